From an optimization exercise on the open Yosys and OpenROAD flow, aimed at small area; shortcuts taken in it are not production practice. Where RTL was checked, it was by simulation tests only, not by an equivalence proof against the original. The runs stand in the order in which they began. Some may have run side by side, so a run need not build on the results above it, and the first need not be the original design. Not every run is shown, and edits may drop behaviour that the tests do not exercise. For runs 1 and 10, only the layout was checked, not whether the RTL still works. The clock port is modelled as an ideal driver; clocking choices that lean on that would not hold on a real chip. No activity file was given, so power comes from the tool's default toggle rates.

==> flow/design.v <==
package general_defines;
    parameter INT_DATA_W = 32;
    parameter POSIT_DATA_W = 8;
    parameter ROB_LENGTH = 16;
    parameter IQ_LENGTH = 8;
    parameter BYPASS_LENGTH = 3;
    parameter PHYS_REG_LENGTH = 64;
    parameter ARCH_REG_LENGTH = 32;
    parameter INSTR_MEM_LENGTH = 256;
    parameter DATA_MEM_LENGTH = 256;
    parameter FETCH_BUFFER_LENGTH = 8;
    parameter PHT_LENGTH = 256; 
    parameter BTB_LENGTH = 64;
    localparam ROB_IDX_W = (ROB_LENGTH > 1) ? $clog2(ROB_LENGTH) : 1;
    localparam IQ_IDX_W = (IQ_LENGTH > 1) ? $clog2(IQ_LENGTH) : 1;
    localparam BYPASS_IDX_W = (BYPASS_LENGTH > 1) ? $clog2(BYPASS_LENGTH) : 1;
    localparam PHYS_REG_IDX_W = (PHYS_REG_LENGTH > 1) ? $clog2(PHYS_REG_LENGTH) : 1;
    localparam ARCH_REG_IDX_W = (ARCH_REG_LENGTH > 1) ? $clog2(ARCH_REG_LENGTH) : 1;
    localparam INSTR_MEM_IDX_W = (INSTR_MEM_LENGTH > 1) ? $clog2(INSTR_MEM_LENGTH) : 1;
    localparam DATA_MEM_IDX_W = (DATA_MEM_LENGTH > 1) ? $clog2(DATA_MEM_LENGTH) : 1;
    localparam FETCH_BUFFER_IDX_W = (FETCH_BUFFER_LENGTH > 1) ? $clog2(FETCH_BUFFER_LENGTH) : 1;
    localparam PHT_IDX_W = (PHT_LENGTH> 1) ? $clog2(PHT_LENGTH) : 1;
    localparam BTB_IDX_W = (BTB_LENGTH > 1) ? $clog2(BTB_LENGTH) : 1;
    typedef struct packed{
        logic valid;
        logic [INSTR_MEM_IDX_W-1:0] pc;
        logic [ARCH_REG_IDX_W-1:0] logical_rd;
        logic [PHYS_REG_IDX_W-1:0] phys_rd;
        logic [PHYS_REG_IDX_W-1:0] old_phys_rd;   
        logic [INT_DATA_W-1:0] result;
        logic done;
        logic is_store;
        logic is_load;
        logic [6:0] opcode;
        logic [2:0] funct3;
        logic [6:0] funct7;
        logic is_branch;
        logic pred_taken;
        logic [INSTR_MEM_IDX_W-1:0] pred_target;
        logic branch_taken;                      
        logic [INSTR_MEM_IDX_W-1:0] branch_target;   
    } rob_entry_t;
    typedef struct packed {
        logic [6:0] opcode;
        logic [INSTR_MEM_IDX_W-1:0] pc;
        logic [PHYS_REG_IDX_W-1:0] phys_rd;
        logic [PHYS_REG_IDX_W-1:0] phys_rs1;
        logic [PHYS_REG_IDX_W-1:0] phys_rs2;
        logic [INT_DATA_W-1:0] imm;
        logic [2:0] fu_type;  
        logic rs1_ready;
        logic rs2_ready;
        logic [INT_DATA_W-1:0] rs1_value;  
        logic [INT_DATA_W-1:0] rs2_value;
        logic valid;
        logic [2:0] funct3;
        logic [6:0] funct7;
        logic [ROB_IDX_W-1:0] rob_idx;
    } iq_entry_t;
    typedef struct packed {
        logic valid;
        logic [PHYS_REG_IDX_W-1:0] phys_rd;
        logic [INT_DATA_W-1:0] result;
    } bypass_entry_t;
endpackage
import general_defines::*;
module bp(
    input  logic rst, 
    input  logic clk,
    input  logic [INSTR_MEM_IDX_W-1:0] fetch_pc,    
    input  logic actual_taken,                      
    input  logic update_valid,                      
    input  logic [INSTR_MEM_IDX_W-1:0] update_pc,   
    output logic pred_taken                          
);
    logic [1:0] state [0:PHT_LENGTH-1];    
    logic [PHT_IDX_W-1:0] pht_idx;
    assign pht_idx = fetch_pc[PHT_IDX_W-1:0];
    logic [PHT_IDX_W-1:0] upd_idx;
    assign upd_idx = update_pc[PHT_IDX_W-1:0];
    always_comb begin
        if(state[pht_idx][1] == 1'b0)    
            pred_taken = 1'b1;
        else                             
            pred_taken = 1'b0;
    end
    always_ff @(posedge clk) begin
        if(rst) begin
            for(int i = 0; i < PHT_LENGTH; i++) begin
                state[i] <= 2'b10;
            end
        end
        else if(update_valid) begin
            case(state[upd_idx])
                2'b00: begin   
                    if(actual_taken == 1'b1)
                        state[upd_idx] <= 2'b00;  
                    else
                        state[upd_idx] <= 2'b01;  
                end
                2'b01: begin   
                    if(actual_taken == 1'b1)
                        state[upd_idx] <= 2'b00;  
                    else
                        state[upd_idx] <= 2'b10;  
                end
                2'b10: begin   
                    if(actual_taken == 1'b1)
                        state[upd_idx] <= 2'b01;  
                    else
                        state[upd_idx] <= 2'b11;  
                end
                2'b11: begin   
                    if(actual_taken == 1'b1)
                        state[upd_idx] <= 2'b10;  
                    else
                        state[upd_idx] <= 2'b11;  
                end
            endcase
        end
    end
endmodule
import general_defines::*;
module btb(
    input  logic clk,
    input  logic rst,
    input  logic [INSTR_MEM_IDX_W-1:0] fetch_pc,  
    output logic btb_hit,
    output logic [INSTR_MEM_IDX_W-1:0] btb_target,
    input  logic update_valid,
    input  logic [INSTR_MEM_IDX_W-1:0] update_pc,
    input  logic [INSTR_MEM_IDX_W-1:0] update_target
);
    logic [BTB_LENGTH-1:0] valid;  
    logic [INSTR_MEM_IDX_W-1:0] tag    [0:BTB_LENGTH-1];
    logic [INSTR_MEM_IDX_W-1:0] target [0:BTB_LENGTH-1];
    logic [BTB_IDX_W-1:0] fetch_idx;
    logic [BTB_IDX_W-1:0] update_idx;
    assign fetch_idx  = fetch_pc[BTB_IDX_W-1:0];
    assign update_idx = update_pc[BTB_IDX_W-1:0];
    always_comb begin
        if(valid[fetch_idx] && tag[fetch_idx] == fetch_pc) begin
            btb_hit    = 1'b1;
            btb_target = target[fetch_idx];
        end
        else begin
            btb_hit    = 1'b0;
            btb_target = '0;
        end
    end
    always_ff @(posedge clk) begin
        if(rst) begin
            for(int i = 0; i < BTB_LENGTH; i++) begin
                valid[i]  <= 1'b0;
                tag[i]    <= '0;
                target[i] <= '0;
            end
        end
        else if(update_valid) begin
            valid[update_idx]  <= 1'b1;
            tag[update_idx]    <= update_pc;
            target[update_idx] <= update_target;
        end
    end
endmodule
import general_defines::*;
module bpu (
    input  logic                        clk,
    input  logic                        rst,
    input  logic [INSTR_MEM_IDX_W-1:0]  fetch_pc,
    output logic                        pred_taken,
    output logic                        btb_hit,
    output logic [INSTR_MEM_IDX_W-1:0]  btb_target,
    input  logic                        update_valid,
    input  logic [INSTR_MEM_IDX_W-1:0]  update_pc,
    input  logic                        update_taken,
    input  logic [INSTR_MEM_IDX_W-1:0]  update_target
);
    bp bp_u (
        .clk          (clk),
        .rst          (rst),
        .fetch_pc     (fetch_pc),
        .actual_taken (update_taken),
        .update_valid (update_valid),
        .update_pc    (update_pc),
        .pred_taken   (pred_taken)
    );
    btb btb_u (
        .clk          (clk),
        .rst          (rst),
        .fetch_pc     (fetch_pc),
        .btb_hit      (btb_hit),
        .btb_target   (btb_target),
        .update_valid (update_valid),
        .update_pc    (update_pc),
        .update_target(update_target)
    );
endmodule
==> flow/run.sh <==
#!/bin/bash
# synth_recipe.tcl (not shown) runs the flow's synth.tcl, then flattens the netlist and writes it again
# the make line also repeats each setting of config.mk as NAME=value (left out here)
make -C /OpenROAD-flow-scripts/flow DESIGN_CONFIG=/design/flow/config.mk WORK_HOME=/design/flow/orfs CLKGATE_MAP_FILE= SYNTH_SCRIPT=/design/flow/synth_recipe.tcl finish
==> flow/config.mk <==
export PLATFORM = sky130hd
export DESIGN_NAME = bpu
export DESIGN_NICKNAME = bpu
export VERILOG_FILES = /design/flow/design.v
export SDC_FILE = /design/flow/constraint.sdc
export NUM_CORES = 4
export LEC_CHECK = 0
export CAP_MARGIN = 20
export CORE_MARGIN = 2
export CORE_UTILIZATION = 40
export SLEW_MARGIN = 20
==> flow/constraint.sdc <==
create_clock -name core_clock -period 8.0 [get_ports {clk}]
set_input_delay 1.6000 -clock core_clock [delete_from_list [all_inputs] [get_ports {clk}]]
set_output_delay 1.6000 -clock core_clock [all_outputs]
set_load 0.01 [all_outputs]
==> reports/metrics.cfg, run 1 <==
[logic_synthesis]
yosys_warnings=2
async_flop_share_pct=0
synth_area_leader_cell=edfxtp_1
synthCells=4998
synth.avg_cell_area_um2=14.9
synth-edff-count=1536
yosysTopAreaCellShare_pct=61.9
ys_top_cells_by_area=edfxtp_1 62%, mux4_2 15%, and2_1 5.4%
yosys.cell_types.count=47
synth-seq-cells=1600
synth_area_mm2=0.0745
ys_seq_area_share_pct=63.7
ys.flop_type=edfxtp_1

[clocking]
path_clk_slew_ns=0.06
post_cts_buffers=0
cts_buffers=169
clkLatencyLatePin_ns=0.84
clock-sinks=1600
cts_tree=built
postCtsHoldBufs=0
clk_path_buf_depth=3
cts_htree_levels=4
cts_resized=0
cts_root_buffer=clkbuf_16

[hold_path]
holdCritPathClass=reg2reg

[route]
highest_layer=met5
wl_per_cell_um=29.0
drtIter0Drc=5163
vias=44300
wl_met2_um=107000
wl_met3_um=18800
firstDrtPassIters=6
ant_nets=0
wl_met1_um=87500
drc_errors=0
vias_per_cell=5.82
drt-total-wl_um=221000

[die]
die_area_mm2=0.190
core_mm2=0.185
pin_count=38
die_x_um=435
die_h_um=435
start_util_pct=40.2
fp-row-count=158

[sta]
tns_ns=0
fmax_mhz=138
hold-worst-slack_ns=0.467
setup_viol=0
finalHoldViolCount=0
period_needed_ns=7.27
finalMaxSlewViolations=0
period_share_pct=90.8
worst_pin_slew_ns=1.17
fin_skew_ns=0.0571
slew_headroom_pct=22.1
rsz0062_at_grt=no

[grt]
grt_overflow_total=0
grt_max_degree=177
grt_pass1_wl_um=320000
antenna_found_initial=16
grt_pass1_vias=44600
grtUsageTotal_pct=23.2

[power_and_ir_drop]
powerDensity_mw_per_mm2=229
p_leak_nw=27.6
p_switching_mw=4.64
clkPwrFrac_pct=40.7
irDropWorstVdd_uv=201
p_sw_share_pct=24.4
power_frac_comb_pct=8.6
pwr-share-seq_pct=50.7
power.internal_mw=14.4

[cells_and_area]
layout_commonest_cell=edfxtp_1
finalInstanceArea_mm2=0.0832
fillCellCount=16300
drive_gt1_share_pct=21.4
area_growth_pct=11.7
final_nets=5016
fin_util_pct=44.9
layout_common_cells=1536 x edfxtp_1, 636 x and2_1, 492 x mux4_2

[outcome]
status=complete, no violations

[critical_path]
worstSetupStartpointType=primary input
crit_type=in2out
critPathMaxFanout=45
crit_required_ns=6.40
end_kind=primary output
cp_data_arrival_time_ns=5.67

[run]
maxCapViolations=0

[place]
io_buffer_count=37
hpwl_um=133000
globalplace.congestion=0.826
dpl_cell_area_mm2=0.0778

[registers in the layout, summed over array words and instances, names as in the netlist]
signal,count
btb_u.tag,512
btb_u.target,512
bp_u.state,512
btb_u.valid,64
[worst paths after layout]
check	startpoint	endpoint	slack, ns	depth (start not counted)
worst min register to register	btb_u.valid[31]	btb_u.valid[31]	0.47	2
worst max-delay path	fetch_pc[0]	pred_taken	0.73	9
worst max register to register	bp_u.state[175][1]	bp_u.state[83][1]	3.87	9
worst min-delay path	btb_u.valid[31]	btb_u.valid[31]	0.47	2
[metal layers]
| layer | global-route usage (%) | vias to the layer above |
|---|---|---|
| li1 | - | 18800 |
| met1 | 31.1 | 23000 |
| met2 | 37.5 | 2049 |
| met3 | 4.63 | 420 |
| met4 | 8.19 | 12 |
| met5 | 0 | - |
[power groups by stage]
stage                     Clock (mW)  Sequential [mW]  Combinational (mW)
after detailed placement           0             9.83                1.63
after global routing            8.15             9.68                1.71
after global placement             0             9.82                1.62
final                           7.74             9.65                1.63
after floorplan                    0             9.77                1.09
after CTS                       7.82             9.65                1.63
[cells in the mapped netlist, drive strengths merged (9+ instances only)]
library cell / number
or2: 65
o32ai: 20
a22oi: 72
xnor2: 10
inv: 33
edfxtp: 1536
mux2i: 11
nand2: 114
and3: 19
nor3: 284
o21ai: 30
a21o: 256
a21oi: 93
mux4: 492
buf: 152
nor2b: 17
nor2: 295
nand3: 291
dfxtp: 64
and2: 648
o211ai: 9
clkbuf: 430
[worst max-delay path, cell delays in order]
cell	delay, ns
buf_8	0.37
buf_12	0.31
buf_12	0.30
mux4_2	0.57
mux4_2	0.51
mux4_2	0.52
mux4_2	0.54
inv_1	0.11
clkdlybuf4s50_1	0.55
[through the flow]
step	setup WS (ns)	std cells	total power, mW
floorplan	1.81	5189	10.9
global placement	0.651	7292	11.4
detailed placement	0.676	7292	11.5
CTS	0.669	7603	19.1
global route	0.528	7607	19.5
finish	0.733	7608	19.0
[cells by family after synthesis]
logic type | count (synthesis) | synth area share, %
fa+ha+maj | 7 | 0.113
mux | 503 | 15.0
flops | 1600 | 63.7
xor+xnor | 12 | 0.141
compound gates | 500 | 4.70
simple gates | 1759 | 12.9
buf+inv | 616 | 3.48
other cells | 1 | 0.00504
[final cells by class]
cell class,instances,area (um2),share of cell area [%]
Clock inverter,82,753,0.905
Antenna cell,5,12.5,0.0150
Sequential cell,1600,47400,57.0
Timing Repair Buffer,205,1800,2.17
Clock buffer,229,4650,5.59
Multi-Input combinational cell,2973,25300,30.5
Inverter,34,128,0.153
Tap cell,2480,3100,3.73
==> inputs of run 2 (changes only) <==
--- a/flow/design.v
+++ b/flow/design.v
@@ -65,7 +65,7 @@
 endpackage
 import general_defines::*;
 module bp(
-    input  logic rst, 
+    input  logic rst,
     input  logic clk,
     input  logic [INSTR_MEM_IDX_W-1:0] fetch_pc,    
     input  logic actual_taken,                      
@@ -73,50 +73,34 @@
     input  logic [INSTR_MEM_IDX_W-1:0] update_pc,   
     output logic pred_taken                          
 );
-    logic [1:0] state [0:PHT_LENGTH-1];    
-    logic [PHT_IDX_W-1:0] pht_idx;
-    assign pht_idx = fetch_pc[PHT_IDX_W-1:0];
-    logic [PHT_IDX_W-1:0] upd_idx;
-    assign upd_idx = update_pc[PHT_IDX_W-1:0];
+    logic [PHT_LENGTH-1:0] c1, c0;
+    assign pred_taken = ~c1[fetch_pc];
+    logic u1, u0, n1, n0;
+    assign u1 = c1[update_pc];
+    assign u0 = c0[update_pc];
     always_comb begin
-        if(state[pht_idx][1] == 1'b0)    
-            pred_taken = 1'b1;
-        else                             
-            pred_taken = 1'b0;
+        if (rst) begin
+            n1 = 1'b1;
+            n0 = 1'b0;
+        end else if (actual_taken) begin    
+            n1 = u1 & u0;
+            n0 = u1 & ~u0;
+        end else begin                      
+            n1 = u1 | u0;
+            n0 = u1 | ~u0;
+        end
+    end
+    logic [PHT_LENGTH-1:0] we;
+    always_comb begin
+        for (int i = 0; i < PHT_LENGTH; i++)
+            we[i] = rst | (update_valid & (update_pc == i[INSTR_MEM_IDX_W-1:0]));
     end
     always_ff @(posedge clk) begin
-        if(rst) begin
-            for(int i = 0; i < PHT_LENGTH; i++) begin
-                state[i] <= 2'b10;
+        for (int i = 0; i < PHT_LENGTH; i++) begin
+            if (we[i]) begin
+                c1[i] <= n1;
+                c0[i] <= n0;
             end
-        end
-        else if(update_valid) begin
-            case(state[upd_idx])
-                2'b00: begin   
-                    if(actual_taken == 1'b1)
-                        state[upd_idx] <= 2'b00;  
-                    else
-                        state[upd_idx] <= 2'b01;  
-                end
-                2'b01: begin   
-                    if(actual_taken == 1'b1)
-                        state[upd_idx] <= 2'b00;  
-                    else
-                        state[upd_idx] <= 2'b10;  
-                end
-                2'b10: begin   
-                    if(actual_taken == 1'b1)
-                        state[upd_idx] <= 2'b01;  
-                    else
-                        state[upd_idx] <= 2'b11;  
-                end
-                2'b11: begin   
-                    if(actual_taken == 1'b1)
-                        state[upd_idx] <= 2'b10;  
-                    else
-                        state[upd_idx] <= 2'b11;  
-                end
-            endcase
         end
     end
 endmodule
@@ -131,35 +115,28 @@
     input  logic [INSTR_MEM_IDX_W-1:0] update_pc,
     input  logic [INSTR_MEM_IDX_W-1:0] update_target
 );
-    logic [BTB_LENGTH-1:0] valid;  
-    logic [INSTR_MEM_IDX_W-1:0] tag    [0:BTB_LENGTH-1];
+    localparam TAG_W = INSTR_MEM_IDX_W - BTB_IDX_W;
+    logic [BTB_LENGTH-1:0] valid;
+    logic [TAG_W-1:0]           tag    [0:BTB_LENGTH-1];
     logic [INSTR_MEM_IDX_W-1:0] target [0:BTB_LENGTH-1];
-    logic [BTB_IDX_W-1:0] fetch_idx;
-    logic [BTB_IDX_W-1:0] update_idx;
+    logic [BTB_IDX_W-1:0] fetch_idx, update_idx;
     assign fetch_idx  = fetch_pc[BTB_IDX_W-1:0];
     assign update_idx = update_pc[BTB_IDX_W-1:0];
+    assign btb_hit    = valid[fetch_idx] &&
+                        (tag[fetch_idx] == fetch_pc[INSTR_MEM_IDX_W-1:BTB_IDX_W]);
+    assign btb_target = btb_hit ? target[fetch_idx] : '0;
+    logic [BTB_LENGTH-1:0] we;
     always_comb begin
-        if(valid[fetch_idx] && tag[fetch_idx] == fetch_pc) begin
-            btb_hit    = 1'b1;
-            btb_target = target[fetch_idx];
-        end
-        else begin
-            btb_hit    = 1'b0;
-            btb_target = '0;
-        end
+        for (int i = 0; i < BTB_LENGTH; i++)
+            we[i] = update_valid & (update_idx == i[BTB_IDX_W-1:0]);
     end
     always_ff @(posedge clk) begin
-        if(rst) begin
-            for(int i = 0; i < BTB_LENGTH; i++) begin
-                valid[i]  <= 1'b0;
-                tag[i]    <= '0;
-                target[i] <= '0;
+        for (int i = 0; i < BTB_LENGTH; i++) begin
+            valid[i] <= ~rst & (valid[i] | we[i]);
+            if (we[i]) begin
+                tag[i]    <= update_pc[INSTR_MEM_IDX_W-1:BTB_IDX_W];
+                target[i] <= update_target;
             end
-        end
-        else if(update_valid) begin
-            valid[update_idx]  <= 1'b1;
-            tag[update_idx]    <= update_pc;
-            target[update_idx] <= update_target;
         end
     end
 endmodule
==> run 2 against run 1 <==
Net effect: sequential power fell by 21%; critical path depth is 2 higher; non-clock buffer count down 22; via count decreased by 29%; setup slack worse by 0.17 ns; fmax is 2.3% lower; global-route usage increased by 3.8 points; core utilization grew 0.94 points; critical endpoint is now btb_target[3].
==> reports/metrics.cfg, run 2 <==
[cells_and_area]
largest_register_ffs=512
final_nets=3180  ; was 5016
layout_commonest_cell=edfxtp_1  ; unchanged
reg.largest.list=btb_u.target: 512 flops, bp_u.c0: 256 flops, bp_u.c1: 256 flops  ; was bp_u.state: 512 flops, btb_u.tag: 512 flops, btb_u.target: 512 flops
top_register=btb_u.target
finalInstanceArea_mm2=0.0567  ; was 0.0832 mm2
drive_gt1_share_pct=19.2  ; was 21.4%
final_cell_count_no_fill=4897  ; was 7608
fillCellCount=10700  ; was 16300
layout_common_cells=1152 x edfxtp_1, 302 x a22oi_1, 233 x mux4_2  ; was 1536 x edfxtp_1, 636 x and2_1, 492 x mux4_2
area_growth_pct=13.8  ; was 11.7%

[critical_path]
crit_required_ns=6.40  ; about the same
rr_worst_depth=9  ; unchanged
path_cells=clkdlybuf4s50_1, buf_12, nor4bb_1, nand3_1, nand4_1, nor4_1, and4_1, o21ai_0, nand3b_1, nor4_1, clkdlybuf4s50_1  ; was buf_8, buf_12, buf_12, mux4_2, mux4_2, mux4_2, mux4_2, inv_1, clkdlybuf4s50_1
cp_data_arrival_time_ns=5.84  ; was 5.67 ns
cp.depth=11  ; was 9
slowest_stage=clkdlybuf4s50_1  ; was mux4_2
crit_family=simple AND/OR/NAND/NOR gates  ; was multiplexers
worst-path-buf-inv=3  ; was 5
critPathMaxFanout=21  ; was 45
cpPeakStageDelay_ns=0.96  ; was 0.57 ns
worstSetupStartpointType=primary input  ; unchanged
crit_type=in2out  ; unchanged
end_kind=primary output  ; unchanged
reg2reg_slack_ns=4.01  ; was 3.87 ns

[power_and_ir_drop]
p_leak_nw=18.4  ; was 27.6 nW
irDropWorstVdd_uv=186  ; was 201 uV
powerDensity_mw_per_mm2=255  ; was 229 mW/mm2

[clocking]
cts_resized=0  ; unchanged
cts_htree_levels=3  ; was 4
clkLatencyLatePin_ns=0.74  ; was 0.84 ns
postCtsHoldBufs=0  ; unchanged
clock-sinks=1216  ; was 1600
cts_buffers=121  ; was 169
clk_path_buf_depth=3  ; unchanged
cts_root_buffer=clkbuf_16  ; unchanged
post_cts_buffers=0  ; unchanged
path_clk_slew_ns=0.06  ; about the same
cts_tree=built  ; unchanged

[logic_synthesis]
netlist_top_cells_count=1152 x edfxtp_1, 302 x a22oi_1, 233 x mux4_2  ; was 1536 x edfxtp_1, 648 x and2_1, 492 x mux4_2
ys_top_cells_by_area=edfxtp_1 69%, mux4_2 11%, a22oi_1 4.6%  ; was edfxtp_1 62%, mux4_2 15%, and2_1 5.4%
synth-simple-area-share_pct=6.84  ; was 12.9%
synth_top_family_by_area=multiplexers  ; unchanged
synth.most_common_cell=edfxtp_1  ; unchanged
yosys_warnings=4  ; was 2
synth.avg_cell_area_um2=16.4  ; was 14.9 um2
ys_seq_area_share_pct=72.0  ; was 63.7%
ys.flop_type=edfxtp_1  ; unchanged
yosys.cell_types.count=63  ; was 47
synth_xor_area_share_pct=0.0176  ; was 0.141%
yosysTopAreaCellShare_pct=69.4  ; was 61.9%
synth-edff-count=1152  ; was 1536
synth_area_mm2=0.0498  ; was 0.0745 mm2
synth-seq-cells=1216  ; was 1600
yosys.area_share.adder_pct=0  ; was 0.113%
synthCells=3036  ; was 4998
muxShareOfSynthArea_pct=11.2  ; was 15.0%
synth_area_leader_cell=edfxtp_1  ; unchanged
synth_compound_area_share_pct=7.98  ; was 4.70%
async_flop_share_pct=0  ; unchanged

[grt]
grt_max_degree=129  ; was 177
antenna_found_initial=9  ; was 16
grt_pass1_vias=29900  ; was 44600
grtUsageTotal_pct=27.0  ; was 23.2%
grt_overflow_total=0  ; unchanged
grt_pass1_wl_um=239000  ; was 320000 um

[die]
core_mm2=0.124  ; was 0.185 mm2
die_area_mm2=0.127  ; was 0.190 mm2
pin_count=38  ; unchanged
die_h_um=357  ; was 435 um
die_x_um=357  ; was 435 um
start_util_pct=40.3  ; was 40.2%
fp-row-count=129  ; was 158

[place]
io_buffer_count=37  ; unchanged
dpl_cell_area_mm2=0.0527  ; was 0.0778 mm2
globalplace.congestion=0.963  ; was 0.826
place_ws_ns=0.690  ; was 0.676 ns
numPlacedInstances=4666  ; was 7292
hpwl_um=107000  ; was 133000 um

[sta]
finalMaxSlewViolations=0  ; unchanged
period_needed_ns=7.44  ; was 7.27 ns
fmax_mhz=134  ; was 138 MHz
rsz0062_at_grt=no  ; unchanged
tns_ns=0  ; unchanged
finalHoldViolCount=0  ; unchanged
fin_skew_ns=0.0307  ; was 0.0571 ns
setup_slack_ns=0.560  ; was 0.733 ns
setup_viol=0  ; unchanged
worst_pin_slew_ns=1.20  ; was 1.17 ns
period_share_pct=93.0  ; was 90.8%
slew_headroom_pct=19.6  ; was 22.1%

[outcome]
status=complete, no violations  ; unchanged

[route]
drtIter0Drc=5262  ; was 5163
vias_per_cell=6.44  ; was 5.82
wl_per_cell_um=35.4  ; was 29.0 um
ant_nets=0  ; unchanged
drt-total-wl_um=173000  ; was 221000 um
drc_errors=0  ; unchanged
firstDrtPassIters=5  ; was 6
vias=31500  ; was 44300

[hold_path]
holdPathStages=1  ; was 2
holdCritPathClass=reg2reg  ; unchanged

[run]
maxCapViolations=0  ; unchanged

[run 2: metal layers]
layer	global-route usage (%)	wire [um]	vias up
met5	0	10	-
met4	10.6	7400	2
met3	6.28	21500	350
met2	40.6	77400	2205
met1	38.2	67000	16400
li1	-	-	12500
[run 2: cell families after synthesis]
group | count (synthesis)
mux | 265
xor+xnor | 1
simple gates | 731
compound gates | 587
flops | 1216
buf+inv | 236
[run 2: final cells by class]
| cell class | count | area, um2 | area share [%] |
|---|---|---|---|
| tap | 1637 | 2050 | 3.61 |
| inverter | 46 | 178 | 0.313 |
| antenna | 3 | 7.51 | 0.0132 |
| clock buffer | 165 | 3310 | 5.84 |
| multi-input combinational | 1584 | 13100 | 23.1 |
| timing repair buffer | 183 | 1490 | 2.63 |
| clock inverter | 63 | 677 | 1.19 |
| sequential | 1216 | 35900 | 63.3 |
[run 2: worst paths after layout]
kind	start	endpoint
setup / recovery	fetch_pc[5]	btb_target[3]
hold / removal	btb_u.valid[2]	btb_u.valid[2]
setup reg to reg	bp_u.c1[205]	bp_u.c1[253]
hold reg to reg	btb_u.valid[2]	btb_u.valid[2]
[run 2: stage by stage]
stage / total power [mW] / hold WS, ns / utilization [%]
finish: 14.5 / 0.467 / 45.8
global route: 14.8 / 0.482 / 45.8
CTS: 14.5 / 0.469 / 45.8
detailed placement: 8.86 / 0.454 / 42.6
global placement: 8.84 / 0.443 / 42.6
floorplan: 8.37 / 0.435 / -
[run 2: where the power goes]
group,switching (mW),internal [mW]
combinational,0.738,0.421
clock,2.51,3.20
sequential,0.121,7.47
==> inputs of run 3 (changes only) <==
==> flow/config.mk (replaced) <==
export PLATFORM = sky130hd
export DESIGN_NAME = bpu
export DESIGN_NICKNAME = bpu
export VERILOG_FILES = /design/flow/design.v
export SDC_FILE = /design/flow/constraint.sdc
export NUM_CORES = 4
export LEC_CHECK = 0
export CAP_MARGIN = 0
export CORE_MARGIN = 2
export CORE_UTILIZATION = 60
export CTS_BUF_LIST = sky130_fd_sc_hd__clkbuf_4 sky130_fd_sc_hd__clkbuf_8
export CTS_CLUSTER_DIAMETER = 50
export CTS_CLUSTER_SIZE = 20
export SLEW_MARGIN = 0
==> run 3 against run 2 <==
Net effect: core utilization increased by 21 points; non-clock buffer count rose by 5; final cell count decreased by 12%; synthesized area unchanged.
==> reports/metrics.cfg, run 3 <==
[outcome]
status=complete, no violations  ; unchanged

[critical_path]
r2r_start=bp_u.c0[79]  ; was bp_u.c1[205]
critPathLaunch=fetch_pc[5]  ; unchanged
worstSetupStartpointType=primary input  ; unchanged
critPathMaxFanout=18  ; was 21
cp_data_arrival_time_ns=5.89  ; was 5.84 ns
end_kind=primary output  ; unchanged
crit_type=in2out  ; unchanged
crit_required_ns=6.40  ; about the same

[sta]
fmax_mhz=134  ; about the same
slew_headroom_pct=13.4  ; was 19.6%
worst_pin_slew_ns=1.30  ; was 1.20 ns
rsz0062_at_grt=no  ; unchanged
period_needed_ns=7.49  ; was 7.44 ns
setup_viol=0  ; unchanged
tns_ns=0  ; unchanged
fin_skew_ns=0.0540  ; was 0.0307 ns
period_share_pct=93.6  ; was 93.0%
finalHoldViolCount=0  ; unchanged
setup_slack_ns=0.512  ; was 0.560 ns
finalMaxSlewViolations=0  ; unchanged

[clocking]
clock-sinks=1216  ; unchanged
cts_buffers=118  ; was 121
cts_htree_levels=3  ; unchanged
clk_path_buf_depth=3  ; unchanged
cts_resized=0  ; unchanged
postCtsHoldBufs=0  ; unchanged
cts_tree=built  ; unchanged
path_clk_slew_ns=0.10  ; was 0.06 ns
post_cts_buffers=0  ; unchanged
clkLatencyLatePin_ns=0.82  ; was 0.74 ns
cts_root_buffer=clkbuf_8  ; was clkbuf_16

[cells_and_area]
reg.largest.list=btb_u.target: 512 flops, bp_u.c0: 256 flops, bp_u.c1: 256 flops  ; unchanged
top_register=btb_u.target  ; unchanged
area_growth_pct=9.90  ; was 13.8%
finalInstanceArea_mm2=0.0548  ; was 0.0567 mm2
drive_gt1_share_pct=20.0  ; was 19.2%
largest_register_ffs=512  ; unchanged
final_nets=3182  ; was 3180
layout_commonest_cell=edfxtp_1  ; unchanged
fin_util_pct=66.7  ; was 45.8%
layout_common_cells=1152 x edfxtp_1, 302 x a22oi_1, 233 x mux4_2  ; unchanged
fillCellCount=5629  ; was 10700

[place]
hpwl_um=110000  ; was 107000 um
globalplace.congestion=1.02  ; was 0.963
io_buffer_count=37  ; unchanged
dpl_cell_area_mm2=0.0519  ; was 0.0527 mm2
place_ws_ns=0.758  ; was 0.690 ns

[grt]
grtUsageTotal_pct=40.9  ; was 27.0%
antenna_found_initial=5  ; was 9
grt_overflow_total=0  ; unchanged
grt_pass1_vias=31100  ; was 29900
grt_max_degree=155  ; was 129
grt_pass1_wl_um=240000  ; was 239000 um

[power_and_ir_drop]
p_leak_nw=17.8  ; was 18.4 nW
powerDensity_mw_per_mm2=241  ; was 255 mW/mm2
irDropWorstVdd_uv=166  ; was 186 uV

[hold_path]
min_from=btb_u.valid[30]  ; was btb_u.valid[2]
holdCritPathClass=reg2reg  ; unchanged

[logic_synthesis]
synth-seq-cells=1216  ; unchanged
ys.flop_type=edfxtp_1  ; unchanged
synthCells=3036  ; unchanged
ys_seq_area_share_pct=72.0  ; unchanged
synth-edff-count=1152  ; unchanged
yosysTopAreaCellShare_pct=69.4  ; unchanged
yosys.cell_types.count=63  ; unchanged
yosys_warnings=4  ; unchanged
synth.most_common_cell=edfxtp_1  ; unchanged
netlist_top_cells_count=1152 x edfxtp_1, 302 x a22oi_1, 233 x mux4_2  ; unchanged
ys_top_cells_by_area=edfxtp_1 69%, mux4_2 11%, a22oi_1 4.6%  ; unchanged
synth_area_mm2=0.0498  ; unchanged
synth_area_leader_cell=edfxtp_1  ; unchanged
synth.avg_cell_area_um2=16.4  ; unchanged
async_flop_share_pct=0  ; unchanged

[die]
die_area_mm2=0.0854  ; was 0.127 mm2
start_util_pct=60.7  ; was 40.3%
core_mm2=0.0821  ; was 0.124 mm2
die_x_um=292  ; was 357 um
die_h_um=292  ; was 357 um
fp-row-count=105  ; was 129
pin_count=38  ; unchanged

[route]
vias=31700  ; was 31500
drtIter0Drc=5185  ; was 5262
firstDrtPassIters=8  ; was 5
drt-total-wl_um=172000  ; was 173000 um
vias_per_cell=7.31  ; was 6.44
drc_errors=0  ; unchanged
ant_nets=0  ; unchanged
wl_per_cell_um=39.8  ; was 35.4 um

[run]
maxCapViolations=0  ; unchanged

-- run 3: cell counts after synthesis --
Identical to the previous run, type by type.
-- run 3: kinds of logic after synthesis --
family / after synthesis / share of synthesized area, %
compound gates: 587 / 7.98
xor+xnor: 1 / 0.0176
mux: 265 / 11.2
simple gates: 731 / 6.84
flops: 1216 / 72.0
buf+inv: 236 / 1.96
-- run 3: final timing paths --
kind,cells past startpoint,slack (ns),to
worst max-delay path,11,0.51,btb_target[3]
worst min-delay path,2,0.48,btb_u.valid[30]
worst max register to register,9,3.50,bp_u.c0[160]
worst min register to register,2,0.48,btb_u.valid[30]
-- run 3: critical path, stage by stage --
cell	delay [ns]
clkdlybuf4s50_1	0.74
buf_4	0.38
nor4b_1	0.90
nand3_1	0.19
nand4_1	0.16
nor4_1	0.07
and4_1	0.24
o21ai_0	0.16
nand3b_1	0.41
nor4_1	0.44
clkdlybuf4s50_1	0.60
-- run 3: stage by stage --
step | power, mW | hold WS (ns) | cells
5_1_grt | 13.5 | 0.491 | 4330
3_3_place_gp | 8.81 | 0.441 | 4104
4_1_cts | 13.2 | 0.478 | 4329
2_1_floorplan | 8.37 | 0.435 | 3036
3_5_place_dp | 8.86 | 0.453 | 4104
6_report | 13.2 | 0.477 | 4331
-- run 3: final cells by class --
type                    count  area, um2  area share [%]
diodes                      2       5.00         0.00914
clock buffers             123       1660            3.03
clock inverters           102       1140            2.09
inverters                  46        178           0.325
multi-input cells        1584      13000            23.8
flip-flops and latches   1216      35900            65.5
well taps                1070       1340            2.45
repair buffers            188       1510            2.76
-- run 3: per-layer routing --
layer	track usage [%]	vias up	routed length (um)
met4	26.9	2	14200
met1	53.6	16100	58900
li1	-	12500	-
met5	0	-	8
met3	8.67	614	19800
met2	63.0	2409	79300
-- run 3: where the power goes --
| part | total (mW) | switching (mW) | internal (mW) |
|---|---|---|---|
| registers | 7.59 | 0.131 | 7.46 |
| clock network | 4.46 | 2.58 | 1.87 |
| logic | 1.15 | 0.738 | 0.414 |
| total | 13.2 | 3.45 | 9.75 |
==> inputs of run 4 (changes only) <==
==> flow/design.v (replaced) <==
package general_defines;
    parameter INT_DATA_W = 32;
    parameter POSIT_DATA_W = 8;
    parameter ROB_LENGTH = 16;
    parameter IQ_LENGTH = 8;
    parameter BYPASS_LENGTH = 3;
    parameter PHYS_REG_LENGTH = 64;
    parameter ARCH_REG_LENGTH = 32;
    parameter INSTR_MEM_LENGTH = 256;
    parameter DATA_MEM_LENGTH = 256;
    parameter FETCH_BUFFER_LENGTH = 8;
    parameter PHT_LENGTH = 256; 
    parameter BTB_LENGTH = 64;
    localparam ROB_IDX_W = (ROB_LENGTH > 1) ? $clog2(ROB_LENGTH) : 1;
    localparam IQ_IDX_W = (IQ_LENGTH > 1) ? $clog2(IQ_LENGTH) : 1;
    localparam BYPASS_IDX_W = (BYPASS_LENGTH > 1) ? $clog2(BYPASS_LENGTH) : 1;
    localparam PHYS_REG_IDX_W = (PHYS_REG_LENGTH > 1) ? $clog2(PHYS_REG_LENGTH) : 1;
    localparam ARCH_REG_IDX_W = (ARCH_REG_LENGTH > 1) ? $clog2(ARCH_REG_LENGTH) : 1;
    localparam INSTR_MEM_IDX_W = (INSTR_MEM_LENGTH > 1) ? $clog2(INSTR_MEM_LENGTH) : 1;
    localparam DATA_MEM_IDX_W = (DATA_MEM_LENGTH > 1) ? $clog2(DATA_MEM_LENGTH) : 1;
    localparam FETCH_BUFFER_IDX_W = (FETCH_BUFFER_LENGTH > 1) ? $clog2(FETCH_BUFFER_LENGTH) : 1;
    localparam PHT_IDX_W = (PHT_LENGTH> 1) ? $clog2(PHT_LENGTH) : 1;
    localparam BTB_IDX_W = (BTB_LENGTH > 1) ? $clog2(BTB_LENGTH) : 1;
    typedef struct packed{
        logic valid;
        logic [INSTR_MEM_IDX_W-1:0] pc;
        logic [ARCH_REG_IDX_W-1:0] logical_rd;
        logic [PHYS_REG_IDX_W-1:0] phys_rd;
        logic [PHYS_REG_IDX_W-1:0] old_phys_rd;   
        logic [INT_DATA_W-1:0] result;
        logic done;
        logic is_store;
        logic is_load;
        logic [6:0] opcode;
        logic [2:0] funct3;
        logic [6:0] funct7;
        logic is_branch;
        logic pred_taken;
        logic [INSTR_MEM_IDX_W-1:0] pred_target;
        logic branch_taken;                      
        logic [INSTR_MEM_IDX_W-1:0] branch_target;   
    } rob_entry_t;
    typedef struct packed {
        logic [6:0] opcode;
        logic [INSTR_MEM_IDX_W-1:0] pc;
        logic [PHYS_REG_IDX_W-1:0] phys_rd;
        logic [PHYS_REG_IDX_W-1:0] phys_rs1;
        logic [PHYS_REG_IDX_W-1:0] phys_rs2;
        logic [INT_DATA_W-1:0] imm;
        logic [2:0] fu_type;  
        logic rs1_ready;
        logic rs2_ready;
        logic [INT_DATA_W-1:0] rs1_value;  
        logic [INT_DATA_W-1:0] rs2_value;
        logic valid;
        logic [2:0] funct3;
        logic [6:0] funct7;
        logic [ROB_IDX_W-1:0] rob_idx;
    } iq_entry_t;
    typedef struct packed {
        logic valid;
        logic [PHYS_REG_IDX_W-1:0] phys_rd;
        logic [INT_DATA_W-1:0] result;
    } bypass_entry_t;
endpackage
module bpu_aoi222 (
    input  logic s0, d0,
    input  logic s1, d1,
    input  logic s2, d2,
    output logic y
);
    assign y = ~((s0 & d0) | (s1 & d1) | (s2 & d2));
endmodule
module bpu_sel64 (
    input  logic [63:0] sel,
    input  logic [63:0] d,
    output logic        y
);
    logic [20:0] t;      
    for (genvar g = 0; g < 21; g++) begin : g_aoi
        bpu_aoi222 u (
            .s0(sel[3*g]),   .d0(d[3*g]),
            .s1(sel[3*g+1]), .d1(d[3*g+1]),
            .s2(sel[3*g+2]), .d2(d[3*g+2]),
            .y (t[g])
        );
    end
    assign y = ~(&t) | (sel[63] & d[63]);
endmodule
import general_defines::*;
module bpu (
    input  logic                        clk,
    input  logic                        rst,
    input  logic [INSTR_MEM_IDX_W-1:0]  fetch_pc,
    output logic                        pred_taken,
    output logic                        btb_hit,
    output logic [INSTR_MEM_IDX_W-1:0]  btb_target,
    input  logic                        update_valid,
    input  logic [INSTR_MEM_IDX_W-1:0]  update_pc,
    input  logic                        update_taken,
    input  logic [INSTR_MEM_IDX_W-1:0]  update_target
);
    localparam NS    = BTB_LENGTH;                   
    localparam NB    = PHT_LENGTH / BTB_LENGTH;      
    localparam TAG_W = INSTR_MEM_IDX_W - BTB_IDX_W;  
    logic [PHT_LENGTH-1:0] c1, c0;
    logic [NS-1:0]         valid;
    logic [NS-1:0]         tag    [0:TAG_W-1];
    logic [NS-1:0]         target [0:INSTR_MEM_IDX_W-1];
    logic [NS-1:0] fsel;                             
    always_comb begin
        for (int i = 0; i < NS; i++)
            fsel[i] = (fetch_pc[BTB_IDX_W-1:0] == i[BTB_IDX_W-1:0]);
    end
    logic [NB-1:0] bank1;                            
    for (genvar h = 0; h < NB; h++) begin : g_fbank
        bpu_sel64 u (.sel(fsel), .d(c1[h*NS +: NS]), .y(bank1[h]));
    end
    assign pred_taken = ~bank1[fetch_pc[INSTR_MEM_IDX_W-1:BTB_IDX_W]];
    logic                       r_valid;
    logic [TAG_W-1:0]           r_tag;
    logic [INSTR_MEM_IDX_W-1:0] r_target;
    bpu_sel64 u_rvalid (.sel(fsel), .d(valid), .y(r_valid));
    for (genvar b = 0; b < TAG_W; b++) begin : g_rtag
        bpu_sel64 u (.sel(fsel), .d(tag[b]), .y(r_tag[b]));
    end
    for (genvar b = 0; b < INSTR_MEM_IDX_W; b++) begin : g_rtgt
        bpu_sel64 u (.sel(fsel), .d(target[b]), .y(r_target[b]));
    end
    assign btb_hit    = r_valid && (r_tag == fetch_pc[INSTR_MEM_IDX_W-1:BTB_IDX_W]);
    assign btb_target = btb_hit ? r_target : '0;
    logic [NS-1:0] swe;
    always_comb begin
        for (int i = 0; i < NS; i++)
            swe[i] = rst | (update_valid & (update_pc[BTB_IDX_W-1:0] == i[BTB_IDX_W-1:0]));
    end
    logic [NB-1:0] ub1, ub0;
    for (genvar h = 0; h < NB; h++) begin : g_ubank
        bpu_sel64 u1 (.sel(swe), .d(c1[h*NS +: NS]), .y(ub1[h]));
        bpu_sel64 u0 (.sel(swe), .d(c0[h*NS +: NS]), .y(ub0[h]));
    end
    logic u1, u0, n1, n0;
    assign u1 = ub1[update_pc[INSTR_MEM_IDX_W-1:BTB_IDX_W]];
    assign u0 = ub0[update_pc[INSTR_MEM_IDX_W-1:BTB_IDX_W]];
    always_comb begin
        if (update_taken) begin             
            n1 = u1 & u0;
            n0 = u1 & ~u0;
        end else begin                      
            n1 = u1 | u0;
            n0 = u1 | ~u0;
        end
    end
    logic [NB-1:0] d1, d0;
    always_comb begin
        for (int h = 0; h < NB; h++) begin
            if (rst) begin
                d1[h] = 1'b1;
                d0[h] = 1'b0;
            end else if (update_pc[INSTR_MEM_IDX_W-1:BTB_IDX_W] == h[TAG_W-1:0]) begin
                d1[h] = n1;
                d0[h] = n0;
            end else begin
                d1[h] = ub1[h];
                d0[h] = ub0[h];
            end
        end
    end
    always_ff @(posedge clk) begin
        for (int i = 0; i < NS; i++) begin
            if (swe[i]) begin
                for (int h = 0; h < NB; h++) begin
                    c1[h*NS + i] <= d1[h];
                    c0[h*NS + i] <= d0[h];
                end
            end
            valid[i] <= ~rst & (valid[i] | swe[i]);
            if (swe[i]) begin
                for (int b = 0; b < TAG_W; b++)
                    tag[b][i] <= update_pc[BTB_IDX_W + b];
                for (int b = 0; b < INSTR_MEM_IDX_W; b++)
                    target[b][i] <= update_target[b];
            end
        end
    end
endmodule
--- a/flow/config.mk
+++ b/flow/config.mk
@@ -5,10 +5,13 @@
 export SDC_FILE = /design/flow/constraint.sdc
 export NUM_CORES = 4
 export LEC_CHECK = 0
-export CAP_MARGIN = 0
+export CAP_MARGIN = 20
 export CORE_MARGIN = 2
 export CORE_UTILIZATION = 60
 export CTS_BUF_LIST = sky130_fd_sc_hd__clkbuf_4 sky130_fd_sc_hd__clkbuf_8
 export CTS_CLUSTER_DIAMETER = 50
 export CTS_CLUSTER_SIZE = 20
-export SLEW_MARGIN = 0
+export SETUP_SLACK_MARGIN = 0.2
+export SLEW_MARGIN = 20
+export SYNTH_HIERARCHICAL = 1
+export SYNTH_MINIMUM_KEEP_SIZE = 0
==> run 4 against run 3 <==
Net effect: still clean on timing, DRC and antenna; global-route usage down 7.1 points; synthesized cell count down 22%; clock skew down 0.018 ns; register-to-register slack better by 0.94 ns; via count down 13%; final cell count down 14%; total power down 7.3%; final area down 9.4%; critical path depth unchanged; largest power group unchanged; highest routed layer unchanged.
==> reports/metrics.cfg, run 4 <==
[logic_synthesis]
yosys.cell_types.count=38  ; was 63
ys_top_cells_by_area=edfxtp_1 78%, a222oi_1 11%, dfxtp_1 2.9%  ; was edfxtp_1 69%, mux4_2 11%, a22oi_1 4.6%
synth-edff-count=1152  ; unchanged
netlist_top_cells_count=1152 x edfxtp_1, 483 x a222oi_1, 186 x nand2_1  ; was 1152 x edfxtp_1, 302 x a22oi_1, 233 x mux4_2
synth_area_leader_cell=edfxtp_1  ; unchanged
yosys_warnings=11  ; was 4
ys.flop_type=edfxtp_1  ; unchanged
synth.most_common_cell=edfxtp_1  ; unchanged
ys_seq_area_share_pct=81.3  ; was 72.0%
async_flop_share_pct=0  ; unchanged
yosysTopAreaCellShare_pct=78.4  ; was 69.4%
synth_area_mm2=0.0441  ; was 0.0498 mm2
synth.avg_cell_area_um2=18.6  ; was 16.4 um2
synth-seq-cells=1216  ; unchanged
synthCells=2372  ; was 3036

[clocking]
path_clk_slew_ns=0.10  ; about the same
clk_path_buf_depth=3  ; unchanged
clock-sinks=1216  ; unchanged
clkLatencyLatePin_ns=0.78  ; was 0.82 ns
post_cts_buffers=0  ; unchanged
cts_htree_levels=3  ; unchanged
cts_root_buffer=clkbuf_8  ; unchanged
cts_buffers=106  ; was 118
cts_tree=built  ; unchanged

[critical_path]
worst-path-buf-inv=4  ; was 3
cpPeakStageDelay_ns=0.81  ; was 0.90 ns
r2r_start=c0[131]  ; was bp_u.c0[79]
slowest_stage=nor4_1  ; was nor4b_1
worstSetupStartpointType=primary input  ; unchanged
crit_family=simple AND/OR/NAND/NOR gates  ; unchanged
crit_type=in2out  ; unchanged
critPathMaxFanout=16  ; was 18
path_cells=clkdlybuf4s50_1, nand2b_2, nor2_1, buf_4, a222oi_1, nand4_1, nor4_1, nand2_1, mux4_2, inv_1, clkdlybuf4s50_1  ; was clkdlybuf4s50_1, buf_4, nor4b_1, nand3_1, nand4_1, nor4_1, and4_1, o21ai_0, nand3b_1, nor4_1, clkdlybuf4s50_1
critPathLaunch=fetch_pc[4]  ; was fetch_pc[5]
crit_required_ns=6.40  ; about the same
cp_data_arrival_time_ns=6.06  ; was 5.89 ns
worst_path_most_repeated_cell=clkdlybuf4s50_1
end_kind=primary output  ; unchanged

[grt]
antenna_found_initial=2  ; was 5
grt_pass1_vias=25700  ; was 31100
grt_overflow_total=0  ; unchanged
use_met2_pct=51.1  ; was 63.0%
use_met3_pct=7.53  ; was 8.67%
grtUsageTotal_pct=33.9  ; was 40.9%
grt_use_met1_pct=48.4  ; was 53.6%
grt_pass1_wl_um=182000  ; was 240000 um
grt_max_degree=67  ; was 155
busiest_layer=met2  ; unchanged

[route]
wl_per_cell_um=34.6  ; was 39.8 um
drtIter0Drc=6056  ; was 5185
drt-total-wl_um=128000  ; was 172000 um
firstDrtPassIters=13  ; was 8
drc_errors=0  ; unchanged
vias=27500  ; was 31700
vias_per_cell=7.41  ; was 7.31
ant_nets=0  ; unchanged

[sta]
setup_viol=0  ; unchanged
tns_ns=0  ; unchanged
worst_pin_slew_ns=1.06  ; was 1.30 ns
period_share_pct=95.7  ; was 93.6%
fin_skew_ns=0.0361  ; was 0.0540 ns
fmax_mhz=131  ; was 134 MHz
rsz0062_at_grt=no  ; unchanged
finalHoldViolCount=0  ; unchanged
period_needed_ns=7.66  ; was 7.49 ns
slew_headroom_pct=28.8  ; was 13.4%
finalMaxSlewViolations=0  ; unchanged

[die]
start_util_pct=60.6  ; was 60.7%
die_x_um=275  ; was 292 um
pin_count=38  ; unchanged
fp-row-count=99  ; was 105
core_mm2=0.0728  ; was 0.0821 mm2
die_h_um=275  ; was 292 um
die_area_mm2=0.0757  ; was 0.0854 mm2

[run]
maxCapViolations=0  ; unchanged

[place]
globalplace.congestion=1.02  ; about the same
io_buffer_count=37  ; unchanged
numPlacedInstances=3506  ; was 4104
hpwl_um=84300  ; was 110000 um

[power_and_ir_drop]
powerDensity_mw_per_mm2=247  ; was 241 mW/mm2
p_total_mw=12.2  ; was 13.2 mW
irDropWorstVdd_uv=282  ; was 166 uV
p_leak_nw=16.0  ; was 17.8 nW

[cells_and_area]
final_nets=2684  ; was 3182
area_growth_pct=12.5  ; was 9.90%
top_register=target  ; was btb_u.target
fin_util_pct=68.1  ; was 66.7%
final_cell_count_no_fill=3707  ; was 4331
reg.largest.list=target: 512 flops, c0: 256 flops, c1: 256 flops  ; was btb_u.target: 512 flops, bp_u.c0: 256 flops, bp_u.c1: 256 flops
fillCellCount=4856  ; was 5629
drive_gt1_share_pct=15.6  ; was 20.0%
largest_register_ffs=512  ; unchanged
layout_commonest_cell=edfxtp_1  ; unchanged
layout_common_cells=1152 x edfxtp_1, 483 x a222oi_1, 186 x nand2_1  ; was 1152 x edfxtp_1, 302 x a22oi_1, 233 x mux4_2

[hold_path]
holdCritPathClass=reg2reg  ; unchanged
min_from=valid[43]  ; was btb_u.valid[30]

[outcome]
status=complete, no violations  ; unchanged

## run 4: report_power, final
group / total [mW] / leakage (nW) / switching, mW / internal, mW
Clock: 4.05 / 1.28 / 2.43 / 1.62
Sequential: 7.48 / 11.3 / 0.106 / 7.37
Combinational: 0.706 / 3.43 / 0.532 / 0.174
## run 4: per-stage QoR
step	hold WS [ns]	setup slack, ns	cell area [um2]
6_report	0.482	0.344	49600
5_1_grt	0.503	0.294	49600
4_1_cts	0.480	0.222	49600
3_5_place_dp	0.454	0.237	47000
3_3_place_gp	0.446	0.274	47000
2_1_floorplan	0.436	1.38	44100
## run 4: logic make-up (layout without fill, tap and decap cells)
logic type               after synthesis  after routing  synth area share (%)
buffers and inverters                 59            431                 0.624
other                                  0              4                     0
AO/OA/AOI/OAI                        587            587                  12.3
AND/OR/NAND/NOR                      504            504                  5.61
multiplexers                           1              1                0.0510
adder cells (fa/ha/maj)                3              3                0.0681
flip-flops                          1216           1216                  81.3
XOR/XNOR                               2              2                0.0397
## run 4: cell type report
cell class / count / area (um2) / share of cell area, %
Sequential cell: 1216 / 35900 / 72.3
Inverter: 7 / 26.3 / 0.0529
Timing Repair Buffer: 228 / 1850 / 3.74
Clock inverter: 84 / 1030 / 2.07
Tap cell: 959 / 1200 / 2.42
Antenna cell: 4 / 10.0 / 0.0202
Multi-Input combinational cell: 1097 / 8120 / 16.4
Clock buffer: 112 / 1520 / 3.06
## run 4: timing repair
item,4_1_cts,5_1_grt
endpoints found under the setup margin,0,9
hold buffers,0,0
resized for setup,0,2
## run 4: modules after synthesis, one instance, submodules excluded
module	area, um2	times used	cells
bpu_sel64	51.3	23	9
bpu	38100	1	1682
bpu_aoi222	10.0	483	1
## run 4: tightest hold or removal path, stage by stage, from the launching register on
cell and delay (ns):
dfxtp_1 0.34, a21oi_1 0.04, nor2_1 0.07
## run 4: worst paths after layout
| path | end | slack [ns] | depth (start not counted) |
|---|---|---|---|
| setup / recovery | pred_taken | 0.34 | 11 |
| hold / removal | valid[43] | 0.48 | 2 |
| setup reg to reg | c0[170] | 4.44 | 7 |
| hold reg to reg | valid[43] | 0.48 | 2 |
## run 4: routing by layer
layer	vias up	wire length, um
li1	11300	-
met3	306	16200
met5	-	13
met2	1999	58000
met4	2	5930
met1	13800	47900
==> inputs of run 5 (changes only) <==
--- a/flow/config.mk
+++ b/flow/config.mk
@@ -8,9 +8,9 @@
 export CAP_MARGIN = 20
 export CORE_MARGIN = 2
 export CORE_UTILIZATION = 60
-export CTS_BUF_LIST = sky130_fd_sc_hd__clkbuf_4 sky130_fd_sc_hd__clkbuf_8
-export CTS_CLUSTER_DIAMETER = 50
-export CTS_CLUSTER_SIZE = 20
+export CTS_BUF_LIST = sky130_fd_sc_hd__clkbuf_8
+export CTS_CLUSTER_DIAMETER = 80
+export CTS_CLUSTER_SIZE = 16
 export SETUP_SLACK_MARGIN = 0.2
 export SLEW_MARGIN = 20
 export SYNTH_HIERARCHICAL = 1
==> run 5 against run 4 <==
Net effect: hold slack better by 0.00062 ns; register-to-register slack about the same; synthesized cell count unchanged; total power down 9.6%; sequential cell count unchanged; global-route usage down 0.23 points; core utilization down 1.6 points; non-clock buffer count unchanged.
==> reports/metrics.cfg, run 5 <==
[critical_path]
crit_required_ns=6.40  ; about the same
worst-path-buf-inv=4  ; unchanged
r2r_start=c1[54]  ; was c0[131]
end_kind=primary output  ; unchanged
critPathMaxFanout=16  ; unchanged
crit_family=simple AND/OR/NAND/NOR gates  ; unchanged
cp_data_arrival_time_ns=6.05  ; was 6.06 ns
reg2reg_slack_ns=4.44  ; about the same
worst_path_most_repeated_cell=clkdlybuf4s50_1  ; unchanged
cpPeakStageDelay_ns=0.74  ; was 0.81 ns
worstSetupStartpointType=primary input  ; unchanged
crit_type=in2out  ; unchanged
rr_worst_depth=7  ; unchanged
path_cells=clkdlybuf4s50_1, nand2b_2, nor2_1, buf_4, a222oi_1, nand4_1, nor4_1, nand2_1, mux4_2, inv_1, clkdlybuf4s50_1  ; unchanged
r2r_end=c1[51]  ; was c0[170]
slowest_stage=nor4_1  ; unchanged

[sta]
tns_ns=0  ; unchanged
finalMaxSlewViolations=0  ; unchanged
fin_skew_ns=0.0346  ; was 0.0361 ns
setup_viol=0  ; unchanged
finalHoldViolCount=0  ; unchanged
slew_headroom_pct=27.0  ; was 28.8%
hold-worst-slack_ns=0.482  ; about the same
period_needed_ns=7.65  ; was 7.66 ns
worst_pin_slew_ns=1.09  ; was 1.06 ns
period_share_pct=95.7  ; about the same
setup_slack_ns=0.346  ; was 0.344 ns
fmax_mhz=131  ; about the same
rsz0062_at_grt=no  ; unchanged

[route]
vias_per_cell=7.48  ; was 7.41
wl_per_cell_um=35.0  ; was 34.6 um
drt-total-wl_um=127000  ; was 128000 um
drc_errors=0  ; unchanged
firstDrtPassIters=14  ; was 13
ant_nets=0  ; unchanged
drtIter0Drc=6115  ; was 6056
vias=27200  ; was 27500

[die]
die_h_um=275  ; unchanged
die_x_um=275  ; unchanged
fp-row-count=99  ; unchanged
die_area_mm2=0.0757  ; unchanged
start_util_pct=60.6  ; unchanged
pin_count=38  ; unchanged
core_mm2=0.0728  ; unchanged

[power_and_ir_drop]
power_frac_comb_pct=6.4  ; was 5.8%
powerDensity_mw_per_mm2=228  ; was 247 mW/mm2
pwr-share-seq_pct=67.7  ; was 61.1%
p_leak_nw=15.5  ; was 16.0 nW
clkPwrFrac_pct=25.9  ; was 33.1%
power.internal_mw=8.54  ; was 9.17 mW
p_switching_mw=2.51  ; was 3.07 mW
p_sw_share_pct=22.7  ; was 25.1%
irDropWorstVdd_uv=172  ; was 282 uV

[cells_and_area]
largest_register_ffs=512  ; unchanged
drive_gt1_share_pct=12.1  ; was 15.6%
final_nets=2663  ; was 2684
layout_commonest_cell=edfxtp_1  ; unchanged
seq_area_mm2=0.0359  ; unchanged
fillCellCount=4969  ; was 4856
top_register=target  ; unchanged
layout_common_cells=1152 x edfxtp_1, 483 x a222oi_1, 186 x nand2_1  ; unchanged
reg.largest.list=target: 512 flops, c0: 256 flops, c1: 256 flops  ; unchanged
fin_util_pct=66.5  ; was 68.1%
multi_input_area_mm2=0.00812  ; unchanged
area_growth_pct=9.82  ; was 12.5%

[clocking]
cts_tree=built  ; unchanged
clk_path_buf_depth=3  ; unchanged
clkLatencyLatePin_ns=0.74  ; was 0.78 ns
cts_htree_levels=3  ; unchanged
cts_buffers=85  ; was 106
postCtsHoldBufs=0  ; unchanged
clock-sinks=1216  ; unchanged
cts_root_buffer=clkbuf_8  ; unchanged
path_clk_slew_ns=0.09  ; was 0.10 ns

[logic_synthesis]
synth.most_common_cell=edfxtp_1  ; unchanged
ys.flop_type=edfxtp_1  ; unchanged
yosys.cell_types.count=38  ; unchanged
synth_area_leader_cell=edfxtp_1  ; unchanged
synth-seq-cells=1216  ; unchanged
synthCells=2372  ; unchanged
async_flop_share_pct=0  ; unchanged
synth_area_mm2=0.0441  ; unchanged
netlist_top_cells_count=1152 x edfxtp_1, 483 x a222oi_1, 186 x nand2_1  ; unchanged
yosys_warnings=11  ; unchanged
synth-edff-count=1152  ; unchanged
yosysTopAreaCellShare_pct=78.4  ; unchanged
synth.avg_cell_area_um2=18.6  ; unchanged
ys_top_cells_by_area=edfxtp_1 78%, a222oi_1 11%, dfxtp_1 2.9%  ; unchanged
ys_seq_area_share_pct=81.3  ; unchanged

[grt]
grt_pass1_wl_um=180000  ; was 182000 um
use_met3_pct=7.26  ; was 7.53%
busiest_layer=met2  ; unchanged
grtUsageTotal_pct=33.6  ; was 33.9%
grt_overflow_total=0  ; unchanged
grt_max_degree=67  ; unchanged
grt_pass1_vias=25400  ; was 25700
antenna_found_initial=6  ; was 2
use_met2_pct=50.4  ; was 51.1%
grt_use_met1_pct=48.4  ; about the same

[hold_path]
holdPathStages=2  ; unchanged
min_from=valid[5]  ; was valid[43]
holdCritPathClass=reg2reg  ; unchanged
whs_endpoint=valid[5]  ; was valid[43]

[place]
io_buffer_count=37  ; unchanged
place_ws_ns=0.237  ; unchanged
hpwl_um=84300  ; unchanged
globalplace.congestion=1.02  ; unchanged

[run]
maxCapViolations=0  ; unchanged

[outcome]
status=complete, no violations  ; unchanged

## run 5: cell counts after synthesis
Identical to the previous run, type by type.
## run 5: area by class of cell
type                       instances  share of cell area (%)
antenna                            2                  0.0103
clock buffer                      85                    2.41
clock inverter                    46                   0.434
inverter                           7                  0.0542
multi-input combinational       1097                    16.8
sequential                      1216                    74.0
tap                              959                    2.48
timing repair buffer             228                    3.83
## run 5: logic make-up (layout without fill, tap and decap cells)
kind of cell             count (synthesis)  count (layout)  share of synthesized area [%]
adder cells (fa/ha/maj)                  3               3                         0.0681
buffers and inverters                   59             366                          0.624
AO/OA/AOI/OAI                          587             587                           12.3
other                                    0               2                              0
AND/OR/NAND/NOR                        504             504                           5.61
XOR/XNOR                                 2               2                         0.0397
multiplexers                             1               1                         0.0510
flip-flops                            1216            1216                           81.3
## run 5: power groups by stage
stage	Sequential, mW	Combinational, mW	Clock (mW)
after floorplan	7.59	0.301	0
after global placement	7.61	0.677	0
after detailed placement	7.63	0.690	0
after CTS	7.48	0.691	2.91
after global routing	7.51	0.733	3.13
final	7.48	0.707	2.87
## run 5: Yosys stat by module (local to each module, per instance)
module	cell area [um2]	cells inside
bpu	38100	1682
bpu_aoi222	10.0	1
bpu_sel64	51.3	9
## run 5: per-layer routing
layer  vias to the layer above  share of wire, %
li1                      11200                 -
met4                         8               4.7
met5                         -             0.035
met1                     13700                37
met2                      2004                45
met3                       299                13
## run 5: worst max path at each step
stage / start / endpoint / slack, ns / depth (start not counted)
after global routing: fetch_pc[4] / pred_taken / 0.34 / 11
after CTS: fetch_pc[4] / btb_target[4] / 0.22 / 11
after floorplan: update_pc[0] / c1[0] / 1.38 / 10
after detailed placement: fetch_pc[4] / btb_target[4] / 0.24 / 11
after global placement: fetch_pc[5] / btb_target[4] / 0.27 / 12
final: fetch_pc[4] / pred_taken / 0.35 / 11
## run 5: worst reg2reg max path, cell delays in order (launching register included)
cell and delay (ns):
edfxtp_1 0.40, a222oi_1 0.48, nand4_1 0.43, nor4_1 0.80, nand2_1 0.17, a31oi_1 0.29
o21ai_4 0.27, buf_4 0.38
## run 5: through the flow
step | area [um2] | std cells | power [mW]
after floorplan | 44100 | 2372 | 7.89
after global placement | 47000 | 3503 | 8.29
after detailed placement | 47000 | 3506 | 8.32
after CTS | 48400 | 3637 | 11.1
after global routing | 48500 | 3640 | 11.4
final | 48500 | 3640 | 11.1
## run 5: timing repair
action                     in CTS  in global routing
buffers inserted                0                  0
setup endpoints to repair       0                  4
gates resized for setup         0                  2
==> inputs of run 6 (changes only) <==
--- a/flow/config.mk
+++ b/flow/config.mk
@@ -7,7 +7,7 @@
 export LEC_CHECK = 0
 export CAP_MARGIN = 20
 export CORE_MARGIN = 2
-export CORE_UTILIZATION = 60
+export CORE_UTILIZATION = 75
 export CTS_BUF_LIST = sky130_fd_sc_hd__clkbuf_8
 export CTS_CLUSTER_DIAMETER = 80
 export CTS_CLUSTER_SIZE = 16
==> run 6 against run 5 <==
Net effect: via count rose by 2.5%; final area shrank 0.92%; wire length fell by 3.8%; critical path type unchanged; clock skew rose by 0.0076 ns; sequential share of layout area is 0.69 points higher; setup slack worse by 0.22 ns.
==> reports/metrics.cfg, run 6 <==
[route]
vias=27900  ; was 27200
vias_per_cell=8.13  ; was 7.48
ant_nets=0  ; unchanged
firstDrtPassIters=14  ; unchanged
drc_errors=0  ; unchanged
drt-total-wl_um=122000  ; was 127000 um
drtIter0Drc=7421  ; was 6115
wl_per_cell_um=35.7  ; was 35.0 um

[clocking]
cts_root_buffer=clkbuf_8  ; unchanged
clk_path_buf_depth=3  ; unchanged
post_cts_buffers=0  ; unchanged
cts_tree=built  ; unchanged
clkLatencyLatePin_ns=0.74  ; about the same
cts_buffers=85  ; unchanged
cts_htree_levels=3  ; unchanged
path_clk_slew_ns=0.10  ; was 0.09 ns
clock-sinks=1216  ; unchanged

[power_and_ir_drop]
power_frac_comb_pct=6.3  ; was 6.4%
powerDensity_mw_per_mm2=230  ; was 228 mW/mm2
pwr-share-seq_pct=67.8  ; was 67.7%
p_sw_share_pct=22.6  ; was 22.7%
p_leak_nw=15.5  ; about the same
p_switching_mw=2.50  ; was 2.51 mW
clkPwrFrac_pct=25.9  ; about the same
power.internal_mw=8.56  ; was 8.54 mW
irDropWorstVdd_uv=239  ; was 172 uV

[place]
hpwl_um=79900  ; was 84300 um
globalplace.congestion=0.989  ; was 1.02
place_ws_ns=0.147  ; was 0.237 ns
numPlacedInstances=3289  ; was 3506
io_buffer_count=37  ; unchanged

[sta]
period_share_pct=98.4  ; was 95.7%
rsz0062_at_grt=yes  ; was no
period_needed_ns=7.87  ; was 7.65 ns
slew_headroom_pct=23.4  ; was 27.0%
worst_pin_slew_ns=1.14  ; was 1.09 ns
fin_skew_ns=0.0422  ; was 0.0346 ns
tns_ns=0  ; unchanged
setup_viol=0  ; unchanged
setup_slack_ns=0.125  ; was 0.346 ns
finalHoldViolCount=0  ; unchanged
hold-worst-slack_ns=0.482  ; about the same
fmax_mhz=127  ; was 131 MHz
finalMaxSlewViolations=0  ; unchanged

[grt]
grtUsageTotal_pct=40.9  ; was 33.6%
grt_max_degree=71  ; was 67
grt_pass1_vias=26300  ; was 25400
grt_overflow_total=0  ; unchanged
grt_pass1_wl_um=176000  ; was 180000 um
antenna_found_initial=2  ; was 6

[cells_and_area]
reg.largest.list=target: 512 flops, c0: 256 flops, c1: 256 flops  ; unchanged
drive_gt1_share_pct=11.7  ; was 12.1%
multi_input_area_mm2=0.00815  ; was 0.00812 mm2
seq_area_mm2=0.0359  ; unchanged
area_growth_pct=8.81  ; was 9.82%
fillCellCount=2753  ; was 4969
final_cell_count_no_fill=3433  ; was 3640
largest_register_ffs=512  ; unchanged
layout_common_cells=1152 x edfxtp_1, 483 x a222oi_1, 185 x nand2_1  ; was 1152 x edfxtp_1, 483 x a222oi_1, 186 x nand2_1
layout_commonest_cell=edfxtp_1  ; unchanged
top_register=target  ; unchanged
final_nets=2641  ; was 2663

[logic_synthesis]
async_flop_share_pct=0  ; unchanged
synth-seq-cells=1216  ; unchanged
synth_area_mm2=0.0441  ; unchanged
ys.flop_type=edfxtp_1  ; unchanged
synthCells=2372  ; unchanged
synth_area_leader_cell=edfxtp_1  ; unchanged
yosysTopAreaCellShare_pct=78.4  ; unchanged
yosys_warnings=11  ; unchanged
yosys.cell_types.count=38  ; unchanged
synth.most_common_cell=edfxtp_1  ; unchanged
netlist_top_cells_count=1152 x edfxtp_1, 483 x a222oi_1, 186 x nand2_1  ; unchanged
ys_top_cells_by_area=edfxtp_1 78%, a222oi_1 11%, dfxtp_1 2.9%  ; unchanged
synth-edff-count=1152  ; unchanged
synth.avg_cell_area_um2=18.6  ; unchanged
ys_seq_area_share_pct=81.3  ; unchanged

[die]
start_util_pct=76.2  ; was 60.6%
fp-row-count=88  ; was 99
die_x_um=247  ; was 275 um
die_area_mm2=0.0608  ; was 0.0757 mm2
die_h_um=247  ; was 275 um
pin_count=38  ; unchanged
core_mm2=0.0579  ; was 0.0728 mm2

[critical_path]
crit_type=in2out  ; unchanged
r2r_start=c1[118]  ; was c1[54]
r2r_end=c1[69]  ; was c1[51]
worstSetupStartpointType=primary input  ; unchanged
rr_worst_depth=7  ; unchanged
end_kind=primary output  ; unchanged
crit_end=pred_taken  ; unchanged
cp_data_arrival_time_ns=6.27  ; was 6.05 ns
critPathLaunch=fetch_pc[5]  ; was fetch_pc[4]
reg2reg_slack_ns=4.09  ; was 4.44 ns
critPathMaxFanout=15  ; was 16
crit_required_ns=6.40  ; about the same

[outcome]
status=complete, no violations  ; unchanged

[hold_path]
min_from=valid[5]  ; unchanged
holdCritPathClass=reg2reg  ; unchanged
holdPathStages=2  ; unchanged

[run]
maxCapViolations=0  ; unchanged

[run 6: cell counts after synthesis]
Identical to the previous run, type by type.
[run 6: per-module statistics from Yosys, one instance, submodules excluded]
module      times used  flops+latches
bpu_sel64           23              0
bpu_aoi222         483              0
bpu                  1           1216
[run 6: logic make-up after synthesis]
logic type	share of synthesized area, %
DFF	81.3
AOI/OAI and AO/OA	12.3
and+or+nand+nor	5.61
buffers and inverters	0.624
adders and majority gates	0.0681
xor gates and xnor gates	0.0397
muxes	0.0510
[run 6: worst min path at each step]
stage	end	slack, ns
2_1_floorplan	valid[0]	0.44
3_3_place_gp	valid[60]	0.45
3_5_place_dp	valid[19]	0.46
4_1_cts	valid[19]	0.48
5_1_grt	valid[48]	0.50
6_report	valid[5]	0.48
[run 6: power by group through the flow]
stage               Combinational (mW)  Clock [mW]  Sequential [mW]
finish                           0.693        2.87             7.50
global route                     0.710        3.07             7.52
CTS                              0.659        2.85             7.49
detailed placement               0.658           0             7.64
global placement                 0.637           0             7.61
floorplan                        0.301           0             7.59
[run 6: metrics by stage]
| step | cell area (um2) | utilization [%] | total power [mW] |
|---|---|---|---|
| 2_1_floorplan | 44100 | - | 7.89 |
| 3_3_place_gp | 46500 | 80.3 | 8.24 |
| 3_5_place_dp | 46500 | 80.3 | 8.30 |
| 4_1_cts | 47900 | 82.8 | 11.0 |
| 5_1_grt | 48000 | 82.9 | 11.3 |
| 6_report | 48000 | 82.9 | 11.1 |
[run 6: area by class of cell]
class	count	area share [%]
Inverter	7	0.0547
Tap cell	765	1.99
Antenna cell	3	0.0156
Clock buffer	87	2.49
Multi-Input combinational cell	1097	17.0
Clock inverter	52	0.443
Sequential cell	1216	74.7
Timing Repair Buffer	206	3.30
[run 6: timing repair]
| action | CTS | global route |
|---|---|---|
| resized for setup | 2 | 4 |
| hold buffers | 0 | 0 |
| endpoints found under the setup margin | 9 | 2 |
[run 6: metal layers]
layer,global-route usage (%),up-vias,wire length (um)
met5,0.572,-,41
met4,22.4,2,8280
met3,11.6,431,20600
met2,59.6,2861,53900
met1,57.0,13400,39700
li1,-,11200,-
[run 6: critical path, cell delays in order]
cell,delay [ns]
clkdlybuf4s50_1,0.64
or2_1,0.55
nor2_1,0.13
buf_4,0.23
a222oi_1,0.48
nand4_1,0.41
nor4_1,0.93
nand2_1,0.11
mux4_2,0.52
inv_1,0.09
clkdlybuf4s50_1,0.57
==> inputs of run 7 (changes only) <==
==> flow/flow/run.sh (new file) <==
#!/bin/bash
set -uo pipefail
export BUFFER_PORTS_ARGS="-buffer_cell sky130_fd_sc_hd__buf_2"
export RECOVER_POWER=100
bash standard.sh > standard.log 2>&1
==> flow/standard.sh (new file) <==
#!/bin/bash
# synth_recipe.tcl (not shown) runs the flow's synth.tcl, then flattens the netlist and writes it again
# the make line also repeats each setting of config.mk as NAME=value (left out here)
make -C /OpenROAD-flow-scripts/flow DESIGN_CONFIG=/design/flow/config.mk WORK_HOME=/design/flow/orfs CLKGATE_MAP_FILE= SYNTH_SCRIPT=/design/flow/synth_recipe.tcl "${@:-finish}"
--- a/flow/config.mk
+++ b/flow/config.mk
@@ -7,7 +7,7 @@
 export LEC_CHECK = 0
 export CAP_MARGIN = 20
 export CORE_MARGIN = 2
-export CORE_UTILIZATION = 75
+export CORE_UTILIZATION = 60
 export CTS_BUF_LIST = sky130_fd_sc_hd__clkbuf_8
 export CTS_CLUSTER_DIAMETER = 80
 export CTS_CLUSTER_SIZE = 16
removed: flow/run.sh
==> run 7 against run 6 <==
Net effect: now fails the layout checks on capacitance limit, slew limit; sequential power hardly changed; first-iteration DRC count is 21% lower; final cell count is 5.2% higher; wire length grew 5.2%; fmax is 6.7% higher; non-clock buffer count is 1 lower; clock power barely moved; die area rose by 25%; clock skew about the same; clock-buffer cell count shrank 1; critical path type is now in2reg; largest power group unchanged; highest routed layer unchanged.
==> reports/metrics.cfg, run 7 <==
[logic_synthesis]
ys_seq_area_share_pct=81.3  ; unchanged
synth_area_leader_cell=edfxtp_1  ; unchanged
yosys_warnings=11  ; unchanged
synth_area_mm2=0.0441  ; unchanged
synth.avg_cell_area_um2=18.6  ; unchanged
synth-edff-count=1152  ; unchanged
async_flop_share_pct=0  ; unchanged
synth-seq-cells=1216  ; unchanged
netlist_top_cells_count=1152 x edfxtp_1, 483 x a222oi_1, 186 x nand2_1  ; unchanged
synth.most_common_cell=edfxtp_1  ; unchanged
synthCells=2372  ; unchanged
ys_top_cells_by_area=edfxtp_1 78%, a222oi_1 11%, dfxtp_1 2.9%  ; unchanged
ys.flop_type=edfxtp_1  ; unchanged
yosysTopAreaCellShare_pct=78.4  ; unchanged
yosys.cell_types.count=38  ; unchanged

[route]
drt-total-wl_um=129000  ; was 122000 um
wl_per_cell_um=35.7  ; about the same
firstDrtPassIters=10  ; was 14
drc_errors=0  ; unchanged
vias_per_cell=7.52  ; was 8.13
ant_nets=0  ; unchanged
drtIter0Drc=5885  ; was 7421
vias=27100  ; was 27900

[cells_and_area]
drive_gt1_share_pct=8.02  ; was 11.7%
area_growth_pct=7.85  ; was 8.81%
largest_register_ffs=512  ; unchanged
finalInstanceArea_mm2=0.0476  ; was 0.0480 mm2
final_nets=2640  ; was 2641
fin_util_pct=65.3  ; was 82.9%
final_cell_count_no_fill=3610  ; was 3433
reg.largest.list=target: 512 flops, c0: 256 flops, c1: 256 flops  ; unchanged
top_register=target  ; unchanged
layout_commonest_cell=edfxtp_1  ; unchanged
layout_common_cells=1152 x edfxtp_1, 483 x a222oi_1, 186 x nand2_1  ; was 1152 x edfxtp_1, 483 x a222oi_1, 185 x nand2_1

[critical_path]
worst_path_most_repeated_cell=nand2_1  ; was clkdlybuf4s50_1
slowest_stage=nor4b_1  ; was nor4_1
cpPeakStageDelay_ns=2.50  ; was 0.93 ns
critPathLaunch=update_pc[3]  ; was fetch_pc[5]
path_cells=clkbuf_1, nor4b_1, nand2_1, nand2_1, buf_4, a222oi_1, nand4_1, nor4_1, nand2_1, inv_1, maj3_1, a21oi_1, clkbuf_2  ; was clkdlybuf4s50_1, or2_1, nor2_1, buf_4, a222oi_1, nand4_1, nor4_1, nand2_1, mux4_2, inv_1, clkdlybuf4s50_1
rr_worst_depth=7  ; unchanged
r2r_end=c0[95]  ; was c1[69]
critPathMaxFanout=33  ; was 15
cp_data_arrival_time_ns=7.78  ; was 6.27 ns
crit_required_ns=8.40  ; was 6.40 ns
r2r_start=c0[100]  ; was c1[118]
crit_family=simple AND/OR/NAND/NOR gates  ; unchanged
crit_type=in2reg  ; was in2out
cp.depth=13  ; was 11
worstSetupStartpointType=primary input  ; unchanged
reg2reg_slack_ns=3.94  ; was 4.09 ns
crit_end=c0[95]  ; was pred_taken
worst-path-buf-inv=4  ; unchanged
end_kind=flip-flop  ; was primary output

[clocking]
clkLatencyLatePin_ns=0.75  ; was 0.74 ns
cts_resized=0  ; was 2
cts_htree_levels=3  ; unchanged
post_cts_buffers=0  ; unchanged
clk_path_buf_depth=3  ; unchanged
path_clk_slew_ns=0.10  ; about the same
cts_buffers=85  ; unchanged
cts_root_buffer=clkbuf_8  ; unchanged
clock-sinks=1216  ; unchanged
cts_tree=built  ; unchanged
postCtsHoldBufs=0  ; unchanged

[place]
hpwl_um=83400  ; was 79900 um
globalplace.congestion=1.02  ; was 0.989
dpl_cell_area_mm2=0.0467  ; was 0.0465 mm2
io_buffer_count=37  ; unchanged
place_ws_ns=1.04  ; was 0.147 ns
numPlacedInstances=3483  ; was 3289

[die]
pin_count=38  ; unchanged
die_x_um=275  ; was 247 um
die_area_mm2=0.0757  ; was 0.0608 mm2
die_h_um=275  ; was 247 um
fp-row-count=99  ; was 88
start_util_pct=60.6  ; was 76.2%
core_mm2=0.0728  ; was 0.0579 mm2

[sta]
tns_ns=0  ; unchanged
slew_headroom_pct=-151  ; was 23.4%
rsz0062_at_grt=no  ; was yes
period_needed_ns=7.38  ; was 7.87 ns
finalHoldViolCount=0  ; unchanged
finalMaxSlewViolations=837  ; was 0
hold-worst-slack_ns=0.478  ; was 0.482 ns
setup_viol=0  ; unchanged
setup_slack_ns=0.622  ; was 0.125 ns
worst_pin_slew_ns=3.77  ; was 1.14 ns
fmax_mhz=136  ; was 127 MHz
period_share_pct=92.2  ; was 98.4%
fin_skew_ns=0.0419  ; was 0.0422 ns

[grt]
grt_overflow_total=0  ; unchanged
grt_pass1_wl_um=182000  ; was 176000 um
grt_pass1_vias=25300  ; was 26300
grtUsageTotal_pct=34.1  ; was 40.9%
grt_max_degree=71  ; unchanged
antenna_found_initial=5  ; was 2

[power_and_ir_drop]
powerDensity_mw_per_mm2=231  ; was 230 mW/mm2
irDropWorstVdd_uv=219  ; was 239 uV
p_leak_nw=15.0  ; was 15.5 nW
p_total_mw=11.0  ; was 11.1 mW

[outcome]
failed_checks=capacitance limit, slew limit
status=failed layout checks  ; was complete, no violations

[hold_path]
holdCritPathClass=reg2reg  ; unchanged

[run]
maxCapViolations=18  ; was 0

-- run 7: cell counts after synthesis --
No cell type changed its count.
-- run 7: area by class of cell --
type	instances	area, um2
Antenna cell	7	17.5
Clock buffer	86	1180
Clock inverter	33	143
Fill cell	5061	25200
Inverter	7	26.3
Multi-Input combinational cell	1097	8020
Sequential cell	1216	35900
Tap cell	959	1200
Timing Repair Buffer	205	1120
-- run 7: how the worst min path moves through the flow --
stage / start / endpoint / slack, ns / cells after the start
2_1_floorplan: valid[0] / valid[0] / 0.44 / 2
3_3_place_gp: valid[53] / valid[53] / 0.45 / 2
3_5_place_dp: valid[4] / valid[4] / 0.45 / 2
4_1_cts: valid[10] / valid[10] / 0.48 / 2
5_1_grt: valid[7] / valid[7] / 0.50 / 2
6_report: valid[10] / valid[10] / 0.48 / 2
-- run 7: per-module statistics from Yosys, one instance, submodules excluded --
module	cells	times used	cell area, um2	flops+latches
bpu	1682	1	38100	1216
bpu_aoi222	1	483	10.0	0
bpu_sel64	9	23	51.3	0
-- run 7: layer usage --
layer / up-vias / routed length [um] / global-route usage (%)
met5: - / 12 / 0
met4: 2 / 6620 / 15.4
met3: 303 / 14900 / 6.59
met2: 1928 / 60300 / 53.1
met1: 13800 / 47100 / 47.5
li1: 11200 / - / -
-- run 7: kinds of logic after synthesis --
family | Yosys count | synth area share [%]
fa+ha+maj | 3 | 0.0681
buf+inv | 59 | 0.624
xor+xnor | 2 | 0.0397
flops | 1216 | 81.3
mux | 1 | 0.0510
compound gates | 587 | 12.3
simple gates | 504 | 5.61
-- run 7: where the power goes --
group	total (mW)	switching [mW]	internal, mW
Clock	2.84	1.85	0.992
Combinational	0.645	0.517	0.128
Sequential	7.50	0.108	7.39
-- run 7: worst register-to-register path, stage by stage, from the launching register on --
cell,delay [ns]
edfxtp_1,0.39
a222oi_1,0.43
nand4_1,0.50
nor4_1,0.74
nand2_1,0.21
maj3_1,0.38
a21oi_1,0.28
clkbuf_2,0.80
==> inputs of run 8 (changes only) <==
==> flow/flow/run.sh (replaced) <==
#!/bin/bash
# The standard layout (standard.sh, standard synthesis unchanged),
# with port buffers of a plain buffer cell instead of the default delay
# buffer. The whole make output goes to standard.log in this folder.
set -uo pipefail
export BUFFER_PORTS_ARGS="-buffer_cell sky130_fd_sc_hd__buf_2"
bash standard.sh > standard.log 2>&1
--- a/flow/config.mk
+++ b/flow/config.mk
@@ -7,7 +7,7 @@
 export LEC_CHECK = 0
 export CAP_MARGIN = 20
 export CORE_MARGIN = 2
-export CORE_UTILIZATION = 60
+export CORE_UTILIZATION = 75
 export CTS_BUF_LIST = sky130_fd_sc_hd__clkbuf_8
 export CTS_CLUSTER_DIAMETER = 80
 export CTS_CLUSTER_SIZE = 16
==> run 8 against run 7 <==
Net effect: now clean on timing, DRC and antenna; sequential share of layout area decreased by 0.32 points; non-clock buffer count decreased by 9; wire length shrank 2.7%; largest power group unchanged; sequential cell count unchanged; synthesized cell count unchanged; final area is 0.43% higher.
==> reports/metrics.cfg, run 8 <==
[route]
drc_errors=0  ; unchanged
wl_per_cell_um=36.6  ; was 35.7 um
ant_nets=0  ; unchanged
drt-total-wl_um=125000  ; was 129000 um
firstDrtPassIters=13  ; was 10
drtIter0Drc=7730  ; was 5885
vias_per_cell=8.14  ; was 7.52
vias=27900  ; was 27100

[cells_and_area]
drive_gt1_share_pct=11.8  ; was 8.02%
top_register=target  ; unchanged
fin_util_pct=82.5  ; was 65.3%
layout_common_cells=1152 x edfxtp_1, 483 x a222oi_1, 185 x nand2_1  ; was 1152 x edfxtp_1, 483 x a222oi_1, 186 x nand2_1
area_growth_pct=8.32  ; was 7.85%
final_cell_count_no_fill=3425  ; was 3610
finalInstanceArea_mm2=0.0478  ; was 0.0476 mm2
reg.largest.list=target: 512 flops, c0: 256 flops, c1: 256 flops  ; unchanged
layout_commonest_cell=edfxtp_1  ; unchanged
final_nets=2631  ; was 2640
largest_register_ffs=512  ; unchanged

[grt]
grtUsageTotal_pct=42.1  ; was 34.1%
grt_overflow_total=0  ; unchanged
grt_pass1_wl_um=179000  ; was 182000 um
grt_max_degree=71  ; unchanged
antenna_found_initial=6  ; was 5
grt_pass1_vias=26000  ; was 25300

[logic_synthesis]
synth-edff-count=1152  ; unchanged
synth-simple-area-share_pct=5.61  ; unchanged
synth.most_common_cell=edfxtp_1  ; unchanged
synth-seq-cells=1216  ; unchanged
synth_area_leader_cell=edfxtp_1  ; unchanged
yosysTopAreaCellShare_pct=78.4  ; unchanged
async_flop_share_pct=0  ; unchanged
muxShareOfSynthArea_pct=0.0510  ; unchanged
synth_top_family_by_area=compound AO/OA/AOI/OAI gates  ; unchanged
synthCells=2372  ; unchanged
yosys_warnings=11  ; unchanged
ys_top_cells_by_area=edfxtp_1 78%, a222oi_1 11%, dfxtp_1 2.9%  ; unchanged
synth_area_mm2=0.0441  ; unchanged
yosys.area_share.adder_pct=0.0681  ; unchanged
netlist_top_cells_count=1152 x edfxtp_1, 483 x a222oi_1, 186 x nand2_1  ; unchanged
synth_compound_area_share_pct=12.3  ; unchanged
synth.avg_cell_area_um2=18.6  ; unchanged
ys.flop_type=edfxtp_1  ; unchanged
synth_xor_area_share_pct=0.0397  ; unchanged
ys_seq_area_share_pct=81.3  ; unchanged
yosys.cell_types.count=38  ; unchanged

[die]
pin_count=38  ; unchanged
die_h_um=247  ; was 275 um
die_area_mm2=0.0608  ; was 0.0757 mm2
die_x_um=247  ; was 275 um
fp-row-count=88  ; was 99
start_util_pct=76.2  ; was 60.6%
core_mm2=0.0579  ; was 0.0728 mm2

[sta]
fin_skew_ns=0.0472  ; was 0.0419 ns
period_share_pct=90.3  ; was 92.2%
tns_ns=0  ; unchanged
period_needed_ns=7.22  ; was 7.38 ns
setup_viol=0  ; unchanged
worst_pin_slew_ns=1.19  ; was 3.77 ns
rsz0062_at_grt=no  ; unchanged
finalMaxSlewViolations=0  ; was 837
finalHoldViolCount=0  ; unchanged
slew_headroom_pct=20.4  ; was -151%
fmax_mhz=138  ; was 136 MHz

[place]
io_buffer_count=37  ; unchanged
hpwl_um=79700  ; was 83400 um
globalplace.congestion=0.980  ; was 1.02
dpl_cell_area_mm2=0.0463  ; was 0.0467 mm2
numPlacedInstances=3280  ; was 3483

[clocking]
cts_buffers=85  ; unchanged
post_cts_buffers=0  ; unchanged
cts_tree=built  ; unchanged
clkLatencyLatePin_ns=0.76  ; was 0.75 ns
cts_htree_levels=3  ; unchanged
postCtsHoldBufs=0  ; unchanged
path_clk_slew_ns=0.11  ; was 0.10 ns
clock-sinks=1216  ; unchanged
cts_root_buffer=clkbuf_8  ; unchanged
cts_resized=0  ; unchanged
clk_path_buf_depth=3  ; unchanged

[critical_path]
r2r_end=c1[36]  ; was c0[95]
crit_type=in2out  ; was in2reg
crit_required_ns=6.40  ; was 8.40 ns
cp_data_arrival_time_ns=5.62  ; was 7.78 ns
critPathMaxFanout=16  ; was 33
r2r_start=c0[3]  ; was c0[100]
end_kind=primary output  ; was flip-flop
rr_worst_depth=7  ; unchanged
reg2reg_slack_ns=3.87  ; was 3.94 ns
worstSetupStartpointType=primary input  ; unchanged

[power_and_ir_drop]
p_leak_nw=15.5  ; was 15.0 nW
p_total_mw=11.0  ; about the same
irDropWorstVdd_uv=226  ; was 219 uV
powerDensity_mw_per_mm2=231  ; about the same

[hold_path]
min_from=valid[16]  ; was valid[10]
whs_endpoint=valid[16]  ; was valid[10]
holdPathStages=2  ; unchanged
holdCritPathClass=reg2reg  ; unchanged

[outcome]
status=complete, no violations  ; was failed layout checks

[run]
maxCapViolations=0  ; was 18

==> run 8: worst max-delay path by stage <==
stage | cells past startpoint | end | slack (ns) | start
after floorplan | 10 | c1[0] | 1.38 | update_pc[0]
after global placement | 10 | pred_taken | 1.02 | fetch_pc[5]
after detailed placement | 10 | pred_taken | 0.96 | fetch_pc[5]
after CTS | 10 | pred_taken | 0.96 | fetch_pc[5]
after global routing | 10 | pred_taken | 0.78 | fetch_pc[5]
final | 11 | pred_taken | 0.78 | fetch_pc[4]
==> run 8: through the flow <==
stage	setup WS [ns]	hold WS, ns
floorplan	1.38	0.436
global placement	1.02	0.446
detailed placement	0.962	0.457
CTS	0.960	0.482
global route	0.782	0.505
finish	0.779	0.486
==> run 8: Yosys stat by module, one instance, submodules excluded <==
module      times used  cell area (um2)
bpu                  1            38100
bpu_sel64           23             51.3
bpu_aoi222         483             10.0
==> run 8: cell type report <==
class                   instances  area [um2]
flip-flops and latches       1216       35900
fillers                      2775       10100
multi-input cells            1097        8100
repair buffers                196        1400
clock buffers                  88        1210
well taps                     765         957
clock inverters                52         210
inverters                       7        26.3
diodes                          4        10.0
==> run 8: cell families after synthesis <==
| family | after synthesis |
|---|---|
| buffers and inverters | 59 |
| and+or+nand+nor | 504 |
| muxes | 1 |
| AOI/OAI and AO/OA | 587 |
| xor gates and xnor gates | 2 |
| DFF | 1216 |
| adders and majority gates | 3 |
==> run 8: report_power, final <==
group          total (mW)  internal [mW]  switching, mW
sequential           7.50           7.38          0.118
clock                2.88           1.02           1.86
combinational       0.667          0.146          0.521
==> run 8: worst max-delay path, cell delays in order <==
cell and delay, ns:
buf_2 0.15, or2_1 0.65, nor2_1 0.14, buf_4 0.25, a222oi_1 0.63, nand4_1 0.37
nor4_1 0.93, nand2_1 0.13, mux4_2 0.54, inv_1 0.09, buf_2 0.13
==> run 8: per-layer routing <==
| metal | up-vias | global-route usage, % | wire (um) |
|---|---|---|---|
| li1 | 11100 | - | - |
| met1 | 13500 | 59.6 | 40500 |
| met2 | 2856 | 61.6 | 56000 |
| met3 | 400 | 13.0 | 21900 |
| met4 | 8 | 19.0 | 6920 |
| met5 | - | 0 | 63 |
==> inputs of run 9 (changes only) <==
==> flow/flow/run.sh (replaced) <==
#!/bin/bash
set -uo pipefail
here=$(pwd)
export BUFFER_PORTS_ARGS="-buffer_cell sky130_fd_sc_hd__buf_2"
export POST_CTS_TCL="$here/flow/post_cts.tcl"
bash standard.sh > standard.log 2>&1
==> flow/flow/post_cts.tcl (new file) <==
# After clock tree synthesis and its timing repair: downsize gates that have
# slack to spare, then repair any slew or capacitance limit that this breaks,
# and legalise the placement again.
estimate_parasitics -placement
repair_timing -recover_power 100 -verbose
repair_design -slew_margin 20 -cap_margin 20 -verbose
detailed_placement
check_placement -verbose
==> run 9 against run 8 <==
Net effect: still clean; clock-buffer cell count unchanged; sequential power about the same; first-iteration DRC count grew 4.8%; clock skew rose by 0.0075 ns; global-route usage rose by 0.23 points; critical path type unchanged.
==> reports/metrics.cfg, run 9 <==
[outcome]
status=complete, no violations  ; unchanged

[critical_path]
worstSetupStartpointType=primary input  ; unchanged
crit_required_ns=6.40  ; about the same
slowest_stage=a222oi_1  ; was nor4_1
cpPeakStageDelay_ns=0.92  ; was 0.93 ns
worst-path-buf-inv=3  ; was 4
worst_path_most_repeated_cell=buf_2  ; unchanged
end_kind=primary output  ; unchanged
reg2reg_slack_ns=3.47  ; was 3.87 ns
critPathMaxFanout=16  ; unchanged
crit_family=simple AND/OR/NAND/NOR gates  ; unchanged
cp_data_arrival_time_ns=5.93  ; was 5.62 ns
crit_type=in2out  ; unchanged
path_cells=buf_2, nand2b_1, nor2_1, clkbuf_1, a222oi_1, nand4_1, nor4_1, nand2_1, xnor2_1, and3_1, and2_0, buf_2  ; was buf_2, or2_1, nor2_1, buf_4, a222oi_1, nand4_1, nor4_1, nand2_1, mux4_2, inv_1, buf_2

[route]
firstDrtPassIters=17  ; was 13
drtIter0Drc=8104  ; was 7730
ant_nets=0  ; unchanged
wl_per_cell_um=36.6  ; about the same
vias=28100  ; was 27900
vias_per_cell=8.17  ; was 8.14
drt-total-wl_um=126000  ; was 125000 um
drc_errors=0  ; unchanged

[logic_synthesis]
synth-simple-area-share_pct=5.61  ; unchanged
synth.avg_cell_area_um2=18.6  ; unchanged
ys_seq_area_share_pct=81.3  ; unchanged
ys_top_cells_by_area=edfxtp_1 78%, a222oi_1 11%, dfxtp_1 2.9%  ; unchanged
synth_top_family_by_area=compound AO/OA/AOI/OAI gates  ; unchanged
synth_compound_area_share_pct=12.3  ; unchanged
synth_xor_area_share_pct=0.0397  ; unchanged
yosys.area_share.adder_pct=0.0681  ; unchanged
ys.flop_type=edfxtp_1  ; unchanged
yosys_warnings=11  ; unchanged
netlist_top_cells_count=1152 x edfxtp_1, 483 x a222oi_1, 186 x nand2_1  ; unchanged
yosys.cell_types.count=38  ; unchanged
synth.most_common_cell=edfxtp_1  ; unchanged
muxShareOfSynthArea_pct=0.0510  ; unchanged
synth-seq-cells=1216  ; unchanged
synth_area_mm2=0.0441  ; unchanged
yosysTopAreaCellShare_pct=78.4  ; unchanged
synth_area_leader_cell=edfxtp_1  ; unchanged
synth-edff-count=1152  ; unchanged
async_flop_share_pct=0  ; unchanged
synthCells=2372  ; unchanged

[die]
start_util_pct=76.2  ; unchanged
pin_count=38  ; unchanged
fp-row-count=88  ; unchanged
die_x_um=247  ; unchanged
core_mm2=0.0579  ; unchanged
die_h_um=247  ; unchanged
die_area_mm2=0.0608  ; unchanged

[sta]
worst_pin_slew_ns=1.22  ; was 1.19 ns
period_needed_ns=7.53  ; was 7.22 ns
slew_headroom_pct=18.8  ; was 20.4%
period_share_pct=94.1  ; was 90.3%
setup_viol=0  ; unchanged
finalHoldViolCount=0  ; unchanged
fin_skew_ns=0.0547  ; was 0.0472 ns
fmax_mhz=133  ; was 138 MHz
hold-worst-slack_ns=0.486  ; about the same
finalMaxSlewViolations=0  ; unchanged
tns_ns=0  ; unchanged
rsz0062_at_grt=no  ; unchanged

[power_and_ir_drop]
power_frac_comb_pct=6.0  ; about the same
p_sw_share_pct=22.6  ; about the same
pwr-share-seq_pct=67.9  ; was 67.8%
powerDensity_mw_per_mm2=231  ; about the same
power.internal_mw=8.55  ; about the same
irDropWorstVdd_uv=233  ; was 226 uV
p_switching_mw=2.50  ; about the same
clkPwrFrac_pct=26.1  ; about the same
p_leak_nw=15.3  ; was 15.5 nW

[grt]
grt_max_degree=67  ; was 71
grt_pass1_wl_um=180000  ; was 179000 um
grt_pass1_vias=26100  ; was 26000
antenna_found_initial=7  ; was 6
grt_overflow_total=0  ; unchanged
grtUsageTotal_pct=42.3  ; was 42.1%

[cells_and_area]
reg.largest.list=target: 512 flops, c0: 256 flops, c1: 256 flops  ; unchanged
area_growth_pct=8.22  ; was 8.32%
top_register=target  ; unchanged
final_nets=2647  ; was 2631
finalInstanceArea_mm2=0.0478  ; about the same
layout_commonest_cell=edfxtp_1  ; unchanged
largest_register_ffs=512  ; unchanged
layout_common_cells=1152 x edfxtp_1, 483 x a222oi_1, 185 x nand2_1  ; unchanged
multi_input_area_mm2=0.00804  ; was 0.00810 mm2
drive_gt1_share_pct=10.1  ; was 11.8%
seq_area_mm2=0.0359  ; unchanged
fillCellCount=2829  ; was 2775

[place]
globalplace.congestion=0.980  ; unchanged
io_buffer_count=37  ; unchanged
dpl_cell_area_mm2=0.0463  ; unchanged
hpwl_um=79700  ; unchanged

[clocking]
clkLatencyLatePin_ns=0.76  ; about the same
cts_tree=built  ; unchanged
clock-sinks=1216  ; unchanged
path_clk_slew_ns=0.10  ; was 0.11 ns

[hold_path]
holdCritPathClass=reg2reg  ; unchanged

[run]
maxCapViolations=0  ; unchanged

[run 9: cell count changes in the layout (fill, tap and decap cells not counted), sizes merged]
cell | before | now
buf | 196 | 103
clkbuf | 88 | 197
clkinv | 0 | 1
inv | 59 | 58
[run 9: final timing paths]
path	start	endpoint	cells after the start
hold reg to reg	valid[44]	valid[44]	2
setup reg to reg	c0[3]	c0[42]	7
hold / removal	valid[44]	valid[44]	2
setup / recovery	fetch_pc[5]	btb_target[1]	12
[run 9: per-layer routing]
layer | vias up | routed length, um | GRT usage (%)
li1 | 11200 | - | -
met1 | 13600 | 40700 | 60.6
met2 | 2931 | 55500 | 61.7
met3 | 408 | 22400 | 12.6
met4 | 10 | 7300 | 18.9
met5 | - | 80 | 0
[run 9: metrics by stage]
stage          setup WS, ns  util (%)  instances  power [mW]
6_report              0.471      82.4       3441        11.0
5_1_grt               0.598      82.4       3439        11.3
3_3_place_gp           1.02      79.9       3279        8.22
2_1_floorplan          1.38         -       2372        7.89
3_5_place_dp          0.962      80.0       3280        8.28
[run 9: layout make-up]
class                           instances  area share [%]
Clock inverter                         52           0.440
Tap cell                              765            2.00
Antenna cell                            4          0.0210
Timing Repair Buffer                  212            2.97
Sequential cell                      1216            75.1
Multi-Input combinational cell       1097            16.8
Inverter                                7          0.0550
Clock buffer                           88            2.54
[run 9: power groups by stage]
stage / Sequential, mW / Clock, mW / Combinational [mW]
finish: 7.50 / 2.88 / 0.667
floorplan: 7.59 / 0 / 0.301
global placement: 7.61 / 0 / 0.618
global route: 7.53 / 3.08 / 0.682
detailed placement: 7.64 / 0 / 0.640
[run 9: Yosys stat by module (local to each module, per instance)]
module	cell area [um2]	flops+latches
bpu_sel64	51.3	0
bpu	38100	1216
bpu_aoi222	10.0	0
[run 9: cell families (layout without fill, tap and decap cells)]
kind of cell / after synthesis / in the layout
AO/OA/AOI/OAI: 587 / 587
multiplexers: 1 / 1
flip-flops: 1216 / 1216
other: 0 / 4
XOR/XNOR: 2 / 2
AND/OR/NAND/NOR: 504 / 504
buffers and inverters: 59 / 359
adder cells (fa/ha/maj): 3 / 3
[run 9: worst min-delay path: stages (launching register included)]
cell and delay, ns:
dfxtp_1 0.34, a21oi_1 0.04, nor2_1 0.07
==> inputs of run 10 (changes only) <==
--- a/flow/design.v
+++ b/flow/design.v
@@ -71,6 +71,38 @@
 );
     assign y = ~((s0 & d0) | (s1 & d1) | (s2 & d2));
 endmodule
+module bpu_dec64 (
+    input  logic [5:0]  a,
+    input  logic        en,
+    input  logic        all,
+    output logic [63:0] y
+);
+    logic [7:0] lo, hi;
+    always_comb begin
+        for (int i = 0; i < 8; i++) begin
+            lo[i] = all | (en & (a[2:0] == i[2:0]));
+            hi[i] = all | (a[5:3] == i[2:0]);
+        end
+        for (int j = 0; j < 8; j++)
+            for (int i = 0; i < 8; i++)
+                y[8*j + i] = hi[j] & lo[i];
+    end
+endmodule
+module bpu_fdec64 (
+    input  logic [5:0]  a,
+    output logic [63:0] y
+);
+    logic [7:0] lo, hi;
+    always_comb begin
+        for (int i = 0; i < 8; i++) begin
+            lo[i] = (a[2:0] == i[2:0]);
+            hi[i] = (a[5:3] == i[2:0]);
+        end
+        for (int j = 0; j < 8; j++)
+            for (int i = 0; i < 8; i++)
+                y[8*j + i] = hi[j] & lo[i];
+    end
+endmodule
 module bpu_sel64 (
     input  logic [63:0] sel,
     input  logic [63:0] d,
@@ -107,11 +139,9 @@
     logic [NS-1:0]         valid;
     logic [NS-1:0]         tag    [0:TAG_W-1];
     logic [NS-1:0]         target [0:INSTR_MEM_IDX_W-1];
-    logic [NS-1:0] fsel;                             
-    always_comb begin
-        for (int i = 0; i < NS; i++)
-            fsel[i] = (fetch_pc[BTB_IDX_W-1:0] == i[BTB_IDX_W-1:0]);
-    end
+    logic [NS-1:0] fsel, fsel_b;
+    bpu_fdec64 u_fdec   (.a(fetch_pc[BTB_IDX_W-1:0]), .y(fsel));
+    bpu_fdec64 u_fdec_b (.a(fetch_pc[BTB_IDX_W-1:0]), .y(fsel_b));
     logic [NB-1:0] bank1;                            
     for (genvar h = 0; h < NB; h++) begin : g_fbank
         bpu_sel64 u (.sel(fsel), .d(c1[h*NS +: NS]), .y(bank1[h]));
@@ -120,24 +150,22 @@
     logic                       r_valid;
     logic [TAG_W-1:0]           r_tag;
     logic [INSTR_MEM_IDX_W-1:0] r_target;
-    bpu_sel64 u_rvalid (.sel(fsel), .d(valid), .y(r_valid));
+    bpu_sel64 u_rvalid (.sel(fsel_b), .d(valid), .y(r_valid));
     for (genvar b = 0; b < TAG_W; b++) begin : g_rtag
-        bpu_sel64 u (.sel(fsel), .d(tag[b]), .y(r_tag[b]));
+        bpu_sel64 u (.sel(fsel_b), .d(tag[b]), .y(r_tag[b]));
     end
     for (genvar b = 0; b < INSTR_MEM_IDX_W; b++) begin : g_rtgt
-        bpu_sel64 u (.sel(fsel), .d(target[b]), .y(r_target[b]));
+        bpu_sel64 u (.sel(fsel_b), .d(target[b]), .y(r_target[b]));
     end
     assign btb_hit    = r_valid && (r_tag == fetch_pc[INSTR_MEM_IDX_W-1:BTB_IDX_W]);
     assign btb_target = btb_hit ? r_target : '0;
-    logic [NS-1:0] swe;
-    always_comb begin
-        for (int i = 0; i < NS; i++)
-            swe[i] = rst | (update_valid & (update_pc[BTB_IDX_W-1:0] == i[BTB_IDX_W-1:0]));
-    end
+    logic [NS-1:0] swe, cwe;
+    bpu_dec64 u_sdec (.a(update_pc[BTB_IDX_W-1:0]), .en(update_valid), .all(rst), .y(swe));
+    bpu_dec64 u_cdec (.a(update_pc[BTB_IDX_W-1:0]), .en(update_valid), .all(rst), .y(cwe));
     logic [NB-1:0] ub1, ub0;
     for (genvar h = 0; h < NB; h++) begin : g_ubank
-        bpu_sel64 u1 (.sel(swe), .d(c1[h*NS +: NS]), .y(ub1[h]));
-        bpu_sel64 u0 (.sel(swe), .d(c0[h*NS +: NS]), .y(ub0[h]));
+        bpu_sel64 u1 (.sel(cwe), .d(c1[h*NS +: NS]), .y(ub1[h]));
+        bpu_sel64 u0 (.sel(cwe), .d(c0[h*NS +: NS]), .y(ub0[h]));
     end
     logic u1, u0, n1, n0;
     assign u1 = ub1[update_pc[INSTR_MEM_IDX_W-1:BTB_IDX_W]];
@@ -168,7 +196,7 @@
     end
     always_ff @(posedge clk) begin
         for (int i = 0; i < NS; i++) begin
-            if (swe[i]) begin
+            if (cwe[i]) begin
                 for (int h = 0; h < NB; h++) begin
                     c1[h*NS + i] <= d1[h];
                     c0[h*NS + i] <= d0[h];
==> flow/run.sh (new file) <==
#!/bin/bash
# synth_recipe.tcl (not shown) runs the flow's synth.tcl, then flattens the netlist and writes it again
# the make line also repeats each setting of config.mk as NAME=value (left out here)
make -C /OpenROAD-flow-scripts/flow DESIGN_CONFIG=/design/flow/config.mk WORK_HOME=/design/flow/orfs CLKGATE_MAP_FILE= SYNTH_SCRIPT=/design/flow/synth_recipe.tcl finish
removed: flow/flow/run.sh
removed: flow/flow/post_cts.tcl
removed: flow/standard.sh
==> run 10 against run 9 <==
Net effect: still clean on timing, DRC and antenna; clock-buffer cell count shrank 3; clock power is essentially flat; setup slack lost 0.29 ns; clock skew shrank 0.023 ns; first-iteration DRC count shrank 12%; sequential cell count is the same; sequential power grew 0.7%; final area grew 1.8%; core utilization shrank 0.12 points; largest cell class unchanged.
==> reports/metrics.cfg, run 10 <==
[outcome]
status=complete, no violations  ; unchanged

[power_and_ir_drop]
p_leak_nw=15.4  ; was 15.3 nW
powerDensity_mw_per_mm2=230  ; was 231 mW/mm2
irDropWorstVdd_uv=251  ; was 233 uV

[clocking]
clock-sinks=1216  ; unchanged
post_cts_buffers=0
cts_root_buffer=clkbuf_8
cts_tree=built  ; unchanged
path_clk_slew_ns=0.09  ; was 0.10 ns
clkLatencyLatePin_ns=0.75  ; was 0.76 ns
cts_buffers=85
clk_path_buf_depth=3
cts_htree_levels=3
postCtsHoldBufs=0
cts_resized=0

[logic_synthesis]
synth_area_leader_cell=edfxtp_1  ; unchanged
ys_seq_area_share_pct=80.2  ; was 81.3%
muxShareOfSynthArea_pct=0.0504  ; was 0.0510%
yosysTopAreaCellShare_pct=77.4  ; was 78.4%
synth_compound_area_share_pct=12.9  ; was 12.3%
synth_top_family_by_area=compound AO/OA/AOI/OAI gates  ; unchanged
synth-seq-cells=1216  ; unchanged
yosys.area_share.adder_pct=0.0672  ; was 0.0681%
ys.flop_type=edfxtp_1  ; unchanged
synth.avg_cell_area_um2=18.1  ; was 18.6 um2
synthCells=2466  ; was 2372
synth.most_common_cell=edfxtp_1  ; unchanged
synth-edff-count=1152  ; unchanged
synth-simple-area-share_pct=6.07  ; was 5.61%
synth_area_mm2=0.0447  ; was 0.0441 mm2
async_flop_share_pct=0  ; unchanged
yosys.cell_types.count=42  ; was 38
synth_xor_area_share_pct=0.0392  ; was 0.0397%
yosys_warnings=13  ; was 11
netlist_top_cells_count=1152 x edfxtp_1, 483 x a222oi_1, 259 x nor2_1  ; was 1152 x edfxtp_1, 483 x a222oi_1, 186 x nand2_1
ys_top_cells_by_area=edfxtp_1 77%, a222oi_1 11%, dfxtp_1 2.9%  ; was edfxtp_1 78%, a222oi_1 11%, dfxtp_1 2.9%

[critical_path]
worstSetupStartpointType=primary input  ; unchanged
path_cells=clkdlybuf4s50_1, nand2b_1, nor2_1, a222oi_1, nand4_1, nor4_2, nand2_1, xnor2_1, and3_1, and2_1, clkdlybuf4s50_1  ; was buf_2, nand2b_1, nor2_1, clkbuf_1, a222oi_1, nand4_1, nor4_1, nand2_1, xnor2_1, and3_1, and2_0, buf_2
crit_required_ns=6.40  ; about the same
worst_path_most_repeated_cell=clkdlybuf4s50_1  ; was buf_2
worst-path-buf-inv=2  ; was 3
critPathMaxFanout=12  ; was 16
slowest_stage=clkdlybuf4s50_1  ; was a222oi_1
crit_type=in2out  ; unchanged
end_kind=primary output  ; unchanged
crit_family=simple AND/OR/NAND/NOR gates  ; unchanged
cp_data_arrival_time_ns=6.22  ; was 5.93 ns
cpPeakStageDelay_ns=0.63  ; was 0.92 ns

[cells_and_area]
layout_commonest_cell=edfxtp_1  ; unchanged
reg.largest.list=target: 512 flops, c0: 256 flops, c1: 256 flops  ; unchanged
drive_gt1_share_pct=11.2  ; was 10.1%
seq_area_mm2=0.0359  ; unchanged
multi_input_area_mm2=0.00873  ; was 0.00804 mm2
fillCellCount=2774  ; was 2829
largest_register_ffs=512  ; unchanged
layout_common_cells=1152 x edfxtp_1, 483 x a222oi_1, 259 x nor2_1  ; was 1152 x edfxtp_1, 483 x a222oi_1, 185 x nand2_1
area_growth_pct=8.67  ; was 8.22%
final_nets=2731  ; was 2647
top_register=target  ; unchanged

[sta]
slew_headroom_pct=21.6  ; was 18.8%
setup_slack_ns=0.180  ; was 0.471 ns
setup_viol=0  ; unchanged
fin_skew_ns=0.0315  ; was 0.0547 ns
tns_ns=0  ; unchanged
rsz0062_at_grt=no  ; unchanged
period_needed_ns=7.82  ; was 7.53 ns
finalHoldViolCount=0  ; unchanged
finalMaxSlewViolations=0  ; unchanged
worst_pin_slew_ns=1.18  ; was 1.22 ns
fmax_mhz=128  ; was 133 MHz
period_share_pct=97.8  ; was 94.1%

[route]
vias=28600  ; was 28100
ant_nets=0  ; unchanged
drc_errors=0  ; unchanged
drtIter0Drc=7102  ; was 8104
drt-total-wl_um=122000  ; was 126000 um
vias_per_cell=8.13  ; was 8.17
firstDrtPassIters=16  ; was 17
wl_per_cell_um=34.5  ; was 36.6 um

[grt]
use_met2_pct=61.9  ; was 61.7%
grt_pass1_vias=27000  ; was 26100
busiest_layer=met2  ; unchanged
grt_pass1_wl_um=175000  ; was 180000 um
grt_overflow_total=0  ; unchanged
antenna_found_initial=3  ; was 7
grtUsageTotal_pct=39.7  ; was 42.3%
grt_max_degree=71  ; was 67
use_met3_pct=8.65  ; was 12.6%
grt_use_met1_pct=53.8  ; was 60.6%

[die]
die_x_um=248  ; was 247 um
die_area_mm2=0.0616  ; was 0.0608 mm2
start_util_pct=75.8  ; was 76.2%
die_h_um=248  ; was 247 um
core_mm2=0.0590  ; was 0.0579 mm2
pin_count=38  ; unchanged
fp-row-count=89  ; was 88

[place]
io_buffer_count=37  ; unchanged
place_ws_ns=0.301  ; was 0.962 ns
globalplace.congestion=0.970  ; was 0.980
hpwl_um=79100  ; was 79700 um

[hold_path]
holdCritPathClass=reg2reg  ; unchanged

[run]
maxCapViolations=0  ; unchanged

-- run 10: cell count changes after synthesis, sizes merged, moves of 6 or more --
cell,change
buf,-12
nand2,-136
o21ai,+98
and4bb,-6
or4b,+10
nand3,-6
nand3b,+6
a21oi,-36
clkbuf,+14
or3b,+6
nor2,+128
nor2b,-6
nand4b,+14
nand4bb,+18
-- run 10: worst reg2reg max path, stage by stage (launching register included) --
cell and delay (ns):
edfxtp_1 0.37, a222oi_1 0.35, nand3_1 0.39, nor4_1 0.79
nand2_1 0.27, or3_1 0.47, a31oi_4 0.16, buf_4 0.57
-- run 10: stage by stage --
stage	hold WS [ns]	utilization (%)	cells	power, mW	area, um2
finish	0.478	82.3	3524	11.2	48600
global route	0.492	82.3	3522	11.4	48600
CTS	0.477	82.2	3518	11.1	48500
detailed placement	0.455	79.8	3386	8.41	47100
global placement	0.443	79.8	3386	8.34	47100
floorplan	0.433	-	2466	7.99	44700
-- run 10: logic make-up after synthesis --
logic type,after synthesis
xor+xnor,2
compound gates,653
buf+inv,63
mux,1
flops,1216
fa+ha+maj,3
simple gates,528
-- run 10: worst paths after layout --
path	startpoint	cells after the start	end	slack, ns
max	fetch_pc[2]	11	btb_target[1]	0.18
min	valid[38]	2	valid[38]	0.48
max reg2reg	c0[201]	7	c0[223]	4.24
min reg2reg	valid[38]	2	valid[38]	0.48
-- run 10: modules after synthesis, one instance, submodules excluded --
module	times used	flops+latches	area, um2	cells inside
bpu	1	1216	36700	1400
bpu_dec64	2	0	527	93
bpu_fdec64	2	0	469	95
bpu_aoi222	483	0	10.0	1
bpu_sel64	23	0	51.3	9
-- run 10: cell type report --
class | count | share of cell area (%)
flip-flops and latches | 1216 | 73.8
multi-input cells | 1187 | 18.0
repair buffers | 204 | 3.28
clock buffers | 85 | 2.41
well taps | 773 | 1.99
clock inverters | 47 | 0.445
inverters | 9 | 0.0695
diodes | 3 | 0.0155
-- run 10: routing by layer --
metal  vias to the layer above  part of all wire (%)
li1                      11600                     -
met1                     13800                    33
met2                      2862                    47
met3                       440                    14
met4                         0                   6.3
met5                         -                     0
-- run 10: power by group --
part | total (mW) | switching, mW | leakage [nW] | internal, mW
registers | 7.55 | 0.142 | 11.2 | 7.41
logic | 0.758 | 0.558 | 3.29 | 0.200
clock network | 2.85 | 1.86 | 0.842 | 0.995
total | 11.2 | 2.56 | 15.4 | 8.60
==> inputs of run 11 (changes only) <==
==> flow/design.v: back to that of run 4 <==
==> flow/flow/run.sh (new file) <==
#!/bin/bash
set -uo pipefail
export BUFFER_PORTS_ARGS="-buffer_cell sky130_fd_sc_hd__buf_2"
export CTS_ARGS="-sink_clustering_enable -repair_clock_nets -sink_clustering_size 30 -sink_clustering_max_diameter 80 -buf_list sky130_fd_sc_hd__clkbuf_16 -dont_use_dummy_load"
bash standard.sh > standard.log 2>&1
==> flow/standard.sh (new file) <==
#!/bin/bash
# synth_recipe.tcl (not shown) runs the flow's synth.tcl, then flattens the netlist and writes it again
# the make line also repeats each setting of config.mk as NAME=value (left out here)
make -C /OpenROAD-flow-scripts/flow DESIGN_CONFIG=/design/flow/config.mk WORK_HOME=/design/flow/orfs CLKGATE_MAP_FILE= SYNTH_SCRIPT=/design/flow/synth_recipe.tcl "${@:-finish}"
removed: flow/run.sh
==> run 11 against run 10 <==
Net effect: still clean on timing, DRC and antenna; clock skew rose by 0.045 ns; register-to-register slack got worse by 0.42 ns; core utilization fell by 0.24 points; total power fell by 1.7%; first-iteration DRC count rose by 15%; via count fell by 2.5%; fmax rose by 6.7%; combinational power fell by 11%; clock power fell by 2%; critical path type unchanged; highest routed layer is now met5.
==> reports/metrics.cfg, run 11 <==
[outcome]
status=complete, no violations  ; unchanged

[clocking]
cts_htree_levels=2  ; was 3
clock-sinks=1216  ; unchanged
clkLatencyLatePin_ns=0.66  ; was 0.75 ns
postCtsHoldBufs=0  ; unchanged
post_cts_buffers=0  ; unchanged
clk_path_buf_depth=3  ; unchanged
cts_root_buffer=clkbuf_16  ; was clkbuf_8
cts_tree=built  ; unchanged
cts_resized=0  ; unchanged
cts_buffers=47  ; was 85
path_clk_slew_ns=0.11  ; was 0.09 ns

[critical_path]
crit_end=pred_taken  ; was btb_target[1]
end_kind=primary output  ; unchanged
r2r_start=c0[234]  ; was c0[201]
slowest_stage=nor4_1  ; was clkdlybuf4s50_1
reg2reg_slack_ns=3.82  ; was 4.24 ns
worstSetupStartpointType=primary input  ; unchanged
worst_path_most_repeated_cell=buf_2  ; was clkdlybuf4s50_1
cpPeakStageDelay_ns=0.96  ; was 0.63 ns
rr_worst_depth=7  ; unchanged
critPathLaunch=fetch_pc[5]  ; was fetch_pc[2]
path_cells=buf_2, nand2b_1, nor2_1, a222oi_1, nand4_1, nor4_1, nand2_1, mux4_2, inv_1, buf_2  ; was clkdlybuf4s50_1, nand2b_1, nor2_1, a222oi_1, nand4_1, nor4_2, nand2_1, xnor2_1, and3_1, and2_1, clkdlybuf4s50_1
critPathMaxFanout=16  ; was 12
cp_data_arrival_time_ns=5.73  ; was 6.22 ns
r2r_end=c1[216]  ; was c0[223]
crit_type=in2out  ; unchanged
crit_required_ns=6.40  ; about the same

[sta]
fmax_mhz=136  ; was 128 MHz
finalHoldViolCount=0  ; unchanged
rsz0062_at_grt=no  ; unchanged
tns_ns=0  ; unchanged
worst_pin_slew_ns=1.22  ; was 1.18 ns
slew_headroom_pct=18.4  ; was 21.6%
fin_skew_ns=0.0765  ; was 0.0315 ns
hold-worst-slack_ns=0.482  ; was 0.478 ns
setup_viol=0  ; unchanged
finalMaxSlewViolations=0  ; unchanged
period_share_pct=91.6  ; was 97.8%
period_needed_ns=7.33  ; was 7.82 ns

[logic_synthesis]
yosys.cell_types.count=38  ; was 42
synth-seq-cells=1216  ; unchanged
ys.flop_type=edfxtp_1  ; unchanged
ys_seq_area_share_pct=81.3  ; was 80.2%
synth.most_common_cell=edfxtp_1  ; unchanged
netlist_top_cells_count=1152 x edfxtp_1, 483 x a222oi_1, 186 x nand2_1  ; was 1152 x edfxtp_1, 483 x a222oi_1, 259 x nor2_1
synth.avg_cell_area_um2=18.6  ; was 18.1 um2
ys_top_cells_by_area=edfxtp_1 78%, a222oi_1 11%, dfxtp_1 2.9%  ; was edfxtp_1 77%, a222oi_1 11%, dfxtp_1 2.9%
synthCells=2372  ; was 2466
synth-edff-count=1152  ; unchanged
yosys_warnings=11  ; was 13
yosysTopAreaCellShare_pct=78.4  ; was 77.4%
synth_area_leader_cell=edfxtp_1  ; unchanged
synth_area_mm2=0.0441  ; was 0.0447 mm2
async_flop_share_pct=0  ; unchanged

[place]
numPlacedInstances=3280  ; was 3386
io_buffer_count=37  ; unchanged
hpwl_um=79700  ; was 79100 um
globalplace.congestion=0.980  ; was 0.970

[route]
drc_errors=0  ; unchanged
vias_per_cell=8.39  ; was 8.13
drt-total-wl_um=127000  ; was 122000 um
drtIter0Drc=8183  ; was 7102
firstDrtPassIters=12  ; was 16
vias=27900  ; was 28600
ant_nets=0  ; unchanged
wl_per_cell_um=38.0  ; was 34.5 um

[run]
maxCapViolations=0  ; unchanged

[die]
core_mm2=0.0579  ; was 0.0590 mm2
fp-row-count=88  ; was 89
die_x_um=247  ; was 248 um
die_h_um=247  ; was 248 um
start_util_pct=76.2  ; was 75.8%
pin_count=38  ; unchanged
die_area_mm2=0.0608  ; was 0.0616 mm2

[power_and_ir_drop]
irDropWorstVdd_uv=222  ; was 251 uV
p_leak_nw=15.1  ; was 15.4 nW
powerDensity_mw_per_mm2=231  ; was 230 mW/mm2

[grt]
grt_pass1_vias=26000  ; was 27000
grt_pass1_wl_um=181000  ; was 175000 um
grtUsageTotal_pct=42.5  ; was 39.7%
grt_overflow_total=0  ; unchanged
grt_max_degree=71  ; unchanged
antenna_found_initial=4  ; was 3

[cells_and_area]
drive_gt1_share_pct=10.5  ; was 11.2%
reg.largest.list=target: 512 flops, c0: 256 flops, c1: 256 flops  ; unchanged
area_growth_pct=7.74  ; was 8.67%
top_register=target  ; unchanged
layout_commonest_cell=edfxtp_1  ; unchanged
layout_common_cells=1152 x edfxtp_1, 483 x a222oi_1, 185 x nand2_1  ; was 1152 x edfxtp_1, 483 x a222oi_1, 259 x nor2_1
final_cell_count_no_fill=3329  ; was 3524
largest_register_ffs=512  ; unchanged
final_nets=2593  ; was 2731

[hold_path]
holdCritPathClass=reg2reg  ; unchanged

run 11: cell count changes after synthesis, sizes merged, moves of 10 or more:
cell / before / now
a21oi: 31 / 67
o21ai: 105 / 7
nand4b: 14 / 0
buf: 12 / 24
nand2: 50 / 186
clkbuf: 42 / 28
nor2: 259 / 131
or4b: 10 / 0
nand4bb: 18 / 0
run 11: worst max-delay path: cells and delay by family:
kind	cells	cell delay (ns)
buf+inv	3	0.35
simple gates	5	2.53
compound gates	1	0.67
mux	1	0.55
run 11: worst min path at each step:
stage | start | endpoint | cells past startpoint
5_1_grt | valid[16] | valid[16] | 2
2_1_floorplan | valid[0] | valid[0] | 2
4_1_cts | valid[16] | valid[16] | 2
3_5_place_dp | valid[49] | valid[49] | 2
6_report | valid[16] | valid[16] | 2
3_3_place_gp | valid[48] | valid[48] | 2
run 11: metrics by stage:
step | utilization, % | power (mW) | instance area [um2] | setup WS (ns)
after CTS | 82.0 | 10.9 | 47500 | 0.928
final | 82.1 | 11.0 | 47500 | 0.673
after global routing | 82.1 | 11.2 | 47500 | 0.743
after floorplan | - | 7.89 | 44100 | 1.38
after global placement | 79.9 | 8.22 | 46300 | 1.02
after detailed placement | 80.0 | 8.28 | 46300 | 0.962
run 11: layout make-up:
| type | count | area, um2 |
|---|---|---|
| multi-input cells | 1097 | 8100 |
| flip-flops and latches | 1216 | 35900 |
| inverters | 7 | 26.3 |
| well taps | 765 | 957 |
| diodes | 1 | 2.50 |
| repair buffers | 196 | 1400 |
| clock buffers | 47 | 1180 |
| fillers | 2804 | 10400 |
run 11: report_power, final:
group          switching (mW)  internal [mW]
Clock                    1.73           1.06
Combinational           0.525          0.146
Sequential              0.121           7.38
run 11: Yosys stat by module (local to each module, per instance):
module / copies in the design / flip-flops and latches
bpu: 1 / 1216
bpu_aoi222: 483 / 0
bpu_sel64: 23 / 0
run 11: cells by family after synthesis:
family          count (synthesis)  share of synthesized area, %
flops                        1216                          81.3
compound gates                587                          12.3
simple gates                  504                          5.61
buf+inv                        59                         0.624
fa+ha+maj                       3                        0.0681
xor+xnor                        2                        0.0397
mux                             1                        0.0510
run 11: layer usage:
layer	track usage, %	part of all wire [%]	vias to the layer above
met5	0	0.036	-
met4	19.0	5.9	6
met3	12.6	18	392
met2	62.7	45	2954
met1	60.1	31	13600
li1	-	-	11000
==> inputs of run 12 (changes only) <==
==> flow/flow/run.sh (replaced) <==
#!/bin/bash
set -uo pipefail
export BUFFER_PORTS_ARGS="-buffer_cell sky130_fd_sc_hd__buf_2"
export CTS_ARGS="-sink_clustering_enable -repair_clock_nets -sink_clustering_size 16 -sink_clustering_max_diameter 80 -buf_list sky130_fd_sc_hd__clkbuf_8 -dont_use_dummy_load"
bash standard.sh > standard.log 2>&1
==> run 12 against run 11 <==
Net effect: largest cell class unchanged; highest routed layer unchanged; critical endpoint unchanged; synthesized cell count unchanged; sequential share of layout area hardly changed; clock skew increased by 0.0026 ns; clock-buffer cell count up 38; still clean on timing, DRC and antenna.
==> reports/metrics.cfg, run 12 <==
[place]
place_ws_ns=0.962  ; unchanged
globalplace.congestion=0.980  ; unchanged
io_buffer_count=37  ; unchanged
numPlacedInstances=3280  ; unchanged
hpwl_um=79700  ; unchanged

[grt]
grtUsageTotal_pct=41.9  ; was 42.5%
antenna_found_initial=10  ; was 4
grt_max_degree=71  ; unchanged
grt_pass1_vias=26000  ; about the same
grt_overflow_total=0  ; unchanged
grt_pass1_wl_um=179000  ; was 181000 um

[logic_synthesis]
ys_seq_area_share_pct=81.3  ; unchanged
synth_area_leader_cell=edfxtp_1  ; unchanged
netlist_top_cells_count=1152 x edfxtp_1, 483 x a222oi_1, 186 x nand2_1  ; unchanged
yosys_warnings=11  ; unchanged
synthCells=2372  ; unchanged
yosys.cell_types.count=38  ; unchanged
yosysTopAreaCellShare_pct=78.4  ; unchanged
synth.avg_cell_area_um2=18.6  ; unchanged
ys_top_cells_by_area=edfxtp_1 78%, a222oi_1 11%, dfxtp_1 2.9%  ; unchanged
async_flop_share_pct=0  ; unchanged
synth-edff-count=1152  ; unchanged
synth.most_common_cell=edfxtp_1  ; unchanged
ys.flop_type=edfxtp_1  ; unchanged
synth-seq-cells=1216  ; unchanged
synth_area_mm2=0.0441  ; unchanged

[cells_and_area]
top_register=target  ; unchanged
final_nets=2631  ; was 2593
layout_common_cells=1152 x edfxtp_1, 483 x a222oi_1, 185 x nand2_1  ; unchanged
area_growth_pct=7.76  ; was 7.74%
layout_commonest_cell=edfxtp_1  ; unchanged
drive_gt1_share_pct=11.8  ; was 10.5%
largest_register_ffs=512  ; unchanged
reg.largest.list=target: 512 flops, c0: 256 flops, c1: 256 flops  ; unchanged
final_cell_count_no_fill=3372  ; was 3329

[critical_path]
slowest_stage=nor4_1  ; unchanged
path_cells=buf_2, nand2b_1, nor2_1, a222oi_1, nand4_1, nor4_1, nand2_1, mux4_2, inv_1, buf_2  ; unchanged
worst_path_most_repeated_cell=buf_2  ; unchanged
crit_required_ns=6.40  ; about the same
end_kind=primary output  ; unchanged
worstSetupStartpointType=primary input  ; unchanged
crit_type=in2out  ; unchanged
critPathMaxFanout=16  ; unchanged
cp_data_arrival_time_ns=5.75  ; was 5.73 ns
cpPeakStageDelay_ns=0.97  ; was 0.96 ns

[sta]
finalHoldViolCount=0  ; unchanged
rsz0062_at_grt=no  ; unchanged
slew_headroom_pct=21.6  ; was 18.4%
worst_pin_slew_ns=1.17  ; was 1.22 ns
fin_skew_ns=0.0792  ; was 0.0765 ns
finalMaxSlewViolations=0  ; unchanged
period_needed_ns=7.35  ; was 7.33 ns
fmax_mhz=136  ; about the same
setup_viol=0  ; unchanged
period_share_pct=91.9  ; was 91.6%
setup_slack_ns=0.647  ; was 0.673 ns
tns_ns=0  ; unchanged
hold-worst-slack_ns=0.486  ; was 0.482 ns

[power_and_ir_drop]
p_total_mw=10.9  ; was 11.0 mW
irDropWorstVdd_uv=227  ; was 222 uV
powerDensity_mw_per_mm2=229  ; was 231 mW/mm2
p_leak_nw=15.2  ; was 15.1 nW

[clocking]
cts_tree=built  ; unchanged
cts_htree_levels=3  ; was 2
post_cts_buffers=0  ; unchanged
cts_resized=0  ; unchanged
cts_buffers=85  ; was 47
clk_path_buf_depth=3  ; unchanged
postCtsHoldBufs=0  ; unchanged
cts_root_buffer=clkbuf_8  ; was clkbuf_16
path_clk_slew_ns=0.10  ; was 0.11 ns
clock-sinks=1216  ; unchanged
clkLatencyLatePin_ns=0.75  ; was 0.66 ns

[die]
core_mm2=0.0579  ; unchanged
start_util_pct=76.2  ; unchanged
die_area_mm2=0.0608  ; unchanged
die_x_um=247  ; unchanged
die_h_um=247  ; unchanged
fp-row-count=88  ; unchanged
pin_count=38  ; unchanged

[route]
vias_per_cell=8.27  ; was 8.39
drc_errors=0  ; unchanged
drtIter0Drc=7615  ; was 8183
firstDrtPassIters=11  ; was 12
drt-total-wl_um=125000  ; was 127000 um
vias=27900  ; about the same
ant_nets=0  ; unchanged
wl_per_cell_um=37.0  ; was 38.0 um

[outcome]
status=complete, no violations  ; unchanged

[run]
maxCapViolations=0  ; unchanged

[hold_path]
holdCritPathClass=reg2reg  ; unchanged

==> run 12: metal layers <==
layer  routed length [um]  track usage [%]  share of wire, %
met1                39900             59.3                32
met2                55300             61.1                44
met3                22200             13.2                18
met4                 7080             19.0               5.7
met5                   75                0             0.060
==> run 12: logic make-up after synthesis <==
family	share of synthesized area [%]
flip-flops	81.3
multiplexers	0.0510
AND/OR/NAND/NOR	5.61
XOR/XNOR	0.0397
buffers and inverters	0.624
AO/OA/AOI/OAI	12.3
adder cells (fa/ha/maj)	0.0681
==> run 12: power breakdown <==
| group | switching, mW | internal, mW |
|---|---|---|
| logic | 0.521 | 0.146 |
| registers | 0.117 | 7.38 |
| clock network | 1.78 | 0.955 |
| total | 2.41 | 8.48 |
==> run 12: critical path: cells and delay by family <==
kind	cells	cell delay (ns)
simple gates	5	2.55
compound gates	1	0.72
mux	1	0.55
buf+inv	3	0.32
==> run 12: path summary, 6_finish.rpt <==
kind               start          to  slack, ns  cells past startpoint
max          fetch_pc[5]  pred_taken       0.65                     10
min            valid[44]   valid[44]       0.49                      2
max reg2reg        c0[3]      c1[36]       3.84                      7
min reg2reg    valid[44]   valid[44]       0.49                      2
==> run 12: cell type report <==
class                      count  area, um2
fill                        2815      10400
sequential                  1216      35900
multi-input combinational   1097       8100
timing repair buffer         196       1400
inverter                       7       26.3
tap                          765        957
clock buffer                  85       1170
antenna                        6       15.0
==> run 12: per-module statistics from Yosys, one instance, submodules excluded <==
module	cell area, um2	times used
bpu	38100	1
bpu_sel64	51.3	23
bpu_aoi222	10.0	483
==> run 12: metrics by stage <==
stage | area [um2] | utilization [%]
floorplan | 44100 | -
global placement | 46300 | 79.9
detailed placement | 46300 | 80.0
CTS | 47500 | 82.0
global route | 47500 | 82.1
finish | 47500 | 82.1
==> inputs of run 13 (changes only) <==
==> flow/flow/run.sh (replaced) <==
#!/bin/bash
set -uo pipefail
here=$(pwd)
export BUFFER_PORTS_ARGS="-buffer_cell sky130_fd_sc_hd__buf_2"
export CTS_ARGS="-sink_clustering_enable -repair_clock_nets -sink_clustering_size 16 -sink_clustering_max_diameter 80 -buf_list sky130_fd_sc_hd__clkbuf_8 -dont_use_dummy_load"
export PRE_GLOBAL_PLACE_TCL="$here/flow/pre_gpl.tcl"
bash standard.sh > standard.log 2>&1
==> flow/flow/pre_gpl.tcl (new file) <==
# Remove the buffers synthesis inserted, as ORFS does before timing-driven
# global placement; repair_design after placement buffers what needs it.
remove_buffers
--- a/flow/config.mk
+++ b/flow/config.mk
@@ -11,6 +11,7 @@
 export CTS_BUF_LIST = sky130_fd_sc_hd__clkbuf_8
 export CTS_CLUSTER_DIAMETER = 80
 export CTS_CLUSTER_SIZE = 16
+export GPL_TIMING_DRIVEN = 0
 export SETUP_SLACK_MARGIN = 0.2
 export SLEW_MARGIN = 20
 export SYNTH_HIERARCHICAL = 1
==> run 13 against run 12 <==
Net effect: clock power hardly changed; clock-buffer cell count stayed put; register-to-register slack lost 0.19 ns; combinational power fell by 5.7%; largest cell class unchanged; critical path depth up 1; wire length decreased by 8.5%; sequential share of layout area up 0.78 points; critical endpoint is now btb_target[2].
==> reports/metrics.cfg, run 13 <==
[sta]
fin_skew_ns=0.0400  ; was 0.0792 ns
setup_viol=0  ; unchanged
fmax_mhz=131  ; was 136 MHz
finalHoldViolCount=0  ; unchanged
period_share_pct=95.5  ; was 91.9%
finalMaxSlewViolations=0  ; unchanged
rsz0062_at_grt=no  ; unchanged
period_needed_ns=7.64  ; was 7.35 ns
worst_pin_slew_ns=1.25  ; was 1.17 ns
tns_ns=0  ; unchanged
slew_headroom_pct=16.0  ; was 21.6%
setup_slack_ns=0.363  ; was 0.647 ns

[clocking]
cts_buffers=85  ; unchanged
path_clk_slew_ns=0.12  ; was 0.10 ns
clkLatencyLatePin_ns=0.73  ; was 0.75 ns
cts_htree_levels=3  ; unchanged
cts_tree=built  ; unchanged
postCtsHoldBufs=0  ; unchanged
clk_path_buf_depth=3  ; unchanged
clock-sinks=1216  ; unchanged
post_cts_buffers=0  ; unchanged
cts_root_buffer=clkbuf_8  ; unchanged

[hold_path]
holdCritPathClass=reg2reg  ; unchanged

[logic_synthesis]
synth-edff-count=1152  ; unchanged
yosys.area_share.adder_pct=0.0681  ; unchanged
async_flop_share_pct=0  ; unchanged
synth-seq-cells=1216  ; unchanged
yosys_warnings=11  ; unchanged
muxShareOfSynthArea_pct=0.0510  ; unchanged
synth_compound_area_share_pct=12.3  ; unchanged
ys.flop_type=edfxtp_1  ; unchanged
yosys.cell_types.count=38  ; unchanged
synth-simple-area-share_pct=5.61  ; unchanged
yosysTopAreaCellShare_pct=78.4  ; unchanged
synth_area_leader_cell=edfxtp_1  ; unchanged
synthCells=2372  ; unchanged
synth_area_mm2=0.0441  ; unchanged
synth_xor_area_share_pct=0.0397  ; unchanged
ys_seq_area_share_pct=81.3  ; unchanged
synth_top_family_by_area=compound AO/OA/AOI/OAI gates  ; unchanged
synth.most_common_cell=edfxtp_1  ; unchanged
netlist_top_cells_count=1152 x edfxtp_1, 483 x a222oi_1, 186 x nand2_1  ; unchanged
ys_top_cells_by_area=edfxtp_1 78%, a222oi_1 11%, dfxtp_1 2.9%  ; unchanged
synth.avg_cell_area_um2=18.6  ; unchanged

[power_and_ir_drop]
irDropWorstVdd_uv=197  ; was 227 uV
p_leak_nw=14.5  ; was 15.2 nW
powerDensity_mw_per_mm2=230  ; was 229 mW/mm2
p_total_mw=10.8  ; was 10.9 mW

[route]
vias_per_cell=8.21  ; was 8.27
firstDrtPassIters=10  ; was 11
drtIter0Drc=6485  ; was 7615
wl_per_cell_um=35.3  ; was 37.0 um
drc_errors=0  ; unchanged
ant_nets=0  ; unchanged
vias=26500  ; was 27900
drt-total-wl_um=114000  ; was 125000 um

[critical_path]
cpPeakStageDelay_ns=0.80  ; was 0.97 ns
reg2reg_slack_ns=3.65  ; was 3.84 ns
r2r_end=c0[243]  ; was c1[36]
crit_required_ns=6.40  ; about the same
rr_worst_depth=7  ; unchanged
end_kind=primary output  ; unchanged
critPathLaunch=fetch_pc[5]  ; unchanged
slowest_stage=nor4_4  ; was nor4_1
critPathMaxFanout=16  ; unchanged
r2r_start=c0[249]  ; was c0[3]
cp_data_arrival_time_ns=6.04  ; was 5.75 ns
crit_type=in2out  ; unchanged
worstSetupStartpointType=primary input  ; unchanged
crit_end=btb_target[2]  ; was pred_taken
path_cells=buf_2, nand2_1, nor2_2, a222oi_1, nand4_1, nor4_4, nand2_1, xnor2_1, and3_1, and2_1, buf_2  ; was buf_2, nand2b_1, nor2_1, a222oi_1, nand4_1, nor4_1, nand2_1, mux4_2, inv_1, buf_2

[grt]
grt_max_degree=72  ; was 71
busiest_layer=met2  ; unchanged
use_met3_pct=9.95  ; was 13.2%
grt_pass1_vias=25000  ; was 26000
grtUsageTotal_pct=37.9  ; was 41.9%
use_met2_pct=57.6  ; was 61.1%
grt_use_met1_pct=52.1  ; was 59.3%
grt_pass1_wl_um=164000  ; was 179000 um
antenna_found_initial=14  ; was 10
grt_overflow_total=0  ; unchanged

[place]
io_buffer_count=37  ; unchanged
dpl_cell_area_mm2=0.0458  ; was 0.0463 mm2
hpwl_um=67200  ; was 79700 um
place_ws_ns=0.486  ; was 0.962 ns
globalplace.congestion=0.968  ; was 0.980

[die]
start_util_pct=76.2  ; unchanged
fp-row-count=88  ; unchanged
pin_count=38  ; unchanged
die_h_um=247  ; unchanged
die_area_mm2=0.0608  ; unchanged
die_x_um=247  ; unchanged
core_mm2=0.0579  ; unchanged

[cells_and_area]
layout_commonest_cell=edfxtp_1  ; unchanged
drive_gt1_share_pct=11.6  ; was 11.8%
final_nets=2490  ; was 2631
area_growth_pct=6.65  ; was 7.76%
largest_register_ffs=512  ; unchanged
reg.largest.list=target: 512 flops, c0: 256 flops, c1: 256 flops  ; unchanged
layout_common_cells=1152 x edfxtp_1, 483 x a222oi_1, 128 x nand2_1  ; was 1152 x edfxtp_1, 483 x a222oi_1, 185 x nand2_1
top_register=target  ; unchanged
finalInstanceArea_mm2=0.0471  ; was 0.0475 mm2

[run]
maxCapViolations=0  ; unchanged

[outcome]
status=complete, no violations  ; unchanged

run 13: cell counts after synthesis:
No cell type changed its count.
run 13: worst max-delay path: cells and delay by family:
kind / cells / cell delay (ns)
xor gates and xnor gates: 1 / 0.15
and+or+nand+nor: 7 / 3.46
buffers and inverters: 2 / 0.31
AOI/OAI and AO/OA: 1 / 0.49
run 13: kinds of logic after synthesis:
family / Yosys count
AO/OA/AOI/OAI: 587
XOR/XNOR: 2
adder cells (fa/ha/maj): 3
buffers and inverters: 59
flip-flops: 1216
multiplexers: 1
AND/OR/NAND/NOR: 504
run 13: what timing repair did:
action | CTS | global route
endpoints found under the hold margin | 0 | 0
gates resized for setup | 0 | 2
endpoints found under the setup margin | 0 | 2
run 13: cell type report:
type,count,area (um2)
antenna,8,20.0
clock buffer,85,1170
fill,2936,10900
inverter,7,28.8
multi-input combinational,1097,8430
sequential,1216,35900
tap,765,957
timing repair buffer,55,582
run 13: per-layer routing:
layer,wire [um],vias to the layer above
li1,-,10800
met1,37500,13000
met2,52500,2338
met3,17800,377
met4,6210,14
met5,99,-
run 13: worst min-delay path by stage:
stage                endpoint  cells past startpoint       from
finish              valid[37]                      2  valid[37]
global route        valid[41]                      2  valid[41]
CTS                 valid[32]                      2  valid[32]
detailed placement  valid[32]                      2  valid[32]
global placement     valid[9]                      2   valid[9]
floorplan            valid[0]                      2   valid[0]
run 13: per-module statistics from Yosys, one instance, submodules excluded:
module	cell area, um2	flip-flops and latches	times used	cells inside
bpu_aoi222	10.0	0	483	1
bpu_sel64	51.3	0	23	9
bpu	38100	1216	1	1682
run 13: stage by stage:
| stage | hold WS, ns | instances | utilization, % |
|---|---|---|---|
| after floorplan | 0.436 | 2372 | - |
| after global placement | 0.446 | 3122 | 77.7 |
| after detailed placement | 0.455 | 3138 | 79.0 |
| after CTS | 0.480 | 3223 | 81.0 |
| after global routing | 0.502 | 3230 | 81.2 |
| final | 0.483 | 3233 | 81.3 |
run 13: power by group:
part           switching [mW]  internal, mW  leakage (nW)  total [mW]
combinational           0.498         0.131          2.65       0.629
sequential              0.108          7.38          11.3        7.49
clock                    1.75         0.954         0.611        2.71
total                    2.36          8.46          14.5        10.8
==> inputs of run 14 (changes only) <==
--- a/flow/config.mk
+++ b/flow/config.mk
@@ -12,7 +12,7 @@
 export CTS_CLUSTER_DIAMETER = 80
 export CTS_CLUSTER_SIZE = 16
 export GPL_TIMING_DRIVEN = 0
-export SETUP_SLACK_MARGIN = 0.2
+export SETUP_SLACK_MARGIN = 0.05
 export SLEW_MARGIN = 20
 export SYNTH_HIERARCHICAL = 1
 export SYNTH_MINIMUM_KEEP_SIZE = 0
==> run 14 against run 13 <==
Net effect: still clean; total power did not move; synthesized area did not move; clock skew fell by 0.0048 ns; synthesized cell count did not move; critical path depth did not move; final area barely moved; non-clock buffer count did not move; clock-buffer cell count did not move; core utilization barely moved; wire length barely moved.
==> reports/metrics.cfg, run 14 <==
[hold_path]
min_from=valid[37]  ; unchanged
holdCritPathClass=reg2reg  ; unchanged

[sta]
setup_viol=0  ; unchanged
finalMaxSlewViolations=0  ; unchanged
worst_pin_slew_ns=1.25  ; about the same
period_share_pct=98.4  ; was 95.5%
fmax_mhz=127  ; was 131 MHz
fin_skew_ns=0.0352  ; was 0.0400 ns
rsz0062_at_grt=no  ; unchanged
slew_headroom_pct=16.0  ; about the same
period_needed_ns=7.87  ; was 7.64 ns
finalHoldViolCount=0  ; unchanged

[grt]
grt_pass1_vias=25000  ; unchanged
grtUsageTotal_pct=37.9  ; unchanged
grt_pass1_wl_um=164000  ; unchanged
antenna_found_initial=14  ; unchanged
grt_max_degree=72  ; unchanged
grt_overflow_total=0  ; unchanged

[logic_synthesis]
synth.most_common_cell=edfxtp_1  ; unchanged
yosys_warnings=11  ; unchanged
ys_top_cells_by_area=edfxtp_1 78%, a222oi_1 11%, dfxtp_1 2.9%  ; unchanged
synthCells=2372  ; unchanged
yosysTopAreaCellShare_pct=78.4  ; unchanged
synth_area_mm2=0.0441  ; unchanged
synth-edff-count=1152  ; unchanged
synth_area_leader_cell=edfxtp_1  ; unchanged
async_flop_share_pct=0  ; unchanged
synth-seq-cells=1216  ; unchanged
ys.flop_type=edfxtp_1  ; unchanged
ys_seq_area_share_pct=81.3  ; unchanged
netlist_top_cells_count=1152 x edfxtp_1, 483 x a222oi_1, 186 x nand2_1  ; unchanged
synth.avg_cell_area_um2=18.6  ; unchanged
yosys.cell_types.count=38  ; unchanged

[critical_path]
critPathMaxFanout=16  ; unchanged
end_kind=primary output  ; unchanged
worstSetupStartpointType=primary input  ; unchanged
r2r_start=c0[246]  ; was c0[249]
critPathLaunch=fetch_pc[5]  ; unchanged
cp_data_arrival_time_ns=6.27  ; was 6.04 ns
crit_required_ns=6.40  ; about the same
crit_type=in2out  ; unchanged
reg2reg_slack_ns=3.67  ; was 3.65 ns

[clocking]
cts_buffers=85  ; unchanged
clk_path_buf_depth=3  ; unchanged
post_cts_buffers=0  ; unchanged
cts_htree_levels=3  ; unchanged
cts_root_buffer=clkbuf_8  ; unchanged
postCtsHoldBufs=0  ; unchanged
cts_resized=0  ; unchanged
clkLatencyLatePin_ns=0.73  ; about the same
clock-sinks=1216  ; unchanged
cts_tree=built  ; unchanged
path_clk_slew_ns=0.12  ; about the same

[power_and_ir_drop]
p_leak_nw=14.5  ; about the same
power.internal_mw=8.46  ; about the same
p_switching_mw=2.36  ; about the same
pwr-share-seq_pct=69.2  ; about the same
irDropWorstVdd_uv=198  ; was 197 uV
p_sw_share_pct=21.8  ; about the same
power_frac_comb_pct=5.8  ; about the same
clkPwrFrac_pct=25.0  ; about the same
powerDensity_mw_per_mm2=230  ; about the same
p_total_mw=10.8  ; unchanged

[place]
globalplace.congestion=0.968  ; unchanged
numPlacedInstances=3138  ; unchanged
io_buffer_count=37  ; unchanged
hpwl_um=67200  ; unchanged

[route]
drtIter0Drc=6712  ; was 6485
vias=26600  ; was 26500
ant_nets=0  ; unchanged
drc_errors=0  ; unchanged
wl_per_cell_um=35.3  ; about the same
firstDrtPassIters=9  ; was 10
drt-total-wl_um=114000  ; about the same
vias_per_cell=8.24  ; was 8.21

[die]
die_h_um=247  ; unchanged
fp-row-count=88  ; unchanged
die_area_mm2=0.0608  ; unchanged
core_mm2=0.0579  ; unchanged
start_util_pct=76.2  ; unchanged
pin_count=38  ; unchanged
die_x_um=247  ; unchanged

[outcome]
status=complete, no violations  ; unchanged

[cells_and_area]
final_cell_count_no_fill=3232  ; was 3233
reg.largest.list=target: 512 flops, c0: 256 flops, c1: 256 flops  ; unchanged
final_nets=2490  ; unchanged
largest_register_ffs=512  ; unchanged
drive_gt1_share_pct=11.6  ; about the same
layout_commonest_cell=edfxtp_1  ; unchanged
layout_common_cells=1152 x edfxtp_1, 483 x a222oi_1, 128 x nand2_1  ; unchanged
area_growth_pct=6.61  ; was 6.65%
fillCellCount=2942  ; was 2936
top_register=target  ; unchanged

[run]
maxCapViolations=0  ; unchanged

[run 14: cell counts after synthesis]
Identical to the previous run, type by type.
[run 14: power groups by stage]
stage                     Combinational (mW)  Clock, mW  Sequential [mW]
after floorplan                        0.301          0             7.59
after global placement                 0.548          0             7.61
after detailed placement               0.600          0             7.64
after CTS                              0.601       2.71             7.49
after global routing                   0.648       2.93             7.52
final                                  0.627       2.71             7.49
[run 14: kinds of logic after synthesis]
kind of cell	count (synthesis)	synth area share (%)
AOI/OAI and AO/OA	587	12.3
xor gates and xnor gates	2	0.0397
adders and majority gates	3	0.0681
buffers and inverters	59	0.624
DFF	1216	81.3
muxes	1	0.0510
and+or+nand+nor	504	5.61
[run 14: routing by layer]
layer / vias up / GRT usage, % / part of all wire, %
li1: 10800 / - / -
met1: 13000 / 52.1 / 33
met2: 2450 / 57.6 / 46
met5: - / 0 / 0.082
met4: 14 / 19.1 / 5.7
met3: 396 / 9.95 / 16
[run 14: path summary, 6_finish.rpt]
check,endpoint,cells past startpoint
hold / removal,valid[37],2
setup / recovery,btb_target[2],11
hold reg to reg,valid[37],2
setup reg to reg,c0[215],7
[run 14: cell type report]
type,instances,area [um2],share of cell area (%)
Sequential cell,1216,35900,76.3
Multi-Input combinational cell,1097,8410,17.9
Clock buffer,85,1170,2.49
Tap cell,765,957,2.03
Timing Repair Buffer,55,582,1.24
Inverter,7,28.8,0.0612
Antenna cell,7,17.5,0.0372
[run 14: through the flow]
stage	instance area (um2)	setup slack (ns)	hold WS (ns)	setup TNS, ns	util [%]
after floorplan	44100	1.38	0.436	0	-
after global placement	45000	-4.01	0.446	-1338.32	77.7
after detailed placement	45800	0.486	0.455	0	79.0
after CTS	46900	0.488	0.480	0	81.0
after global routing	47000	0.123	0.502	0	81.2
final	47000	0.128	0.484	0	81.2
[run 14: worst max-delay path, stage by stage]
cell and delay (ns):
buf_2 0.13, nand2_1 0.68, nor2_2 0.40, a222oi_1 0.51
nand4_1 0.56, nor4_1 1.07, nand2_1 0.15, xnor2_1 0.18
and3_1 0.47, and2_1 0.33, buf_2 0.18
[run 14: Yosys stat by module, one instance, submodules excluded]
| module | copies in the design | flops+latches | cell area (um2) | cells inside |
|---|---|---|---|---|
| bpu | 1 | 1216 | 38100 | 1682 |
| bpu_sel64 | 23 | 0 | 51.3 | 9 |
| bpu_aoi222 | 483 | 0 | 10.0 | 1 |
==> inputs of run 15 (changes only) <==
--- a/flow/config.mk
+++ b/flow/config.mk
@@ -12,7 +12,8 @@
 export CTS_CLUSTER_DIAMETER = 80
 export CTS_CLUSTER_SIZE = 16
 export GPL_TIMING_DRIVEN = 0
-export SETUP_SLACK_MARGIN = 0.05
+export PLACE_DENSITY = 0.85
+export SETUP_SLACK_MARGIN = 0.2
 export SLEW_MARGIN = 20
 export SYNTH_HIERARCHICAL = 1
 export SYNTH_MINIMUM_KEEP_SIZE = 0
==> run 15 against run 14 <==
Net effect: via count grew 2.1%; core utilization rose by 0.28 points; wire length increased by 3.1%; final cell count up 0.34%; clock-buffer cell count did not move; setup slack improved by 0.065 ns; total power increased by 0.21%; critical endpoint unchanged; synthesized cell count is the same; synthesized area unchanged; combinational power rose by 1%; sequential cell count stayed put; critical path depth stayed put.
==> reports/metrics.cfg, run 15 <==
[die]
fp-row-count=88  ; unchanged
core_mm2=0.0579  ; unchanged
start_util_pct=76.2  ; unchanged
pin_count=38  ; unchanged
die_x_um=247  ; unchanged
die_area_mm2=0.0608  ; unchanged
die_h_um=247  ; unchanged

[logic_synthesis]
ys_seq_area_share_pct=81.3  ; unchanged
yosys.cell_types.count=38  ; unchanged
yosysTopAreaCellShare_pct=78.4  ; unchanged
synthCells=2372  ; unchanged
synth_area_leader_cell=edfxtp_1  ; unchanged
netlist_top_cells_count=1152 x edfxtp_1, 483 x a222oi_1, 186 x nand2_1  ; unchanged
synth.most_common_cell=edfxtp_1  ; unchanged
async_flop_share_pct=0  ; unchanged
ys.flop_type=edfxtp_1  ; unchanged
synth_area_mm2=0.0441  ; unchanged
yosys_warnings=11  ; unchanged
synth.avg_cell_area_um2=18.6  ; unchanged
ys_top_cells_by_area=edfxtp_1 78%, a222oi_1 11%, dfxtp_1 2.9%  ; unchanged
synth-seq-cells=1216  ; unchanged
synth-edff-count=1152  ; unchanged

[cells_and_area]
reg.largest.list=target: 512 flops, c0: 256 flops, c1: 256 flops  ; unchanged
final_nets=2499  ; was 2490
multi_input_area_mm2=0.00838  ; was 0.00841 mm2
fillCellCount=2803  ; was 2942
area_growth_pct=6.97  ; was 6.61%
layout_commonest_cell=edfxtp_1  ; unchanged
top_register=target  ; unchanged
drive_gt1_share_pct=11.5  ; was 11.6%
layout_common_cells=1152 x edfxtp_1, 483 x a222oi_1, 128 x nand2_1  ; unchanged
largest_register_ffs=512  ; unchanged
seq_area_mm2=0.0359  ; unchanged

[grt]
grt_pass1_wl_um=170000  ; was 164000 um
grt_max_degree=72  ; unchanged
antenna_found_initial=7  ; was 14
grt_pass1_vias=25700  ; was 25000
grt_overflow_total=0  ; unchanged
grtUsageTotal_pct=39.4  ; was 37.9%

[clocking]
clkLatencyLatePin_ns=0.74  ; was 0.73 ns
post_cts_buffers=0  ; unchanged
cts_tree=built  ; unchanged
cts_htree_levels=3  ; unchanged
cts_resized=0  ; unchanged
clk_path_buf_depth=3  ; unchanged
path_clk_slew_ns=0.09  ; was 0.12 ns
clock-sinks=1216  ; unchanged
cts_buffers=85  ; unchanged
postCtsHoldBufs=0  ; unchanged
cts_root_buffer=clkbuf_8  ; unchanged

[sta]
rsz0062_at_grt=no  ; unchanged
fin_skew_ns=0.0528  ; was 0.0352 ns
worst_pin_slew_ns=1.25  ; about the same
slew_headroom_pct=15.7  ; was 16.0%
fmax_mhz=128  ; was 127 MHz
hold-worst-slack_ns=0.486  ; was 0.484 ns
setup_viol=0  ; unchanged
period_share_pct=97.6  ; was 98.4%
period_needed_ns=7.81  ; was 7.87 ns
finalMaxSlewViolations=0  ; unchanged
finalHoldViolCount=0  ; unchanged

[critical_path]
r2r_start=c0[176]  ; was c0[246]
rr_worst_depth=7  ; unchanged
reg2reg_slack_ns=4.17  ; was 3.67 ns
r2r_end=c1[157]  ; was c0[215]
critPathMaxFanout=16  ; unchanged
crit_type=in2out  ; unchanged
crit_required_ns=6.40  ; about the same
cp_data_arrival_time_ns=6.21  ; was 6.27 ns
worstSetupStartpointType=primary input  ; unchanged
end_kind=primary output  ; unchanged

[hold_path]
min_from=valid[51]  ; was valid[37]
holdPathStages=2  ; unchanged
holdCritPathClass=reg2reg  ; unchanged
whs_endpoint=valid[51]  ; was valid[37]

[route]
drt-total-wl_um=118000  ; was 114000 um
vias_per_cell=8.38  ; was 8.24
vias=27200  ; was 26600
drtIter0Drc=6624  ; was 6712
wl_per_cell_um=36.3  ; was 35.3 um
ant_nets=0  ; unchanged
firstDrtPassIters=12  ; was 9
drc_errors=0  ; unchanged

[power_and_ir_drop]
irDropWorstVdd_uv=202  ; was 198 uV
p_leak_nw=14.6  ; was 14.5 nW
powerDensity_mw_per_mm2=230  ; about the same
p_total_mw=10.8  ; about the same

[outcome]
status=complete, no violations  ; unchanged

[place]
hpwl_um=70100  ; was 67200 um
io_buffer_count=37  ; unchanged
globalplace.congestion=1.04  ; was 0.968

[run]
maxCapViolations=0  ; unchanged

run 15: layout make-up:
cell class / instances / area share [%]
Clock buffer: 85 / 2.48
Tap cell: 765 / 2.03
Inverter: 7 / 0.0610
Timing Repair Buffer: 64 / 1.63
Sequential cell: 1216 / 76.0
Multi-Input combinational cell: 1097 / 17.8
Antenna cell: 9 / 0.0477
run 15: logic make-up (layout without fill, tap and decap cells):
logic type | after synthesis | in the layout | synth area share (%)
compound gates | 587 | 587 | 12.3
xor+xnor | 2 | 2 | 0.0397
fa+ha+maj | 3 | 3 | 0.0681
buf+inv | 59 | 156 | 0.624
flops | 1216 | 1216 | 81.3
mux | 1 | 1 | 0.0510
other cells | 0 | 9 | 0
simple gates | 504 | 504 | 5.61
run 15: worst max-delay path by stage:
stage	start	endpoint	slack, ns	depth (start not counted)
floorplan	update_pc[0]	c1[0]	1.38	10
detailed placement	rst	c1[230]	0.60	11
global placement	rst	c1[27]	-3.36	9
global route	fetch_pc[5]	btb_target[2]	0.36	11
CTS	fetch_pc[4]	btb_target[2]	0.61	11
finish	fetch_pc[5]	btb_target[2]	0.19	11
run 15: per-module statistics from Yosys (local to each module, per instance):
| module | cells inside | cell area [um2] | flops+latches |
|---|---|---|---|
| bpu | 1682 | 38100 | 1216 |
| bpu_sel64 | 9 | 51.3 | 0 |
| bpu_aoi222 | 1 | 10.0 | 0 |
run 15: layer usage:
layer	global-route usage, %	routed length (um)
met2	59.0	53300
met4	19.3	6790
met5	0	68
met1	55.5	37900
met3	9.79	19700
run 15: metrics by stage:
step,cell area (um2),utilization [%],setup TNS (ns),setup slack [ns],instances
2_1_floorplan,44100,-,0,1.38,2372
3_3_place_gp,45000,77.7,-1241.75,-3.36,3122
3_5_place_dp,45900,79.2,0,0.604,3146
4_1_cts,47100,81.2,0,0.606,3231
5_1_grt,47200,81.5,0,0.364,3235
6_report,47200,81.5,0,0.194,3243
run 15: worst max-delay path, cell delays in order:
cell and delay (ns):
buf_2 0.12, nand2_1 0.69, nor2_1 0.52, a222oi_1 0.76, nand4_1 0.29, nor4_1 1.06, nand2_1 0.22, xnor2_1 0.22
and3_1 0.35, and2_1 0.21, buf_2 0.14
run 15: report_power, final:
group / switching [mW] / internal [mW] / total, mW
clock: 1.76 / 0.955 / 2.71
sequential: 0.116 / 7.38 / 7.50
combinational: 0.505 / 0.131 / 0.636

[re-timing with driven ports]
The flow's constraints put no driver on any port. The routed layouts listed below were extracted and timed again, unchanged, in two steps.
Step 1 assumes that a clkbuf_16 drives the clock port and a buf_2 every other input.
Step 2, shift: input delay + t, output delay - t, t = (earliest + latest rising clock arrival at the registers) / 2. This alone moves slack from input paths to output paths.
Three values: ideal, step 1, step 2; two values: the first two.
run | t, ns | setup WS [ns] | worst setup path after step 2 | latest minus earliest clock arrival (ns)
run 1 | 0.899 | 0.733 / 0.678 / 0.678 | input to output | 0.062 / 0.061
run 2 | 0.801 | 0.560 / 0.518 / 0.518 | input to output | 0.055 / 0.054
run 3 | 0.847 | 0.512 / 0.462 / 0.462 | input to output | 0.080 / 0.080
run 4 | 0.827 | 0.344 / 0.317 / 0.317 | input to output | 0.037 / 0.036
run 5 | 0.785 | 0.346 / 0.308 / 0.308 | input to output | 0.042 / 0.042
run 6 | 0.783 | 0.125 / 0.097 / 0.097 | input to output | 0.042 / 0.042
run 7 | 0.784 | 0.622 / 0.577 / -0.175 | input to register | 0.042 / 0.041
run 8 | 0.802 | 0.779 / 0.671 / 0.671 | input to output | 0.048 / 0.049
run 9 | 0.796 | 0.471 / 0.363 / 0.039 | input to register | 0.057 / 0.057
run 10 | 0.798 | 0.180 / 0.151 / 0.151 | input to output | 0.034 / 0.033
run 11 | 0.685 | 0.673 / 0.572 / 0.572 | input to output | 0.078 / 0.078
run 12 | 0.778 | 0.647 / 0.538 / 0.538 | input to output | 0.081 / 0.081
run 13 | 0.768 | 0.363 / 0.282 / 0.101 | input to register | 0.042 / 0.042
run 14 | 0.771 | 0.128 / 0.052 / 0.052 | input to output | 0.038 / 0.038
run 15 | 0.778 | 0.194 / 0.134 / 0.134 | input to output | 0.054 / 0.054
For run 7, which loses most, drivers alone change the setup slack by -0.045 ns; drivers and shift together by -0.797 ns.
